From an optimization exercise on the open Yosys and OpenROAD flow, aimed at small area and a short achievable clock period; shortcuts taken in it are not production practice.
At most, simulation tests tie the RTL to the original design; equivalence was not proved.
The runs stand in the order in which they began. Some may have run side by side, so a run need not build on the results above it, and the first need not be the original design.
The series may have gaps, and a smaller design here may also do less where the tests do not look.
Function not checked in runs 6, 7 and 13: the RTL went through the layout flow alone.
Power figures rest on the tool's default switching activity, not on a simulated workload.

`flow/config.mk`:
```
export PLATFORM = sky130hd
export DESIGN_NAME = APB_INT_Count
export DESIGN_NICKNAME = APB_INT_Count
export VERILOG_FILES = /design/flow/design.v
export SDC_FILE = /design/flow/constraint.sdc
export NUM_CORES = 4
export LEC_CHECK = 0
export CAP_MARGIN = 20
export CORE_MARGIN = 2
export CORE_UTILIZATION = 40
export SLEW_MARGIN = 20
```
`flow/constraint.sdc`:
```
create_clock -name core_clock -period 10.0 [get_ports {PCLK}]
set_input_delay 2.0000 -clock core_clock [delete_from_list [all_inputs] [get_ports {PCLK}]]
set_output_delay 2.0000 -clock core_clock [all_outputs]
set_load 0.01 [all_outputs]
```
`flow/design.v`:
```
module APB_INT_Count#(
    parameter DATA_WIDTH = 32,
    parameter ADDR_WIDTH = 16
) 
(
    input  wire                     PCLK,         
    input  wire                     PRESETn,      
    input  wire                     PSEL,         
    input  wire                     PENABLE,      
    input  wire                     PWRITE,       
    input  wire [ADDR_WIDTH-1:0]    PADDR,        
    input  wire [DATA_WIDTH-1:0]    PWDATA,       
    output reg  [DATA_WIDTH-1:0]    PRDATA,       
    output reg                      PREADY,       
    output reg                      PSLVERR,      
    output  wire                    linux_irq,    
    output  wire                    lim_irq,      
    output  wire                    itim_irq,     
    input  wire                     linux_ack,    
    input  wire                     lim_ack,      
    input  wire                     itim_ack      
);
    reg [DATA_WIDTH-1:0] control_regs[0:3];           
    reg [DATA_WIDTH-1:0] linux_count[0:9];            
    reg [DATA_WIDTH-1:0] lim_count[0:9];              
    reg [DATA_WIDTH-1:0] itim_count[0:9];             
    reg invalid_access;   
    always @(posedge PCLK) begin
        if (!PRESETn) begin
            integer x;
            for (x = 0; x < 10; x = x + 1) begin
                linux_count[x] <= {DATA_WIDTH{1'b0}};
            end
        end else if (PSEL && PENABLE && PWRITE && (PADDR == 16'h0010)) begin
            linux_count[0] <= PWDATA;   
        end else if (linux_irq) begin
            linux_count[0] <= linux_count[0] + 1;
        end else if (linux_ack) begin
            integer j;
            for (j = 9; j > 0; j = j - 1) begin
                linux_count[j] <= linux_count[j-1];
            end
            linux_count[0] <= 0;
        end
    end
    always @(posedge PCLK) begin
        if (!PRESETn) begin
            integer y;
            for (y = 0; y < 10; y = y + 1) begin
                lim_count[y] <= {DATA_WIDTH{1'b0}};
            end
        end else if (PSEL && PENABLE && PWRITE && (PADDR == 16'h0040)) begin
            lim_count[0] <= PWDATA;   
        end else if (lim_irq) begin
            lim_count [0] <= lim_count[0] + 1;
        end else if (lim_ack) begin
            integer k;
            for (k = 9; k > 0; k = k - 1) begin 
                lim_count[k] <= lim_count[k-1];
            end
            lim_count[0] <= 0;
        end
    end
    always @(posedge PCLK) begin
        if (!PRESETn) begin
            integer z;
            for (z = 0; z < 10; z = z + 1) begin
                itim_count[z] <= {DATA_WIDTH{1'b0}};
            end
        end else if (PSEL && PENABLE && PWRITE && (PADDR == 16'h0080)) begin
            itim_count[0] <= PWDATA;   
        end else if (itim_irq) begin
            itim_count [0] <= itim_count[0] + 1;
        end else if (itim_ack) begin
            integer l;
            for (l = 9; l > 0; l = l - 1) begin
                itim_count[l] <= itim_count[l-1];
            end
            itim_count[0] <= 0;
        end
    end 
    localparam [31:0] VERSION = 32'h0000_0001;  
    assign linux_irq = control_regs[1][0];
    assign lim_irq = control_regs[2][0];
    assign itim_irq = control_regs[3][0];
    always @(posedge PCLK or negedge PRESETn) begin
        if (!PRESETn) begin
            integer i;
            for (i = 1; i < 4; i = i + 1) control_regs[i] <= {DATA_WIDTH{1'b0}};
            PREADY <= 1'b0;
            PRDATA <= {DATA_WIDTH{1'b0}};
            PSLVERR <= 1'b0;
            invalid_access <= 1'b0;
        end else begin
            PREADY <= 1'b1;
            PSLVERR <= 1'b0;
            if (linux_ack) begin
                control_regs[1][0] <= 0;
            end
            if (lim_ack) begin
                control_regs[2][0] <= 0;
            end            
            if (itim_ack) begin
                control_regs[3][0] <= 0;
            end
            invalid_access <= 1'b0;
            if (PSEL && PENABLE) begin
                if (PWRITE) begin  
                    case (PADDR)
                        16'h0000, 16'h0004, 16'h0008, 16'h000C:
                            control_regs[(PADDR >> 2)] <= PWDATA;
                        16'h0010, 16'h0040, 16'h0080: ;  
                        default: begin
                            invalid_access <= 1'b1;   
                        end
                    endcase
                end else begin
                    case (PADDR)
                        16'h0000: PRDATA <= VERSION;
                        16'h0004, 16'h0008, 16'h000C: PRDATA <= control_regs[(PADDR >> 2)];
                        16'h0010: PRDATA <= linux_count[0];
                        16'h0014: PRDATA <= linux_count[1];
                        16'h0018: PRDATA <= linux_count[2];
                        16'h001C: PRDATA <= linux_count[3];
                        16'h0020: PRDATA <= linux_count[4];
                        16'h0024: PRDATA <= linux_count[5];
                        16'h0028: PRDATA <= linux_count[6];
                        16'h002C: PRDATA <= linux_count[7];
                        16'h0030: PRDATA <= linux_count[8];
                        16'h0034: PRDATA <= linux_count[9];
                        16'h0040: PRDATA <= lim_count[0];
                        16'h0044: PRDATA <= lim_count[1];
                        16'h0048: PRDATA <= lim_count[2];
                        16'h004C: PRDATA <= lim_count[3];
                        16'h0050: PRDATA <= lim_count[4];
                        16'h0054: PRDATA <= lim_count[5];
                        16'h0058: PRDATA <= lim_count[6];
                        16'h005C: PRDATA <= lim_count[7];
                        16'h0060: PRDATA <= lim_count[8];
                        16'h0064: PRDATA <= lim_count[9];
                        16'h0080: PRDATA <= itim_count[0];
                        16'h0084: PRDATA <= itim_count[1];
                        16'h0088: PRDATA <= itim_count[2];
                        16'h008C: PRDATA <= itim_count[3];
                        16'h0090: PRDATA <= itim_count[4];
                        16'h0094: PRDATA <= itim_count[5];
                        16'h0098: PRDATA <= itim_count[6];
                        16'h009C: PRDATA <= itim_count[7];
                        16'h00A0: PRDATA <= itim_count[8];
                        16'h00A4: PRDATA <= itim_count[9];
                        default: begin
                            PRDATA <= {DATA_WIDTH{1'b0}};   
                            invalid_access <= 1'b1;         
                        end
                    endcase
                end 
                if (invalid_access) begin
                    PSLVERR <= 1'b1;
                    PREADY <= 1'b0;   
                end else begin
                    PSLVERR <= 1'b0;
                    PREADY <= 1'b1;   
                end
            end else begin
                    PREADY <= 1'b0;   
            end
        end
    end
endmodule
```
`flow/run.sh`:
```
#!/bin/bash
# synth_recipe.tcl (not shown) runs the flow's synth.tcl, then flattens the netlist and writes it again
# the make line also repeats each setting of config.mk as NAME=value (left out here)
make -C /OpenROAD-flow-scripts/flow DESIGN_CONFIG=/design/flow/config.mk WORK_HOME=/design/flow/orfs CLKGATE_MAP_FILE= SYNTH_SCRIPT=/design/flow/synth_recipe.tcl finish
```
==> results.cfg, run 1 <==
[timing]
period_minus_slack_ps = 6590
finClkSkew_ps = 20.2
relSlewSlack_pct = 13.3
worst_pin_slew_ps = 1290
drv_slew = 0
rsz0062_at_grt = false
finalCritPeriodShare_pct = 65.9
setup_viol = 0
max_freq_ghz = 0.152
hold_viol_final = 0
fin_tns_setup_ps = 0

[logic_synthesis]
ys_ff_latch = 1091
synth.distinct_cells = 82
ys_top_cells_by_count = 1948 x nand2_1, 974 x a21oi_1, 960 x dfxtp_1
synth-xor-area-share_pct = 0.519
synth_most_common_cell = nand2_1
synth-edff-count = 0
ys_seq_area_share_pct = 47.6
yosys_warnings = 5
async_reset_ff_share_pct = 12.0
synth_top_family_by_area = compound AO/OA/AOI/OAI gates
syn_area_sq_mm = 0.0472
syn_area_per_cell_sq_um = 8.00
synth_compound_area_share_pct = 21.9
synthTopCellsByArea = dfxtp_1 41%, nand2_1 15%, a21oi_1 10%
ys.flop_type = dfxtp_1
synthAdderAreaFrac_pct = 0.0795
synth_simple_gate_area_share_pct = 21.8
synthMuxAreaShare_pct = 3.03
synth_top_area_share_pct = 40.7
synth_top_cell_by_area = dfxtp_1
syn_inst = 5902

[min_path]
hold_path_class = flop to flop

[layout]
final_nets = 5803
nFillCells = 11700
area_growth_pct = 12.4
final-seq-area_sq_mm = 0.0225
multi_input_area_sq_mm = 0.0228
drive_above_1_share_pct = 8.18

[route]
wl_mm = 190
drt_iter0_drc = 5772
vias = 44700
routedWlPerCell_microns = 25.8
drtAntennaViolNets = 0
vias_per_cell = 6.07
drc = 0
drt-pass1-iter-count = 9

[clocking]
clockBufferDepth = 3
ctsResizeCount = 0
hold_buffers = 0
cts.sinks = 1091
cts.clk_slew.worst_paths_ps = 60
cts_buffers = 114
cts_root_buf = clkbuf_16
postCtsSetupBuffers = 0
htreeDepth = 3
clock_latency_ps = 710
cts_tree = yes

[global_route]
track_usage_pct = 30.3
grt_pass1_vias = 40500
grt-ovfl-total = 0
grt_pass1_wl_mm = 276
grt_start_max_net_pins = 262
antenna_found_initial = 5

[floorplanning]
core_region_area_sq_mm = 0.118
initial_utilization_pct = 40.2
dieArea_sq_mm = 0.121
num_rows = 126
die_w_microns = 348
dieHeight_microns = 348
io_pins = 93

[worst_setup_path]
critPathKind = input pin to flop
crit_required_ps = 10600
slowest_delay_ps = 1010
crit_fanout = 54
worstSetupStartpointType = input pin
crit_chain = clkdlybuf4s50_1 -> or4b_1 -> nor4_4 -> nand2_1 -> buf_4 -> nand3_4 -> buf_4 -> buf_4 -> nand2_1 -> a21oi_1
arrival_ps = 7200
cpMaxStageDelayCell = or4b_1
path_common_cell = buf_4
end_kind = flop

[place]
io_buffers = 92
gp_congestion = 0.985
hpwl_mm = 116

[pwr]
p_per_area_mw_per_mm2 = 170
p_total_w = 0.00904
p_leak_nw = 17.7
vdd_ir_drop_max_uv = 128

[run_status]
status = complete, no violations

[run]
drv_cap = 0
==> logic make-up after synthesis <==
group,Yosys count
muxes,131
xor gates and xnor gates,28
AOI/OAI and AO/OA,1700
buffers and inverters,512
adders and majority gates,3
and+or+nand+nor,2437
DFF,1091
==> worst max-delay path: cells and delay by family <==
kind	cells	cell delay (ps)
AND/OR/NAND/NOR	5	2450
buffers and inverters	4	2410
AO/OA/AOI/OAI	1	190
==> flip-flops by register name, summed over array words and instances (netlist names) <==
name,cells
PSLVERR,1
itim_count,320
lim_count,320
linux_count,320
PREADY,1
PRDATA,32
invalid_access,1
control_regs,96
==> metrics by stage <==
stage	setup WS [ps]	utilization [%]	cell area, sq um	instances	hold WS (ps)
after floorplan	5660	-	47200	5902	393
after global placement	3110	41.9	49200	7162	413
after detailed placement	2960	41.9	49200	7162	412
after CTS	3650	45.1	53000	7368	420
after global routing	3290	45.1	53100	7370	433
final	3410	45.1	53100	7372	417
==> worst paths after layout <==
path	from	endpoint	slack, ps	depth (start not counted)
setup / recovery	PADDR[5]	linux_count[2][26]	3410	10
min in group asynchronous	PRESETn	control_regs[3][5]	1300	1
max in group asynchronous	PRESETn	control_regs[2][28]	6720	3
hold reg to reg	invalid_access	PREADY	420	1
hold / removal	invalid_access	PREADY	420	1
setup reg to reg	control_regs[3][0]	itim_count[1][6]	6410	6
==> final cells by class <==
type | count | share of cell area, %
clock buffer | 181 | 6.50
sequential | 1091 | 42.4
inverter | 12 | 0.0990
clock inverter | 25 | 0.545
timing repair buffer | 226 | 3.89
multi-input combinational | 4299 | 42.9
antenna | 2 | 0.00943
tap | 1536 | 3.62
==> per-layer routing <==
metal / part of all wire (%) / wire [microns] / vias to the layer above / global-route usage [%]
met5: 0.013 / 25 / - / 0
met4: 6.4 / 12200 / 4 / 17.0
met3: 11 / 20200 / 518 / 6.13
met2: 43 / 81700 / 2380 / 45.8
met1: 40 / 76100 / 21500 / 40.4
li1: - / - / 20300 / -
==> power breakdown <==
| part | switching, W | internal, W | total (W) |
|---|---|---|---|
| clock network | 0.00182 | 0.00250 | 0.00431 |
| registers | 0.00000427 | 0.00436 | 0.00436 |
| logic | 0.000307 | 0.0000558 | 0.000363 |
| total | 0.00213 | 0.00691 | 0.00904 |
==> cells in the final DEF (no fill, tap or decap), types with 15 or more instances in the layout <==
master           Yosys  layout
o21ai_0            119     119
clkbuf_8             0      29
a31oi_1             27      25
mux2_2              95      95
nor3_1              42      37
a22o_1              82      82
nor4_1              45      34
nor4_4               4      27
nand3_1             95      93
o211ai_1            15      15
clkbuf_16            0     117
a22oi_1            244     244
mux2i_1             36      36
dfxtp_1            960     960
and3_1              22      22
buf_4               20     123
a21oi_1            974     974
nor2_1             110     107
nand2_1           1948    1947
nand4_1             60      60
a211oi_1            29      29
dfrtp_1            131     131
a222oi_1            44      44
clkbuf_1           252      36
clkdlybuf4s50_1      0      89
a221oi_1            74      74
==> inputs of run 2 (changes only) <==
==> flow/design.v (replaced) <==
module APB_INT_Count #(
    parameter DATA_WIDTH = 32,
    parameter ADDR_WIDTH = 16
)
(
    input  wire                     PCLK,
    input  wire                     PRESETn,
    input  wire                     PSEL,
    input  wire                     PENABLE,
    input  wire                     PWRITE,
    input  wire [ADDR_WIDTH-1:0]    PADDR,
    input  wire [DATA_WIDTH-1:0]    PWDATA,
    output reg  [DATA_WIDTH-1:0]    PRDATA,
    output reg                      PREADY,
    output reg                      PSLVERR,
    output wire                     linux_irq,
    output wire                     lim_irq,
    output wire                     itim_irq,
    input  wire                     linux_ack,
    input  wire                     lim_ack,
    input  wire                     itim_ack
);
    reg  [31:0] ctrl [1:3];
    reg  [31:0] cnt0 [1:3];           
    reg  [31:0] slot [1:3][0:8];      
    reg  [8:0]  ptr  [1:3];           
    reg         invalid_access;
    assign linux_irq = ctrl[1][0];
    assign lim_irq   = ctrl[2][0];
    assign itim_irq  = ctrl[3][0];
    wire [3:1] ack = {itim_ack, lim_ack, linux_ack};
    wire [3:1] irq = {itim_irq, lim_irq, linux_irq};
    wire       acc  = PSEL & PENABLE;
    wire       wacc = acc & PWRITE;
    wire       racc = acc & ~PWRITE;
    wire       hi0  = (PADDR[15:8] == 8'h00) && (PADDR[1:0] == 2'b00);
    wire [5:0] a    = PADDR[7:2];
    wire [3:0] lo   = PADDR[5:2];
    wire [15:0] dlo;
    genvar gi;
    generate
        for (gi = 0; gi < 16; gi = gi + 1) begin : g_dlo
            assign dlo[gi] = (lo == gi);
        end
    endgenerate
    wire grp0 = hi0 & (PADDR[7:6] == 2'b00);
    wire grp1 = hi0 & (PADDR[7:6] == 2'b01);
    wire grp2 = hi0 & (PADDR[7:6] == 2'b10);
    wire [3:1] wr_ctrl = {wacc & grp0 & dlo[3], wacc & grp0 & dlo[2], wacc & grp0 & dlo[1]};
    wire [3:1] load    = {wacc & grp2 & dlo[0], wacc & grp1 & dlo[0], wacc & grp0 & dlo[4]};
    wire       wvalid  = grp0 & (dlo[0] | dlo[1] | dlo[2] | dlo[3] | dlo[4])
                       | (grp1 | grp2) & dlo[0];
    wire       rvalid  = grp0 & (lo <= 4'd13) | (grp1 | grp2) & (lo <= 4'd9);
    wire [3:1] grp = {grp2, grp1, grp0};
    wire [3:0] off [1:3];
    assign off[1] = 4'd4;
    assign off[2] = 4'd0;
    assign off[3] = 4'd0;
    reg  [31:0] rdata;
    integer c, s, j;
    always @* begin
        rdata = {31'd0, racc & grp0 & dlo[0]};                    
        for (c = 1; c <= 3; c = c + 1) begin
            rdata = rdata | ({32{racc & grp0 & dlo[c]}} & ctrl[c]);
            rdata = rdata | ({32{racc & grp[c] & dlo[off[c]]}} & cnt0[c]);
            for (s = 0; s < 9; s = s + 1) begin : g_sel
                reg sel;
                sel = 1'b0;
                for (j = 1; j <= 9; j = j + 1)
                    sel = sel | (dlo[off[c] + j] & ptr[c][(s + j) % 9]);
                rdata = rdata | ({32{racc & grp[c] & sel}} & slot[c][s]);
            end
        end
        rdata = rdata | ({32{~racc}} & PRDATA);                    
    end
    wire [31:0] bus [1:3];
    genvar gc, gs;
    generate
        for (gc = 1; gc <= 3; gc = gc + 1) begin : g_ch
            wire shift = ack[gc] & ~irq[gc] & ~load[gc];
            assign bus[gc] = cnt0[gc] & {32{PRESETn}};
            always @(posedge PCLK) begin
                if (!PRESETn)
                    cnt0[gc] <= 32'd0;
                else if (load[gc])
                    cnt0[gc] <= PWDATA;
                else if (irq[gc])
                    cnt0[gc] <= cnt0[gc] + 32'd1;
                else if (ack[gc])
                    cnt0[gc] <= 32'd0;
            end
            always @(posedge PCLK) begin
                if (!PRESETn)
                    ptr[gc] <= 9'b000000001;
                else if (shift)
                    ptr[gc] <= {ptr[gc][7:0], ptr[gc][8]};
            end
            for (gs = 0; gs < 9; gs = gs + 1) begin : g_slot
                always @(posedge PCLK) begin
                    if (!PRESETn || (shift && ptr[gc][gs]))
                        slot[gc][gs] <= bus[gc];
                end
            end
        end
    endgenerate
    always @(posedge PCLK or negedge PRESETn) begin
        if (!PRESETn) begin
            ctrl[1] <= 32'd0;
            ctrl[2] <= 32'd0;
            ctrl[3] <= 32'd0;
            PRDATA <= 32'd0;
            PREADY <= 1'b0;
            PSLVERR <= 1'b0;
            invalid_access <= 1'b0;
        end else begin
            for (c = 1; c <= 3; c = c + 1) begin
                if (wr_ctrl[c])
                    ctrl[c] <= PWDATA;
                else if (ack[c])
                    ctrl[c][0] <= 1'b0;
            end
            PRDATA <= rdata;
            invalid_access <= acc & ~(PWRITE ? wvalid : rvalid);
            PREADY <= acc & ~invalid_access;
            PSLVERR <= acc & invalid_access;
        end
    end
endmodule
==> run 2 against run 1 <==
First-iteration DRC count shrank 3.0%; largest cell class is now sequential cells; clock skew rose by 32 ps; non-clock buffer count down 36; routed wire length is 8.9% lower; highest routed layer unchanged; global-route usage fell by 2.3 points; final area grew 0.73%.
==> results.cfg, run 2 <==
[floorplanning]
num_rows = 126
io_pins = 93
dieHeight_microns = 348
dieArea_sq_mm = 0.121
core_region_area_sq_mm = 0.118
initial_utilization_pct = 40.3
die_w_microns = 348

[clocking]
cts.sinks = 1118
htreeDepth = 3
clockBufferDepth = 3
cts_root_buf = clkbuf_16
clock_latency_ps = 720
hold_buffers = 0
cts_tree = yes
ctsResizeCount = 0
cts_buffers = 109
cts.clk_slew.worst_paths_ps = 60
postCtsSetupBuffers = 0

[layout]
area_growth_pct = 12.7
final_nets = 3617
nFillCells = 10400
drive_above_1_share_pct = 12.7
final_cell_mix = 864 x edfxtp_1, 265 x a22oi_1, 230 x nand2_1
fin_area_sq_mm = 0.0535
layout_commonest_cell = edfxtp_1
largest_register_ffs = 864
regMostFlops = slot
top_regs = slot x864, cnt0 x96, ctrl x96

[route]
vias = 34200
vias_per_cell = 6.59
wl_mm = 173
drt_iter0_drc = 5600
drtAntennaViolNets = 0
routedWlPerCell_microns = 33.4
drc = 0
drt-pass1-iter-count = 8

[run]
drv_cap = 0

[timing]
period_minus_slack_ps = 5540
fin_tns_setup_ps = 0
worst_pin_slew_ps = 1240
hold_viol_final = 0
finalCritPeriodShare_pct = 55.4
fin_ws_ps = 4460
max_freq_ghz = 0.180
setup_viol = 0
drv_slew = 0
relSlewSlack_pct = 17.3
rsz0062_at_grt = false
finClkSkew_ps = 52.6

[logic_synthesis]
synth.distinct_cells = 94
synth_most_common_cell = edfxtp_1
synthTopCellsByArea = edfxtp_1 55%, dfrtp_1 6.9%, dfxtp_1 5.2%
syn_inst = 3541
ys_seq_area_share_pct = 66.8
synth-edff-count = 864
async_reset_ff_share_pct = 11.7
ys.flop_type = edfxtp_1
synth_top_area_share_pct = 54.7
synth_top_cell_by_area = edfxtp_1
syn_area_per_cell_sq_um = 13.4
ys_top_cells_by_count = 864 x edfxtp_1, 265 x a22oi_1, 257 x nand2_1
ys_ff_latch = 1118
yosys_warnings = 5
syn_area_sq_mm = 0.0474

[global_route]
grt_start_max_net_pins = 164
grt-ovfl-total = 0
antenna_found_initial = 11
grt_pass1_vias = 31800
track_usage_pct = 28.0
grt_pass1_wl_mm = 243

[run_status]
status = complete, no violations

[worst_setup_path]
end_kind = flop
slowest_delay_ps = 800
path_buf_inv = 2
arrival_ps = 5880
critPathKind = input pin to flop
cp_top_family = simple AND/OR/NAND/NOR gates
crit_required_ps = 10330
crit_chain = clkdlybuf4s50_1 -> or4_1 -> nor3_1 -> and3_1 -> nand2_2 -> and3_1 -> nand2_1 -> nand2_2 -> buf_4
cpMaxStageDelayCell = nor3_1
worstSetupStartpointType = input pin
crit_fanout = 50

[pwr]
vdd_ir_drop_max_uv = 142
p_per_area_mw_per_mm2 = 180
p_leak_nw = 19.1
p_total_w = 0.00963

[place]
io_buffers = 92
detailedPlace.worstSlack_ps = 3820
dpl_cell_area_sq_mm = 0.0499
gp_congestion = 0.935
hpwl_mm = 105

[min_path]
hold_path_class = flop to flop
[run 2: cell types whose count changed after synthesis, moves of 61 or more]
cell	delta
a21oi_1	-832
and2_1	+106
buf_2	-124
clkbuf_1	-92
dfxtp_1	-837
edfxtp_1	+864
nand2_1	-1691
nand3b_1	+61
[run 2: cells by family (layout without fill, tap and decap cells)]
family          count (synthesis)  after routing  share of synthesized area (%)
flops                        1118           1118                           66.8
mux                           137            137                           3.17
simple gates                  949            949                           10.9
xor+xnor                       25             25                          0.462
compound gates               1001           1001                           15.7
buf+inv                       307            418                           2.89
fa+ha+maj                       4              4                          0.100
other cells                     0              2                              0
[run 2: stage by stage]
step	utilization (%)	hold WS, ps	cells
final	45.4	422	5190
after global routing	45.4	440	5188
after CTS	45.3	424	5182
after detailed placement	42.4	416	4977
after global placement	42.4	406	4976
after floorplan	-	395	3541
[run 2: final cells by class]
class,instances,area (sq um),share of cell area [%]
sequential,1118,31700,59.3
multi-input combinational,2116,14600,27.3
clock buffer,145,2940,5.51
tap,1536,1920,3.60
timing repair buffer,190,1650,3.09
clock inverter,60,556,1.04
inverter,23,86.3,0.162
antenna,2,5.00,0.00936
[run 2: final timing paths]
path / from / to / slack (ps) / depth (start not counted)
max in group asynchronous: PRESETn / PRDATA[2] / 7350 / 2
min: invalid_access / PREADY / 420 / 1
min reg2reg: invalid_access / PREADY / 420 / 1
min in group asynchronous: PRESETn / ctrl[2][27] / 1270 / 1
max: PADDR[9] / slot[18][21] / 4460 / 9
max reg2reg: ptr[2][2] / PRDATA[24] / 6510 / 9
[run 2: worst register-to-register path: stages (launching register included)]
cell       delay [ps]
dfxtp_1           470
mux2i_1           210
o2bb2ai_1          80
or4_1             770
and2_2            520
buf_4             370
a22o_1            220
a221oi_1          220
nand3_1           120
or3_1             350
[run 2: metal layers]
metal  wire length (microns)  global-route usage (%)  vias to the layer above
met2                   76200                    42.0                     2351
li1                        -                       -                    14100
met4                    6970                    10.5                        2
met1                   70000                    39.8                    17400
met3                   20000                    6.17                      350
met5                      11                       0                        -
[run 2: power by group]
group	switching (W)	internal, W	leakage (nW)	total (W)
logic	0.000293	0.0000703	5.58	0.000363
clock network	0.00183	0.00226	1.70	0.00409
registers	0.0000486	0.00514	11.8	0.00519
==> inputs of run 3 (changes only) <==
--- a/flow/config.mk
+++ b/flow/config.mk
@@ -6,6 +6,8 @@
 export NUM_CORES = 4
 export LEC_CHECK = 0
+export ABC_CLOCK_PERIOD_IN_PS = 1000
 export CAP_MARGIN = 20
 export CORE_MARGIN = 2
 export CORE_UTILIZATION = 40
+export SETUP_SLACK_MARGIN = 5
 export SLEW_MARGIN = 20
==> run 3 against run 2 <==
Worst setup slack gained 550 ps; global-route usage decreased by 0.34 points; register-to-register slack improved by 120 ps; die area unchanged; critical endpoint is now PRDATA[27]; core utilization increased by 0.45 points; critical path depth increased by 2; final area up 0.99%; sequential share of layout area decreased by 0.58 points; total power up 3.2%.
==> results.cfg, run 3 <==
[timing]
setup_viol = 0
drv_slew = 0
finClkSkew_ps = 43.8
hold_viol_final = 0
rsz0062_at_grt = false
finalCritPeriodShare_pct = 49.9
fin_tns_setup_ps = 0
worst_pin_slew_ps = 1320
period_minus_slack_ps = 4990
relSlewSlack_pct = 12.0
max_freq_ghz = 0.200

[route]
vias = 33900
drt-pass1-iter-count = 6
drt_iter0_drc = 5414
routedWlPerCell_microns = 33.0
drtAntennaViolNets = 0
drc = 0
wl_mm = 171
vias_per_cell = 6.53

[global_route]
grt_start_max_net_pins = 125
antenna_found_initial = 10
grt_pass1_vias = 31400
grt_pass1_wl_mm = 240
track_usage_pct = 27.7
grt-ovfl-total = 0

[logic_synthesis]
syn_inst = 3541
synth.distinct_cells = 94
synthTopCellsByArea = edfxtp_1 55%, dfrtp_1 6.9%, dfxtp_1 5.2%
yosys_warnings = 5
synth_top_cell_by_area = edfxtp_1
ys_ff_latch = 1118
ys_seq_area_share_pct = 66.8
ys.flop_type = edfxtp_1
async_reset_ff_share_pct = 11.7
synth_most_common_cell = edfxtp_1
syn_area_sq_mm = 0.0474
syn_area_per_cell_sq_um = 13.4
synth-edff-count = 864
synth_top_area_share_pct = 54.7
ys_top_cells_by_count = 864 x edfxtp_1, 265 x a22oi_1, 257 x nand2_1

[worst_setup_path]
slowest_delay_ps = 770
critPathKind = input pin to flop
cpMaxStageDelayCell = nor3b_1
end_kind = flop
path_common_cell = a221oi_1
crit_required_ps = 10650
arrival_ps = 5640
crit_fanout = 71
worstSetupStartpointType = input pin
r2r_slack_ps = 6630
crit_chain = buf_2 -> buf_6 -> nor3b_1 -> a221oi_1 -> o211ai_1 -> and2_2 -> buf_4 -> a22o_1 -> a221oi_1 -> and3_1 -> nand3_1

[pwr]
p_total_w = 0.00994
p_per_area_mw_per_mm2 = 184
vdd_ir_drop_max_uv = 157
p_leak_nw = 19.3

[place]
dpl_cell_area_sq_mm = 0.0499
hpwl_mm = 103
gp_congestion = 0.906
io_buffers = 92

[layout]
largest_register_ffs = 864
final_nets = 3614
final_cell_mix = 864 x edfxtp_1, 264 x a22oi_1, 229 x nand2_1
fin_area_sq_mm = 0.0540
layout_commonest_cell = edfxtp_1
area_growth_pct = 13.8
top_regs = slot x864, cnt0 x96, ctrl x96
drive_above_1_share_pct = 13.2
nFillCells = 10300
regMostFlops = slot

[clocking]
cts.clk_slew.worst_paths_ps = 60
cts_root_buf = clkbuf_16
cts_tree = yes
cts.sinks = 1118
clockBufferDepth = 3
htreeDepth = 3
cts_buffers = 110
hold_buffers = 0
clock_latency_ps = 720

[floorplanning]
initial_utilization_pct = 40.3
dieArea_sq_mm = 0.121
core_region_area_sq_mm = 0.118
num_rows = 126
dieHeight_microns = 348
die_w_microns = 348
io_pins = 93

[min_path]
hold_path_class = flop to flop

[run]
drv_cap = 0

[run_status]
status = complete, no violations
## run 3: cell counts after synthesis
Identical to the previous run, type by type.
## run 3: metal layers
layer | track usage (%) | up-vias | wire, microns
li1 | - | 14100 | -
met1 | 38.9 | 17100 | 68900
met2 | 41.6 | 2287 | 75200
met3 | 6.64 | 356 | 20400
met4 | 10.2 | 6 | 6930
met5 | 0 | - | 40
## run 3: final cells by class
type                    count  area [sq um]  area share [%]
repair buffers            186          1730            3.20
clock buffers             148          3030            5.61
well taps                1536          1920            3.56
multi-input cells        2116         14700            27.2
inverters                  23          86.3           0.160
diodes                      3          7.51          0.0139
clock inverters            61           832            1.54
flip-flops and latches   1118         31700            58.7
## run 3: path summary, 6_finish.rpt
path / end / depth (start not counted) / from
hold / removal: PREADY / 1 / invalid_access
min in group asynchronous: ctrl[1][15] / 1 / PRESETn
max in group asynchronous: PSLVERR / 2 / PRESETn
setup reg to reg: PRDATA[14] / 8 / ptr[1][0]
hold reg to reg: PREADY / 1 / invalid_access
setup / recovery: PRDATA[27] / 11 / PADDR[5]
## run 3: timing repair
action                                  in CTS  in global routing
endpoints found under the setup margin     895                429
pin swaps                                    0                  1
setup buffers                                1                  1
gates resized for setup                     26                 17
## run 3: logic make-up after synthesis
family	synth area share, %
AOI/OAI and AO/OA	15.7
xor gates and xnor gates	0.462
adders and majority gates	0.100
buffers and inverters	2.89
DFF	66.8
muxes	3.17
and+or+nand+nor	10.9
## run 3: per-stage QoR
step / instances / hold slack, ps / util [%] / worst slack, ps
floorplan: 3541 / 395 / - / 5000
global placement: 4975 / 416 / 42.4 / 3450
detailed placement: 4976 / 418 / 42.4 / 3560
CTS: 5186 / 426 / 45.7 / 4970
global route: 5188 / 452 / 45.8 / 5000
finish: 5191 / 423 / 45.8 / 5010
## run 3: critical path, delay by kind of cell
kind	cells	cell delay, ps
simple gates	4	1290
buf+inv	3	1100
compound gates	4	1130
## run 3: where the power goes
group          switching [W]  leakage (nW)  internal, W
combinational       0.000294          5.65    0.0000745
sequential         0.0000475          11.8      0.00514
clock                0.00187          1.87      0.00251
total                0.00222          19.3      0.00772
==> inputs of run 4 (changes only) <==
--- a/flow/config.mk
+++ b/flow/config.mk
@@ -6,8 +6,10 @@
 export NUM_CORES = 4
 export LEC_CHECK = 0
-export ABC_CLOCK_PERIOD_IN_PS = 1000
 export CAP_MARGIN = 20
 export CORE_MARGIN = 2
 export CORE_UTILIZATION = 40
+export CTS_BUF_LIST = sky130_fd_sc_hd__clkbuf_8
+export CTS_CLUSTER_SIZE = 24
 export SETUP_SLACK_MARGIN = 5
 export SLEW_MARGIN = 20
+export TNS_END_PERCENT = 10
==> run 4 against run 3 <==
Still clean; sequential share of layout area is 0.47 points higher; die area stayed put; non-clock buffer count is 1 higher; critical endpoint is now PRDATA[30].
==> results.cfg, run 4 <==
[run_status]
status = complete, no violations

[timing]
max_freq_ghz = 0.195
setup_viol = 0
worst_pin_slew_ps = 1340
fin_tns_setup_ps = 0
relSlewSlack_pct = 10.3
period_minus_slack_ps = 5130
hold_slack_ps = 427
drv_slew = 0
hold_viol_final = 0
finalCritPeriodShare_pct = 51.3
finClkSkew_ps = 46.5
rsz0062_at_grt = true

[layout]
top_regs = slot x864, cnt0 x96, ctrl x96
largest_register_ffs = 864
final_nets = 3683
drive_above_1_share_pct = 14.3
final_cell_mix = 864 x edfxtp_1, 265 x a22oi_1, 229 x nand2_1
nFillCells = 10400
instances_no_fill = 5317
layout_commonest_cell = edfxtp_1
area_growth_pct = 12.9
final-seq-area_sq_mm = 0.0317
fin_util_pct = 45.5
multi_input_area_sq_mm = 0.0146
regMostFlops = slot

[worst_setup_path]
critPathKind = input pin to flop
cp-startpoint = PADDR[5]
crit_end = PRDATA[30]
r2r-end = PRDATA[1]
crit_required_ps = 10720
end_kind = flop
worstSetupStartpointType = input pin
arrival_ps = 5850
crit_fanout = 71
r2r-start = ptr[1][0]
rr_worst_depth = 9
r2r_slack_ps = 6570

[logic_synthesis]
ys_seq_area_share_pct = 66.8
synth_top_family_by_area = compound AO/OA/AOI/OAI gates
syn_area_per_cell_sq_um = 13.4
yosys_warnings = 5
syn_inst = 3541
synth_simple_gate_area_share_pct = 10.9
ys.flop_type = edfxtp_1
synth_top_cell_by_area = edfxtp_1
syn_area_sq_mm = 0.0474
synth_top_area_share_pct = 54.7
synthTopCellsByArea = edfxtp_1 55%, dfrtp_1 6.9%, dfxtp_1 5.2%
ys_ff_latch = 1118
ys_top_cells_by_count = 864 x edfxtp_1, 265 x a22oi_1, 257 x nand2_1
synth-xor-area-share_pct = 0.462
synth_most_common_cell = edfxtp_1
synth_compound_area_share_pct = 15.7
synthMuxAreaShare_pct = 3.17
synthAdderAreaFrac_pct = 0.100
synth-edff-count = 864
async_reset_ff_share_pct = 11.7
synth.distinct_cells = 94

[route]
routedWlPerCell_microns = 32.4
wl_mm = 172
drt-pass1-iter-count = 7
drtAntennaViolNets = 0
drt_iter0_drc = 5490
drc = 0
vias_per_cell = 6.49
vias = 34500

[floorplanning]
dieArea_sq_mm = 0.121
io_pins = 93
dieHeight_microns = 348
num_rows = 126
die_w_microns = 348
core_region_area_sq_mm = 0.118
initial_utilization_pct = 40.3

[clocking]
clock_latency_ps = 870
cts_tree = yes
cts.sinks = 1118
cts.clk_slew.worst_paths_ps = 60
cts_root_buf = clkbuf_8
cts_buffers = 178
clockBufferDepth = 3
hold_buffers = 0
htreeDepth = 4

[place]
post-place-cells = 4976
hpwl_mm = 103
gp_congestion = 0.906
io_buffers = 92

[pwr]
p_sw_w = 0.00223
swShare_pct = 23.6
vdd_ir_drop_max_uv = 144
p_leak_nw = 19.5
p_total_w = 0.00944
power_frac_seq_pct = 55.0
pwr-share-comb_pct = 3.9
intPower_w = 0.00721
p_per_area_mw_per_mm2 = 176
pwr-share-clk_pct = 41.2

[global_route]
grt_start_max_net_pins = 125
grt_pass1_vias = 32100
busiest_layer = met2
met1_usage_pct = 39.3
grt_util_met3_pct = 6.66
grt-ovfl-total = 0
use_met2_pct = 41.7
grt_pass1_wl_mm = 242
track_usage_pct = 27.9
antenna_found_initial = 6

[run]
drv_cap = 0

[min_path]
hold_path_class = flop to flop
hp-start = invalid_access
[run 4: cell counts after synthesis]
No cell type changed its count.
[run 4: how the worst min path moves through the flow]
| stage | to | slack, ps | depth (start not counted) |
|---|---|---|---|
| finish | PREADY | 430 | 1 |
| global route | PREADY | 450 | 1 |
| CTS | PREADY | 430 | 1 |
| detailed placement | PREADY | 420 | 1 |
| global placement | PREADY | 420 | 1 |
| floorplan | PREADY | 390 | 1 |
[run 4: power groups by stage]
stage / logic (W) / registers (W) / clock network, W
2_1_floorplan: 0.000166 / 0.00526 / 0
3_3_place_gp: 0.000354 / 0.00528 / 0
3_5_place_dp: 0.000354 / 0.00528 / 0
4_1_cts: 0.000356 / 0.00519 / 0.00391
5_1_grt: 0.000371 / 0.00520 / 0.00411
6_report: 0.000364 / 0.00519 / 0.00388
[run 4: cell families after synthesis]
group           Yosys count
compound gates         1001
xor+xnor                 25
fa+ha+maj                 4
buf+inv                 307
flops                  1118
mux                     137
simple gates            949
[run 4: metal layers]
| layer | share of wire, % | vias to the layer above |
|---|---|---|
| met3 | 12 | 343 |
| met5 | 0.017 | - |
| li1 | - | 14300 |
| met2 | 44 | 2384 |
| met4 | 3.7 | 4 |
| met1 | 40 | 17400 |
[run 4: critical path, stage by stage]
cell	delay [ps]
buf_2	70
buf_4	610
nor4bb_4	100
buf_4	320
a22o_1	300
a221oi_1	1030
o21ai_0	480
a221oi_1	370
and3_1	250
nand3_1	80
nand3b_1	150
[run 4: cell type report]
class | count | share of cell area [%]
well taps | 1536 | 3.59
flip-flops and latches | 1118 | 59.2
diodes | 4 | 0.0187
multi-input cells | 2116 | 27.3
repair buffers | 187 | 3.10
clock buffers | 198 | 5.09
clock inverters | 135 | 1.53
inverters | 23 | 0.161
[run 4: per-stage QoR]
step	cell area, sq um	worst slack (ps)
4_1_cts	53500	5040
5_1_grt	53500	4850
3_3_place_gp	49900	3450
6_report	53500	4870
2_1_floorplan	47400	5000
3_5_place_dp	49900	3560
[run 4: repair_timing]
item / CTS / global route
setup endpoints to repair: 303 / 612
buffers inserted: 1 / 0
resized for setup: 7 / 3
==> inputs of run 5 (changes only) <==
--- a/flow/config.mk
+++ b/flow/config.mk
@@ -6,10 +6,8 @@
 export NUM_CORES = 4
 export LEC_CHECK = 0
+export ABC_CLOCK_PERIOD_IN_PS = 2500
 export CAP_MARGIN = 20
 export CORE_MARGIN = 2
 export CORE_UTILIZATION = 40
-export CTS_BUF_LIST = sky130_fd_sc_hd__clkbuf_8
-export CTS_CLUSTER_SIZE = 24
 export SETUP_SLACK_MARGIN = 5
 export SLEW_MARGIN = 20
-export TNS_END_PERCENT = 10
==> run 5 against run 4 <==
Still clean; final cell count shrank 2.4%; maximum frequency is 2.7% higher; core utilization increased by 0.37 points; synthesized cell count stayed put; sequential power hardly changed; total power increased by 5.4%; critical path depth unchanged; routed wire length decreased by 0.53%; clock power increased by 13%; combinational power grew 1%; hold slack worse by 3.9 ps; critical path type unchanged; largest cell class unchanged.
==> results.cfg, run 5 <==
[run_status]
status = complete, no violations

[global_route]
grt_pass1_vias = 31400
grt_pass1_wl_mm = 240
track_usage_pct = 27.7
grt_start_max_net_pins = 125
grt-ovfl-total = 0
antenna_found_initial = 10

[logic_synthesis]
syn_area_per_cell_sq_um = 13.4
synth_top_cell_by_area = edfxtp_1
ys_top_cells_by_count = 864 x edfxtp_1, 265 x a22oi_1, 257 x nand2_1
synth.distinct_cells = 94
synthTopCellsByArea = edfxtp_1 55%, dfrtp_1 6.9%, dfxtp_1 5.2%
synth-edff-count = 864
synth_most_common_cell = edfxtp_1
async_reset_ff_share_pct = 11.7
ys_ff_latch = 1118
synth_top_area_share_pct = 54.7
ys_seq_area_share_pct = 66.8
ys.flop_type = edfxtp_1
yosys_warnings = 5
syn_inst = 3541
syn_area_sq_mm = 0.0474

[clocking]
cts_buffers = 110
clock_latency_ps = 720
hold_buffers = 0
cts.sinks = 1118
cts_tree = yes
htreeDepth = 3
clockBufferDepth = 3
cts.clk_slew.worst_paths_ps = 60
cts_root_buf = clkbuf_16

[layout]
largest_register_ffs = 864
multi_input_area_sq_mm = 0.0147
drive_above_1_share_pct = 13.2
top_regs = slot x864, cnt0 x96, ctrl x96
nFillCells = 10300
final-seq-area_sq_mm = 0.0317
regMostFlops = slot
final_cell_mix = 864 x edfxtp_1, 264 x a22oi_1, 229 x nand2_1
layout_commonest_cell = edfxtp_1
final_nets = 3614
area_growth_pct = 13.8

[route]
drc = 0
drtAntennaViolNets = 0
wl_mm = 171
vias = 33900
vias_per_cell = 6.53
routedWlPerCell_microns = 33.0
drt-pass1-iter-count = 6
drt_iter0_drc = 5414

[pwr]
vdd_ir_drop_max_uv = 157
p_per_area_mw_per_mm2 = 184
p_leak_nw = 19.3
p_total_w = 0.00994

[floorplanning]
io_pins = 93
core_region_area_sq_mm = 0.118
die_w_microns = 348
dieArea_sq_mm = 0.121
num_rows = 126
dieHeight_microns = 348
initial_utilization_pct = 40.3

[place]
io_buffers = 92
detailedPlace.worstSlack_ps = 3560
gp_congestion = 0.906
hpwl_mm = 103

[timing]
finClkSkew_ps = 43.8
period_minus_slack_ps = 4990
rsz0062_at_grt = false
relSlewSlack_pct = 12.0
worst_pin_slew_ps = 1320
fin_ws_ps = 5010
fin_tns_setup_ps = 0
setup_viol = 0
max_freq_ghz = 0.200
hold_viol_final = 0
finalCritPeriodShare_pct = 49.9
drv_slew = 0

[worst_setup_path]
worstSetupStartpointType = input pin
critPathKind = input pin to flop
slowest_delay_ps = 770
arrival_ps = 5640
r2r-start = ptr[1][0]
r2r_slack_ps = 6630
crit_fanout = 71
rr_worst_depth = 8
end_kind = flop
r2r-end = PRDATA[14]
crit_required_ps = 10650
path_common_cell = a221oi_1
cpMaxStageDelayCell = nor3b_1
crit_chain = buf_2 -> buf_6 -> nor3b_1 -> a221oi_1 -> o211ai_1 -> and2_2 -> buf_4 -> a22o_1 -> a221oi_1 -> and3_1 -> nand3_1

[run]
drv_cap = 0

[min_path]
hold_path_class = flop to flop
hold_path_end = PREADY
hold_depth = 1
hp-start = invalid_access
==> run 5: how the worst max path moves through the flow <==
| stage | from | slack (ps) | cells after the start | end |
|---|---|---|---|---|
| after floorplan | PADDR[2] | 5000 | 11 | slot[22][0] |
| after global placement | PADDR[3] | 3450 | 11 | PRDATA[6] |
| after detailed placement | PADDR[9] | 3560 | 10 | PRDATA[6] |
| after CTS | PADDR[2] | 4970 | 11 | PRDATA[6] |
| after global routing | PADDR[5] | 5000 | 11 | PRDATA[27] |
| final | PADDR[5] | 5010 | 11 | PRDATA[27] |
==> run 5: area by class of cell <==
| class | count | share of cell area [%] |
|---|---|---|
| flip-flops and latches | 1118 | 58.7 |
| multi-input cells | 2116 | 27.2 |
| clock buffers | 148 | 5.61 |
| well taps | 1536 | 3.56 |
| repair buffers | 186 | 3.20 |
| clock inverters | 61 | 1.54 |
| inverters | 23 | 0.160 |
| diodes | 3 | 0.0139 |
==> run 5: cell families after synthesis <==
logic type / Yosys count / synth area share, %
DFF: 1118 / 66.8
AOI/OAI and AO/OA: 1001 / 15.7
and+or+nand+nor: 949 / 10.9
buffers and inverters: 307 / 2.89
muxes: 137 / 3.17
xor gates and xnor gates: 25 / 0.462
adders and majority gates: 4 / 0.100
==> run 5: worst max-delay path, delay by kind of cell <==
family | cells | cell delay (ps)
AOI/OAI and AO/OA | 4 | 1130
buffers and inverters | 3 | 1100
and+or+nand+nor | 4 | 1290
==> run 5: per-stage QoR <==
step                util [%]  instances  cell area [sq um]  hold WS [ps]
CTS                     45.7       5186              53900           426
finish                  45.8       5191              54000           423
global route            45.8       5188              54000           452
detailed placement      42.4       4976              49900           418
floorplan                  -       3541              47400           395
global placement        42.4       4975              49900           416
==> run 5: repair_timing <==
action / in CTS / in global routing
endpoints found under the setup margin: 895 / 429
resized for setup: 26 / 17
setup buffers: 1 / 1
pin swaps: 0 / 1
==> run 5: layer usage <==
metal	global-route usage, %	wire length (microns)	up-vias	part of all wire, %
li1	-	-	14100	-
met1	38.9	68900	17100	40
met2	41.6	75200	2287	44
met3	6.64	20400	356	12
met4	10.2	6930	6	4.0
met5	0	40	-	0.023
==> run 5: report_power, final <==
part           internal, W  leakage, nW  switching, W  total (W)
Clock              0.00251         1.87       0.00187    0.00439
Sequential         0.00514         11.8     0.0000475    0.00518
Combinational    0.0000745         5.65      0.000294   0.000369
==> inputs of run 6 (changes only) <==
--- a/flow/design.v
+++ b/flow/design.v
@@ -21,8 +21,9 @@
     input  wire                     itim_ack
 );
-    reg  [31:0] ctrl [1:3];
-    reg  [31:0] cnt0 [1:3];           
-    reg  [31:0] slot [1:3][0:8];      
-    reg  [8:0]  ptr  [1:3];           
+    reg  [31:0] ctrl  [1:3];
+    reg  [31:0] cnt0  [1:3];           
+    reg  [31:0] slot  [1:3][0:9];      
+    reg  [9:0]  ptr   [1:3];           
+    reg  [9:1]  fill  [1:3];           
     reg         invalid_access;
     assign linux_irq = ctrl[1][0];
@@ -35,5 +36,4 @@
     wire       racc = acc & ~PWRITE;
     wire       hi0  = (PADDR[15:8] == 8'h00) && (PADDR[1:0] == 2'b00);
-    wire [5:0] a    = PADDR[7:2];
     wire [3:0] lo   = PADDR[5:2];
     wire [15:0] dlo;
@@ -47,4 +47,9 @@
     wire grp1 = hi0 & (PADDR[7:6] == 2'b01);
     wire grp2 = hi0 & (PADDR[7:6] == 2'b10);
+    wire [3:1] grp = {grp2, grp1, grp0};
+    function [3:0] base;
+        input integer ch;
+        base = (ch == 1) ? 4'd4 : 4'd0;
+    endfunction
     wire [3:1] wr_ctrl = {wacc & grp0 & dlo[3], wacc & grp0 & dlo[2], wacc & grp0 & dlo[1]};
     wire [3:1] load    = {wacc & grp2 & dlo[0], wacc & grp1 & dlo[0], wacc & grp0 & dlo[4]};
@@ -52,10 +57,7 @@
                        | (grp1 | grp2) & dlo[0];
     wire       rvalid  = grp0 & (lo <= 4'd13) | (grp1 | grp2) & (lo <= 4'd9);
-    wire [3:1] grp = {grp2, grp1, grp0};
-    wire [3:0] off [1:3];
-    assign off[1] = 4'd4;
-    assign off[2] = 4'd0;
-    assign off[3] = 4'd0;
     reg  [31:0] rdata;
+    reg  [9:1]  rk;
+    reg         sel;
     integer c, s, j;
     always @* begin
@@ -63,21 +65,20 @@
         for (c = 1; c <= 3; c = c + 1) begin
             rdata = rdata | ({32{racc & grp0 & dlo[c]}} & ctrl[c]);
-            rdata = rdata | ({32{racc & grp[c] & dlo[off[c]]}} & cnt0[c]);
-            for (s = 0; s < 9; s = s + 1) begin : g_sel
-                reg sel;
+            rdata = rdata | ({32{racc & grp[c] & dlo[base(c)]}} & cnt0[c]);
+            for (j = 1; j <= 9; j = j + 1)
+                rk[j] = racc & grp[c] & dlo[base(c) + j] & fill[c][j];   
+            for (s = 0; s < 10; s = s + 1) begin
                 sel = 1'b0;
                 for (j = 1; j <= 9; j = j + 1)
-                    sel = sel | (dlo[off[c] + j] & ptr[c][(s + j) % 9]);
-                rdata = rdata | ({32{racc & grp[c] & sel}} & slot[c][s]);
+                    sel = sel | (rk[j] & ptr[c][(s + j) % 10]);
+                rdata = rdata | ({32{sel}} & slot[c][s]);
             end
         end
         rdata = rdata | ({32{~racc}} & PRDATA);                    
     end
-    wire [31:0] bus [1:3];
     genvar gc, gs;
     generate
         for (gc = 1; gc <= 3; gc = gc + 1) begin : g_ch
             wire shift = ack[gc] & ~irq[gc] & ~load[gc];
-            assign bus[gc] = cnt0[gc] & {32{PRESETn}};
             always @(posedge PCLK) begin
                 if (!PRESETn)
@@ -91,14 +92,16 @@
             end
             always @(posedge PCLK) begin
-                if (!PRESETn)
-                    ptr[gc] <= 9'b000000001;
-                else if (shift)
-                    ptr[gc] <= {ptr[gc][7:0], ptr[gc][8]};
+                if (!PRESETn) begin
+                    ptr[gc]   <= 10'd1;
+                    fill[gc]  <= 9'd0;
+                end else if (shift) begin
+                    ptr[gc]   <= {ptr[gc][8:0], ptr[gc][9]};
+                    fill[gc]  <= {fill[gc][8:1], 1'b1};
+                end
             end
-            for (gs = 0; gs < 9; gs = gs + 1) begin : g_slot
-                always @(posedge PCLK) begin
-                    if (!PRESETn || (shift && ptr[gc][gs]))
-                        slot[gc][gs] <= bus[gc];
-                end
+            for (gs = 0; gs < 10; gs = gs + 1) begin : g_slot
+                always @(posedge PCLK)
+                    if (ptr[gc][gs])
+                        slot[gc][gs] <= cnt0[gc];
             end
         end
==> run 6 against run 5 <==
Still clean on timing, DRC and antenna; flip-flop and latch count increased by 126; register-to-register slack got worse by 800 ps; final area increased by 9.5%; sequential power increased by 8.3%; worst setup slack got worse by 10 ps; combinational power decreased by 35%; non-clock buffer count increased by 83; final cell count increased by 8.7%; core utilization increased by 0.59 points; synthesized cell count increased by 6.1%; clock power increased by 5.9%; via count increased by 14%; largest cell class unchanged.
==> results.cfg, run 6 <==
[global_route]
grt_start_max_net_pins = 105
grt_pass1_vias = 36100
track_usage_pct = 30.7
antenna_found_initial = 15
grt-ovfl-total = 0
grt_pass1_wl_mm = 284

[worst_setup_path]
r2r-start = cnt0[1][2]
r2r-end = cnt0[1][31]
cp_top_family = simple AND/OR/NAND/NOR gates
rr_worst_depth = 7
critPathKind = input pin to flop
crit_fanout = 35
slowest_delay_ps = 640
timing.critical_path.depth = 12
arrival_ps = 5610
path_buf_inv = 4
crit_chain = clkdlybuf4s50_1 -> nand3b_1 -> buf_4 -> buf_12 -> nor2_2 -> and3_1 -> a31o_1 -> a2111o_1 -> buf_6 -> a222oi_1 -> nand4_1 -> or4_1
cp-startpoint = PENABLE
crit_end = PRDATA[3]
end_kind = flop
crit_required_ps = 10610
r2r_slack_ps = 5830
cpMaxStageDelayCell = or4_1
worstSetupStartpointType = input pin

[timing]
worst_pin_slew_ps = 1160
hold_viol_final = 0
relSlewSlack_pct = 22.7
max_freq_ghz = 0.200
finalCritPeriodShare_pct = 50.0
period_minus_slack_ps = 5000
finClkSkew_ps = 54.1
rsz0062_at_grt = true
setup_viol = 0
drv_slew = 0
fin_tns_setup_ps = 0

[pwr]
vdd_ir_drop_max_uv = 131
p_leak_nw = 20.3
p_per_area_mw_per_mm2 = 178

[route]
vias_per_cell = 6.83
drt_iter0_drc = 6727
drt-pass1-iter-count = 27
drc = 0
vias = 38600
wl_mm = 205
routedWlPerCell_microns = 36.3
drtAntennaViolNets = 0

[run_status]
status = complete, no violations

[layout]
regMostFlops = slot
layout_commonest_cell = edfxtp_1
instances_no_fill = 5641
largest_register_ffs = 960
final-seq-area_sq_mm = 0.0352
top_regs = slot x960, cnt0 x96, ctrl x96
final_nets = 3930
nFillCells = 11100
drive_above_1_share_pct = 14.6
final_cell_mix = 960 x edfxtp_1, 321 x nand2_1, 293 x a22oi_1
multi_input_area_sq_mm = 0.0153
area_growth_pct = 15.3

[place]
hpwl_mm = 120
post-place-cells = 5375
gp_congestion = 0.920
io_buffers = 92

[logic_synthesis]
ys.flop_type = edfxtp_1
ys_seq_area_share_pct = 68.6
ys_ff_latch = 1244
syn_area_sq_mm = 0.0513
synth_most_common_cell = edfxtp_1
ys_top_cells_by_count = 960 x edfxtp_1, 329 x nand2_1, 293 x a22oi_1
syn_inst = 3756
async_reset_ff_share_pct = 10.5
synth_top_area_share_pct = 56.2
synth-edff-count = 960
synth_top_cell_by_area = edfxtp_1
syn_area_per_cell_sq_um = 13.7
synth.distinct_cells = 90
synthTopCellsByArea = edfxtp_1 56%, dfrtp_1 6.4%, dfxtp_1 6.0%
yosys_warnings = 6

[floorplanning]
core_region_area_sq_mm = 0.127
initial_utilization_pct = 40.3
num_rows = 131
die_w_microns = 362
dieArea_sq_mm = 0.131
io_pins = 93
dieHeight_microns = 362

[clocking]
clockBufferDepth = 3
cts.clk_slew.worst_paths_ps = 70
cts.sinks = 1244
cts_root_buf = clkbuf_16
clock_latency_ps = 770
htreeDepth = 3
cts_buffers = 119
cts_tree = yes

[min_path]
hold_path_class = flop to flop

[run]
drv_cap = 0
==> run 6: timing repair <==
action                                 CTS  global route
pin swaps                               11            11
endpoints found under the hold margin    0             0
setup buffers                           22            13
gates resized for setup                 38            32
hold buffers                             0             0
setup endpoints to repair               51            82
gates cloned                             1             1
==> run 6: worst min-delay path by stage <==
| stage | cells past startpoint | from | to | slack, ps |
|---|---|---|---|---|
| finish | 1 | invalid_access | PREADY | 450 |
| global route | 1 | invalid_access | PREADY | 450 |
| CTS | 1 | invalid_access | PREADY | 440 |
| detailed placement | 1 | invalid_access | PREADY | 410 |
| global placement | 1 | invalid_access | PREADY | 410 |
| floorplan | 1 | invalid_access | PREADY | 390 |
==> run 6: kinds of logic after synthesis <==
logic type      after synthesis  share of synthesized area [%]
compound gates             1039                           15.4
xor+xnor                     23                          0.393
flops                      1244                           68.6
buf+inv                     295                           2.55
fa+ha+maj                     4                         0.0927
mux                         115                           2.47
simple gates               1036                           10.5
==> run 6: worst register-to-register path: cells and delay by family, from the launching register on <==
kind | cells | cell delay, ps
AND/OR/NAND/NOR | 6 | 2970
flip-flops | 1 | 930
AO/OA/AOI/OAI | 1 | 180
==> run 6: layout make-up <==
cell class / count / area share, %
flip-flops and latches: 1244 / 59.5
multi-input cells: 2218 / 25.9
clock buffers: 172 / 5.59
repair buffers: 269 / 4.14
well taps: 1662 / 3.52
clock inverters: 52 / 1.19
inverters: 19 / 0.121
diodes: 5 / 0.0212
==> run 6: layer usage <==
layer,wire length [microns],vias up,global-route usage [%]
met5,96,-,0
li1,-,15500,-
met3,29300,553,8.70
met1,75600,19400,41.0
met4,10800,8,15.1
met2,88900,3145,45.8
==> run 6: metrics by stage <==
step	worst slack [ps]	utilization [%]	hold slack, ps	instance area, sq um	power (W)
2_1_floorplan	5480	-	395	51300	0.00580
3_3_place_gp	3330	42.7	407	54400	0.00594
3_5_place_dp	3400	42.8	410	54500	0.00595
4_1_cts	4950	46.2	443	58900	0.0105
5_1_grt	4930	46.4	450	59100	0.0107
6_report	5000	46.4	449	59100	0.0105
==> run 6: power breakdown <==
group,leakage (nW),switching (W),internal (W),total [W]
sequential,12.1,0.0000303,0.00558,0.00561
combinational,6.24,0.000187,0.0000529,0.000240
clock,1.94,0.00203,0.00262,0.00465
==> inputs of run 7 (changes only) <==
==> flow/flow/run.sh (new file) <==
#!/bin/bash
set -euo pipefail
bash standard.sh SETUP_SLACK_MARGIN=7 finish > flow_make.log 2>&1
==> flow/standard.sh (new file) <==
#!/bin/bash
# synth_recipe.tcl (not shown) runs the flow's synth.tcl, then flattens the netlist and writes it again
# the make line also repeats each setting of config.mk as NAME=value (left out here)
make -C /OpenROAD-flow-scripts/flow DESIGN_CONFIG=/design/flow/config.mk WORK_HOME=/design/flow/orfs CLKGATE_MAP_FILE= SYNTH_SCRIPT=/design/flow/synth_recipe.tcl "${@:-finish}"
--- a/flow/config.mk
+++ b/flow/config.mk
@@ -6,5 +6,5 @@
 export NUM_CORES = 4
 export LEC_CHECK = 0
-export ABC_CLOCK_PERIOD_IN_PS = 2500
+export ABC_CLOCK_PERIOD_IN_PS = 1000
 export CAP_MARGIN = 20
 export CORE_MARGIN = 2
removed: flow/run.sh
==> run 7 against run 6 <==
Still clean; synthesized cell count stayed put; global-route usage is 4.6 points higher; first-iteration DRC count grew 18%; die area did not move; core utilization is 6.2 points higher; clock-buffer cell count is 19 lower; worst setup slack gained 680 ps; largest cell class unchanged; highest routed layer unchanged.
==> results.cfg, run 7 <==
[timing]
drv_slew = 0
fin_tns_setup_ps = 0
period_minus_slack_ps = 4330
finClkSkew_ps = 32.7
hold_viol_final = 0
finalCritPeriodShare_pct = 43.3
setup_viol = 0
rsz0062_at_grt = true
fin_ws_ps = 5670
max_freq_ghz = 0.231
relSlewSlack_pct = 7.54
worst_pin_slew_ps = 1380

[logic_synthesis]
synth_top_cell_by_area = edfxtp_1
synth.distinct_cells = 90
syn_area_per_cell_sq_um = 13.7
ys_top_cells_by_count = 960 x edfxtp_1, 329 x nand2_1, 293 x a22oi_1
yosys_warnings = 6
synth_top_area_share_pct = 56.2
ys.flop_type = edfxtp_1
syn_area_sq_mm = 0.0513
syn_inst = 3756
synthTopCellsByArea = edfxtp_1 56%, dfrtp_1 6.4%, dfxtp_1 6.0%
ys_seq_area_share_pct = 68.6
synth-edff-count = 960
async_reset_ff_share_pct = 10.5
synth_most_common_cell = edfxtp_1
ys_ff_latch = 1244

[worst_setup_path]
crit_fanout = 8
slowest_delay_ps = 460
end_kind = flop
r2r-start = ptr[3][5]
worstSetupStartpointType = input pin
arrival_ps = 4930
rr_worst_depth = 13
crit_chain = buf_16 -> buf_16 -> nor4b_4 -> buf_6 -> and2_4 -> a222oi_1 -> a41oi_2 -> a31o_4 -> buf_6 -> buf_12 -> buf_16 -> a222oi_1 -> nand4_1 -> or3_1
r2r-end = PRDATA[19]
path_common_cell = buf_16
critPathKind = input pin to flop
r2r_slack_ps = 6350
cpMaxStageDelayCell = a222oi_1
crit_required_ps = 10600

[floorplanning]
dieArea_sq_mm = 0.131
core_region_area_sq_mm = 0.127
initial_utilization_pct = 40.3
die_w_microns = 362
dieHeight_microns = 362
io_pins = 93
num_rows = 131

[route]
drt-met1-wl_mm = 81.2
wl_met3_mm = 37.2
dr_wl_met2_mm = 101
top_layer_used = met5
drtAntennaViolNets = 0
vias = 42900
drc = 0
drt-pass1-iter-count = 12
wl_mm = 241
vias_per_cell = 7.12
routedWlPerCell_microns = 39.9
drt_iter0_drc = 7916

[layout]
top_regs = slot x960, cnt0 x96, ctrl x96
largest_register_ffs = 960
layout_commonest_cell = edfxtp_1
regMostFlops = slot
drive_above_1_share_pct = 30.7
fin_area_sq_mm = 0.0670
instances_no_fill = 6029
final_nets = 4308
area_growth_pct = 30.5
final_cell_mix = 960 x edfxtp_1, 293 x buf_4, 291 x nand2_1
fin_util_pct = 52.6

[clocking]
htreeDepth = 3
cts_tree = yes
clock_latency_ps = 750
cts_buffers = 119
cts.clk_slew.worst_paths_ps = 70
clockBufferDepth = 3
cts.sinks = 1244
cts_root_buf = clkbuf_16

[global_route]
grt_pass1_vias = 38900
grt_pass1_wl_mm = 320
grt_start_max_net_pins = 83
antenna_found_initial = 16
grt-ovfl-total = 0
track_usage_pct = 35.2

[run_status]
status = complete, no violations

[min_path]
hp-start = invalid_access
hold_path_end = PREADY
hold_depth = 1
hold_path_class = flop to flop

[place]
detailedPlace.worstSlack_ps = 3130
post-place-cells = 5383
dpl_cell_area_sq_mm = 0.0549
io_buffers = 92
gp_congestion = 0.958
hpwl_mm = 124

[pwr]
p_per_area_mw_per_mm2 = 162
vdd_ir_drop_max_uv = 148
p_leak_nw = 23.9

[run]
drv_cap = 0
## run 7: cell counts after synthesis
Identical to the previous run, type by type.
## run 7: stage by stage
step	total power, W	hold WS (ps)
after global placement	0.00596	447
after floorplan	0.00581	395
final	0.0108	472
after CTS	0.0108	456
after global routing	0.0110	487
after detailed placement	0.00596	443
## run 7: how the worst max path moves through the flow
stage	from	end	slack, ps	cells past startpoint
after floorplan	PADDR[13]	PRDATA[18]	5590	14
after global placement	PWRITE	PRDATA[29]	3300	12
after detailed placement	PWRITE	PRDATA[29]	3130	12
after CTS	PADDR[4]	PRDATA[11]	5850	14
after global routing	PADDR[4]	PRDATA[21]	5650	14
final	PADDR[4]	PRDATA[17]	5670	14
## run 7: cell type report
type / instances / area (sq um)
clock inverter: 73 / 943
timing repair buffer: 622 / 7720
antenna: 13 / 32.5
multi-input combinational: 2243 / 17600
fill: 10300 / 60400
sequential: 1244 / 35200
clock buffer: 153 / 3240
tap: 1662 / 2080
inverter: 19 / 83.8
## run 7: critical path: cells and delay by family
kind / cells / cell delay (ps)
AOI/OAI and AO/OA: 4 / 1280
buffers and inverters: 6 / 810
and+or+nand+nor: 4 / 800
## run 7: routing by layer
layer | global-route usage [%] | vias up
li1 | - | 16400
met1 | 44.0 | 21300
met2 | 51.1 | 4062
met3 | 12.6 | 1138
met4 | 23.9 | 12
met5 | 0.222 | -
## run 7: repair_timing
| action | 4_1_cts | 5_1_grt |
|---|---|---|
| pin swaps | 146 | 173 |
| endpoints found under the setup margin | 319 | 349 |
| hold buffers | 0 | 0 |
| gates resized for setup | 760 | 226 |
| setup buffers | 268 | 64 |
| gates cloned | 64 | 11 |
## run 7: cell families after synthesis
family / share of synthesized area (%)
XOR/XNOR: 0.393
buffers and inverters: 2.55
multiplexers: 2.47
adder cells (fa/ha/maj): 0.0927
flip-flops: 68.6
AND/OR/NAND/NOR: 10.5
AO/OA/AOI/OAI: 15.4
## run 7: where the power goes
part | switching (W) | total, W | internal (W)
clock network | 0.00207 | 0.00486 | 0.00279
logic | 0.000241 | 0.000338 | 0.0000979
registers | 0.0000387 | 0.00562 | 0.00558
total | 0.00235 | 0.0108 | 0.00847
==> inputs of run 8 (changes only) <==
==> flow/design.v: back to that of run 2 <==
==> flow/flow/run.sh (replaced) <==
#!/bin/bash
set -euo pipefail
bash standard.sh SETUP_SLACK_MARGIN=6.5 TNS_END_PERCENT=20 finish > flow_make.log 2>&1
==> run 8 against run 7 <==
Routed wire length shrank 0.94%; clock-buffer cell count shrank 8; combinational power grew 89%; the layout now fails its checks (slew limit); sequential power is 7.5% lower; synthesized cell count fell by 5.7%; first-iteration DRC count is 9.6% higher.
==> results.cfg, run 8 <==
[global_route]
antenna_found_initial = 23
grt_pass1_wl_mm = 296
track_usage_pct = 35.3
grt-ovfl-total = 0
grt_start_max_net_pins = 147
grt_pass1_vias = 35200

[floorplanning]
io_pins = 93
core_region_area_sq_mm = 0.118
initial_utilization_pct = 40.3
dieHeight_microns = 348
die_w_microns = 348
num_rows = 126
dieArea_sq_mm = 0.121

[clocking]
cts.clk_slew.worst_paths_ps = 60
cts_buffers = 111
htreeDepth = 3
clockBufferDepth = 3
cts.sinks = 1118
hold_buffers = 0
cts_tree = yes
cts_root_buf = clkbuf_16
clock_latency_ps = 790

[route]
vias = 40600
routedWlPerCell_microns = 42.6
vias_per_cell = 7.25
drtAntennaViolNets = 0
drt-pass1-iter-count = 9
drt_iter0_drc = 8672
wl_mm = 238
drc = 0

[timing]
drv_slew = 21
worst_pin_slew_ps = 1540
fin_ws_ps = 5670
hold_viol_final = 0
fin_tns_setup_ps = 0
period_minus_slack_ps = 4330
finClkSkew_ps = 69.8
rsz0062_at_grt = true
setup_viol = 0
finalCritPeriodShare_pct = 43.3
max_freq_ghz = 0.231
relSlewSlack_pct = -2.98

[layout]
area_growth_pct = 32.2
fin_area_sq_mm = 0.0627
final_cell_mix = 864 x edfxtp_1, 241 x a22oi_1, 196 x nand2_1
drive_above_1_share_pct = 26.5
final_nets = 4009
largest_register_ffs = 864
regMostFlops = slot
layout_commonest_cell = edfxtp_1
top_regs = slot x864, cnt0 x96, ctrl x96

[logic_synthesis]
synthTopCellsByArea = edfxtp_1 55%, dfrtp_1 6.9%, dfxtp_1 5.2%
async_reset_ff_share_pct = 11.7
ys.flop_type = edfxtp_1
ys_ff_latch = 1118
synth_most_common_cell = edfxtp_1
yosys_warnings = 5
syn_inst = 3541
ys_top_cells_by_count = 864 x edfxtp_1, 265 x a22oi_1, 257 x nand2_1
synth_top_area_share_pct = 54.7
synth.distinct_cells = 94
syn_area_per_cell_sq_um = 13.4
syn_area_sq_mm = 0.0474
synth_top_cell_by_area = edfxtp_1
synth-edff-count = 864
ys_seq_area_share_pct = 66.8

[worst_setup_path]
crit_chain = buf_16 -> buf_16 -> buf_4 -> nor2_1 -> a222oi_1 -> o21ai_1 -> a21o_1 -> a221oi_2 -> nand3_1 -> or3_1
path_common_cell = buf_16
slowest_delay_ps = 1230
crit_fanout = 7
cpMaxStageDelayCell = a222oi_1
crit_required_ps = 10610
critPathKind = input pin to flop
worstSetupStartpointType = input pin
end_kind = flop
arrival_ps = 4940

[place]
io_buffers = 92
detailedPlace.worstSlack_ps = 3960
hpwl_mm = 105
dpl_cell_area_sq_mm = 0.0498
gp_congestion = 0.924

[run]
drv_cap = 0

[pwr]
p_leak_nw = 23.1
vdd_ir_drop_max_uv = 150
p_per_area_mw_per_mm2 = 163

[run_status]
status = complete, but fails checks
failed_checks = slew limit

[min_path]
hold_path_class = flop to flop
==> run 8: changes by cell type after synthesis, sizes merged, moves of 23 or more <==
| cell | change |
|---|---|
| nand2 | -72 |
| a21boi | +23 |
| and3 | -36 |
| a22oi | -28 |
| nand3b | +44 |
| a31oi | -32 |
| dfxtp | -30 |
| nand4 | -53 |
| a222oi | -68 |
| edfxtp | -96 |
| nor2 | -26 |
| and2 | +97 |
| a221oi | +32 |
| a21oi | +24 |
==> run 8: layout make-up <==
cell class / count / area, sq um
diodes: 12 / 30.0
clock buffers: 145 / 3010
clock inverters: 67 / 790
fillers: 9171 / 55100
inverters: 23 / 86.3
multi-input cells: 2195 / 18000
flip-flops and latches: 1118 / 31700
well taps: 1536 / 1920
repair buffers: 501 / 7150
==> run 8: path summary, 6_finish.rpt <==
check	from	endpoint	slack, ps	depth (start not counted)
max in group asynchronous	PRESETn	PRDATA[5]	7000	2
worst max register to register	cnt0[2][4]	cnt0[2][31]	6690	8
worst min register to register	invalid_access	PREADY	430	1
min in group asynchronous	PRESETn	ctrl[2][31]	1130	1
worst max-delay path	PADDR[3]	PRDATA[25]	5670	10
worst min-delay path	invalid_access	PREADY	430	1
==> run 8: kinds of logic (layout without fill, tap and decap cells) <==
logic type / after synthesis / after routing / synth area share (%)
muxes: 137 / 137 / 3.17
and+or+nand+nor: 949 / 1028 / 10.9
xor gates and xnor gates: 25 / 25 / 0.462
AOI/OAI and AO/OA: 1001 / 1001 / 15.7
DFF: 1118 / 1118 / 66.8
buffers and inverters: 307 / 736 / 2.89
adders and majority gates: 4 / 4 / 0.100
other: 0 / 12 / 0
==> run 8: metal layers <==
| metal | track usage [%] | up-vias | part of all wire (%) |
|---|---|---|---|
| met4 | 26.1 | 24 | 10 |
| li1 | - | 15100 | - |
| met5 | 1.20 | - | 0.17 |
| met1 | 43.9 | 19900 | 32 |
| met2 | 49.3 | 4358 | 40 |
| met3 | 14.1 | 1194 | 18 |
==> run 8: metrics by stage <==
stage / hold slack (ps) / total power (W) / cells / util [%]
floorplan: 395 / 0.00544 / 3541 / -
global placement: 416 / 0.00563 / 4946 / 42.3
detailed placement: 418 / 0.00563 / 4946 / 42.3
CTS: 426 / 0.0100 / 5434 / 50.7
global route: 465 / 0.0104 / 5586 / 53.2
finish: 432 / 0.0102 / 5597 / 53.2
==> run 8: repair_timing <==
item,4_1_cts,5_1_grt
gates cloned,102,44
endpoints found under the setup margin,1440,1665
pin swaps,107,109
resized for setup,460,198
buffers inserted,174,105
==> run 8: report_power, final <==
part / internal, W / total (W) / leakage, nW / switching (W)
Combinational: 0.000180 / 0.000638 / 9.42 / 0.000458
Sequential: 0.00514 / 0.00520 / 11.8 / 0.0000632
Clock: 0.00245 / 0.00441 / 1.85 / 0.00196
==> run 8: critical path: cells and delay by family <==
family,cells,cell delay [ps]
and+or+nand+nor,3,610
AOI/OAI and AO/OA,4,1890
buffers and inverters,3,420
==> inputs of run 9 (changes only) <==
--- a/flow/design.v
+++ b/flow/design.v
@@ -57,21 +57,39 @@
     assign off[2] = 4'd0;
     assign off[3] = 4'd0;
-    reg  [31:0] rdata;
-    integer c, s, j;
-    always @* begin
-        rdata = {31'd0, racc & grp0 & dlo[0]};                    
-        for (c = 1; c <= 3; c = c + 1) begin
-            rdata = rdata | ({32{racc & grp0 & dlo[c]}} & ctrl[c]);
-            rdata = rdata | ({32{racc & grp[c] & dlo[off[c]]}} & cnt0[c]);
-            for (s = 0; s < 9; s = s + 1) begin : g_sel
-                reg sel;
-                sel = 1'b0;
-                for (j = 1; j <= 9; j = j + 1)
-                    sel = sel | (dlo[off[c] + j] & ptr[c][(s + j) % 9]);
-                rdata = rdata | ({32{racc & grp[c] & sel}} & slot[c][s]);
+    localparam NSRC = 35;
+    wire [NSRC-1:0] rsel;
+    wire [31:0]     rsrc [0:NSRC-1];
+    assign rsel[0] = racc & grp0 & dlo[0];                       
+    assign rsrc[0] = 32'h0000_0001;
+    assign rsel[1] = ~racc;                                      
+    assign rsrc[1] = PRDATA;
+    genvar rc, rs, rj;
+    generate
+        for (rc = 1; rc <= 3; rc = rc + 1) begin : g_rsel
+            assign rsel[rc + 1] = racc & grp0 & dlo[rc];
+            assign rsrc[rc + 1] = ctrl[rc];
+            assign rsel[rc + 4] = racc & grp[rc] & dlo[off[rc]];
+            assign rsrc[rc + 4] = cnt0[rc];
+            for (rs = 0; rs < 9; rs = rs + 1) begin : g_slot
+                wire [9:1] m;
+                for (rj = 1; rj <= 9; rj = rj + 1) begin : g_j
+                    assign m[rj] = dlo[off[rc] + rj] & ptr[rc][(rs + rj) % 9];
+                end
+                assign rsel[8 + (rc - 1) * 9 + rs] = racc & grp[rc] & (|m);
+                assign rsrc[8 + (rc - 1) * 9 + rs] = slot[rc][rs];
             end
         end
-        rdata = rdata | ({32{~racc}} & PRDATA);                    
-    end
+    endgenerate
+    wire [31:0] rdata;
+    genvar rb, rk;
+    generate
+        for (rb = 0; rb < 32; rb = rb + 1) begin : g_rbit
+            wire [NSRC-1:0] d;
+            for (rk = 0; rk < NSRC; rk = rk + 1) begin : g_k
+                assign d[rk] = rsrc[rk][rb];
+            end
+            rd_bit #(.N(NSRC)) u_rd (.sel(rsel), .d(d), .q(rdata[rb]));
+        end
+    endgenerate
     wire [31:0] bus [1:3];
     genvar gc, gs;
@@ -80,14 +98,9 @@
             wire shift = ack[gc] & ~irq[gc] & ~load[gc];
             assign bus[gc] = cnt0[gc] & {32{PRESETn}};
-            always @(posedge PCLK) begin
-                if (!PRESETn)
-                    cnt0[gc] <= 32'd0;
-                else if (load[gc])
-                    cnt0[gc] <= PWDATA;
-                else if (irq[gc])
-                    cnt0[gc] <= cnt0[gc] + 32'd1;
-                else if (ack[gc])
-                    cnt0[gc] <= 32'd0;
-            end
+            wire [31:0] cnt0_d;
+            cnt_next u_cnt (.q(cnt0[gc]), .pw(PWDATA), .rstn(PRESETn), .load(load[gc]),
+                            .inc(irq[gc]), .clr(ack[gc]), .d(cnt0_d));
+            always @(posedge PCLK)
+                cnt0[gc] <= cnt0_d;
             always @(posedge PCLK) begin
                 if (!PRESETn)
@@ -104,4 +117,5 @@
         end
     endgenerate
+    integer c;
     always @(posedge PCLK or negedge PRESETn) begin
         if (!PRESETn) begin
@@ -127,2 +141,43 @@
     end
 endmodule
+module rd_bit #(
+    parameter N = 2
+) (
+    input  wire [N-1:0] sel,
+    input  wire [N-1:0] d,
+    output wire         q
+);
+    assign q = |(sel & d);
+endmodule
+module cnt_next (
+    input  wire [31:0] q,
+    input  wire [31:0] pw,
+    input  wire        rstn,
+    input  wire        load,
+    input  wire        inc,
+    input  wire        clr,
+    output wire [31:0] d
+);
+    wire [7:0] g;
+    wire [7:0] gin;
+    wire [31:0] c;
+    genvar i;
+    generate
+        for (i = 0; i < 8; i = i + 1) begin : g_grp
+            assign g[i] = &q[4 * i + 3:4 * i];
+            if (i == 0) begin : g_first
+                assign gin[i] = 1'b1;
+            end else begin : g_rest
+                assign gin[i] = &g[i - 1:0];
+            end
+            assign c[4 * i]     = gin[i];
+            assign c[4 * i + 1] = gin[i] & q[4 * i];
+            assign c[4 * i + 2] = gin[i] & q[4 * i] & q[4 * i + 1];
+            assign c[4 * i + 3] = gin[i] & q[4 * i] & q[4 * i + 1] & q[4 * i + 2];
+        end
+    endgenerate
+    wire ld = rstn & load;
+    wire up = rstn & ~load & inc;
+    wire hd = rstn & ~load & ~inc & ~clr;
+    assign d = ({32{ld}} & pw) | ({32{up}} & (q ^ c)) | ({32{hd}} & q);
+endmodule
==> flow/run.sh (new file) <==
#!/bin/bash
# synth_recipe.tcl (not shown) runs the flow's synth.tcl, then flattens the netlist and writes it again
# the make line also repeats each setting of config.mk as NAME=value (left out here)
make -C /OpenROAD-flow-scripts/flow DESIGN_CONFIG=/design/flow/config.mk WORK_HOME=/design/flow/orfs CLKGATE_MAP_FILE= SYNTH_SCRIPT=/design/flow/synth_recipe.tcl finish
--- a/flow/config.mk
+++ b/flow/config.mk
@@ -6,5 +6,4 @@
 export NUM_CORES = 4
 export LEC_CHECK = 0
-export ABC_CLOCK_PERIOD_IN_PS = 1000
 export CAP_MARGIN = 20
 export CORE_MARGIN = 2
@@ -12,2 +11,4 @@
 export SETUP_SLACK_MARGIN = 5
 export SLEW_MARGIN = 20
+export SYNTH_HIERARCHICAL = 1
+export SYNTH_MINIMUM_KEEP_SIZE = 0
removed: flow/flow/run.sh
removed: flow/standard.sh
==> run 9 against run 8 <==
Now clean on timing, DRC and antenna; core utilization fell by 6.1 points; final area fell by 16%; clock-buffer cell count fell by 4; register-to-register slack improved by 120 ps; routed wire length fell by 33%; maximum frequency fell by 12%; global-route usage fell by 8.2 points; non-clock buffer count fell by 306; total power fell by 3.4%; critical endpoint is now PRDATA[1].
==> results.cfg, run 9 <==
[place]
post-place-cells = 4449
hpwl_mm = 89.6
io_buffers = 92
gp_congestion = 0.840

[route]
routedWlPerCell_microns = 34.1
drt_iter0_drc = 4191
vias = 30800
drc = 0
wl_mm = 160
drt-pass1-iter-count = 9
drtAntennaViolNets = 0
vias_per_cell = 6.59

[layout]
drive_above_1_share_pct = 16.1
layout_commonest_cell = edfxtp_1
area_growth_pct = 16.9
largest_register_ffs = 864
top_regs = slot x864, cnt0 x96, ctrl x96
final_nets = 3208
final_cell_mix = 864 x edfxtp_1, 228 x a22oi_1, 177 x a22o_1
regMostFlops = slot
instances_no_fill = 4684

[floorplanning]
die_w_microns = 341
num_rows = 123
initial_utilization_pct = 40.3
dieArea_sq_mm = 0.116
core_region_area_sq_mm = 0.112
dieHeight_microns = 341
io_pins = 93

[logic_synthesis]
async_reset_ff_share_pct = 11.7
yosys_warnings = 15
synth_most_common_cell = edfxtp_1
syn_area_per_cell_sq_um = 15.6
ys.flop_type = edfxtp_1
synth.distinct_cells = 69
synthTopCellsByArea = edfxtp_1 57%, dfrtp_1 7.2%, dfxtp_1 5.4%
ys_top_cells_by_count = 864 x edfxtp_1, 228 x a22oi_1, 177 x a22o_1
ys_ff_latch = 1118
ys_seq_area_share_pct = 69.9
synth_top_cell_by_area = edfxtp_1
synth-edff-count = 864
syn_area_sq_mm = 0.0453
synth_top_area_share_pct = 57.3
syn_inst = 2896

[worst_setup_path]
rr_worst_depth = 9
path_buf_inv = 5
timing.critical_path.depth = 12
critPathKind = input pin to flop
crit_chain = clkdlybuf4s50_1 -> inv_1 -> nand3_4 -> buf_8 -> or3_1 -> buf_6 -> a31oi_4 -> buf_4 -> a22o_1 -> a221oi_1 -> nand4_1 -> or3_1
slowest_delay_ps = 540
r2r_slack_ps = 6810
path_common_cell = or3_1
crit_required_ps = 10540
cpMaxStageDelayCell = clkdlybuf4s50_1
worstSetupStartpointType = input pin
crit_fanout = 32
cp_top_family = buffers and inverters
end_kind = flop
arrival_ps = 5480

[global_route]
grt_pass1_wl_mm = 225
track_usage_pct = 27.1
grt-ovfl-total = 0
grt_pass1_vias = 30800
grt_start_max_net_pins = 119
antenna_found_initial = 7

[clocking]
htreeDepth = 3
clock_latency_ps = 720
cts.clk_slew.worst_paths_ps = 60
cts_tree = yes
hold_buffers = 0
cts_buffers = 113
cts_root_buf = clkbuf_16
clockBufferDepth = 3
cts.sinks = 1118

[pwr]
vdd_ir_drop_max_uv = 147
p_total_w = 0.00990
p_per_area_mw_per_mm2 = 187
p_leak_nw = 20.0

[timing]
relSlewSlack_pct = 31.4
rsz0062_at_grt = false
max_freq_ghz = 0.202
worst_pin_slew_ps = 1030
finalCritPeriodShare_pct = 49.4
hold_viol_final = 0
finClkSkew_ps = 58.1
setup_viol = 0
fin_tns_setup_ps = 0
drv_slew = 0
period_minus_slack_ps = 4940

[min_path]
hold_path_class = flop to flop
hold_depth = 1

[run_status]
status = complete, no violations

[run]
drv_cap = 0
## run 9: changes by cell type after synthesis, moves of 62 or more
cell	before	now
a21oi_1	142	16
nand2_1	257	86
ha_1	3	69
a222oi_1	37	108
nand3_1	128	14
a22o_1	93	177
nor2_1	93	31
clkbuf_1	160	67
inv_1	21	100
o21ai_0	113	51
## run 9: final cells by class
| class | count | area, sq um |
|---|---|---|
| fillers | 9596 | 59400 |
| repair buffers | 195 | 1850 |
| multi-input cells | 1555 | 13300 |
| well taps | 1500 | 1880 |
| clock buffers | 141 | 3040 |
| clock inverters | 74 | 817 |
| diodes | 1 | 2.50 |
| inverters | 100 | 375 |
| flip-flops and latches | 1118 | 31700 |
## run 9: per-module statistics from Yosys, one instance, submodules excluded, excerpt
module / cells / flip-flops and latches / area [sq um] / copies in the design
APB_INT_Count: 1849 / 1118 / 36700 / 1
cnt_next: 125 / 0 / 998 / 3
## run 9: timing repair
action / in CTS / in global routing
setup buffers: 7 / 11
resized for setup: 9 / 18
setup endpoints to repair: 440 / 386
pin swaps: 2 / 4
## run 9: stage by stage
stage / instance area, sq um / util, % / hold slack, ps / worst slack, ps
floorplan: 45500 / - / 393 / 4570
global placement: 48700 / 43.4 / 413 / 3830
detailed placement: 48700 / 43.4 / 439 / 3730
CTS: 52700 / 46.9 / 441 / 4870
global route: 53000 / 47.1 / 459 / 5020
finish: 53000 / 47.1 / 435 / 5060
## run 9: worst paths after layout
check	startpoint	endpoint
setup / recovery	PWRITE	PRDATA[1]
hold / removal	invalid_access	PREADY
setup reg to reg	cnt0[1][0]	cnt0[1][30]
hold reg to reg	invalid_access	PREADY
max in group asynchronous	PRESETn	ctrl[2][16]
min in group asynchronous	PRESETn	PRDATA[2]
## run 9: routing by layer
| layer | global-route usage, % | part of all wire, % | vias up |
|---|---|---|---|
| met4 | 12.7 | 5.1 | 6 |
| met2 | 44.9 | 48 | 1969 |
| met5 | 0.368 | 0.055 | - |
| li1 | - | - | 12500 |
| met3 | 7.03 | 10 | 497 |
| met1 | 33.0 | 36 | 15900 |
## run 9: power breakdown
| group | switching (W) | total [W] | leakage, nW | internal, W |
|---|---|---|---|---|
| clock network | 0.00184 | 0.00437 | 1.91 | 0.00253 |
| logic | 0.000270 | 0.000336 | 6.24 | 0.0000663 |
| registers | 0.0000510 | 0.00519 | 11.8 | 0.00514 |
| total | 0.00216 | 0.00990 | 20.0 | 0.00774 |
## run 9: logic make-up (layout without fill, tap and decap cells)
kind of cell	Yosys count	after routing	synth area share [%]
adders and majority gates	69	69	1.91
muxes	127	127	3.07
AOI/OAI and AO/OA	849	849	15.9
DFF	1118	1118	69.9
xor gates and xnor gates	3	3	0.0580
and+or+nand+nor	475	475	6.45
other	2	33	0.0166
buffers and inverters	253	510	2.65
==> inputs of run 10 (changes only) <==
==> flow/flow/run.sh (new file) <==
#!/bin/bash
set -euo pipefail
bash standard.sh SETUP_SLACK_MARGIN=6 finish > flow_make.log 2>&1
==> flow/standard.sh (new file) <==
#!/bin/bash
# synth_recipe.tcl (not shown) runs the flow's synth.tcl, then flattens the netlist and writes it again
# the make line also repeats each setting of config.mk as NAME=value (left out here)
make -C /OpenROAD-flow-scripts/flow DESIGN_CONFIG=/design/flow/config.mk WORK_HOME=/design/flow/orfs CLKGATE_MAP_FILE= SYNTH_SCRIPT=/design/flow/synth_recipe.tcl "${@:-finish}"
removed: flow/run.sh
==> run 10 against run 9 <==
Still clean; non-clock buffer count rose by 152; maximum frequency rose by 19%; clock power rose by 0.9%; register-to-register slack got worse by 80 ps; sequential share of layout area fell by 3.4 points; hold slack got worse by 2.7 ps; critical path type unchanged; largest cell class unchanged.
==> results.cfg, run 10 <==
[run_status]
status = complete, no violations

[worst_setup_path]
arrival_ps = 4720
end_kind = flop
path_buf_inv = 5
path_common_cell = buf_12
cp_top_family = compound AO/OA/AOI/OAI gates
crit_fanout = 32
cpMaxStageDelayCell = or3_1
worstSetupStartpointType = input pin
crit_chain = buf_4 -> buf_12 -> nor4bb_4 -> buf_6 -> buf_12 -> a22oi_1 -> nand2_1 -> o31a_2 -> buf_8 -> a221oi_2 -> nand4_1 -> or3_1
crit_required_ps = 10580
slowest_delay_ps = 410
critPathKind = input pin to flop

[pwr]
p_leak_nw = 21.4
p_per_area_mw_per_mm2 = 178
vdd_ir_drop_max_uv = 156
p_total_w = 0.00999

[place]
dpl_cell_area_sq_mm = 0.0487
io_buffers = 92
gp_congestion = 0.871
hpwl_mm = 88.5

[run]
drv_cap = 0

[logic_synthesis]
synthTopCellsByArea = edfxtp_1 57%, dfrtp_1 7.2%, dfxtp_1 5.4%
synth_top_area_share_pct = 57.3
synth_top_cell_by_area = edfxtp_1
syn_inst = 2896
ys_seq_area_share_pct = 69.9
synth_most_common_cell = edfxtp_1
yosys_warnings = 15
ys_ff_latch = 1118
syn_area_per_cell_sq_um = 15.6
synth-edff-count = 864
async_reset_ff_share_pct = 11.7
synth.distinct_cells = 69
ys.flop_type = edfxtp_1
ys_top_cells_by_count = 864 x edfxtp_1, 228 x a22oi_1, 177 x a22o_1
syn_area_sq_mm = 0.0453

[route]
drc = 0
wl_mm = 180
vias_per_cell = 6.75
drtAntennaViolNets = 0
drt-pass1-iter-count = 10
routedWlPerCell_microns = 37.1
vias = 32700
drt_iter0_drc = 5483

[layout]
fin_area_sq_mm = 0.0561
final_cell_mix = 864 x edfxtp_1, 225 x a22oi_1, 177 x a22o_1
final_nets = 3366
area_growth_pct = 23.9
largest_register_ffs = 864
nFillCells = 9251
top_regs = slot x864, cnt0 x96, ctrl x96
regMostFlops = slot
multi_input_area_sq_mm = 0.0140
drive_above_1_share_pct = 22.5
final-seq-area_sq_mm = 0.0317
layout_commonest_cell = edfxtp_1

[timing]
fin_tns_setup_ps = 0
max_freq_ghz = 0.242
setup_viol = 0
drv_slew = 0
rsz0062_at_grt = true
period_minus_slack_ps = 4140
hold_viol_final = 0
finClkSkew_ps = 26.4
finalCritPeriodShare_pct = 41.4
worst_pin_slew_ps = 1050
relSlewSlack_pct = 30.2

[clocking]
htreeDepth = 3
clockBufferDepth = 3
cts_tree = yes
clock_latency_ps = 710
hold_buffers = 0
cts_root_buf = clkbuf_16
cts.sinks = 1118
cts_buffers = 112
cts.clk_slew.worst_paths_ps = 60

[floorplanning]
dieHeight_microns = 341
core_region_area_sq_mm = 0.112
die_w_microns = 341
dieArea_sq_mm = 0.116
initial_utilization_pct = 40.3
io_pins = 93
num_rows = 123

[global_route]
antenna_found_initial = 4
track_usage_pct = 29.8
grt_pass1_vias = 32100
grt_pass1_wl_mm = 243
grt_start_max_net_pins = 93
grt-ovfl-total = 0

[min_path]
hold_path_class = flop to flop
[run 10: changes by cell type in the layout (fill, tap and decap cells not counted), moves of 9 or more]
cell	previous run	this run
a221oi_2	33	80
buf_4	84	124
clkdlybuf4s50_1	91	78
buf_12	7	55
a221oi_1	137	88
o31a_4	1	11
buf_8	2	12
buf_16	1	11
clkinv_2	36	27
clkbuf_16	114	123
buf_6	10	41
[run 10: layout make-up]
cell class / count / area share (%)
antenna: 6 / 0.0268
inverter: 100 / 0.676
sequential: 1118 / 56.5
tap: 1500 / 3.34
clock inverter: 72 / 1.56
clock buffer: 141 / 5.31
multi-input combinational: 1562 / 24.9
timing repair buffer: 347 / 7.71
[run 10: metal layers]
| metal | vias to the layer above | routed length (microns) | GRT usage (%) |
|---|---|---|---|
| li1 | 12900 | - | - |
| met1 | 16600 | 62500 | 36.8 |
| met2 | 2624 | 81200 | 46.3 |
| met3 | 623 | 23400 | 9.06 |
| met4 | 8 | 12300 | 17.8 |
| met5 | - | 121 | 0.286 |
[run 10: worst reg2reg max path, stage by stage, from the launching register on]
cell      delay (ps)
dfxtp_1          480
ha_1             250
nand3_1          240
or4_4            680
nor4_2           520
ha_1             240
ha_1             140
ha_1             220
a222oi_1         310
inv_1             80
[run 10: power breakdown]
group | internal (W) | switching (W)
clock | 0.00256 | 0.00184
sequential | 0.00514 | 0.0000536
combinational | 0.000100 | 0.000293
total | 0.00780 | 0.00219
[run 10: final timing paths]
check,start,endpoint,slack (ps),cells after the start
max,PADDR[3],PRDATA[31],5860,12
min,invalid_access,PREADY,430,1
max reg2reg,cnt0[2][1],cnt0[2][30],6730,9
min reg2reg,invalid_access,PREADY,430,1
max in group asynchronous,PRESETn,ctrl[1][30],7210,3
min in group asynchronous,PRESETn,PRDATA[1],1270,1
[run 10: logic make-up (layout without fill, tap and decap cells)]
family / count (synthesis) / count (layout) / share of synthesized area (%)
DFF: 1118 / 1118 / 69.9
AOI/OAI and AO/OA: 849 / 854 / 15.9
and+or+nand+nor: 475 / 477 / 6.45
buffers and inverters: 253 / 660 / 2.65
muxes: 127 / 127 / 3.07
adders and majority gates: 69 / 69 / 1.91
xor gates and xnor gates: 3 / 3 / 0.0580
other: 2 / 38 / 0.0166
[run 10: modules after synthesis, one instance, submodules excluded, excerpt]
module / flip-flops and latches / cells inside / cell area [sq um]
APB_INT_Count: 1118 / 1849 / 36700
cnt_next: 0 / 125 / 998
[run 10: stage by stage]
step	cells	setup WS (ps)	hold slack, ps	util (%)
floorplan	2926	5480	393	-
global placement	4445	4060	409	43.4
detailed placement	4445	3920	419	43.4
CTS	4786	6000	427	48.9
global route	4840	5870	464	49.9
finish	4846	5860	432	50.0
[run 10: what timing repair did]
item,CTS,global route
buffers inserted,105,43
gates resized for setup,210,94
cloned,23,11
setup endpoints to repair,1156,202
pin swaps,53,44
==> inputs of run 11 (changes only) <==
==> flow/flow/run.sh (replaced) <==
#!/bin/bash
set -euo pipefail
bash standard.sh SETUP_SLACK_MARGIN=7 finish > flow_make.log 2>&1
==> run 11 against run 10 <==
Still clean on timing, DRC and antenna; global-route usage grew 0.79 points; critical path depth grew 2; register-to-register slack lost 130 ps; final cell count grew 3.7%; area after synthesis is the same; sequential share of layout area shrank 4.1 points; combinational power grew about 60%; first-iteration DRC count grew 32%; critical path type unchanged.
==> results.cfg, run 11 <==
[route]
drt_iter0_drc = 7251
wl_mm = 212
routedWlPerCell_microns = 42.3
drtAntennaViolNets = 0
vias_per_cell = 7.08
vias = 35600
drc = 0
drt-pass1-iter-count = 12

[layout]
fin_area_sq_mm = 0.0605
layout_commonest_cell = edfxtp_1
area_growth_pct = 33.6
final_cell_mix = 864 x edfxtp_1, 222 x a22oi_1, 177 x a22o_1
final_nets = 3540
nFillCells = 8665
drive_above_1_share_pct = 30.7
instances_no_fill = 5024
regMostFlops = slot
largest_register_ffs = 864
top_regs = slot x864, cnt0 x96, ctrl x96

[worst_setup_path]
crit_required_ps = 10590
critPathKind = input pin to flop
end_kind = flop
path_buf_inv = 6
crit_chain = buf_8 -> buf_12 -> nor4bb_4 -> buf_6 -> buf_12 -> buf_12 -> a22oi_2 -> nand2_1 -> o21a_4 -> buf_12 -> a22o_1 -> a221oi_2 -> nand4_1 -> or3_1
slowest_delay_ps = 400
arrival_ps = 4760
cp_top_family = compound AO/OA/AOI/OAI gates
cpMaxStageDelayCell = or3_1
worstSetupStartpointType = input pin
crit_fanout = 6
path_common_cell = buf_12

[logic_synthesis]
async_reset_ff_share_pct = 11.7
synth_compound_area_share_pct = 15.9
synth_top_area_share_pct = 57.3
ys_seq_area_share_pct = 69.9
syn_inst = 2896
syn_area_sq_mm = 0.0453
synthTopCellsByArea = edfxtp_1 57%, dfrtp_1 7.2%, dfxtp_1 5.4%
ys.flop_type = edfxtp_1
ys_top_cells_by_count = 864 x edfxtp_1, 228 x a22oi_1, 177 x a22o_1
syn_area_per_cell_sq_um = 15.6
synthAdderAreaFrac_pct = 1.91
synth_simple_gate_area_share_pct = 6.45
synthMuxAreaShare_pct = 3.07
ys_ff_latch = 1118
synth_most_common_cell = edfxtp_1
synth_top_family_by_area = compound AO/OA/AOI/OAI gates
synth-edff-count = 864
synth-xor-area-share_pct = 0.0580
synth_top_cell_by_area = edfxtp_1
yosys_warnings = 15
synth.distinct_cells = 69

[timing]
worst_pin_slew_ps = 774
relSlewSlack_pct = 48.4
drv_slew = 0
hold_viol_final = 0
fin_ws_ps = 5830
max_freq_ghz = 0.240
period_minus_slack_ps = 4170
fin_tns_setup_ps = 0
rsz0062_at_grt = true
finClkSkew_ps = 44.1
setup_viol = 0
finalCritPeriodShare_pct = 41.7

[clocking]
clockBufferDepth = 3
cts.sinks = 1118
hold_buffers = 0
cts_tree = yes
clock_latency_ps = 750
cts_root_buf = clkbuf_16
cts.clk_slew.worst_paths_ps = 60
htreeDepth = 3
cts_buffers = 112

[global_route]
grt_start_max_net_pins = 69
antenna_found_initial = 14
track_usage_pct = 30.6
grt-ovfl-total = 0
grt_pass1_vias = 32700
grt_pass1_wl_mm = 250

[pwr]
p_leak_nw = 23.5
vdd_ir_drop_max_uv = 142
p_per_area_mw_per_mm2 = 169

[floorplanning]
initial_utilization_pct = 40.3
core_region_area_sq_mm = 0.112
dieHeight_microns = 341
num_rows = 123
dieArea_sq_mm = 0.116
die_w_microns = 341
io_pins = 93

[min_path]
hold_path_class = flop to flop

[place]
post-place-cells = 4449
detailedPlace.worstSlack_ps = 4260
hpwl_mm = 86.0
dpl_cell_area_sq_mm = 0.0493
io_buffers = 92
gp_congestion = 0.854

[run_status]
status = complete, no violations

[run]
drv_cap = 0
==> run 11: cell families after synthesis <==
family / after synthesis
adder cells (fa/ha/maj): 69
AO/OA/AOI/OAI: 849
XOR/XNOR: 3
buffers and inverters: 253
AND/OR/NAND/NOR: 475
flip-flops: 1118
other: 2
multiplexers: 127
==> run 11: worst paths after layout <==
check | start | to | slack [ps] | depth (start not counted)
setup / recovery | PADDR[4] | PRDATA[8] | 5830 | 14
hold / removal | invalid_access | PREADY | 420 | 1
max in group asynchronous | PRESETn | PRDATA[22] | 7500 | 3
hold reg to reg | invalid_access | PREADY | 420 | 1
setup reg to reg | cnt0[3][0] | cnt0[3][30] | 6600 | 9
min in group asynchronous | PRESETn | PRDATA[5] | 1120 | 1
==> run 11: cell type report <==
cell class	instances	area (sq um)	share of cell area, %
Sequential cell	1118	31700	52.4
Multi-Input combinational cell	1561	14700	24.3
Timing Repair Buffer	522	8060	13.3
Clock buffer	137	3000	4.96
Tap cell	1500	1880	3.10
Clock inverter	77	806	1.33
Inverter	100	375	0.620
Antenna cell	9	22.5	0.0372
==> run 11: layer usage <==
metal  vias up  track usage (%)  wire (microns)  share of wire (%)
met3       992             9.55           35400                 17
met5         -                0             747               0.35
met4        25             17.3           18900                8.9
li1      13200                -               -                  -
met1     17800             39.4           70000                 33
met2      3519             46.0           87200                 41
==> run 11: worst register-to-register path, cell delays in order, from the launching register on <==
cell and delay [ps]:
dfxtp_1 420, ha_1 240, nand3_1 330, or4_4 710, nor4_2 470, ha_1 260, ha_1 150, ha_1 230
a222oi_1 350, inv_1 80
==> run 11: report_power, final <==
part | internal, W | leakage (nW) | switching (W)
Clock | 0.00250 | 1.86 | 0.00189
Combinational | 0.000211 | 9.84 | 0.000417
Sequential | 0.00514 | 11.8 | 0.0000560
Total | 0.00785 | 23.5 | 0.00237
==> run 11: timing repair <==
action,in CTS,in global routing
endpoints found under the hold margin,0,0
endpoints found under the setup margin,1979,1376
resized for setup,594,235
setup buffers,148,88
pin swaps,79,113
cloned,42,74
==> run 11: Yosys stat by module (local to each module, per instance), a selection <==
module	cell area (sq um)	cells	times used	flip-flops and latches
APB_INT_Count	36700	1849	1	1118
cnt_next	998	125	3	0
==> run 11: through the flow <==
step / utilization [%] / hold slack, ps / power (W)
floorplan: - / 393 / 0.00540
CTS: 50.9 / 424 / 0.00996
finish: 53.9 / 421 / 0.0102
detailed placement: 43.9 / 417 / 0.00561
global route: 53.8 / 439 / 0.0104
global placement: 43.9 / 409 / 0.00560
==> inputs of run 12 (changes only) <==
==> flow/flow/run.sh (replaced) <==
#!/bin/bash
set -euo pipefail
bash standard.sh SETUP_SLACK_MARGIN=6.5 'BUFFER_PORTS_ARGS=-buffer_cell sky130_fd_sc_hd__buf_2' finish > flow_make.log 2>&1
==> run 12 against run 11 <==
Final cell count down 5.6%; worst setup slack better by 87 ps; maximum frequency up 2.1%; non-clock buffer count down 273; synthesized cell count unchanged.
==> results.cfg, run 12 <==
[timing]
relSlewSlack_pct = 38.0
fin_tns_setup_ps = 0
hold_slack_ps = 424
setup_viol = 0
finClkSkew_ps = 18.1
worst_pin_slew_ps = 930
max_freq_ghz = 0.245
rsz0062_at_grt = true
drv_slew = 0
hold_viol_final = 0
period_minus_slack_ps = 4080
finalCritPeriodShare_pct = 40.8

[logic_synthesis]
synth_simple_gate_area_share_pct = 6.45
syn_area_sq_mm = 0.0453
synth_top_cell_by_area = edfxtp_1
synth_top_area_share_pct = 57.3
syn_inst = 2896
synthAdderAreaFrac_pct = 1.91
synth_top_family_by_area = compound AO/OA/AOI/OAI gates
yosys_warnings = 15
synth.distinct_cells = 69
synthTopCellsByArea = edfxtp_1 57%, dfrtp_1 7.2%, dfxtp_1 5.4%
ys.flop_type = edfxtp_1
ys_top_cells_by_count = 864 x edfxtp_1, 228 x a22oi_1, 177 x a22o_1
synth_most_common_cell = edfxtp_1
ys_seq_area_share_pct = 69.9
synthMuxAreaShare_pct = 3.07
synth-xor-area-share_pct = 0.0580
ys_ff_latch = 1118
synth-edff-count = 864
async_reset_ff_share_pct = 11.7
syn_area_per_cell_sq_um = 15.6
synth_compound_area_share_pct = 15.9

[worst_setup_path]
crit_chain = buf_2 -> nor4_4 -> nand2_2 -> or3_4 -> buf_4 -> a31oi_4 -> clkbuf_16 -> a22oi_1 -> nand4_1 -> or3_1
r2r_slack_ps = 6790
crit_required_ps = 10630
end_kind = flop
cpMaxStageDelayCell = a31oi_4
critPathKind = input pin to flop
worstSetupStartpointType = input pin
crit_fanout = 8
slowest_delay_ps = 530
arrival_ps = 4720

[layout]
largest_register_ffs = 864
drive_above_1_share_pct = 23.2
instances_no_fill = 4744
regMostFlops = slot
final_nets = 3266
area_growth_pct = 20.7
final_cell_mix = 864 x edfxtp_1, 222 x a22oi_1, 177 x a22o_1
multi_input_area_sq_mm = 0.0143
final-seq-area_sq_mm = 0.0317
layout_commonest_cell = edfxtp_1
nFillCells = 9428
fin_util_pct = 48.7
top_regs = slot x864, cnt0 x96, ctrl x96

[pwr]
p_leak_nw = 20.8
swShare_pct = 21.8
vdd_ir_drop_max_uv = 152
intPower_w = 0.00780
pwr-share-comb_pct = 3.6
p_sw_w = 0.00217
p_per_area_mw_per_mm2 = 182
pwr-share-clk_pct = 44.3
power_frac_seq_pct = 52.1

[floorplanning]
dieArea_sq_mm = 0.116
die_w_microns = 341
initial_utilization_pct = 40.3
io_pins = 93
dieHeight_microns = 341
num_rows = 123
core_region_area_sq_mm = 0.112

[run]
drv_cap = 0

[place]
post-place-cells = 4445
hpwl_mm = 86.1
gp_congestion = 0.872
io_buffers = 92

[global_route]
grt_pass1_wl_mm = 238
grt_pass1_vias = 31400
grt_start_max_net_pins = 82
grt-ovfl-total = 0
antenna_found_initial = 10
track_usage_pct = 29.0

[clocking]
hold_buffers = 0
cts_buffers = 112
cts.sinks = 1118
cts_tree = yes
cts_root_buf = clkbuf_16
clockBufferDepth = 3
cts.clk_slew.worst_paths_ps = 60
htreeDepth = 3
clock_latency_ps = 710

[route]
drt_iter0_drc = 5599
drc = 0
wl_mm = 175
vias_per_cell = 6.82
drtAntennaViolNets = 0
vias = 32400
routedWlPerCell_microns = 37.0
drt-pass1-iter-count = 11

[run_status]
status = complete, no violations

[min_path]
hold_path_class = flop to flop
==> run 12: cell types whose count changed in the layout (fill, tap and decap cells not counted), moves of 11 or more <==
cell / change
buf_12: -92
buf_6: -67
buf_2: +64
buf_4: -46
and2_1: +40
buf_16: -40
clkbuf_16: -39
clkdlybuf4s50_1: -33
a221oi_1: +23
a221oi_2: -23
and2_2: -20
and2_4: -20
bufbuf_16: -11
==> run 12: routing by layer <==
metal | vias up | global-route usage (%) | share of wire (%)
met5 | - | 0 | 0.050
met4 | 12 | 14.5 | 5.8
met3 | 554 | 7.71 | 13
met2 | 2542 | 44.8 | 45
met1 | 16600 | 38.0 | 36
li1 | 12600 | - | -
==> run 12: power by group through the flow <==
stage                     combinational [W]  clock [W]  sequential, W
final                              0.000362    0.00442        0.00519
after detailed placement           0.000317          0        0.00529
after CTS                          0.000338    0.00444        0.00519
after global placement             0.000311          0        0.00528
after global routing               0.000364    0.00463        0.00520
after floorplan                    0.000136          0        0.00526
==> run 12: cell type report <==
class / instances / area share, %
multi-input combinational: 1560 / 26.1
antenna: 3 / 0.0137
inverter: 100 / 0.686
clock inverter: 67 / 1.53
clock buffer: 147 / 5.55
tap: 1500 / 3.43
timing repair buffer: 249 / 4.74
sequential: 1118 / 58.0
==> run 12: worst max-delay path, delay by kind of cell <==
kind	cells	cell delay [ps]
compound gates	2	640
buf+inv	3	690
simple gates	5	1360
==> run 12: timing repair <==
item / in CTS / in global routing
setup endpoints to repair: 1355 / 1025
pin swaps: 21 / 38
gates resized for setup: 136 / 83
buffers inserted: 45 / 21
cloned: 5 / 11
endpoints found under the hold margin: 0 / 0
==> run 12: final timing paths <==
check / startpoint / end / cells past startpoint
setup / recovery: PADDR[13] / PRDATA[31] / 10
hold / removal: invalid_access / PREADY / 1
setup reg to reg: cnt0[2][0] / cnt0[2][30] / 9
hold reg to reg: invalid_access / PREADY / 1
max in group asynchronous: PRESETn / ctrl[1][22] / 3
min in group asynchronous: PRESETn / ctrl[2][7] / 1
==> run 12: cells by family after synthesis <==
group / after synthesis
and+or+nand+nor: 475
xor gates and xnor gates: 3
AOI/OAI and AO/OA: 849
buffers and inverters: 253
DFF: 1118
muxes: 127
adders and majority gates: 69
other: 2
==> run 12: Yosys stat by module, one instance, submodules excluded, a selection <==
module / times used / flip-flops and latches / cells
APB_INT_Count: 1 / 1118 / 1849
cnt_next: 3 / 0 / 125
==> run 12: stage by stage <==
stage	cell area, sq um	worst slack [ps]	power (W)
after floorplan	46500	5780	0.00540
after global placement	48700	4670	0.00559
after detailed placement	48700	4650	0.00560
after CTS	53800	5970	0.00997
after global routing	54700	5900	0.0102
final	54700	5920	0.00997
==> inputs of run 13 (changes only) <==
--- a/flow/design.v
+++ b/flow/design.v
@@ -23,6 +23,6 @@
     reg  [31:0] ctrl [1:3];
     reg  [31:0] cnt0 [1:3];           
-    reg  [31:0] slot [1:3][0:8];      
-    reg  [8:0]  ptr  [1:3];           
+    reg  [31:0] hist [1:3][1:9];      
+    reg  [9:1]  fill [1:3];           
     reg         invalid_access;
     assign linux_irq = ctrl[1][0];
@@ -57,29 +57,27 @@
     assign off[2] = 4'd0;
     assign off[3] = 4'd0;
-    localparam NSRC = 35;
+    wire g0 = PADDR[7:6] == 2'b00;
+    wire g1 = PADDR[7:6] == 2'b01;
+    wire g2 = PADDR[7:6] == 2'b10;
+    wire [3:1] g = {g2, g1, g0};
+    localparam NSRC = 34;
     wire [NSRC-1:0] rsel;
     wire [31:0]     rsrc [0:NSRC-1];
-    assign rsel[0] = racc & grp0 & dlo[0];                       
+    assign rsel[0] = g0 & dlo[0];                                
     assign rsrc[0] = 32'h0000_0001;
-    assign rsel[1] = ~racc;                                      
-    assign rsrc[1] = PRDATA;
-    genvar rc, rs, rj;
+    genvar rc, rs;
     generate
         for (rc = 1; rc <= 3; rc = rc + 1) begin : g_rsel
-            assign rsel[rc + 1] = racc & grp0 & dlo[rc];
-            assign rsrc[rc + 1] = ctrl[rc];
-            assign rsel[rc + 4] = racc & grp[rc] & dlo[off[rc]];
-            assign rsrc[rc + 4] = cnt0[rc];
-            for (rs = 0; rs < 9; rs = rs + 1) begin : g_slot
-                wire [9:1] m;
-                for (rj = 1; rj <= 9; rj = rj + 1) begin : g_j
-                    assign m[rj] = dlo[off[rc] + rj] & ptr[rc][(rs + rj) % 9];
-                end
-                assign rsel[8 + (rc - 1) * 9 + rs] = racc & grp[rc] & (|m);
-                assign rsrc[8 + (rc - 1) * 9 + rs] = slot[rc][rs];
+            assign rsel[rc] = g0 & dlo[rc];
+            assign rsrc[rc] = ctrl[rc];
+            assign rsel[rc + 3] = g[rc] & dlo[off[rc]];
+            assign rsrc[rc + 3] = cnt0[rc];
+            for (rs = 1; rs <= 9; rs = rs + 1) begin : g_hist
+                assign rsel[6 + (rc - 1) * 9 + rs] = g[rc] & dlo[off[rc] + rs] & fill[rc][rs];
+                assign rsrc[6 + (rc - 1) * 9 + rs] = hist[rc][rs];
             end
         end
     endgenerate
-    wire [31:0] rdata;
+    wire [31:0] rmux;
     genvar rb, rk;
     generate
@@ -89,13 +87,14 @@
                 assign d[rk] = rsrc[rk][rb];
             end
-            rd_bit #(.N(NSRC)) u_rd (.sel(rsel), .d(d), .q(rdata[rb]));
+            rd_bit #(.N(NSRC)) u_rd (.sel(rsel), .d(d), .q(rmux[rb]));
         end
     endgenerate
-    wire [31:0] bus [1:3];
-    genvar gc, gs;
+    wire        rok   = racc & hi0;
+    wire [31:0] rdata = ({32{rok}} & rmux) | ({32{~racc}} & PRDATA);
+    genvar gc;
+    integer k;
     generate
         for (gc = 1; gc <= 3; gc = gc + 1) begin : g_ch
             wire shift = ack[gc] & ~irq[gc] & ~load[gc];
-            assign bus[gc] = cnt0[gc] & {32{PRESETn}};
             wire [31:0] cnt0_d;
             cnt_next u_cnt (.q(cnt0[gc]), .pw(PWDATA), .rstn(PRESETn), .load(load[gc]),
@@ -105,12 +104,13 @@
             always @(posedge PCLK) begin
                 if (!PRESETn)
-                    ptr[gc] <= 9'b000000001;
+                    fill[gc] <= 9'd0;
                 else if (shift)
-                    ptr[gc] <= {ptr[gc][7:0], ptr[gc][8]};
+                    fill[gc] <= {fill[gc][8:1], 1'b1};
             end
-            for (gs = 0; gs < 9; gs = gs + 1) begin : g_slot
-                always @(posedge PCLK) begin
-                    if (!PRESETn || (shift && ptr[gc][gs]))
-                        slot[gc][gs] <= bus[gc];
+            always @(posedge PCLK) begin
+                if (shift) begin
+                    hist[gc][1] <= cnt0[gc];
+                    for (k = 2; k <= 9; k = k + 1)
+                        hist[gc][k] <= hist[gc][k - 1];
                 end
             end
==> run 13 against run 12 <==
Register-to-register slack worse by 170 ps; combinational power is 5% lower; sequential power is 3% higher; non-clock buffer count is 75 higher; routed wire length is 5.6% lower; maximum frequency is 8.1% higher; area after synthesis is 4.9% lower; global-route usage is 2.1 points lower; critical path type unchanged; largest cell class unchanged.
==> results.cfg, run 13 <==
[run_status]
status = complete, no violations

[worst_setup_path]
crit_fanout = 6
crit_end = cnt0[1][30]
r2r-start = cnt0[1][0]
cp_top_family = simple AND/OR/NAND/NOR gates
r2r_slack_ps = 6620
critPathKind = input pin to flop
r2r-end = cnt0[1][30]
crit_required_ps = 10560
worstSetupStartpointType = input pin
cpMaxStageDelayCell = or4_4
end_kind = flop
crit_chain = buf_6 -> or4_4 -> or3_4 -> nor4_4 -> buf_6 -> buf_6 -> and3b_4 -> a222oi_1 -> inv_1
arrival_ps = 4340
rr_worst_depth = 9
timing.critical_path.depth = 9
path_buf_inv = 4
cp-startpoint = PADDR[10]
slowest_delay_ps = 520
path_common_cell = buf_6

[timing]
max_freq_ghz = 0.265
fin_tns_setup_ps = 0
finalCritPeriodShare_pct = 37.7
worst_pin_slew_ps = 898
fin_ws_ps = 6230
finClkSkew_ps = 37.9
relSlewSlack_pct = 40.2
setup_viol = 0
hold_viol_final = 0
period_minus_slack_ps = 3770
drv_slew = 0
rsz0062_at_grt = true

[clocking]
cts_buffers = 108
cts_root_buf = clkbuf_16
clock_latency_ps = 700
cts_tree = yes
cts.sinks = 1118
htreeDepth = 3
clockBufferDepth = 3
cts.clk_slew.worst_paths_ps = 70

[logic_synthesis]
synth_top_area_share_pct = 60.2
ys_seq_area_share_pct = 73.6
synth-edff-count = 864
ys_top_cells_by_count = 864 x edfxtp_1, 515 x a22oi_1, 159 x nand4_1
syn_inst = 2639
syn_area_sq_mm = 0.0431
synth_top_cell_by_area = edfxtp_1
ys.flop_type = edfxtp_1
synth_most_common_cell = edfxtp_1
synthTopCellsByArea = edfxtp_1 60%, a22oi_1 9.0%, dfrtp_1 7.6%
syn_area_per_cell_sq_um = 16.3
async_reset_ff_share_pct = 11.7
synth.distinct_cells = 56
ys_ff_latch = 1118
yosys_warnings = 15

[pwr]
p_leak_nw = 20.2
pwr-share-comb_pct = 3.4
swShare_pct = 21.7
power_frac_seq_pct = 52.9
p_sw_w = 0.00220
vdd_ir_drop_max_uv = 147
intPower_w = 0.00791
pwr-share-clk_pct = 43.7
p_per_area_mw_per_mm2 = 188

[route]
drc = 0
wl_mm = 166
drt-pass1-iter-count = 9
drtAntennaViolNets = 0
vias = 30800
routedWlPerCell_microns = 36.5
drt_iter0_drc = 5686
vias_per_cell = 6.78

[place]
hpwl_mm = 78.3
gp_congestion = 0.870
io_buffers = 92
detailedPlace.worstSlack_ps = 4430

[layout]
top_regs = hist x864, cnt0 x96, ctrl x96
regMostFlops = hist
nFillCells = 8689
drive_above_1_share_pct = 26.2
area_growth_pct = 24.7
largest_register_ffs = 864
final_nets = 3164
layout_commonest_cell = edfxtp_1
final_cell_mix = 864 x edfxtp_1, 483 x a22oi_1, 159 x nand4_1

[min_path]
hp-start = invalid_access
hold_path_class = flop to flop

[run]
drv_cap = 0

[global_route]
grt-ovfl-total = 0
antenna_found_initial = 5
grt_pass1_vias = 28700
track_usage_pct = 26.9
grt_start_max_net_pins = 94
grt_pass1_wl_mm = 215

[floorplanning]
dieHeight_microns = 332
die_w_microns = 332
initial_utilization_pct = 40.3
num_rows = 120
dieArea_sq_mm = 0.110
io_pins = 93
core_region_area_sq_mm = 0.107
-- run 13: cell types whose count changed in the layout (fill, tap and decap cells not counted), moves of 39 or more --
cell      change
a22oi_1     +261
a22o_1      -145
and2_1       -95
mux2_4       -87
a221oi_1     -86
a221oi_2     -84
mux2_2       +82
a22oi_2      +58
nand2_1      -50
nand4_1      +44
a222oi_1     -39
-- run 13: worst min-delay path by stage --
stage              to  depth (start not counted)
2_1_floorplan  PREADY                          1
3_3_place_gp   PREADY                          1
3_5_place_dp   PREADY                          1
4_1_cts        PREADY                          1
5_1_grt        PREADY                          1
6_report       PREADY                          1
-- run 13: worst reg2reg max path, stage by stage (launching register included) --
cell and delay (ps):
dfxtp_1 450, ha_1 230, nand3_1 320, or4_4 690, nor4_2 480, ha_1 240
ha_1 150, ha_1 230, a222oi_1 370, inv_1 80
-- run 13: stage by stage --
stage	util (%)	power, W	cells	hold slack, ps	area, sq um
2_1_floorplan	-	0.00552	2669	395	43400
3_3_place_gp	42.8	0.00563	4144	419	45800
3_5_place_dp	42.8	0.00565	4144	413	45800
4_1_cts	48.3	0.0100	4443	422	51700
5_1_grt	50.2	0.0103	4539	429	53700
6_report	50.2	0.0101	4539	419	53700
-- run 13: repair_timing --
| action | in CTS | in global routing |
|---|---|---|
| gates cloned | 30 | 55 |
| resized for setup | 205 | 139 |
| pin swaps | 34 | 53 |
| hold buffers | 0 | 0 |
| setup endpoints to repair | 970 | 694 |
| setup buffers | 63 | 40 |
-- run 13: routing by layer --
layer  global-route usage [%]  routed length [microns]  up-vias
met4                     11.2                     8670        2
met1                     37.0                    60000    15700
met5                        0                        9        -
met3                     6.69                    24400      425
li1                         -                        -    12000
met2                     40.9                    72500     2597
-- run 13: Yosys stat by module (local to each module, per instance), a selection --
module	cells	area (sq um)	copies in the design	flops+latches
cnt_next	125	998	3	0
APB_INT_Count	1528	34600	1	1118
-- run 13: cell families (layout without fill, tap and decap cells) --
| group | count (synthesis) | after routing | share of synthesized area [%] |
|---|---|---|---|
| buffers and inverters | 154 | 609 | 1.43 |
| other | 2 | 33 | 0.0174 |
| DFF | 1118 | 1118 | 73.6 |
| xor gates and xnor gates | 3 | 3 | 0.0610 |
| AOI/OAI and AO/OA | 758 | 758 | 14.1 |
| muxes | 96 | 96 | 2.51 |
| adders and majority gates | 69 | 69 | 2.00 |
| and+or+nand+nor | 439 | 450 | 6.29 |
-- run 13: cell type report --
cell class	count	area, sq um	area share (%)
sequential	1118	31700	59.0
multi-input combinational	1408	11800	21.9
timing repair buffer	324	4350	8.09
clock buffer	142	3000	5.60
tap	1403	1760	3.27
clock inverter	64	796	1.48
inverter	78	332	0.618
timing repair inverter	1	8.76	0.0163
antenna	1	2.50	0.00466
-- run 13: power groups by stage --
stage | combinational [W] | clock (W) | sequential, W
floorplan | 0.000103 | 0 | 0.00541
detailed placement | 0.000212 | 0 | 0.00544
global placement | 0.000204 | 0 | 0.00543
finish | 0.000344 | 0.00441 | 0.00535
CTS | 0.000268 | 0.00444 | 0.00534
global route | 0.000352 | 0.00462 | 0.00536
==> inputs of run 14 (changes only) <==
--- a/flow/design.v
+++ b/flow/design.v
@@ -57,27 +57,25 @@
     assign off[2] = 4'd0;
     assign off[3] = 4'd0;
-    wire g0 = PADDR[7:6] == 2'b00;
-    wire g1 = PADDR[7:6] == 2'b01;
-    wire g2 = PADDR[7:6] == 2'b10;
-    wire [3:1] g = {g2, g1, g0};
-    localparam NSRC = 34;
+    localparam NSRC = 35;
     wire [NSRC-1:0] rsel;
     wire [31:0]     rsrc [0:NSRC-1];
-    assign rsel[0] = g0 & dlo[0];                                
+    assign rsel[0] = racc & grp0 & dlo[0];                       
     assign rsrc[0] = 32'h0000_0001;
+    assign rsel[1] = ~racc;                                      
+    assign rsrc[1] = PRDATA;
     genvar rc, rs;
     generate
         for (rc = 1; rc <= 3; rc = rc + 1) begin : g_rsel
-            assign rsel[rc] = g0 & dlo[rc];
-            assign rsrc[rc] = ctrl[rc];
-            assign rsel[rc + 3] = g[rc] & dlo[off[rc]];
-            assign rsrc[rc + 3] = cnt0[rc];
+            assign rsel[rc + 1] = racc & grp0 & dlo[rc];
+            assign rsrc[rc + 1] = ctrl[rc];
+            assign rsel[rc + 4] = racc & grp[rc] & dlo[off[rc]];
+            assign rsrc[rc + 4] = cnt0[rc];
             for (rs = 1; rs <= 9; rs = rs + 1) begin : g_hist
-                assign rsel[6 + (rc - 1) * 9 + rs] = g[rc] & dlo[off[rc] + rs] & fill[rc][rs];
-                assign rsrc[6 + (rc - 1) * 9 + rs] = hist[rc][rs];
+                assign rsel[7 + (rc - 1) * 9 + rs] = racc & grp[rc] & dlo[off[rc] + rs] & fill[rc][rs];
+                assign rsrc[7 + (rc - 1) * 9 + rs] = hist[rc][rs];
             end
         end
     endgenerate
-    wire [31:0] rmux;
+    wire [31:0] rdata;
     genvar rb, rk;
     generate
@@ -87,9 +85,7 @@
                 assign d[rk] = rsrc[rk][rb];
             end
-            rd_bit #(.N(NSRC)) u_rd (.sel(rsel), .d(d), .q(rmux[rb]));
+            rd_bit #(.N(NSRC)) u_rd (.sel(rsel), .d(d), .q(rdata[rb]));
         end
     endgenerate
-    wire        rok   = racc & hi0;
-    wire [31:0] rdata = ({32{rok}} & rmux) | ({32{~racc}} & PRDATA);
     genvar gc;
     integer k;
==> run 14 against run 13 <==
Still clean; synthesized cell count down 6.1%; routed wire length shrank 2.5%; total power decreased by 1.5%; hold slack better by 1.3 ps; flip-flop and latch count did not move; combinational power down 17%; global-route usage rose by 0.63 points; critical path depth shrank 1; register-to-register slack about the same; sequential power is essentially flat; final area shrank 1.7%; critical endpoint is now PRDATA[4].
==> results.cfg, run 14 <==
[logic_synthesis]
ys.flop_type = edfxtp_1
synth_top_area_share_pct = 60.4
synth_top_cell_by_area = edfxtp_1
yosys_warnings = 15
ys_top_cells_by_count = 864 x edfxtp_1, 195 x a22oi_1, 160 x a22o_1
syn_area_per_cell_sq_um = 17.4
synth-edff-count = 864
synth_most_common_cell = edfxtp_1
synthTopCellsByArea = edfxtp_1 60%, dfrtp_1 7.6%, dfxtp_1 5.7%
syn_inst = 2477
async_reset_ff_share_pct = 11.7
ys_seq_area_share_pct = 73.7
syn_area_sq_mm = 0.0430
synth.distinct_cells = 52
ys_ff_latch = 1118

[timing]
hold_slack_ps = 420
period_minus_slack_ps = 3760
hold_viol_final = 0
finalCritPeriodShare_pct = 37.6
rsz0062_at_grt = true
setup_viol = 0
fin_tns_setup_ps = 0
worst_pin_slew_ps = 999
relSlewSlack_pct = 33.2
max_freq_ghz = 0.266
finClkSkew_ps = 36.6
fin_ws_ps = 6240
drv_slew = 0

[pwr]
p_total_w = 0.00995
p_leak_nw = 20.3
p_per_area_mw_per_mm2 = 189
vdd_ir_drop_max_uv = 137

[clocking]
hold_buffers = 0
cts.sinks = 1118
clock_latency_ps = 690
htreeDepth = 3
cts_root_buf = clkbuf_16
cts_buffers = 113
cts_tree = yes
clockBufferDepth = 3
cts.clk_slew.worst_paths_ps = 60

[layout]
final_cell_mix = 864 x edfxtp_1, 195 x a22oi_1, 159 x a22o_1
largest_register_ffs = 864
layout_commonest_cell = edfxtp_1
area_growth_pct = 22.8
final_nets = 2976
drive_above_1_share_pct = 24.8
top_regs = hist x864, cnt0 x96, ctrl x96
regMostFlops = hist

[route]
drt-pass1-iter-count = 10
drt_iter0_drc = 5144
vias_per_cell = 6.71
routedWlPerCell_microns = 37.1
drtAntennaViolNets = 0
wl_mm = 162
vias = 29200
drc = 0

[worst_setup_path]
crit_required_ps = 10600
crit_chain = buf_2 -> nand2_1 -> nor2_1 -> and3_2 -> buf_8 -> a22oi_1 -> nand4_1 -> or3_1
cpMaxStageDelayCell = nor2_1
arrival_ps = 4360
slowest_delay_ps = 770
end_kind = flop
critPathKind = input pin to flop
crit_fanout = 32
worstSetupStartpointType = input pin

[global_route]
grt_pass1_wl_mm = 216
antenna_found_initial = 9
track_usage_pct = 27.6
grt_pass1_vias = 28500
grt-ovfl-total = 0
grt_start_max_net_pins = 86

[min_path]
hold_path_class = flop to flop

[place]
io_buffers = 92
hpwl_mm = 77.0
detailedPlace.worstSlack_ps = 4530
gp_congestion = 0.835

[run_status]
status = complete, no violations

[floorplanning]
die_w_microns = 332
dieArea_sq_mm = 0.110
core_region_area_sq_mm = 0.107
num_rows = 120
initial_utilization_pct = 40.2
dieHeight_microns = 332
io_pins = 93

[run]
drv_cap = 0
run 14: modules after synthesis, one instance, submodules excluded, a selection:
module         cells  copies in the design
APB_INT_Count   1430                     1
cnt_next         125                     3
run 14: worst paths after layout:
check / to / slack (ps) / startpoint / cells past startpoint
setup reg to reg: cnt0[1][30] / 6620 / cnt0[1][0] / 9
setup / recovery: PRDATA[4] / 6240 / PADDR[3] / 8
hold / removal: PREADY / 420 / invalid_access / 1
max in group asynchronous: PRDATA[28] / 7170 / PRESETn / 2
hold reg to reg: PREADY / 420 / invalid_access / 1
min in group asynchronous: ctrl[3][7] / 1340 / PRESETn / 1
run 14: area by class of cell:
| type | count | area, sq um |
|---|---|---|
| flip-flops and latches | 1118 | 31700 |
| diodes | 2 | 5.00 |
| fillers | 8791 | 54100 |
| repair buffers | 306 | 4120 |
| multi-input cells | 1232 | 11200 |
| clock inverters | 66 | 651 |
| well taps | 1403 | 1760 |
| clock buffers | 148 | 3100 |
| inverters | 80 | 308 |
run 14: stage by stage:
step / area, sq um / util [%] / instances
3_3_place_gp: 45400 / 42.5 / 3979
5_1_grt: 52800 / 49.4 / 4354
2_1_floorplan: 43100 / - / 2507
6_report: 52800 / 49.4 / 4355
3_5_place_dp: 45400 / 42.5 / 3979
4_1_cts: 51400 / 48.0 / 4287
run 14: worst max-delay path: cells and delay by family:
family | cells | cell delay, ps
simple gates | 5 | 1500
buf+inv | 2 | 630
compound gates | 1 | 150
run 14: power by group:
group	leakage [nW]	internal, W	switching, W
sequential	11.4	0.00523	0.000114
clock	1.85	0.00249	0.00183
combinational	7.12	0.0000913	0.000196
total	20.3	0.00781	0.00214
run 14: repair_timing:
action,4_1_cts,5_1_grt
setup endpoints to repair,959,990
gates cloned,29,40
buffers inserted,65,26
pin swaps,34,49
resized for setup,179,97
run 14: metal layers:
metal	track usage, %	routed length [microns]
met1	35.1	56700
met2	42.6	72600
met3	7.56	21000
met4	15.5	11000
met5	0	181
run 14: kinds of logic (layout without fill, tap and decap cells):
kind of cell	after synthesis	count (layout)	share of synthesized area, %
xor+xnor	3	3	0.0611
mux	120	120	3.60
simple gates	327	332	4.86
fa+ha+maj	69	69	2.01
compound gates	675	676	13.8
other cells	2	34	0.0175
buf+inv	163	600	1.96
flops	1118	1118	73.7
==> inputs of run 15 (changes only) <==
==> flow/flow/run.sh (replaced) <==
#!/bin/bash
set -euo pipefail
bash standard.sh SETUP_SLACK_MARGIN=7 'BUFFER_PORTS_ARGS=-buffer_cell sky130_fd_sc_hd__buf_2' finish > flow_make.log 2>&1
==> run 15 against run 14 <==
Still clean; clock skew down 15 ps; clock-buffer cell count grew 16; critical path depth is 3 higher; final area grew 5.4%; critical path type unchanged.
==> results.cfg, run 15 <==
[global_route]
use_met2_pct = 44.0
track_usage_pct = 28.9
antenna_found_initial = 12
grt-ovfl-total = 0
grt_pass1_wl_mm = 225
grt_pass1_vias = 29000
grt_util_met3_pct = 8.83
busiest_layer = met2
grt_start_max_net_pins = 87
met1_usage_pct = 36.9

[clocking]
clock_latency_ps = 700
hold_buffers = 0
cts_tree = yes
cts_root_buf = clkbuf_16
clockBufferDepth = 3
htreeDepth = 3
cts.sinks = 1118
cts.clk_slew.worst_paths_ps = 70
cts_buffers = 113

[min_path]
hold_path_class = flop to flop

[worst_setup_path]
cpMaxStageDelayCell = buf_8
slowest_delay_ps = 420
crit_required_ps = 10620
end_kind = flop
arrival_ps = 4470
worstSetupStartpointType = input pin
crit_chain = buf_6 -> nor4_4 -> buf_4 -> nand3b_1 -> buf_6 -> buf_4 -> nor4_2 -> buf_8 -> a221oi_1 -> nand4_1 -> or3_4
crit_fanout = 32
critPathKind = input pin to flop

[timing]
finClkSkew_ps = 21.9
finalCritPeriodShare_pct = 38.5
hold_viol_final = 0
max_freq_ghz = 0.260
drv_slew = 0
rsz0062_at_grt = true
fin_tns_setup_ps = 0
worst_pin_slew_ps = 927
period_minus_slack_ps = 3850
relSlewSlack_pct = 37.9
setup_viol = 0

[logic_synthesis]
synth_top_area_share_pct = 60.4
synth_top_cell_by_area = edfxtp_1
ys.flop_type = edfxtp_1
synth.distinct_cells = 52
ys_ff_latch = 1118
syn_area_per_cell_sq_um = 17.4
synth_most_common_cell = edfxtp_1
async_reset_ff_share_pct = 11.7
synthTopCellsByArea = edfxtp_1 60%, dfrtp_1 7.6%, dfxtp_1 5.7%
yosys_warnings = 15
ys_seq_area_share_pct = 73.7
syn_area_sq_mm = 0.0430
synth-edff-count = 864
ys_top_cells_by_count = 864 x edfxtp_1, 195 x a22oi_1, 160 x a22o_1
syn_inst = 2477

[route]
drtAntennaViolNets = 0
routedWlPerCell_microns = 38.6
vias = 30300
drc = 0
drt-pass1-iter-count = 8
drt_iter0_drc = 5355
vias_per_cell = 6.79
wl_mm = 172

[layout]
final_nets = 3075
final_cell_mix = 864 x edfxtp_1, 193 x a22oi_1, 160 x a22o_1
area_growth_pct = 29.4
top_regs = hist x864, cnt0 x96, ctrl x96
largest_register_ffs = 864
drive_above_1_share_pct = 28.0
fin_area_sq_mm = 0.0556
regMostFlops = hist
layout_commonest_cell = edfxtp_1

[floorplanning]
die_w_microns = 332
dieHeight_microns = 332
core_region_area_sq_mm = 0.107
io_pins = 93
num_rows = 120
dieArea_sq_mm = 0.110
initial_utilization_pct = 40.2

[pwr]
vdd_ir_drop_max_uv = 157
p_per_area_mw_per_mm2 = 181
p_leak_nw = 21.5

[place]
gp_congestion = 0.852
dpl_cell_area_sq_mm = 0.0456
io_buffers = 92
hpwl_mm = 74.6

[run_status]
status = complete, no violations

[run]
drv_cap = 0
-- run 15: cell counts after synthesis --
Identical to the previous run, type by type.
-- run 15: per-layer routing --
metal,part of all wire (%),vias up
li1,-,11600
met1,34,15500
met2,44,2586
met3,15,604
met4,6.9,16
met5,0.14,-
-- run 15: timing repair --
action,CTS,global route
resized for setup,374,112
cloned,64,52
setup buffers,110,32
setup endpoints to repair,1147,1155
pin swaps,82,53
-- run 15: worst max-delay path, delay by kind of cell --
kind / cells / cell delay [ps]
buffers and inverters: 5 / 1020
AOI/OAI and AO/OA: 1 / 210
and+or+nand+nor: 5 / 1030
-- run 15: per-stage QoR --
| step | hold slack (ps) | std cells | power [W] | setup slack [ps] | utilization, % |
|---|---|---|---|---|---|
| final | 443 | 4458 | 0.0100 | 6150 | 52.0 |
| after global routing | 451 | 4455 | 0.0103 | 6090 | 52.0 |
| after CTS | 421 | 4370 | 0.00997 | 6410 | 50.3 |
| after detailed placement | 415 | 3980 | 0.00561 | 4450 | 42.6 |
| after global placement | 403 | 3979 | 0.00559 | 3950 | 42.6 |
| after floorplan | 395 | 2507 | 0.00548 | 2170 | - |
-- run 15: cell families after synthesis --
family                   after synthesis  share of synthesized area, %
AND/OR/NAND/NOR                      327                          4.86
XOR/XNOR                               3                        0.0611
other                                  2                        0.0175
AO/OA/AOI/OAI                        675                          13.8
flip-flops                          1118                          73.7
adder cells (fa/ha/maj)               69                          2.01
multiplexers                         120                          3.60
buffers and inverters                163                          1.96
-- run 15: where the power goes --
group	switching [W]	internal [W]
clock network	0.00186	0.00250
logic	0.000215	0.000136
registers	0.000112	0.00523
-- run 15: worst paths after layout --
| check | from | cells after the start | end | slack [ps] |
|---|---|---|---|---|
| setup / recovery | PADDR[9] | 11 | PRDATA[21] | 6150 |
| hold / removal | hist[16][31] | 0 | hist[17][31] | 440 |
| setup reg to reg | cnt0[1][1] | 9 | cnt0[1][30] | 6450 |
| hold reg to reg | hist[16][31] | 0 | hist[17][31] | 440 |
| max in group asynchronous | PRESETn | 2 | ctrl[2][0] | 7350 |
| min in group asynchronous | PRESETn | 1 | ctrl[1][0] | 1420 |
-- run 15: modules after synthesis (local to each module, per instance), a selection --
| module | flops+latches | area, sq um |
|---|---|---|
| cnt_next | 0 | 998 |
| APB_INT_Count | 1118 | 34400 |
-- run 15: layout make-up --
type | instances | area, sq um
tap | 1403 | 1760
antenna | 4 | 10.0
inverter | 80 | 308
sequential | 1118 | 31700
timing repair buffer | 404 | 6590
multi-input combinational | 1233 | 11500
clock inverter | 52 | 500
clock buffer | 164 | 3300
fill | 8356 | 51300
==> inputs of run 16 (changes only) <==
--- a/flow/design.v
+++ b/flow/design.v
@@ -32,50 +32,64 @@
     wire [3:1] irq = {itim_irq, lim_irq, linux_irq};
     wire       acc  = PSEL & PENABLE;
-    wire       wacc = acc & PWRITE;
     wire       racc = acc & ~PWRITE;
-    wire       hi0  = (PADDR[15:8] == 8'h00) && (PADDR[1:0] == 2'b00);
-    wire [5:0] a    = PADDR[7:2];
-    wire [3:0] lo   = PADDR[5:2];
-    wire [15:0] dlo;
+    wire       nh0, nh1, nl, wacc3, racc3, qw, qr;
+    g_nor4 u_nh0 (.a(PADDR[15:12]), .y(nh0));
+    g_nor4 u_nh1 (.a(PADDR[11:8]),  .y(nh1));
+    g_nor2 u_nl  (.a(PADDR[1:0]),   .y(nl));
+    g_and3 u_wa  (.a({PSEL, PENABLE, PWRITE}), .y(wacc3));
+    g_and3 u_ra  (.a({PSEL, PENABLE, ~PWRITE}), .y(racc3));
+    g_and4 u_qw  (.a({nh0, nh1, nl, wacc3}), .y(qw));
+    g_and4 u_qr  (.a({nh0, nh1, nl, racc3}), .y(qr));
+    wire       hi0 = nh0 & nh1 & nl;
+    wire [7:0] pa, pb;
     genvar gi;
     generate
-        for (gi = 0; gi < 16; gi = gi + 1) begin : g_dlo
-            assign dlo[gi] = (lo == gi);
-        end
-    endgenerate
-    wire grp0 = hi0 & (PADDR[7:6] == 2'b00);
-    wire grp1 = hi0 & (PADDR[7:6] == 2'b01);
-    wire grp2 = hi0 & (PADDR[7:6] == 2'b10);
-    wire [3:1] wr_ctrl = {wacc & grp0 & dlo[3], wacc & grp0 & dlo[2], wacc & grp0 & dlo[1]};
-    wire [3:1] load    = {wacc & grp2 & dlo[0], wacc & grp1 & dlo[0], wacc & grp0 & dlo[4]};
-    wire       wvalid  = grp0 & (dlo[0] | dlo[1] | dlo[2] | dlo[3] | dlo[4])
-                       | (grp1 | grp2) & dlo[0];
-    wire       rvalid  = grp0 & (lo <= 4'd13) | (grp1 | grp2) & (lo <= 4'd9);
-    wire [3:1] grp = {grp2, grp1, grp0};
-    wire [3:0] off [1:3];
-    assign off[1] = 4'd4;
-    assign off[2] = 4'd0;
-    assign off[3] = 4'd0;
-    localparam NSRC = 35;
+        for (gi = 0; gi < 8; gi = gi + 1) begin : g_pre
+            wire [2:0] kk = gi;
+            g_and3 u_pa (.a(PADDR[7:5] ~^ kk), .y(pa[gi]));
+            g_and3 u_pb (.a(PADDR[4:2] ~^ kk), .y(pb[gi]));
+        end
+    endgenerate
+    wire [47:0] dw;
+    generate
+        for (gi = 0; gi < 48; gi = gi + 1) begin : g_dw
+            assign dw[gi] = pa[gi >> 3] & pb[gi & 7];
+        end
+    endgenerate
+    wire [3:1] wr_ctrl, load;
+    g_and3 u_wc1 (.a({qw, pa[0], pb[1]}), .y(wr_ctrl[1]));
+    g_and3 u_wc2 (.a({qw, pa[0], pb[2]}), .y(wr_ctrl[2]));
+    g_and3 u_wc3 (.a({qw, pa[0], pb[3]}), .y(wr_ctrl[3]));
+    g_and3 u_ld1 (.a({qw, pa[0], pb[4]}), .y(load[1]));
+    g_and3 u_ld2 (.a({qw, pa[2], pb[0]}), .y(load[2]));
+    g_and3 u_ld3 (.a({qw, pa[4], pb[0]}), .y(load[3]));
+    wire [3:0] lo = PADDR[5:2];
+    wire       wvalid = hi0 & (dw[0] | dw[1] | dw[2] | dw[3] | dw[4] | dw[16] | dw[32]);
+    wire       rvalid = hi0 & ((PADDR[7:6] == 2'b00) & (lo <= 4'd13)
+                             | (PADDR[7:6] == 2'b01) & (lo <= 4'd9)
+                             | (PADDR[7:6] == 2'b10) & (lo <= 4'd9));
+    localparam NSRC = 34;
     wire [NSRC-1:0] rsel;
     wire [31:0]     rsrc [0:NSRC-1];
-    assign rsel[0] = racc & grp0 & dlo[0];                       
+    assign rsel[0] = dw[0];                                     
     assign rsrc[0] = 32'h0000_0001;
-    assign rsel[1] = ~racc;                                      
-    assign rsrc[1] = PRDATA;
+    function integer cbase;
+        input integer ch;
+        cbase = (ch == 1) ? 4 : (ch == 2) ? 16 : 32;
+    endfunction
     genvar rc, rs;
     generate
         for (rc = 1; rc <= 3; rc = rc + 1) begin : g_rsel
-            assign rsel[rc + 1] = racc & grp0 & dlo[rc];
-            assign rsrc[rc + 1] = ctrl[rc];
-            assign rsel[rc + 4] = racc & grp[rc] & dlo[off[rc]];
-            assign rsrc[rc + 4] = cnt0[rc];
+            assign rsel[rc] = dw[rc];
+            assign rsrc[rc] = ctrl[rc];
+            assign rsel[rc + 3] = dw[cbase(rc)];
+            assign rsrc[rc + 3] = cnt0[rc];
             for (rs = 1; rs <= 9; rs = rs + 1) begin : g_hist
-                assign rsel[7 + (rc - 1) * 9 + rs] = racc & grp[rc] & dlo[off[rc] + rs] & fill[rc][rs];
-                assign rsrc[7 + (rc - 1) * 9 + rs] = hist[rc][rs];
-            end
-        end
-    endgenerate
-    wire [31:0] rdata;
+                assign rsel[6 + (rc - 1) * 9 + rs] = dw[cbase(rc) + rs] & fill[rc][rs];
+                assign rsrc[6 + (rc - 1) * 9 + rs] = hist[rc][rs];
+            end
+        end
+    endgenerate
+    wire [31:0] rmux;
     genvar rb, rk;
     generate
@@ -85,7 +99,8 @@
                 assign d[rk] = rsrc[rk][rb];
             end
-            rd_bit #(.N(NSRC)) u_rd (.sel(rsel), .d(d), .q(rdata[rb]));
-        end
-    endgenerate
+            rd_bit #(.N(NSRC)) u_rd (.sel(rsel), .d(d), .q(rmux[rb]));
+        end
+    endgenerate
+    wire [31:0] rdata = ({32{qr}} & rmux) | ({32{~racc}} & PRDATA);
     genvar gc;
     integer k;
@@ -178,2 +193,14 @@
     assign d = ({32{ld}} & pw) | ({32{up}} & (q ^ c)) | ({32{hd}} & q);
 endmodule
+module g_nor4 (input wire [3:0] a, output wire y);
+    assign y = ~|a;
+endmodule
+module g_nor2 (input wire [1:0] a, output wire y);
+    assign y = ~|a;
+endmodule
+module g_and3 (input wire [2:0] a, output wire y);
+    assign y = &a;
+endmodule
+module g_and4 (input wire [3:0] a, output wire y);
+    assign y = &a;
+endmodule
==> flow/flow/run.sh (replaced) <==
#!/bin/bash
set -euo pipefail
bash standard.sh SETUP_SLACK_MARGIN=6.5 'BUFFER_PORTS_ARGS=-buffer_cell sky130_fd_sc_hd__buf_2' finish > flow_make.log 2>&1
==> run 16 against run 15 <==
Core utilization decreased by 3.0 points; still clean on timing, DRC and antenna; clock skew rose by 17 ps; flip-flop and latch count is the same; synthesized cell count rose by 1.9%; via count fell by 0.75%; sequential power about the same; clock-buffer cell count rose by 5.
==> results.cfg, run 16 <==
[run_status]
status = complete, no violations

[global_route]
track_usage_pct = 26.8
grt_pass1_wl_mm = 206
grt_start_max_net_pins = 167
grt_util_met3_pct = 6.08
grt_pass1_vias = 27400
use_met2_pct = 41.8
busiest_layer = met2
met1_usage_pct = 35.4
antenna_found_initial = 11
grt-ovfl-total = 0

[timing]
max_freq_ghz = 0.272
setup_viol = 0
relSlewSlack_pct = 29.9
drv_slew = 0
fin_tns_setup_ps = 0
hold_slack_ps = 416
finClkSkew_ps = 38.6
period_minus_slack_ps = 3680
finalCritPeriodShare_pct = 36.8
rsz0062_at_grt = true
worst_pin_slew_ps = 1050
hold_viol_final = 0

[layout]
final_nets = 3022
area_growth_pct = 21.2
largest_register_ffs = 864
fin_area_sq_mm = 0.0517
drive_above_1_share_pct = 25.9
layout_commonest_cell = edfxtp_1
top_regs = hist x864, cnt0 x96, ctrl x96
fin_util_pct = 49.0
final_cell_mix = 864 x edfxtp_1, 449 x a22oi_1, 143 x nand4_1
regMostFlops = hist

[logic_synthesis]
yosys_warnings = 15
syn_area_sq_mm = 0.0427
ys.flop_type = edfxtp_1
synth_top_area_share_pct = 60.8
synthMuxAreaShare_pct = 3.02
synth.distinct_cells = 50
ys_top_cells_by_count = 864 x edfxtp_1, 515 x a22oi_1, 143 x nand4_1
synth_top_cell_by_area = edfxtp_1
synth-xor-area-share_pct = 0.0616
synthTopCellsByArea = edfxtp_1 61%, a22oi_1 9.1%, dfrtp_1 7.7%
synthAdderAreaFrac_pct = 2.02
synth-edff-count = 864
synth_simple_gate_area_share_pct = 5.80
synth_compound_area_share_pct = 13.3
ys_ff_latch = 1118
syn_area_per_cell_sq_um = 16.9
synth_top_family_by_area = compound AO/OA/AOI/OAI gates
ys_seq_area_share_pct = 74.2
async_reset_ff_share_pct = 11.7
synth_most_common_cell = edfxtp_1
syn_inst = 2523

[place]
gp_congestion = 0.845
hpwl_mm = 72.5
io_buffers = 92
dpl_cell_area_sq_mm = 0.0453

[worst_setup_path]
arrival_ps = 4250
crit_required_ps = 10580
r2r_slack_ps = 6620
critPathKind = input pin to flop
worstSetupStartpointType = input pin
crit_fanout = 16
end_kind = flop

[pwr]
p_per_area_mw_per_mm2 = 191
p_total_w = 0.00989
swShare_pct = 21.4
power_frac_seq_pct = 54.1
pwr-share-clk_pct = 43.5
p_leak_nw = 19.3
p_sw_w = 0.00212
vdd_ir_drop_max_uv = 164
intPower_w = 0.00777
pwr-share-comb_pct = 2.5

[clocking]
cts_root_buf = clkbuf_16
cts.clk_slew.worst_paths_ps = 70
clock_latency_ps = 700
htreeDepth = 3
clockBufferDepth = 3
cts.sinks = 1118
cts_tree = yes
cts_buffers = 113

[floorplanning]
initial_utilization_pct = 40.4
dieArea_sq_mm = 0.109
dieHeight_microns = 331
core_region_area_sq_mm = 0.106
die_w_microns = 331
io_pins = 93
num_rows = 119

[route]
vias = 30100
drt-pass1-iter-count = 10
drc = 0
vias_per_cell = 6.84
wl_mm = 172
routedWlPerCell_microns = 39.2
drt_iter0_drc = 5163
drtAntennaViolNets = 0

[min_path]
hold_path_class = flop to flop

[run]
drv_cap = 0
## run 16: what timing repair did
action                                  CTS  global route
hold buffers                              0             0
endpoints found under the setup margin  711           804
pin swaps                                 2            67
gates resized for setup                  31           147
cloned                                   13            40
buffers inserted                         12            97
## run 16: per-module statistics from Yosys, one instance, submodules excluded, excerpt
| module | flip-flops and latches | area (sq um) | cells | times used |
|---|---|---|---|---|
| g_nor2 | 0 | 3.75 | 1 | 1 |
| g_and3 | 0 | 6.26 | 1 | 22 |
| g_nor4 | 0 | 12.5 | 1 | 2 |
| g_and4 | 0 | 8.76 | 1 | 2 |
| APB_INT_Count | 1118 | 34100 | 1385 | 1 |
| cnt_next | 0 | 998 | 125 | 3 |
## run 16: metrics by stage
stage,setup WS (ps),cells
after detailed placement,4870,4011
after global placement,5020,4010
after CTS,6270,4250
after floorplan,5960,2553
final,6320,4392
after global routing,6310,4389
## run 16: final timing paths
check                             startpoint      endpoint  cells past startpoint
min in group asynchronous            PRESETn   ctrl[2][15]                      1
worst max register to register    cnt0[2][0]   cnt0[2][30]                      9
worst min-delay path            hist[12][26]  hist[13][26]                      0
max in group asynchronous            PRESETn    PRDATA[23]                      2
worst min register to register  hist[12][26]  hist[13][26]                      0
worst max-delay path                PADDR[7]     PRDATA[4]                      8
## run 16: power by group through the flow
stage	clock [W]	sequential, W	combinational (W)
2_1_floorplan	0	0.00538	0.0000921
3_3_place_gp	0	0.00542	0.000182
3_5_place_dp	0	0.00543	0.000189
4_1_cts	0.00432	0.00534	0.000207
5_1_grt	0.00449	0.00536	0.000250
6_report	0.00430	0.00535	0.000244
## run 16: cell families after synthesis
logic type      after synthesis
flops                      1118
other cells                   2
buf+inv                     135
mux                         117
compound gates              708
xor+xnor                      3
simple gates                371
fa+ha+maj                    69
## run 16: cell type report
class                      count  area (sq um)
tap                         1391          1740
fill                        8702         53800
clock inverter                45           478
multi-input combinational   1344         11600
antenna                        5          12.5
sequential                  1118         31700
timing repair buffer         238          2600
clock buffer                 169          3230
inverter                      82           315
## run 16: routing by layer
layer | share of wire, % | routed length [microns]
met1 | 35 | 59700
met5 | 0.037 | 64
met2 | 43 | 74400
met4 | 6.7 | 11500
met3 | 15 | 26500
## run 16: critical path, stage by stage
cell	delay, ps
buf_8	110
and3_2	320
and3_4	410
a22oi_2	260
nand2_2	50
nor4_1	360
nand4_1	350
a22o_1	330
==> inputs of run 17 (changes only) <==
--- a/flow/config.mk
+++ b/flow/config.mk
@@ -9,4 +9,7 @@
 export CORE_MARGIN = 2
 export CORE_UTILIZATION = 40
+export CTS_BUF_LIST = sky130_fd_sc_hd__clkbuf_16
+export CTS_CLUSTER_DIAMETER = 90
+export CTS_CLUSTER_SIZE = 22
 export SETUP_SLACK_MARGIN = 5
 export SLEW_MARGIN = 20
==> run 17 against run 16 <==
Clock power decreased by about 40%; highest routed layer unchanged; synthesized cell count stayed put; flip-flop and latch count is the same.
==> results.cfg, run 17 <==
[route]
drt-pass1-iter-count = 9
drc = 0
wl_mm = 180
vias_per_cell = 7.04
routedWlPerCell_microns = 41.1
drtAntennaViolNets = 0
vias = 30800
drt_iter0_drc = 5779

[worst_setup_path]
arrival_ps = 4330
crit_fanout = 8
r2r_slack_ps = 6610
crit_required_ps = 10560
crit_end = PRDATA[27]
cp-startpoint = PADDR[5]
critPathKind = input pin to flop
r2r-start = cnt0[1][0]
r2r-end = cnt0[1][30]
end_kind = flop
worstSetupStartpointType = input pin
rr_worst_depth = 9

[global_route]
antenna_found_initial = 17
grt_start_max_net_pins = 167
track_usage_pct = 30.6
grt_pass1_wl_mm = 230
grt-ovfl-total = 0
grt_pass1_vias = 28200

[timing]
period_minus_slack_ps = 3770
relSlewSlack_pct = 32.9
setup_viol = 0
hold_viol_final = 0
drv_slew = 0
finClkSkew_ps = 29.5
max_freq_ghz = 0.265
worst_pin_slew_ps = 1010
rsz0062_at_grt = true
fin_tns_setup_ps = 0
finalCritPeriodShare_pct = 37.7

[clocking]
clock_latency_ps = 680
htreeDepth = 2
cts.sinks = 1118
cts_root_buf = clkbuf_16
cts_tree = yes
cts.clk_slew.worst_paths_ps = 90
clockBufferDepth = 3
cts_buffers = 57

[floorplanning]
die_w_microns = 331
initial_utilization_pct = 40.4
dieHeight_microns = 331
num_rows = 119
dieArea_sq_mm = 0.109
core_region_area_sq_mm = 0.106
io_pins = 93

[logic_synthesis]
synthTopCellsByArea = edfxtp_1 61%, a22oi_1 9.1%, dfrtp_1 7.7%
syn_area_sq_mm = 0.0427
synth_top_area_share_pct = 60.8
syn_inst = 2523
async_reset_ff_share_pct = 11.7
synth-edff-count = 864
synth.distinct_cells = 50
ys_top_cells_by_count = 864 x edfxtp_1, 515 x a22oi_1, 143 x nand4_1
ys.flop_type = edfxtp_1
synth_top_cell_by_area = edfxtp_1
syn_area_per_cell_sq_um = 16.9
ys_ff_latch = 1118
yosys_warnings = 15
synth_most_common_cell = edfxtp_1
ys_seq_area_share_pct = 74.2

[layout]
final_nets = 3051
top_regs = hist x864, cnt0 x96, ctrl x96
layout_commonest_cell = edfxtp_1
largest_register_ffs = 864
final_cell_mix = 864 x edfxtp_1, 436 x a22oi_1, 143 x nand4_1
area_growth_pct = 19.0
drive_above_1_share_pct = 26.3
regMostFlops = hist

[place]
hpwl_mm = 72.5
io_buffers = 92
gp_congestion = 0.845

[min_path]
hold_path_class = flop to flop

[pwr]
p_leak_nw = 19.0
p_per_area_mw_per_mm2 = 161
p_total_w = 0.00817
vdd_ir_drop_max_uv = 130

[run_status]
status = complete, no violations

[run]
drv_cap = 0
## run 17: stage by stage
stage	instance area [sq um]	hold slack [ps]	utilization (%)	cells	worst slack [ps]
after floorplan	43200	395	-	2553	5960
after global placement	45300	415	42.9	4010	5020
after detailed placement	45300	418	42.9	4011	4870
after CTS	48900	430	46.3	4260	6280
after global routing	50800	460	48.1	4366	6280
final	50800	431	48.1	4378	6230
## run 17: modules after synthesis (local to each module, per instance), excerpt
module | flops+latches | copies in the design | area, sq um | cells
g_nor4 | 0 | 2 | 12.5 | 1
g_and4 | 0 | 2 | 8.76 | 1
g_and3 | 0 | 22 | 6.26 | 1
cnt_next | 0 | 3 | 998 | 125
APB_INT_Count | 1118 | 1 | 34100 | 1385
g_nor2 | 0 | 1 | 3.75 | 1
## run 17: worst min path at each step
stage	slack, ps	end	depth (start not counted)	from
after detailed placement	420	PREADY	1	invalid_access
after global placement	420	PREADY	1	invalid_access
after floorplan	390	PREADY	1	invalid_access
after CTS	430	PREADY	1	invalid_access
after global routing	460	hist[1][0]	0	hist[0][0]
final	430	PREADY	1	invalid_access
## run 17: area by class of cell
type                       instances  area [sq um]
antenna                           15          37.5
clock buffer                      57          1430
clock inverter                    48           200
fill                            8723         54800
inverter                          82           344
multi-input combinational       1361         12000
sequential                      1118         31700
tap                             1391          1740
timing repair buffer             306          3390
## run 17: repair_timing
action	4_1_cts	5_1_grt
resized for setup	102	154
hold buffers	0	0
buffers inserted	96	76
pin swaps	33	108
cloned	48	27
setup endpoints to repair	749	774
## run 17: report_power, final
group / internal, W / leakage, nW / switching, W
clock: 0.00104 / 0.956 / 0.00151
combinational: 0.0000719 / 6.64 / 0.000204
sequential: 0.00522 / 11.4 / 0.000119
## run 17: worst max-delay path, stage by stage
cell,delay [ps]
buf_8,90
clkinvlp_4,140
buf_6,170
and3_4,180
buf_12,160
and3_4,310
a22oi_1,220
nand4_1,150
nor4_2,290
nand4_1,300
a22o_1,320
## run 17: cells by family (layout without fill, tap and decap cells)
family | after synthesis | in the layout | share of synthesized area, %
DFF | 1118 | 1118 | 74.2
AOI/OAI and AO/OA | 708 | 708 | 13.3
and+or+nand+nor | 371 | 432 | 5.80
buffers and inverters | 135 | 493 | 1.52
muxes | 117 | 117 | 3.02
adders and majority gates | 69 | 69 | 2.02
xor gates and xnor gates | 3 | 3 | 0.0616
other | 2 | 47 | 0.0176
## run 17: metal layers
| metal | GRT usage, % | wire length [microns] | up-vias |
|---|---|---|---|
| met5 | 0.130 | 237 | - |
| met4 | 18.9 | 14200 | 10 |
| met3 | 10.1 | 27900 | 735 |
| met2 | 44.4 | 75500 | 2865 |
| met1 | 39.8 | 62200 | 15600 |
| li1 | - | - | 11600 |
==> inputs of run 18 (changes only) <==
==> flow/flow/run.sh (replaced) <==
#!/bin/bash
set -euo pipefail
bash standard.sh SETUP_SLACK_MARGIN=6 'BUFFER_PORTS_ARGS=-buffer_cell sky130_fd_sc_hd__buf_2' finish > flow_make.log 2>&1
--- a/flow/config.mk
+++ b/flow/config.mk
@@ -9,7 +9,4 @@
 export CORE_MARGIN = 2
 export CORE_UTILIZATION = 40
-export CTS_BUF_LIST = sky130_fd_sc_hd__clkbuf_16
-export CTS_CLUSTER_DIAMETER = 90
-export CTS_CLUSTER_SIZE = 22
 export SETUP_SLACK_MARGIN = 5
 export SLEW_MARGIN = 20
==> run 18 against run 17 <==
Highest routed layer is now met4; still clean on timing, DRC and antenna; final area is 3.4% lower; largest cell class unchanged; synthesized cell count is the same; critical endpoint is now hist[5][22]; final cell count down 2.8%.
==> results.cfg, run 18 <==
[run_status]
status = complete, no violations

[min_path]
hp-start = invalid_access
hold_depth = 1
hold_path_class = flop to flop
hold_path_end = PREADY

[worst_setup_path]
crit_fanout = 68
crit_required_ps = 10310
r2r_slack_ps = 6600
critPathKind = input pin to flop
r2r-end = cnt0[3][30]
worstSetupStartpointType = input pin
rr_worst_depth = 9
r2r-start = cnt0[3][0]
end_kind = flop
arrival_ps = 4240

[layout]
fin_area_sq_mm = 0.0491
regMostFlops = hist
final_cell_mix = 864 x edfxtp_1, 513 x a22oi_1, 143 x nand4_1
nFillCells = 8868
area_growth_pct = 15.0
final-seq-area_sq_mm = 0.0317
fin_util_pct = 46.5
drive_above_1_share_pct = 19.0
multi_input_area_sq_mm = 0.0106
layout_commonest_cell = edfxtp_1
largest_register_ffs = 864
final_nets = 2886
top_regs = hist x864, cnt0 x96, ctrl x96

[run]
drv_cap = 0

[logic_synthesis]
syn_area_per_cell_sq_um = 16.9
synth_top_area_share_pct = 60.8
ys_ff_latch = 1118
ys_seq_area_share_pct = 74.2
syn_area_sq_mm = 0.0427
syn_inst = 2523
ys_top_cells_by_count = 864 x edfxtp_1, 515 x a22oi_1, 143 x nand4_1
synth_top_cell_by_area = edfxtp_1
async_reset_ff_share_pct = 11.7
yosys_warnings = 15
synth_most_common_cell = edfxtp_1
synthTopCellsByArea = edfxtp_1 61%, a22oi_1 9.1%, dfrtp_1 7.7%
synth.distinct_cells = 50
synth-edff-count = 864
ys.flop_type = edfxtp_1

[timing]
finalCritPeriodShare_pct = 39.3
max_freq_ghz = 0.255
rsz0062_at_grt = false
relSlewSlack_pct = 20.5
fin_tns_setup_ps = 0
drv_slew = 0
setup_viol = 0
finClkSkew_ps = 29.6
hold_viol_final = 0
fin_ws_ps = 6070
period_minus_slack_ps = 3930
worst_pin_slew_ps = 1190

[floorplanning]
dieArea_sq_mm = 0.109
core_region_area_sq_mm = 0.106
io_pins = 93
die_w_microns = 331
num_rows = 119
dieHeight_microns = 331
initial_utilization_pct = 40.4

[global_route]
grt_pass1_vias = 27400
antenna_found_initial = 7
grt-ovfl-total = 0
grt_pass1_wl_mm = 197
grt_start_max_net_pins = 164
track_usage_pct = 25.2

[route]
vias = 27500
drt-pass1-iter-count = 7
wl_mm = 139
drc = 0
routedWlPerCell_microns = 32.7
vias_per_cell = 6.46
drt_iter0_drc = 4132
drtAntennaViolNets = 0

[clocking]
cts_tree = yes
cts.sinks = 1118
htreeDepth = 3
postCtsSetupBuffers = 0
clock_latency_ps = 700
clockBufferDepth = 3
hold_buffers = 0
cts_root_buf = clkbuf_16
cts_buffers = 113
cts.clk_slew.worst_paths_ps = 60

[place]
hpwl_mm = 72.0
detailedPlace.worstSlack_ps = 4890
io_buffers = 92
gp_congestion = 0.837
dpl_cell_area_sq_mm = 0.0452

[pwr]
p_per_area_mw_per_mm2 = 199
vdd_ir_drop_max_uv = 143
p_total_w = 0.00976
p_leak_nw = 18.4
## run 18: cell counts after synthesis
No cell type changed its count.
## run 18: final cells by class
cell class | count | share of cell area [%]
timing repair buffer | 146 | 2.09
tap | 1391 | 3.55
multi-input combinational | 1300 | 21.6
inverter | 82 | 0.627
sequential | 1118 | 64.6
clock buffer | 173 | 6.95
clock inverter | 41 | 0.635
antenna | 5 | 0.0255
## run 18: kinds of logic (layout without fill, tap and decap cells)
family	after synthesis	count (layout)	synth area share (%)
mux	117	117	3.02
other cells	2	37	0.0176
xor+xnor	3	3	0.0616
buf+inv	135	442	1.52
simple gates	371	371	5.80
fa+ha+maj	69	69	2.02
flops	1118	1118	74.2
compound gates	708	708	13.3
## run 18: worst max path at each step
stage,startpoint,end,cells past startpoint
floorplan,PSEL,fill[1][2],7
global placement,PADDR[4],hist[17][11],7
detailed placement,PADDR[4],hist[16][11],7
CTS,PADDR[7],hist[5][22],7
global route,PADDR[7],hist[5][22],7
finish,PADDR[7],hist[5][22],7
## run 18: layer usage
layer	vias up	GRT usage (%)	wire length (microns)
met1	14200	33.4	53200
met4	0	10.9	6190
met5	-	0	0
met2	1751	40.4	65400
li1	11200	-	-
met3	332	5.03	14600
## run 18: what timing repair did
item	4_1_cts	5_1_grt
gates resized for setup	6	14
endpoints found under the setup margin	295	300
gates cloned	1	1
## run 18: modules after synthesis (local to each module, per instance), excerpt
module,copies in the design,flip-flops and latches,cells
APB_INT_Count,1,1118,1385
cnt_next,3,0,125
g_nor4,2,0,1
g_and4,2,0,1
g_and3,22,0,1
g_nor2,1,0,1
## run 18: where the power goes
group	total (W)	internal, W	leakage [nW]	switching [W]
Combinational	0.000195	0.0000376	5.19	0.000157
Clock	0.00423	0.00244	1.85	0.00179
Sequential	0.00534	0.00523	11.4	0.000108
Total	0.00976	0.00771	18.4	0.00205
## run 18: metrics by stage
stage	hold WS [ps]	std cells
final	437	4256
after detailed placement	423	4035
after CTS	431	4250
after global placement	419	4035
after floorplan	395	2553
after global routing	446	4252
## run 18: worst max-delay path, cell delays in order
cell     delay, ps
buf_2          120
inv_1           70
and3_1         340
and3_4         270
nor3b_4        250
buf_6          590
buf_8          500
==> inputs of run 19 (changes only) <==
--- a/flow/design.v
+++ b/flow/design.v
@@ -91,5 +91,5 @@
         end
     endgenerate
-    wire [31:0] rmux;
+    wire [31:0] rmux_n;
     genvar rb, rk;
     generate
@@ -99,8 +99,8 @@
                 assign d[rk] = rsrc[rk][rb];
             end
-            rd_bit #(.N(NSRC)) u_rd (.sel(rsel), .d(d), .q(rmux[rb]));
-        end
-    endgenerate
-    wire [31:0] rdata = ({32{qr}} & rmux) | ({32{~racc}} & PRDATA);
+            rd_bit_n u_rd (.sel(rsel), .d(d), .qn(rmux_n[rb]));
+        end
+    endgenerate
+    wire [31:0] rdata = ({32{qr}} & ~rmux_n) | ({32{~racc}} & PRDATA);
     genvar gc;
     integer k;
@@ -152,12 +152,22 @@
     end
 endmodule
-module rd_bit #(
-    parameter N = 2
-) (
-    input  wire [N-1:0] sel,
-    input  wire [N-1:0] d,
-    output wire         q
+module rd_bit_n (
+    input  wire [33:0] sel,
+    input  wire [33:0] d,
+    output wire        qn
 );
-    assign q = |(sel & d);
+    wire [11:0] t;
+    genvar i;
+    generate
+        for (i = 0; i < 11; i = i + 1) begin : g_aoi
+            g_a222oi u_a (.a(sel[3 * i + 2:3 * i]), .b(d[3 * i + 2:3 * i]), .y(t[i]));
+        end
+    endgenerate
+    g_nand2 u_last (.a({sel[33], d[33]}), .y(t[11]));
+    wire [2:0] u;
+    g_nand4 u_n0 (.a(t[3:0]),  .y(u[0]));
+    g_nand4 u_n1 (.a(t[7:4]),  .y(u[1]));
+    g_nand4 u_n2 (.a(t[11:8]), .y(u[2]));
+    g_nor3  u_o  (.a(u), .y(qn));
 endmodule
 module cnt_next (
@@ -205,2 +215,14 @@
     assign y = &a;
 endmodule
+module g_a222oi (input wire [2:0] a, input wire [2:0] b, output wire y);
+    assign y = ~|(a & b);
+endmodule
+module g_nand2 (input wire [1:0] a, output wire y);
+    assign y = ~&a;
+endmodule
+module g_nand4 (input wire [3:0] a, output wire y);
+    assign y = ~&a;
+endmodule
+module g_nor3 (input wire [2:0] a, output wire y);
+    assign y = ~|a;
+endmodule
==> flow/flow/run.sh (replaced) <==
#!/bin/bash
set -euo pipefail
bash standard.sh SETUP_SLACK_MARGIN=6.5 'BUFFER_PORTS_ARGS=-buffer_cell sky130_fd_sc_hd__buf_2' finish > flow_make.log 2>&1
==> run 19 against run 18 <==
Routed wire length down 11%; global-route usage down 4.3 points; hold slack worse by 6.6 ps; core utilization up 0.50 points; synthesized cell count down 7.6%; register-to-register slack better by 30 ps; final cell count down 4.5%; still clean; clock-buffer cell count down 24; critical endpoint is now PRDATA[16].
==> results.cfg, run 19 <==
[worst_setup_path]
cp_top_family = simple AND/OR/NAND/NOR gates
end_kind = flop
critPathKind = input pin to flop
r2r_slack_ps = 6630
rr_worst_depth = 9
crit_fanout = 16
r2r-start = cnt0[3][0]
slowest_delay_ps = 430
r2r-end = cnt0[3][30]
crit_required_ps = 10540
path_buf_inv = 2
crit_chain = buf_2 -> inv_1 -> and3_4 -> and2_2 -> a222oi_1 -> nand4_1 -> nor3_2 -> o21ai_0
cpMaxStageDelayCell = and2_2
arrival_ps = 4080
worstSetupStartpointType = input pin

[floorplanning]
die_w_microns = 327
core_region_area_sq_mm = 0.103
dieHeight_microns = 327
io_pins = 93
num_rows = 118
initial_utilization_pct = 40.4
dieArea_sq_mm = 0.107

[clocking]
clockBufferDepth = 3
cts_buffers = 106
clock_latency_ps = 690
cts.sinks = 1118
cts_root_buf = clkbuf_16
hold_buffers = 0
cts_tree = yes
cts.clk_slew.worst_paths_ps = 60
htreeDepth = 3

[route]
drt-pass1-iter-count = 14
vias = 26200
routedWlPerCell_microns = 30.5
vias_per_cell = 6.45
wl_mm = 124
drtAntennaViolNets = 0
drc = 0
drt_iter0_drc = 5665

[timing]
setup_viol = 0
finClkSkew_ps = 39.5
rsz0062_at_grt = true
worst_pin_slew_ps = 927
period_minus_slack_ps = 3540
fin_tns_setup_ps = 0
hold_slack_ps = 431
drv_slew = 0
max_freq_ghz = 0.283
relSlewSlack_pct = 38.2
hold_viol_final = 0
finalCritPeriodShare_pct = 35.4

[logic_synthesis]
synth-edff-count = 864
synth-xor-area-share_pct = 0.0629
yosys_warnings = 15
synthMuxAreaShare_pct = 3.08
ys_ff_latch = 1118
synth_most_common_cell = edfxtp_1
synth.distinct_cells = 46
synth_top_family_by_area = compound AO/OA/AOI/OAI gates
ys.flop_type = edfxtp_1
ys_seq_area_share_pct = 75.8
synth_top_area_share_pct = 62.1
syn_area_sq_mm = 0.0418
ys_top_cells_by_count = 864 x edfxtp_1, 421 x a222oi_1, 131 x dfrtp_1
syn_area_per_cell_sq_um = 17.9
async_reset_ff_share_pct = 11.7
synthTopCellsByArea = edfxtp_1 62%, a222oi_1 10%, dfrtp_1 7.8%
synth_top_cell_by_area = edfxtp_1
syn_inst = 2332
synthAdderAreaFrac_pct = 2.07
synth_simple_gate_area_share_pct = 5.82
synth_compound_area_share_pct = 11.6

[layout]
instances_no_fill = 4066
top_regs = hist x864, cnt0 x96, ctrl x96
layout_commonest_cell = edfxtp_1
area_growth_pct = 16.4
final_cell_mix = 864 x edfxtp_1, 421 x a222oi_1, 128 x dfrtp_1
regMostFlops = hist
drive_above_1_share_pct = 20.0
fin_util_pct = 47.0
nFillCells = 8636
largest_register_ffs = 864
final_nets = 2708

[place]
hpwl_mm = 71.8
post-place-cells = 3803
io_buffers = 92
gp_congestion = 0.864

[min_path]
hold_path_class = flop to flop
hp-start = hist[7][24]
hold_depth = 0
hold_path_end = hist[8][24]

[run_status]
status = complete, no violations

[global_route]
met1_usage_pct = 30.9
grt-ovfl-total = 0
grt_pass1_vias = 24700
track_usage_pct = 20.9
antenna_found_initial = 12
use_met2_pct = 31.7
grt_util_met3_pct = 3.23
grt_pass1_wl_mm = 168
busiest_layer = met2
grt_start_max_net_pins = 103

[run]
drv_cap = 0

[pwr]
p_per_area_mw_per_mm2 = 197
p_leak_nw = 18.1
vdd_ir_drop_max_uv = 146
pwr-share-comb_pct = 2.2
pwr-share-clk_pct = 42.2
p_sw_w = 0.00199
power_frac_seq_pct = 55.6
swShare_pct = 20.8
intPower_w = 0.00759
p_total_w = 0.00958
==> run 19: power groups by stage <==
stage	logic, W	registers [W]	clock network, W
floorplan	0.0000891	0.00538	0
CTS	0.000194	0.00532	0.00409
global route	0.000224	0.00534	0.00426
detailed placement	0.000173	0.00542	0
global placement	0.000167	0.00540	0
finish	0.000213	0.00533	0.00405
==> run 19: area by class of cell <==
cell class	count	area (sq um)	share of cell area, %
antenna	11	27.5	0.0566
clock buffer	149	3010	6.19
clock inverter	51	498	1.02
inverter	83	319	0.656
multi-input combinational	1127	10000	20.6
sequential	1118	31700	65.2
tap	1380	1730	3.55
timing repair buffer	147	1360	2.80
==> run 19: routing by layer <==
metal	part of all wire, %	vias up
li1	-	10800
met1	41	13400
met2	46	1724
met3	10	210
met4	3.2	0
met5	0	-
==> run 19: modules after synthesis (local to each module, per instance), a selection <==
module / cells / times used / flops+latches
g_and3: 1 / 22 / 0
g_nor4: 1 / 2 / 0
g_and4: 1 / 2 / 0
APB_INT_Count: 1418 / 1 / 1118
g_nand2: 1 / 32 / 0
g_nor3: 1 / 32 / 0
g_nand4: 1 / 96 / 0
g_nor2: 1 / 1 / 0
cnt_next: 125 / 3 / 0
g_a222oi: 1 / 352 / 0
==> run 19: what timing repair did <==
item	in CTS	in global routing
cloned	8	21
setup endpoints to repair	992	616
pin swaps	14	64
resized for setup	63	60
setup buffers	7	16
==> run 19: how the worst max path moves through the flow <==
stage                   from  slack [ps]            to  cells after the start
floorplan               PSEL        5960    fill[1][2]                      7
global placement    PADDR[7]        5180    hist[6][6]                      7
detailed placement  PADDR[7]        5100   hist[4][10]                      7
CTS                 PADDR[4]        6410  hist[15][26]                      7
global route        PADDR[9]        6440    cnt0[3][6]                      7
finish              PADDR[3]        6460    PRDATA[16]                      8
==> run 19: metrics by stage <==
stage / instance area, sq um / setup WS [ps]
after floorplan: 42100 / 5960
after global placement: 44100 / 5180
after detailed placement: 44100 / 5100
after CTS: 48100 / 6410
after global routing: 48600 / 6440
final: 48600 / 6460
==> run 19: cells by family (layout without fill, tap and decap cells) <==
kind of cell,count (synthesis),in the layout
compound gates,516,516
xor+xnor,3,3
fa+ha+maj,69,69
buf+inv,136,430
flops,1118,1118
mux,117,117
other cells,2,43
simple gates,371,390
==> inputs of run 20 (changes only) <==
--- a/flow/config.mk
+++ b/flow/config.mk
@@ -9,4 +9,7 @@
 export CORE_MARGIN = 2
 export CORE_UTILIZATION = 40
+export CTS_BUF_LIST = sky130_fd_sc_hd__clkbuf_16
+export CTS_CLUSTER_DIAMETER = 90
+export CTS_CLUSTER_SIZE = 22
 export SETUP_SLACK_MARGIN = 5
 export SLEW_MARGIN = 20
==> run 20 against run 19 <==
Synthesized cell count is the same; clock-buffer cell count fell by 92; non-clock buffer count grew 5; area after synthesis did not move; maximum frequency decreased by 3.1%; first-iteration DRC count grew 1.6%; clock skew shrank 18 ps; clock power decreased by 38%; worst setup slack got worse by 110 ps; hold slack gained 9.7 ps; die area stayed put; critical endpoint is now PRDATA[14].
==> results.cfg, run 20 <==
[layout]
regMostFlops = hist
fin_util_pct = 45.2
final_nets = 2661
fin_area_sq_mm = 0.0467
top_regs = hist x864, cnt0 x96, ctrl x96
final_cell_mix = 864 x edfxtp_1, 421 x a222oi_1, 128 x dfrtp_1
largest_register_ffs = 864
drive_above_1_share_pct = 17.0
area_growth_pct = 11.8
layout_commonest_cell = edfxtp_1

[min_path]
hold_path_class = flop to flop

[logic_synthesis]
syn_area_sq_mm = 0.0418
synth_top_area_share_pct = 62.1
ys_seq_area_share_pct = 75.8
synth_most_common_cell = edfxtp_1
synthTopCellsByArea = edfxtp_1 62%, a222oi_1 10%, dfrtp_1 7.8%
syn_inst = 2332
ys_ff_latch = 1118
synth.distinct_cells = 46
syn_area_per_cell_sq_um = 17.9
ys.flop_type = edfxtp_1
yosys_warnings = 15
ys_top_cells_by_count = 864 x edfxtp_1, 421 x a222oi_1, 131 x dfrtp_1
synth-edff-count = 864
synth_top_cell_by_area = edfxtp_1
async_reset_ff_share_pct = 11.7

[floorplanning]
initial_utilization_pct = 40.4
num_rows = 118
dieHeight_microns = 327
dieArea_sq_mm = 0.107
io_pins = 93
die_w_microns = 327
core_region_area_sq_mm = 0.103

[clocking]
clock_latency_ps = 670
clockBufferDepth = 3
cts.clk_slew.worst_paths_ps = 90
cts_tree = yes
cts_buffers = 56
cts.sinks = 1118
cts_root_buf = clkbuf_16
hold_buffers = 0
htreeDepth = 2

[route]
drtAntennaViolNets = 0
vias = 25800
wl_mm = 123
vias_per_cell = 6.51
drt_iter0_drc = 5753
drt-pass1-iter-count = 14
routedWlPerCell_microns = 31.1
drc = 0

[timing]
hold_viol_final = 0
finClkSkew_ps = 21.3
worst_pin_slew_ps = 939
relSlewSlack_pct = 37.4
max_freq_ghz = 0.274
setup_viol = 0
finalCritPeriodShare_pct = 36.5
hold_slack_ps = 440
fin_tns_setup_ps = 0
period_minus_slack_ps = 3650
drv_slew = 0
rsz0062_at_grt = true

[global_route]
grt-ovfl-total = 0
grt_pass1_vias = 24000
grt_pass1_wl_mm = 165
grt_start_max_net_pins = 103
track_usage_pct = 20.5
antenna_found_initial = 12

[pwr]
p_per_area_mw_per_mm2 = 172
p_total_w = 0.00803
p_leak_nw = 17.4
vdd_ir_drop_max_uv = 155

[place]
gp_congestion = 0.864
io_buffers = 92
hpwl_mm = 71.8
dpl_cell_area_sq_mm = 0.0441

[worst_setup_path]
end_kind = flop
arrival_ps = 4170
crit_fanout = 32
critPathKind = input pin to flop
crit_required_ps = 10520
worstSetupStartpointType = input pin

[run_status]
status = complete, no violations

[run]
drv_cap = 0
## run 20: worst max-delay path, cell delays in order
cell	delay (ps)
buf_2	140
inv_2	60
and3_2	310
and3_4	410
a222oi_1	390
nand4_1	340
nor3_2	350
o21ai_0	120
## run 20: final timing paths
kind                                      from          end  slack [ps]  depth (start not counted)
worst min register to register  invalid_access       PREADY         440                          1
worst max-delay path                  PADDR[2]   PRDATA[14]        6350                          8
worst min-delay path            invalid_access       PREADY         440                          1
worst max register to register      cnt0[3][1]  cnt0[3][30]        6630                          9
max in group asynchronous              PRESETn   PRDATA[15]        7310                          2
min in group asynchronous              PRESETn   ctrl[2][0]        1310                          1
## run 20: kinds of logic (layout without fill, tap and decap cells)
kind of cell / Yosys count / after routing / synth area share (%)
flops: 1118 / 1118 / 75.8
compound gates: 516 / 516 / 11.6
fa+ha+maj: 69 / 69 / 2.07
buf+inv: 136 / 341 / 1.52
xor+xnor: 3 / 3 / 0.0629
mux: 117 / 117 / 3.08
other cells: 2 / 38 / 0.0180
simple gates: 371 / 388 / 5.82
## run 20: routing by layer
layer  GRT usage (%)  vias to the layer above  part of all wire (%)  wire length (microns)
met2            31.2                     1684                    46                  56700
met4            5.70                        0                   3.2                   4010
met3            3.02                      184                    10                  12700
met5               0                        -                     0                      0
met1            30.7                    13300                    41                  50100
li1                -                    10700                     -                      -
## run 20: final cells by class
class / count / area (sq um)
Clock buffer: 57 / 1430
Clock inverter: 49 / 220
Inverter: 83 / 312
Tap cell: 1380 / 1730
Multi-Input combinational cell: 1125 / 9980
Antenna cell: 6 / 15.0
Timing Repair Buffer: 152 / 1370
Fill cell: 8837 / 56800
Sequential cell: 1118 / 31700
## run 20: Yosys stat by module, one instance, submodules excluded, excerpt
module         area (sq um)  cells inside  flip-flops and latches  copies in the design
g_nor2                 3.75             1                       0                     1
g_nor4                 12.5             1                       0                     2
g_nor3                 10.0             1                       0                    32
g_and3                 6.26             1                       0                    22
g_and4                 8.76             1                       0                     2
g_nand4                6.26             1                       0                    96
g_nand2                3.75             1                       0                    32
g_a222oi               10.0             1                       0                   352
cnt_next                998           125                       0                     3
APB_INT_Count         34000          1418                    1118                     1
## run 20: through the flow
stage / std cells / setup slack, ps
4_1_cts: 3922 / 6410
3_5_place_dp: 3803 / 5100
2_1_floorplan: 2362 / 5960
6_report: 3970 / 6350
5_1_grt: 3965 / 6410
3_3_place_gp: 3803 / 5180
## run 20: what timing repair did
| action | 4_1_cts | 5_1_grt |
|---|---|---|
| cloned | 6 | 23 |
| setup endpoints to repair | 992 | 728 |
| pin swaps | 15 | 63 |
| gates resized for setup | 62 | 40 |
| hold endpoints to repair | 0 | 0 |
| buffers inserted | 7 | 19 |
## run 20: where the power goes
group	leakage, nW	internal [W]	switching [W]
clock network	0.971	0.00107	0.00144
registers	11.4	0.00522	0.0000988
logic	5.07	0.0000540	0.000158
==> inputs of run 21 (changes only) <==
--- a/flow/design.v
+++ b/flow/design.v
@@ -180,6 +180,6 @@
     output wire [31:0] d
 );
-    wire [7:0] g;
-    wire [7:0] gin;
+    wire [7:0]  g;
+    wire [7:0]  gin;
     wire [31:0] c;
     genvar i;
@@ -188,7 +188,7 @@
             assign g[i] = &q[4 * i + 3:4 * i];
             if (i == 0) begin : g_first
-                assign gin[i] = 1'b1;
+                assign gin[i] = inc;
             end else begin : g_rest
-                assign gin[i] = &g[i - 1:0];
+                assign gin[i] = inc & (&g[i - 1:0]);
             end
             assign c[4 * i]     = gin[i];
@@ -198,8 +198,7 @@
         end
     endgenerate
-    wire ld = rstn & load;
-    wire up = rstn & ~load & inc;
-    wire hd = rstn & ~load & ~inc & ~clr;
-    assign d = ({32{ld}} & pw) | ({32{up}} & (q ^ c)) | ({32{hd}} & q);
+    wire ld   = rstn & load;
+    wire keep = rstn & ~load & (inc | ~clr);
+    assign d = ({32{ld}} & pw) | ({32{keep}} & (q ^ c));
 endmodule
 module g_nor4 (input wire [3:0] a, output wire y);
--- a/flow/config.mk
+++ b/flow/config.mk
@@ -8,8 +8,9 @@
 export CAP_MARGIN = 20
 export CORE_MARGIN = 2
-export CORE_UTILIZATION = 40
+export CORE_UTILIZATION = 55
 export CTS_BUF_LIST = sky130_fd_sc_hd__clkbuf_16
 export CTS_CLUSTER_DIAMETER = 90
 export CTS_CLUSTER_SIZE = 22
+export PLACE_DENSITY = 0.72
 export SETUP_SLACK_MARGIN = 5
 export SLEW_MARGIN = 20
==> run 21 against run 20 <==
The layout now fails its checks (antenna rules); final cell count down 13%; maximum frequency up 3.3%; synthesized cell count down 4.4%; critical path type unchanged; non-clock buffer count down 13; worst setup slack better by 120 ps; first-iteration DRC count up 5.2%; sequential power about the same; sequential share of layout area up 1.4 points; combinational power about the same.
==> results.cfg, run 21 <==
[run_status]
status = complete, but fails checks
failed_checks = antenna rules

[min_path]
hp-start = hist[12][31]
hold_path_class = flop to flop
hold_path_end = hist[13][31]
hold_depth = 0

[timing]
drv_slew = 0
max_freq_ghz = 0.283
fin_ws_ps = 6470
finalCritPeriodShare_pct = 35.3
finClkSkew_ps = 31.1
setup_viol = 0
rsz0062_at_grt = true
period_minus_slack_ps = 3530
hold_viol_final = 0
worst_pin_slew_ps = 909
fin_tns_setup_ps = 0
relSlewSlack_pct = 39.4

[logic_synthesis]
ys_seq_area_share_pct = 76.9
synthTopCellsByArea = edfxtp_1 63%, a222oi_1 8.5%, dfrtp_1 8.0%
syn_inst = 2230
synth.distinct_cells = 41
synth_most_common_cell = edfxtp_1
ys_ff_latch = 1118
synth-edff-count = 864
ys.flop_type = edfxtp_1
synth_top_area_share_pct = 62.9
syn_area_sq_mm = 0.0412
async_reset_ff_share_pct = 11.7
synth_top_cell_by_area = edfxtp_1
ys_top_cells_by_count = 864 x edfxtp_1, 352 x a222oi_1, 131 x dfrtp_1
syn_area_per_cell_sq_um = 18.5
yosys_warnings = 15

[global_route]
grt_pass1_wl_mm = 156
grt_start_max_net_pins = 105
antenna_found_initial = 10
grt_pass1_vias = 23100
grt-ovfl-total = 0
track_usage_pct = 27.2

[route]
drt_iter0_drc = 6051
routedWlPerCell_microns = 33.6
drtAntennaViolNets = 1
drt-pass1-iter-count = 13
vias = 25100
wl_mm = 116
drc = 0
vias_per_cell = 7.23

[layout]
top_regs = hist x864, cnt0 x96, ctrl x96
nFillCells = 5334
drive_above_1_share_pct = 17.3
final_cell_mix = 864 x edfxtp_1, 352 x a222oi_1, 131 x dfrtp_1
area_growth_pct = 11.1
fin_area_sq_mm = 0.0458
final_nets = 2571
regMostFlops = hist
layout_commonest_cell = edfxtp_1
largest_register_ffs = 864
fin_util_pct = 61.6

[clocking]
hold_buffers = 0
cts.sinks = 1118
clockBufferDepth = 3
cts.clk_slew.worst_paths_ps = 90
htreeDepth = 2
clock_latency_ps = 660
cts_tree = yes
cts_buffers = 56
cts_root_buf = clkbuf_16

[pwr]
p_leak_nw = 17.0
p_per_area_mw_per_mm2 = 175
vdd_ir_drop_max_uv = 134

[place]
gp_congestion = 0.855
io_buffers = 92
dpl_cell_area_sq_mm = 0.0430
detailedPlace.worstSlack_ps = 5000
hpwl_mm = 65.2

[floorplanning]
initial_utilization_pct = 55.5
num_rows = 100
io_pins = 93
die_w_microns = 278
core_region_area_sq_mm = 0.0743
dieArea_sq_mm = 0.0772
dieHeight_microns = 278

[run]
drv_cap = 0

[worst_setup_path]
r2r_slack_ps = 7150
worstSetupStartpointType = input pin
critPathKind = input pin to flop
crit_required_ps = 10500
rr_worst_depth = 8
crit_fanout = 25
end_kind = flop
arrival_ps = 4040
r2r-start = cnt0[3][1]
r2r-end = cnt0[3][27]
==> run 21: Yosys stat by module, one instance, submodules excluded, a selection <==
| module | area [sq um] | cells |
|---|---|---|
| g_nor2 | 3.75 | 1 |
| g_a222oi | 10.0 | 1 |
| APB_INT_Count | 34000 | 1418 |
| g_nand2 | 3.75 | 1 |
| g_nor4 | 12.5 | 1 |
| g_and3 | 6.26 | 1 |
| cnt_next | 813 | 91 |
| g_nand4 | 6.26 | 1 |
| g_and4 | 8.76 | 1 |
| g_nor3 | 10.0 | 1 |
==> run 21: final cells by class <==
cell class                      count  area [sq um]  share of cell area [%]
Clock buffer                       58          1450                    3.17
Sequential cell                  1118         31700                    69.2
Antenna cell                       10          25.0                  0.0546
Clock inverter                     47           186                   0.407
Multi-Input combinational cell   1117          9890                    21.6
Tap cell                          969          1210                    2.65
Timing Repair Buffer              139          1290                    2.83
Inverter                           11          46.3                   0.101
==> run 21: routing by layer <==
layer	routed length, microns	share of wire [%]	vias up	track usage (%)
met5	39	0.034	-	0
met4	4190	3.6	6	6.65
met3	15700	13	250	6.47
met2	52500	45	1920	39.5
met1	43900	38	12600	41.6
li1	-	-	10300	-
==> run 21: cells by family after synthesis <==
| family | after synthesis | share of synthesized area [%] |
|---|---|---|
| compound gates | 492 | 11.2 |
| xor+xnor | 24 | 0.510 |
| fa+ha+maj | 72 | 2.18 |
| buf+inv | 55 | 0.737 |
| flops | 1118 | 76.9 |
| mux | 117 | 3.12 |
| other cells | 2 | 0.0182 |
| simple gates | 350 | 5.39 |
==> run 21: metrics by stage <==
stage | hold slack [ps] | total power (W) | cells
4_1_cts | 442 | 0.00799 | 3422
3_3_place_gp | 428 | 0.00556 | 3295
3_5_place_dp | 431 | 0.00558 | 3295
2_1_floorplan | 395 | 0.00546 | 2260
5_1_grt | 459 | 0.00821 | 3459
6_report | 443 | 0.00800 | 3469
==> run 21: how the worst max path moves through the flow <==
stage / from / to / slack (ps) / cells past startpoint
after global placement: PADDR[4] / hist[22][16] / 5110 / 7
after detailed placement: PADDR[4] / hist[21][16] / 5000 / 7
final: PADDR[7] / PRDATA[25] / 6470 / 8
after CTS: PADDR[7] / PRDATA[16] / 6450 / 8
after floorplan: PSEL / fill[1][2] / 5980 / 7
after global routing: PADDR[7] / PRDATA[8] / 6410 / 8
==> run 21: critical path: stages <==
cell	delay [ps]
buf_2	130
inv_1	90
and3_4	290
and2_4	290
a222oi_1	590
nand4_1	310
nor3_2	200
o21ai_0	100
==> run 21: what timing repair did <==
action | 4_1_cts | 5_1_grt
setup buffers | 5 | 12
gates cloned | 17 | 25
pin swaps | 33 | 86
resized for setup | 49 | 52
setup endpoints to repair | 717 | 687
==> run 21: where the power goes <==
group,switching [W],total [W],internal (W)
sequential,0.000101,0.00532,0.00522
combinational,0.000156,0.000212,0.0000560
clock,0.00141,0.00247,0.00105
total,0.00167,0.00800,0.00633
==> inputs of run 22 (changes only) <==
--- a/flow/config.mk
+++ b/flow/config.mk
@@ -8,9 +8,8 @@
 export CAP_MARGIN = 20
 export CORE_MARGIN = 2
-export CORE_UTILIZATION = 55
+export CORE_UTILIZATION = 40
 export CTS_BUF_LIST = sky130_fd_sc_hd__clkbuf_16
 export CTS_CLUSTER_DIAMETER = 90
 export CTS_CLUSTER_SIZE = 22
-export PLACE_DENSITY = 0.72
 export SETUP_SLACK_MARGIN = 5
 export SLEW_MARGIN = 20
==> run 22 against run 21 <==
Clock skew decreased by 2.2 ps; final area grew 0.57%; highest routed layer is now met4; area after synthesis unchanged; hold slack improved by 3.1 ps; sequential power is essentially flat; final cell count rose by 11%; register-to-register slack improved by 130 ps; routed wire length shrank 4.4%; the run now finishes clean; maximum frequency fell by 1.0%; clock-buffer cell count decreased by 1; die area increased by 37%; flip-flop and latch count is the same.
==> results.cfg, run 22 <==
[timing]
setup_viol = 0
max_freq_ghz = 0.280
worst_pin_slew_ps = 933
finalCritPeriodShare_pct = 35.7
relSlewSlack_pct = 37.8
fin_tns_setup_ps = 0
finClkSkew_ps = 28.9
drv_slew = 0
hold_viol_final = 0
rsz0062_at_grt = true
period_minus_slack_ps = 3570

[logic_synthesis]
ys_ff_latch = 1118
synth.distinct_cells = 41
syn_inst = 2230
synthTopCellsByArea = edfxtp_1 63%, a222oi_1 8.5%, dfrtp_1 8.0%
async_reset_ff_share_pct = 11.7
ys_seq_area_share_pct = 76.9
yosys_warnings = 15
synth_top_area_share_pct = 62.9
synth-edff-count = 864
synth_top_cell_by_area = edfxtp_1
ys.flop_type = edfxtp_1
synth_most_common_cell = edfxtp_1
syn_area_per_cell_sq_um = 18.5
ys_top_cells_by_count = 864 x edfxtp_1, 352 x a222oi_1, 131 x dfrtp_1
syn_area_sq_mm = 0.0412

[clocking]
cts.clk_slew.worst_paths_ps = 100
hold_buffers = 0
clockBufferDepth = 3
cts_buffers = 56
cts_root_buf = clkbuf_16
htreeDepth = 2
cts.sinks = 1118
clock_latency_ps = 670
cts_tree = yes

[floorplanning]
dieHeight_microns = 325
dieArea_sq_mm = 0.106
num_rows = 117
initial_utilization_pct = 40.4
core_region_area_sq_mm = 0.102
io_pins = 93
die_w_microns = 325

[route]
vias = 24200
vias_per_cell = 6.29
drc = 0
drtAntennaViolNets = 0
routedWlPerCell_microns = 28.9
wl_mm = 111
drt_iter0_drc = 5216
drt-pass1-iter-count = 12

[global_route]
grt_pass1_vias = 22700
antenna_found_initial = 8
grt_start_max_net_pins = 99
grt_pass1_wl_mm = 157
track_usage_pct = 19.5
grt-ovfl-total = 0

[worst_setup_path]
critPathKind = input pin to flop
path_buf_inv = 3
crit_required_ps = 10530
crit_chain = buf_6 -> inv_4 -> and3_4 -> buf_4 -> and2_4 -> a222oi_1 -> nand4_1 -> nor3_2 -> o21ai_0
crit_fanout = 16
arrival_ps = 4100
slowest_delay_ps = 600
worstSetupStartpointType = input pin
r2r_slack_ps = 7280
cp_top_family = simple AND/OR/NAND/NOR gates
cpMaxStageDelayCell = a222oi_1
end_kind = flop

[run]
drv_cap = 0

[pwr]
p_per_area_mw_per_mm2 = 174
p_leak_nw = 16.9
vdd_ir_drop_max_uv = 154
p_total_w = 0.00800

[layout]
regMostFlops = hist
largest_register_ffs = 864
drive_above_1_share_pct = 16.8
area_growth_pct = 11.7
final_nets = 2553
fin_util_pct = 45.1
layout_commonest_cell = edfxtp_1
top_regs = hist x864, cnt0 x96, ctrl x96
final_cell_mix = 864 x edfxtp_1, 352 x a222oi_1, 131 x dfrtp_1

[run_status]
status = complete, no violations

[place]
gp_congestion = 0.835
io_buffers = 92
hpwl_mm = 65.8

[min_path]
hold_path_class = flop to flop
-- run 22: path summary, 6_finish.rpt --
kind	startpoint	end	depth (start not counted)
hold / removal	invalid_access	PREADY	1
max in group asynchronous	PRESETn	PRDATA[22]	2
min in group asynchronous	PRESETn	ctrl[3][2]	1
hold reg to reg	invalid_access	PREADY	1
setup / recovery	PADDR[4]	PRDATA[14]	9
setup reg to reg	ctrl[1][0]	cnt0[1][22]	7
-- run 22: report_power, final --
part           leakage [nW]  switching, W  internal [W]  total (W)
Clock                 0.957       0.00144       0.00104    0.00248
Sequential             11.4     0.0000961       0.00522    0.00531
Combinational          4.58      0.000152     0.0000546   0.000207
-- run 22: kinds of logic (layout without fill, tap and decap cells) --
family	count (synthesis)	count (layout)	share of synthesized area, %
AO/OA/AOI/OAI	492	492	11.2
XOR/XNOR	24	24	0.510
adder cells (fa/ha/maj)	72	72	2.18
buffers and inverters	55	251	0.737
flip-flops	1118	1118	76.9
multiplexers	117	117	3.12
other	2	36	0.0182
AND/OR/NAND/NOR	350	367	5.39
-- run 22: through the flow --
stage / hold WS (ps) / cell area (sq um) / std cells / setup slack (ps)
6_report: 446 / 46100 / 3845 / 6430
2_1_floorplan: 395 / 41500 / 2260 / 5980
5_1_grt: 458 / 46000 / 3843 / 6480
3_5_place_dp: 429 / 43600 / 3696 / 4550
3_3_place_gp: 406 / 43600 / 3696 / 4740
4_1_cts: 442 / 45800 / 3829 / 6460
-- run 22: metal layers --
metal / routed length, microns / part of all wire [%] / vias up / global-route usage [%]
met5: 0 / 0 / - / 0
met4: 2500 / 2.3 / 0 / 3.74
met3: 10500 / 9.4 / 126 / 3.26
met2: 51000 / 46 / 1313 / 29.7
met1: 47300 / 43 / 12500 / 29.7
li1: - / - / 10200 / -
-- run 22: Yosys stat by module (local to each module, per instance), excerpt --
module,flops+latches,times used
APB_INT_Count,1118,1
cnt_next,0,3
g_nor4,0,2
g_a222oi,0,352
g_nor3,0,32
g_and4,0,2
g_and3,0,22
g_nand4,0,96
g_nand2,0,32
g_nor2,0,1
-- run 22: timing repair --
action / CTS / global route
setup buffers: 11 / 2
pin swaps: 41 / 58
endpoints found under the setup margin: 676 / 199
gates cloned: 16 / 10
resized for setup: 67 / 51
-- run 22: cell type report --
type	count	area [sq um]
clock buffer	57	1430
fill	8728	56000
timing repair buffer	134	1180
tap	1368	1710
inverter	11	56.3
sequential	1118	31700
multi-input combinational	1104	9790
clock inverter	49	194
antenna	4	10.0
==> inputs of run 23 (changes only) <==
--- a/flow/config.mk
+++ b/flow/config.mk
@@ -8,8 +8,9 @@
 export CAP_MARGIN = 20
 export CORE_MARGIN = 2
-export CORE_UTILIZATION = 40
+export CORE_UTILIZATION = 50
 export CTS_BUF_LIST = sky130_fd_sc_hd__clkbuf_16
 export CTS_CLUSTER_DIAMETER = 90
 export CTS_CLUSTER_SIZE = 22
+export PLACE_DENSITY = 0.7
 export SETUP_SLACK_MARGIN = 5
 export SLEW_MARGIN = 20
==> run 23 against run 22 <==
Flip-flop and latch count unchanged; area after synthesis unchanged; critical endpoint is now PRDATA[28]; sequential share of layout area increased by 0.10 points; final cell count decreased by 7.3%; core utilization increased by 11 points; first-iteration DRC count increased by 0.40%; register-to-register slack got worse by 20 ps; still clean; maximum frequency decreased by 4.2%; via count increased by 1.7%.
==> results.cfg, run 23 <==
[run_status]
status = complete, no violations

[route]
drt_iter0_drc = 5237
drc = 0
drt-pass1-iter-count = 13
vias = 24600
routedWlPerCell_microns = 30.9
wl_mm = 110
drtAntennaViolNets = 0
vias_per_cell = 6.91

[pwr]
p_leak_nw = 17.0
p_total_w = 0.00802
vdd_ir_drop_max_uv = 149
p_per_area_mw_per_mm2 = 174

[clocking]
clockBufferDepth = 3
cts_tree = yes
cts.sinks = 1118
cts_root_buf = clkbuf_16
cts.clk_slew.worst_paths_ps = 90
clock_latency_ps = 670
cts_buffers = 56
htreeDepth = 2

[logic_synthesis]
ys_top_cells_by_count = 864 x edfxtp_1, 352 x a222oi_1, 131 x dfrtp_1
synthTopCellsByArea = edfxtp_1 63%, a222oi_1 8.5%, dfrtp_1 8.0%
synth_compound_area_share_pct = 11.2
yosys_warnings = 15
async_reset_ff_share_pct = 11.7
synth_most_common_cell = edfxtp_1
synth_top_cell_by_area = edfxtp_1
synth_top_area_share_pct = 62.9
synthMuxAreaShare_pct = 3.12
synth_simple_gate_area_share_pct = 5.39
synth-xor-area-share_pct = 0.510
ys_seq_area_share_pct = 76.9
synth-edff-count = 864
syn_area_sq_mm = 0.0412
syn_area_per_cell_sq_um = 18.5
ys.flop_type = edfxtp_1
ys_ff_latch = 1118
synth.distinct_cells = 41
synth_top_family_by_area = compound AO/OA/AOI/OAI gates
synthAdderAreaFrac_pct = 2.18
syn_inst = 2230

[floorplanning]
dieArea_sq_mm = 0.0848
num_rows = 105
io_pins = 93
dieHeight_microns = 291
core_region_area_sq_mm = 0.0818
initial_utilization_pct = 50.4
die_w_microns = 291

[layout]
largest_register_ffs = 864
top_regs = hist x864, cnt0 x96, ctrl x96
final-seq-area_sq_mm = 0.0317
regMostFlops = hist
nFillCells = 6050
area_growth_pct = 11.5
final_cell_mix = 864 x edfxtp_1, 352 x a222oi_1, 131 x dfrtp_1
fin_area_sq_mm = 0.0460
drive_above_1_share_pct = 17.2
multi_input_area_sq_mm = 0.00981
layout_commonest_cell = edfxtp_1
final_nets = 2567
fin_util_pct = 56.2

[timing]
drv_slew = 0
hold_viol_final = 0
rsz0062_at_grt = true
relSlewSlack_pct = 27.1
worst_pin_slew_ps = 1090
fin_tns_setup_ps = 0
setup_viol = 0
finClkSkew_ps = 46.3
period_minus_slack_ps = 3730
fin_ws_ps = 6270
max_freq_ghz = 0.268
finalCritPeriodShare_pct = 37.3

[worst_setup_path]
end_kind = flop
worstSetupStartpointType = input pin
critPathKind = input pin to flop
arrival_ps = 4230
crit_required_ps = 10500
crit_fanout = 8

[place]
hpwl_mm = 63.6
gp_congestion = 0.858
dpl_cell_area_sq_mm = 0.0432
detailedPlace.worstSlack_ps = 4630
io_buffers = 92

[run]
drv_cap = 0

[global_route]
antenna_found_initial = 8
grt_start_max_net_pins = 89
grt-ovfl-total = 0
track_usage_pct = 24.7
grt_pass1_wl_mm = 157
grt_pass1_vias = 23300

[min_path]
hold_path_class = flop to flop
## run 23: worst max-delay path: stages
cell      delay (ps)
buf_6             90
inv_4             40
and3_4           210
and2_4           220
buf_12           170
a222oi_1         610
nand4_1          460
nor3_4           320
o21ai_1           90
## run 23: timing repair
action / 4_1_cts / 5_1_grt
buffers inserted: 14 / 4
hold buffers: 0 / 0
pin swaps: 48 / 79
gates cloned: 25 / 9
setup endpoints to repair: 894 / 353
resized for setup: 91 / 44
## run 23: worst paths after layout
kind	startpoint	to	slack, ps	depth (start not counted)
worst max-delay path	PADDR[5]	PRDATA[28]	6270	9
min in group asynchronous	PRESETn	ctrl[2][0]	1240	1
worst min-delay path	hist[20][30]	hist[21][30]	440	0
max in group asynchronous	PRESETn	PRDATA[22]	6780	3
worst max register to register	ctrl[1][0]	cnt0[1][22]	7260	7
worst min register to register	hist[20][30]	hist[21][30]	440	0
## run 23: cells by family (layout without fill, tap and decap cells)
| kind of cell | after synthesis | in the layout |
|---|---|---|
| compound gates | 492 | 492 |
| xor+xnor | 24 | 24 |
| fa+ha+maj | 72 | 72 |
| buf+inv | 55 | 264 |
| flops | 1118 | 1118 |
| mux | 117 | 117 |
| other cells | 2 | 38 |
| simple gates | 350 | 368 |
## run 23: area by class of cell
cell class,count,area share (%)
flip-flops and latches,1118,68.9
multi-input cells,1105,21.3
clock buffers,58,3.16
repair buffers,147,3.07
well taps,1070,2.91
clock inverters,48,0.476
inverters,11,0.117
diodes,6,0.0327
## run 23: modules after synthesis, one instance, submodules excluded, excerpt
module / cell area, sq um / flops+latches
APB_INT_Count: 34000 / 1118
g_and4: 8.76 / 0
g_nand4: 6.26 / 0
g_a222oi: 10.0 / 0
g_nor2: 3.75 / 0
cnt_next: 813 / 0
g_and3: 6.26 / 0
g_nor4: 12.5 / 0
g_nor3: 10.0 / 0
g_nand2: 3.75 / 0
## run 23: metrics by stage
step | hold WS [ps] | std cells
after global routing | 455 | 3559
after floorplan | 395 | 2260
final | 440 | 3563
after CTS | 443 | 3544
after global placement | 422 | 3399
after detailed placement | 432 | 3399
## run 23: power breakdown
part           internal [W]  leakage [nW]  switching (W)
Sequential          0.00522          11.4      0.0000985
Clock               0.00108         0.981        0.00141
Combinational     0.0000562          4.69       0.000152
Total               0.00636          17.0        0.00166
## run 23: routing by layer
layer	global-route usage (%)	routed length, microns	vias up	share of wire [%]
li1	-	-	10200	-
met1	35.7	42700	12600	39
met2	37.5	50400	1626	46
met3	5.67	12900	175	12
met4	7.75	3930	2	3.6
met5	0	11	-	0.010
==> inputs of run 24 (changes only) <==
--- a/flow/config.mk
+++ b/flow/config.mk
@@ -8,9 +8,8 @@
 export CAP_MARGIN = 20
 export CORE_MARGIN = 2
-export CORE_UTILIZATION = 50
+export CORE_UTILIZATION = 40
 export CTS_BUF_LIST = sky130_fd_sc_hd__clkbuf_16
-export CTS_CLUSTER_DIAMETER = 90
-export CTS_CLUSTER_SIZE = 22
-export PLACE_DENSITY = 0.7
+export CTS_CLUSTER_DIAMETER = 100
+export CTS_CLUSTER_SIZE = 26
 export SETUP_SLACK_MARGIN = 5
 export SLEW_MARGIN = 20
==> run 24 against run 23 <==
Still clean; clock-buffer cell count is 9 lower; total power is 2.3% lower; sequential share of layout area is 0.27 points lower; largest power group unchanged.
==> results.cfg, run 24 <==
[run_status]
status = complete, no violations

[timing]
fin_tns_setup_ps = 0
hold_viol_final = 0
max_freq_ghz = 0.282
relSlewSlack_pct = 37.2
rsz0062_at_grt = true
worst_pin_slew_ps = 942
drv_slew = 0
setup_viol = 0
period_minus_slack_ps = 3550
finClkSkew_ps = 18.2
finalCritPeriodShare_pct = 35.5

[route]
vias = 24400
routedWlPerCell_microns = 29.7
drt_iter0_drc = 5365
drtAntennaViolNets = 0
drc = 0
wl_mm = 115
drt-pass1-iter-count = 10
vias_per_cell = 6.33

[clocking]
htreeDepth = 2
cts.sinks = 1118
cts_buffers = 48
cts.clk_slew.worst_paths_ps = 100
clockBufferDepth = 3
cts_root_buf = clkbuf_16
clock_latency_ps = 640
cts_tree = yes
hold_buffers = 0

[place]
io_buffers = 92
hpwl_mm = 65.8
gp_congestion = 0.835

[logic_synthesis]
synth-edff-count = 864
ys.flop_type = edfxtp_1
syn_area_sq_mm = 0.0412
ys_ff_latch = 1118
ys_seq_area_share_pct = 76.9
yosys_warnings = 15
async_reset_ff_share_pct = 11.7
syn_inst = 2230
syn_area_per_cell_sq_um = 18.5
synth_top_cell_by_area = edfxtp_1
ys_top_cells_by_count = 864 x edfxtp_1, 352 x a222oi_1, 131 x dfrtp_1
synthTopCellsByArea = edfxtp_1 63%, a222oi_1 8.5%, dfrtp_1 8.0%
synth_top_area_share_pct = 62.9
synth.distinct_cells = 41
synth_most_common_cell = edfxtp_1

[global_route]
grt_pass1_vias = 22800
grt-ovfl-total = 0
track_usage_pct = 19.9
grt_start_max_net_pins = 99
antenna_found_initial = 10
grt_pass1_wl_mm = 159

[layout]
drive_above_1_share_pct = 17.6
largest_register_ffs = 864
area_growth_pct = 12.0
fin_util_pct = 45.2
regMostFlops = hist
final_nets = 2577
top_regs = hist x864, cnt0 x96, ctrl x96
final_cell_mix = 864 x edfxtp_1, 352 x a222oi_1, 131 x dfrtp_1
layout_commonest_cell = edfxtp_1

[run]
drv_cap = 0

[worst_setup_path]
crit_fanout = 32
slowest_delay_ps = 450
critPathKind = input pin to flop
worstSetupStartpointType = input pin
cpMaxStageDelayCell = a222oi_1
crit_required_ps = 10500
end_kind = flop
crit_chain = buf_12 -> and3_1 -> and3_4 -> a222oi_1 -> nand4_1 -> nor3_2 -> o21ai_0
arrival_ps = 4050

[pwr]
pwr-share-comb_pct = 2.7
intPower_w = 0.00618
swShare_pct = 21.1
power_frac_seq_pct = 67.9
p_sw_w = 0.00165
vdd_ir_drop_max_uv = 113
pwr-share-clk_pct = 29.4
p_leak_nw = 17.0
p_per_area_mw_per_mm2 = 170

[min_path]
hold_path_class = flop to flop

[floorplanning]
initial_utilization_pct = 40.4
io_pins = 93
num_rows = 117
dieArea_sq_mm = 0.106
die_w_microns = 325
core_region_area_sq_mm = 0.102
dieHeight_microns = 325
-- run 24: cell counts after synthesis --
Identical to the previous run, type by type.
-- run 24: per-stage QoR --
step                      hold slack (ps)  cells  worst slack (ps)  total power, W  cell area, sq um
final                                 452   3859              6450         0.00783             46200
after global routing                  464   3859              6400         0.00805             46200
after CTS                             444   3828              6440         0.00786             45700
after detailed placement              429   3696              4550         0.00558             43600
after global placement                406   3696              4740         0.00556             43600
after floorplan                       395   2260              5980         0.00546             41500
-- run 24: path summary, 6_finish.rpt --
check | startpoint | end | slack (ps) | cells after the start
setup / recovery | PADDR[4] | PRDATA[12] | 6450 | 7
hold / removal | hist[18][23] | hist[19][23] | 450 | 0
setup reg to reg | cnt0[3][1] | cnt0[3][26] | 7250 | 7
hold reg to reg | hist[18][23] | hist[19][23] | 450 | 0
max in group asynchronous | PRESETn | PRDATA[24] | 7000 | 2
min in group asynchronous | PRESETn | ctrl[3][2] | 1470 | 1
-- run 24: layout make-up --
| cell class | instances | area (sq um) |
|---|---|---|
| antenna | 2 | 5.00 |
| clock buffer | 49 | 1230 |
| clock inverter | 41 | 164 |
| fill | 8718 | 55900 |
| inverter | 11 | 56.3 |
| multi-input combinational | 1108 | 9830 |
| sequential | 1118 | 31700 |
| tap | 1368 | 1710 |
| timing repair buffer | 162 | 1480 |
-- run 24: layer usage --
| layer | wire length (microns) | GRT usage, % | vias up |
|---|---|---|---|
| met5 | 0 | 0 | - |
| met3 | 11200 | 3.56 | 124 |
| li1 | - | - | 10300 |
| met4 | 2610 | 3.78 | 0 |
| met1 | 47600 | 29.6 | 12700 |
| met2 | 53300 | 30.7 | 1343 |
-- run 24: timing repair --
item | 4_1_cts | 5_1_grt
buffers inserted | 22 | 20
gates resized for setup | 82 | 50
endpoints found under the setup margin | 679 | 327
cloned | 20 | 9
pin swaps | 60 | 44
-- run 24: Yosys stat by module, one instance, submodules excluded, a selection --
module / copies in the design / area (sq um) / flip-flops and latches / cells
g_nor2: 1 / 3.75 / 0 / 1
cnt_next: 3 / 813 / 0 / 91
g_nand4: 96 / 6.26 / 0 / 1
g_nor3: 32 / 10.0 / 0 / 1
g_and3: 22 / 6.26 / 0 / 1
g_nand2: 32 / 3.75 / 0 / 1
g_nor4: 2 / 12.5 / 0 / 1
-- run 24: worst max-delay path: cells and delay by family --
kind	cells	cell delay [ps]
compound gates	2	550
buf+inv	1	110
simple gates	4	1330
-- run 24: cell families (layout without fill, tap and decap cells) --
kind of cell	Yosys count	after routing	share of synthesized area (%)
other	2	34	0.0182
muxes	117	117	3.12
DFF	1118	1118	76.9
xor gates and xnor gates	24	24	0.510
buffers and inverters	55	263	0.737
and+or+nand+nor	350	371	5.39
AOI/OAI and AO/OA	492	492	11.2
adders and majority gates	72	72	2.18
-- run 24: power groups by stage --
stage	Clock, W	Combinational, W	Sequential, W
2_1_floorplan	0	0.0000866	0.00538
3_3_place_gp	0	0.000158	0.00540
3_5_place_dp	0	0.000165	0.00542
4_1_cts	0.00235	0.000200	0.00531
5_1_grt	0.00249	0.000226	0.00534
6_report	0.00230	0.000213	0.00532
==> inputs of run 25 (changes only) <==
==> flow/flow/run.sh (replaced) <==
#!/bin/bash
set -euo pipefail
bash standard.sh SETUP_SLACK_MARGIN=6.8 'BUFFER_PORTS_ARGS=-buffer_cell sky130_fd_sc_hd__buf_2' finish > flow_make.log 2>&1
==> run 25 against run 24 <==
Global-route usage increased by 3.9 points; maximum frequency increased by 0.97%; total power rose by 1.3%; first-iteration DRC count is 14% higher; combinational power is 35% higher; clock-buffer cell count is the same; critical path type unchanged.
==> results.cfg, run 25 <==
[place]
io_buffers = 92
gp_congestion = 0.844
detailedPlace.worstSlack_ps = 4880
dpl_cell_area_sq_mm = 0.0437
hpwl_mm = 66.8

[clocking]
cts_tree = yes
cts.clk_slew.worst_paths_ps = 110
htreeDepth = 2
cts_buffers = 48
clockBufferDepth = 3
clock_latency_ps = 670
cts.sinks = 1118
cts_root_buf = clkbuf_16

[logic_synthesis]
ys_ff_latch = 1118
ys.flop_type = edfxtp_1
yosys_warnings = 15
ys_seq_area_share_pct = 76.9
async_reset_ff_share_pct = 11.7
syn_inst = 2230
synth.distinct_cells = 41
syn_area_per_cell_sq_um = 18.5
synth-edff-count = 864
synthTopCellsByArea = edfxtp_1 63%, a222oi_1 8.5%, dfrtp_1 8.0%
synth_most_common_cell = edfxtp_1
synth_top_cell_by_area = edfxtp_1
ys_top_cells_by_count = 864 x edfxtp_1, 352 x a222oi_1, 131 x dfrtp_1
synth_top_area_share_pct = 62.9
syn_area_sq_mm = 0.0412

[worst_setup_path]
worstSetupStartpointType = input pin
crit_fanout = 8
crit_chain = buf_8 -> inv_8 -> and3_4 -> and2_4 -> a222oi_1 -> nand4_1 -> nor3_4 -> o21ai_1
arrival_ps = 4030
r2r_slack_ps = 7260
end_kind = flop
path_buf_inv = 2
crit_end = PRDATA[4]
cp_top_family = simple AND/OR/NAND/NOR gates
timing.critical_path.depth = 8
r2r-start = cnt0[3][0]
slowest_delay_ps = 630
cp-startpoint = PADDR[2]
r2r-end = cnt0[3][26]
critPathKind = input pin to flop
crit_required_ps = 10520
rr_worst_depth = 7
cpMaxStageDelayCell = a222oi_1

[timing]
drv_slew = 0
period_minus_slack_ps = 3510
finalCritPeriodShare_pct = 35.1
fin_ws_ps = 6490
worst_pin_slew_ps = 863
finClkSkew_ps = 27.0
rsz0062_at_grt = true
relSlewSlack_pct = 42.5
hold_viol_final = 0
hold_slack_ps = 438
setup_viol = 0
fin_tns_setup_ps = 0
max_freq_ghz = 0.285

[global_route]
grt_start_max_net_pins = 67
track_usage_pct = 23.7
grt_pass1_wl_mm = 183
antenna_found_initial = 8
grt_pass1_vias = 24300
grt-ovfl-total = 0

[layout]
fin_area_sq_mm = 0.0482
nFillCells = 8511
area_growth_pct = 16.9
final_nets = 2706
regMostFlops = hist
top_regs = hist x864, cnt0 x96, ctrl x96
drive_above_1_share_pct = 22.1
final_cell_mix = 864 x edfxtp_1, 352 x a222oi_1, 125 x dfrtp_1
largest_register_ffs = 864
layout_commonest_cell = edfxtp_1

[floorplanning]
num_rows = 117
core_region_area_sq_mm = 0.102
die_w_microns = 325
dieHeight_microns = 325
io_pins = 93
dieArea_sq_mm = 0.106
initial_utilization_pct = 40.4

[route]
wl_mm = 133
drc = 0
vias = 26100
vias_per_cell = 6.53
drt-pass1-iter-count = 14
drt_iter0_drc = 6098
drtAntennaViolNets = 0
routedWlPerCell_microns = 33.2

[pwr]
power_frac_seq_pct = 67.0
p_per_area_mw_per_mm2 = 165
pwr-share-comb_pct = 3.6
p_sw_w = 0.00171
intPower_w = 0.00622
p_leak_nw = 17.9
vdd_ir_drop_max_uv = 125
pwr-share-clk_pct = 29.3
swShare_pct = 21.6

[run_status]
status = complete, no violations

[min_path]
hp-start = invalid_access
hold_path_class = flop to flop

[run]
drv_cap = 0
[run 25: worst min path at each step]
stage | endpoint | slack [ps] | cells past startpoint
final | PREADY | 440 | 1
after global routing | hist[8][10] | 460 | 0
after CTS | PREADY | 440 | 1
after detailed placement | PREADY | 420 | 1
after global placement | PREADY | 410 | 1
after floorplan | PREADY | 390 | 1
[run 25: repair_timing]
| action | CTS | global route |
|---|---|---|
| setup endpoints to repair | 1160 | 697 |
| gates resized for setup | 157 | 32 |
| hold buffers | 0 | 0 |
| cloned | 65 | 21 |
| pin swaps | 167 | 79 |
| buffers inserted | 65 | 49 |
[run 25: per-module statistics from Yosys (local to each module, per instance), a selection]
module         flip-flops and latches  cells
APB_INT_Count                    1118   1418
cnt_next                            0     91
g_nor4                              0      1
g_a222oi                            0      1
g_nor3                              0      1
g_and4                              0      1
g_and3                              0      1
g_nand4                             0      1
g_nand2                             0      1
g_nor2                              0      1
[run 25: kinds of logic (layout without fill, tap and decap cells)]
kind of cell    after synthesis  in the layout  share of synthesized area [%]
flops                      1118           1118                           76.9
compound gates              492            492                           11.2
simple gates                350            398                           5.39
mux                         117            117                           3.12
fa+ha+maj                    72             72                           2.18
buf+inv                      55            365                          0.737
xor+xnor                     24             24                          0.510
other cells                   2             40                         0.0182
[run 25: layer usage]
| layer | vias up | track usage (%) | routed length (microns) |
|---|---|---|---|
| li1 | 10600 | - | - |
| met2 | 1830 | 36.6 | 61100 |
| met3 | 245 | 4.94 | 14600 |
| met1 | 13400 | 32.7 | 51000 |
| met4 | 2 | 10.3 | 5800 |
| met5 | - | 0 | 14 |
[run 25: final cells by class]
| type | count | area [sq um] | share of cell area, % |
|---|---|---|---|
| tap | 1368 | 1710 | 3.55 |
| timing repair buffer | 264 | 3060 | 6.34 |
| clock inverter | 41 | 164 | 0.340 |
| multi-input combinational | 1135 | 10200 | 21.2 |
| inverter | 11 | 88.8 | 0.184 |
| sequential | 1118 | 31700 | 65.8 |
| antenna | 8 | 20.0 | 0.0415 |
| clock buffer | 49 | 1230 | 2.54 |
[run 25: power groups by stage]
stage / logic, W / clock network (W) / registers [W]
final: 0.000287 / 0.00233 / 0.00532
after global routing: 0.000298 / 0.00251 / 0.00534
after CTS: 0.000255 / 0.00235 / 0.00531
after detailed placement: 0.000173 / 0 / 0.00542
after global placement: 0.000166 / 0 / 0.00540
after floorplan: 0.0000907 / 0 / 0.00538
[run 25: per-stage QoR]
| step | instances | utilization, % | total power [W] |
|---|---|---|---|
| floorplan | 2260 | - | 0.00547 |
| global placement | 3696 | 42.9 | 0.00557 |
| detailed placement | 3696 | 42.9 | 0.00559 |
| CTS | 3916 | 46.3 | 0.00792 |
| global route | 3990 | 47.2 | 0.00814 |
| finish | 3994 | 47.2 | 0.00793 |
==> inputs of run 26 (changes only) <==
==> flow/flow/run.sh (replaced) <==
#!/bin/bash
set -euo pipefail
bash standard.sh SETUP_SLACK_MARGIN=6.3 'BUFFER_PORTS_ARGS=-buffer_cell sky130_fd_sc_hd__buf_2' finish > flow_make.log 2>&1
==> run 26 against run 25 <==
Register-to-register slack got worse by 20 ps; clock power fell by 2%; final area fell by 5.9%; clock-buffer cell count did not move; critical endpoint is now PRDATA[24]; highest routed layer unchanged; final cell count fell by 4.3%; non-clock buffer count fell by 123; flip-flop and latch count did not move; routed wire length fell by 23%; combinational power fell by 38%; critical path depth rose by 1; hold slack got worse by 11 ps.
==> results.cfg, run 26 <==
[logic_synthesis]
async_reset_ff_share_pct = 11.7
synth_top_area_share_pct = 62.9
ys.flop_type = edfxtp_1
synth_most_common_cell = edfxtp_1
ys_ff_latch = 1118
synthMuxAreaShare_pct = 3.12
synthAdderAreaFrac_pct = 2.18
syn_area_sq_mm = 0.0412
synth_top_family_by_area = compound AO/OA/AOI/OAI gates
ys_top_cells_by_count = 864 x edfxtp_1, 352 x a222oi_1, 131 x dfrtp_1
synth-edff-count = 864
syn_area_per_cell_sq_um = 18.5
synth_compound_area_share_pct = 11.2
yosys_warnings = 15
synthTopCellsByArea = edfxtp_1 63%, a222oi_1 8.5%, dfrtp_1 8.0%
ys_seq_area_share_pct = 76.9
synth-xor-area-share_pct = 0.510
synth_top_cell_by_area = edfxtp_1
synth.distinct_cells = 41
syn_inst = 2230
synth_simple_gate_area_share_pct = 5.39

[worst_setup_path]
worstSetupStartpointType = input pin
cpMaxStageDelayCell = a222oi_1
crit_chain = buf_2 -> inv_1 -> and3_2 -> and2_1 -> buf_8 -> a222oi_1 -> nand4_1 -> nor3_2 -> o21ai_0
cp_top_family = simple AND/OR/NAND/NOR gates
end_kind = flop
path_buf_inv = 3
r2r_slack_ps = 7240
crit_required_ps = 10520
slowest_delay_ps = 610
crit_fanout = 32
critPathKind = input pin to flop
r2r-end = cnt0[3][26]
arrival_ps = 4240
r2r-start = ctrl[3][0]
rr_worst_depth = 7

[layout]
area_growth_pct = 9.96
instances_no_fill = 3823
fin_util_pct = 44.4
largest_register_ffs = 864
top_regs = hist x864, cnt0 x96, ctrl x96
final_cell_mix = 864 x edfxtp_1, 352 x a222oi_1, 131 x dfrtp_1
regMostFlops = hist
layout_commonest_cell = edfxtp_1
drive_above_1_share_pct = 14.7
final_nets = 2535

[route]
routedWlPerCell_microns = 26.8
drt_iter0_drc = 4465
drtAntennaViolNets = 0
wl_mm = 102
vias_per_cell = 6.18
vias = 23600
drt-pass1-iter-count = 10
drc = 0

[timing]
worst_pin_slew_ps = 1130
relSlewSlack_pct = 24.7
drv_slew = 0
max_freq_ghz = 0.269
hold_slack_ps = 427
period_minus_slack_ps = 3720
finalCritPeriodShare_pct = 37.2
hold_viol_final = 0
setup_viol = 0
fin_tns_setup_ps = 0
rsz0062_at_grt = true
finClkSkew_ps = 26.4
fin_ws_ps = 6280

[clocking]
clock_latency_ps = 650
htreeDepth = 2
hold_buffers = 0
cts.sinks = 1118
cts_tree = yes
cts_root_buf = clkbuf_16
cts_buffers = 48
cts.clk_slew.worst_paths_ps = 100
clockBufferDepth = 3

[global_route]
antenna_found_initial = 17
grt_pass1_vias = 23200
met1_usage_pct = 28.6
grt_util_met3_pct = 2.80
grt_pass1_wl_mm = 153
grt-ovfl-total = 0
grt_start_max_net_pins = 162
track_usage_pct = 18.8
use_met2_pct = 28.3
busiest_layer = met1

[floorplanning]
initial_utilization_pct = 40.4
io_pins = 93
core_region_area_sq_mm = 0.102
dieHeight_microns = 325
num_rows = 117
dieArea_sq_mm = 0.106
die_w_microns = 325

[min_path]
hp-start = invalid_access
hold_path_end = PREADY
hold_depth = 1
hold_path_class = flop to flop

[pwr]
vdd_ir_drop_max_uv = 138
p_leak_nw = 16.7
p_per_area_mw_per_mm2 = 172

[run]
drv_cap = 0

[place]
gp_congestion = 0.828
io_buffers = 92
post-place-cells = 3716
hpwl_mm = 66.2
detailedPlace.worstSlack_ps = 4670

[run_status]
status = complete, no violations
[run 26: cell types whose count changed in the layout (fill, tap and decap cells not counted), sizes merged]
| cell | before | now |
|---|---|---|
| and2 | 22 | 10 |
| and3 | 87 | 51 |
| buf | 247 | 138 |
| bufbuf | 3 | 1 |
| clkbuf | 63 | 51 |
[run 26: modules after synthesis (local to each module, per instance), a selection]
module | flops+latches | area [sq um] | cells
APB_INT_Count | 1118 | 34000 | 1418
cnt_next | 0 | 813 | 91
g_nor4 | 0 | 12.5 | 1
g_a222oi | 0 | 10.0 | 1
g_nor3 | 0 | 10.0 | 1
g_and4 | 0 | 8.76 | 1
g_and3 | 0 | 6.26 | 1
g_nand4 | 0 | 6.26 | 1
g_nand2 | 0 | 3.75 | 1
g_nor2 | 0 | 3.75 | 1
[run 26: what timing repair did]
item                                    4_1_cts  5_1_grt
endpoints found under the setup margin      771      246
gates resized for setup                      16       10
cloned                                        3        2
buffers inserted                              4        0
pin swaps                                     5       20
[run 26: cell families (layout without fill, tap and decap cells)]
group,Yosys count,in the layout
adder cells (fa/ha/maj),72,72
multiplexers,117,117
AO/OA/AOI/OAI,492,492
XOR/XNOR,24,24
buffers and inverters,55,242
other,2,40
flip-flops,1118,1118
AND/OR/NAND/NOR,350,350
[run 26: how the worst max path moves through the flow]
stage | endpoint | slack, ps | depth (start not counted) | from
3_3_place_gp | hist[14][18] | 4820 | 7 | PSEL
3_5_place_dp | hist[17][23] | 4670 | 7 | PADDR[4]
6_report | PRDATA[24] | 6280 | 9 | PADDR[4]
5_1_grt | PRDATA[0] | 6220 | 8 | PADDR[2]
4_1_cts | PRDATA[3] | 6300 | 8 | PADDR[4]
2_1_floorplan | fill[1][2] | 5980 | 7 | PSEL
[run 26: area by class of cell]
cell class,count,area [sq um]
Antenna cell,8,20.0
Multi-Input combinational cell,1087,9450
Inverter,11,41.3
Clock inverter,41,164
Timing Repair Buffer,141,1040
Sequential cell,1118,31700
Tap cell,1368,1710
Fill cell,8844,56700
Clock buffer,49,1230
[run 26: stage by stage]
step,cell area (sq um),power (W)
floorplan,41400,0.00546
global placement,43700,0.00556
detailed placement,43700,0.00558
CTS,45200,0.00784
global route,45300,0.00803
finish,45300,0.00778
[run 26: routing by layer]
| metal | up-vias | part of all wire [%] |
|---|---|---|
| li1 | 10100 | - |
| met1 | 12200 | 45 |
| met2 | 1128 | 45 |
| met3 | 123 | 8.6 |
| met4 | 2 | 1.8 |
| met5 | - | 0.013 |
[run 26: power by group]
| group | internal [W] | switching [W] |
|---|---|---|
| Sequential | 0.00522 | 0.0000927 |
| Clock | 0.000904 | 0.00139 |
| Combinational | 0.0000397 | 0.000138 |
==> inputs of run 27 (changes only) <==
==> flow/flow/run.sh (replaced) <==
#!/bin/bash
set -euo pipefail
bash standard.sh SETUP_SLACK_MARGIN=6.5 'BUFFER_PORTS_ARGS=-buffer_cell sky130_fd_sc_hd__buf_2' finish > flow_make.log 2>&1
--- a/flow/config.mk
+++ b/flow/config.mk
@@ -8,5 +8,5 @@
 export CAP_MARGIN = 20
 export CORE_MARGIN = 2
-export CORE_UTILIZATION = 40
+export CORE_UTILIZATION = 45
 export CTS_BUF_LIST = sky130_fd_sc_hd__clkbuf_16
 export CTS_CLUSTER_DIAMETER = 100
==> run 27 against run 26 <==
First-iteration DRC count up 15%; sequential power about the same; sequential share of layout area down 0.99 points; clock power about the same; die area down 11%; final cell count down 3.8%; critical path type unchanged; largest cell class unchanged; largest power group unchanged.
==> results.cfg, run 27 <==
[timing]
hold_viol_final = 0
setup_viol = 0
fin_ws_ps = 6370
rsz0062_at_grt = true
drv_slew = 0
finalCritPeriodShare_pct = 36.3
period_minus_slack_ps = 3630
max_freq_ghz = 0.276
finClkSkew_ps = 26.2
worst_pin_slew_ps = 779
relSlewSlack_pct = 48.0
fin_tns_setup_ps = 0

[clocking]
cts.clk_slew.worst_paths_ps = 110
cts_root_buf = clkbuf_16
clockBufferDepth = 3
clock_latency_ps = 630
cts.sinks = 1118
htreeDepth = 2
hold_buffers = 0
cts_tree = yes
cts_buffers = 48

[floorplanning]
dieArea_sq_mm = 0.0941
io_pins = 93
initial_utilization_pct = 45.2
num_rows = 111
core_region_area_sq_mm = 0.0912
die_w_microns = 307
dieHeight_microns = 307

[layout]
final-seq-area_sq_mm = 0.0317
area_growth_pct = 11.5
layout_commonest_cell = edfxtp_1
multi_input_area_sq_mm = 0.00984
largest_register_ffs = 864
final_cell_mix = 864 x edfxtp_1, 352 x a222oi_1, 131 x dfrtp_1
instances_no_fill = 3679
nFillCells = 7318
drive_above_1_share_pct = 17.7
final_nets = 2581
regMostFlops = hist
top_regs = hist x864, cnt0 x96, ctrl x96

[worst_setup_path]
arrival_ps = 4110
worstSetupStartpointType = input pin
end_kind = flop
critPathKind = input pin to flop
cp-startpoint = PADDR[7]
rr_worst_depth = 7
crit_required_ps = 10480
crit_fanout = 7
r2r-start = cnt0[3][1]

[min_path]
hold_path_class = flop to flop
hold_depth = 1
hp-start = invalid_access

[global_route]
grt-ovfl-total = 0
grt_pass1_vias = 22900
track_usage_pct = 22.3
grt_pass1_wl_mm = 158
grt_start_max_net_pins = 156
antenna_found_initial = 10

[pwr]
intPower_w = 0.00618
vdd_ir_drop_max_uv = 126
power_frac_seq_pct = 68.2
pwr-share-comb_pct = 2.7
pwr-share-clk_pct = 29.1
swShare_pct = 20.8
p_leak_nw = 17.0
p_sw_w = 0.00162
p_per_area_mw_per_mm2 = 170

[run_status]
status = complete, no violations

[route]
drc = 0
wl_mm = 115
vias = 24500
drt-pass1-iter-count = 14
routedWlPerCell_microns = 31.1
drt_iter0_drc = 5121
vias_per_cell = 6.66
drtAntennaViolNets = 0

[logic_synthesis]
yosys_warnings = 15
async_reset_ff_share_pct = 11.7
synthTopCellsByArea = edfxtp_1 63%, a222oi_1 8.5%, dfrtp_1 8.0%
syn_inst = 2230
synth-edff-count = 864
synth.distinct_cells = 41
syn_area_sq_mm = 0.0412
syn_area_per_cell_sq_um = 18.5
ys_top_cells_by_count = 864 x edfxtp_1, 352 x a222oi_1, 131 x dfrtp_1
ys_ff_latch = 1118
synth_top_area_share_pct = 62.9
ys_seq_area_share_pct = 76.9
synth_most_common_cell = edfxtp_1
synth_top_cell_by_area = edfxtp_1
ys.flop_type = edfxtp_1

[place]
post-place-cells = 3516
gp_congestion = 0.849
io_buffers = 92
detailedPlace.worstSlack_ps = 4590
hpwl_mm = 65.8

[run]
drv_cap = 0
## run 27: cell counts after synthesis
No cell type changed its count.
## run 27: area by class of cell
| class | count | area share [%] |
|---|---|---|
| well taps | 1186 | 3.23 |
| clock inverters | 38 | 0.310 |
| inverters | 11 | 0.101 |
| multi-input cells | 1107 | 21.4 |
| repair buffers | 167 | 3.39 |
| flip-flops and latches | 1118 | 68.9 |
| clock buffers | 49 | 2.67 |
| diodes | 3 | 0.0163 |
## run 27: critical path: stages
cell and delay [ps]:
buf_8 90, inv_4 40, and3_4 190, and2_4 220
buf_12 170, a222oi_1 570, nand4_1 350, nor3_2 360
o21ai_1 90
## run 27: layer usage
layer	share of wire, %	vias up	track usage, %
li1	-	10300	-
met1	42	12600	35.0
met2	45	1465	32.5
met3	10	145	3.71
met4	2.5	6	5.46
met5	0.033	-	0
## run 27: cells by family (layout without fill, tap and decap cells)
kind of cell | after synthesis | in the layout | share of synthesized area [%]
compound gates | 492 | 492 | 11.2
xor+xnor | 24 | 24 | 0.510
fa+ha+maj | 72 | 72 | 2.18
buf+inv | 55 | 265 | 0.737
flops | 1118 | 1118 | 76.9
mux | 117 | 117 | 3.12
other cells | 2 | 35 | 0.0182
simple gates | 350 | 370 | 5.39
## run 27: path summary, 6_finish.rpt
kind | to | slack [ps]
max in group asynchronous | PRDATA[22] | 6980
max reg2reg | cnt0[3][26] | 7230
max | PRDATA[24] | 6370
min | PREADY | 440
min in group asynchronous | ctrl[3][0] | 1280
min reg2reg | PREADY | 440
## run 27: per-module statistics from Yosys (local to each module, per instance), a selection
module | cells | cell area [sq um] | copies in the design
g_a222oi | 1 | 10.0 | 352
g_and4 | 1 | 8.76 | 2
g_nand2 | 1 | 3.75 | 32
g_nand4 | 1 | 6.26 | 96
g_nor2 | 1 | 3.75 | 1
g_nor4 | 1 | 12.5 | 2
## run 27: power groups by stage
| stage | Clock (W) | Sequential, W | Combinational, W |
|---|---|---|---|
| finish | 0.00227 | 0.00532 | 0.000211 |
| global route | 0.00246 | 0.00534 | 0.000224 |
| CTS | 0.00232 | 0.00531 | 0.000193 |
| detailed placement | 0 | 0.00542 | 0.000165 |
| global placement | 0 | 0.00540 | 0.000159 |
| floorplan | 0 | 0.00538 | 0.0000866 |
## run 27: what timing repair did
action                     4_1_cts  5_1_grt
gates resized for setup         94       43
pin swaps                       57       98
setup endpoints to repair      872      763
cloned                          17       18
buffers inserted                21       17
hold endpoints to repair         0        0
## run 27: stage by stage
step                hold slack [ps]  util, %  power [W]  instance area, sq um
finish                          438     50.4    0.00780                 46000
global route                    453     50.4    0.00802                 46000
CTS                             433     49.9    0.00783                 45500
detailed placement              419     47.5    0.00558                 43300
global placement                413     47.5    0.00556                 43300
floorplan                       395        -    0.00546                 41500

-- re-timing with driven ports --
The results above use ideal ports. As a check the final layouts listed here were re-extracted and re-timed, cells and wires unchanged.
Step 1 (the two cells are an assumption about what drives the block):
set clk [get_ports {PCLK}]
set_driving_cell -lib_cell sky130_fd_sc_hd__clkbuf_16 $clk
set_driving_cell -lib_cell sky130_fd_sc_hd__buf_2 [delete_from_list [all_inputs] $clk]
Step 2, shift: input delay + t, output delay - t, t = (earliest + latest rising clock arrival at the registers) / 2. This alone moves slack from input paths to output paths.
Three values: ideal ports, drivers, drivers and shift; two values: the first two.
run	t (ns)	setup WS [ns]	worst register clock-pin slew, ns	worst data-port slew with drivers (ns)
run 1	0.775	3.407 / 3.420 / 2.645	0.07 / 0.07	0.16
run 2	0.772	4.456 / 4.509 / 3.736	0.07 / 0.07	0.05
run 3	0.780	5.008 / 5.067 / 4.287	0.07 / 0.07	0.05
run 4	0.922	4.872 / 4.923 / 4.001	0.07 / 0.07	0.05
run 5	0.780	5.008 / 5.067 / 4.287	0.07 / 0.07	0.05
run 6	0.811	4.998 / 5.043 / 4.232	0.07 / 0.07	0.09
run 7	0.818	5.675 / 5.555 / 4.737	0.07 / 0.07	0.23
run 8	0.830	5.669 / 5.579 / 4.749	0.08 / 0.08	0.27
run 9	0.766	5.061 / 5.110 / 4.343	0.07 / 0.07	0.07
run 10	0.779	5.859 / 5.906 / 5.127	0.07 / 0.07	0.06
run 11	0.802	5.831 / 5.863 / 5.061	0.07 / 0.07	0.07
run 12	0.770	5.918 / 5.960 / 5.191	0.07 / 0.07	0.16
run 13	0.763	6.226 / 6.275 / 5.512	0.07 / 0.07	0.18
run 14	0.742	6.240 / 6.281 / 5.540	0.07 / 0.07	0.14
run 15	0.769	6.149 / 6.191 / 5.422	0.07 / 0.07	0.13
run 16	0.749	6.323 / 6.346 / 5.597	0.07 / 0.07	0.13
run 17	0.737	6.225 / 6.227 / 5.490	0.10 / 0.10	0.14
run 18	0.747	6.071 / 6.116 / 5.369	0.07 / 0.07	0.13
run 19	0.734	6.462 / 6.498 / 5.764	0.07 / 0.07	0.12
run 20	0.726	6.349 / 6.376 / 5.650	0.10 / 0.10	0.12
run 21	0.710	6.466 / 6.505 / 5.795	0.10 / 0.10	0.06
run 22	0.720	6.429 / 6.451 / 5.731	0.10 / 0.10	0.12
run 23	0.707	6.273 / 6.271 / 5.564	0.10 / 0.10	0.17
run 24	0.697	6.454 / 6.473 / 5.776	0.11 / 0.11	0.12
run 25	0.715	6.488 / 6.482 / 5.767	0.11 / 0.11	0.13
run 26	0.697	6.276 / 6.318 / 5.621	0.11 / 0.11	0.12
run 27	0.685	6.374 / 6.381 / 5.696	0.11 / 0.11	0.10
The setup slack of run 7, which loses most, moves by -0.120 ns with the drivers and by -0.938 ns with both steps.
